This is an optimization exercise on Yosys and OpenROAD, whose aim is small area, not a production implementation.
Where RTL was checked, it was by simulation tests only, not by an equivalence proof against the original.
Runs are listed by start time; runs that overlapped did not see each other's results, and the first one shown may already differ from the original design.
The series may have gaps, and a smaller design here may also do less where the tests do not look.
Function not checked in runs 1, 2, 4 and 12: the RTL went through the layout flow alone.

$ cat config.mk
export PLATFORM = sky130hd
export DESIGN_NAME = feed_forward_neural_network_top
export DESIGN_NICKNAME = feed_forward_neural_network_top
export VERILOG_FILES = /design/flow/design.v
export SDC_FILE = /design/flow/constraint.sdc
export NUM_CORES = 4
export LEC_CHECK = 0
export CAP_MARGIN = 20
export CORE_MARGIN = 2
export CORE_UTILIZATION = 40
export SLEW_MARGIN = 20
$ cat constraint.sdc
create_clock -name core_clock -period 20.0 [get_ports {clk}]
set_input_delay 4.0000 -clock core_clock [delete_from_list [all_inputs] [get_ports {clk}]]
set_output_delay 4.0000 -clock core_clock [all_outputs]
set_load 0.01 [all_outputs]
$ cat design.v
module feed_forward_neural_network_top #(parameter
    BITS_PER_WORD = 32,
    INPUT_VECTOR_COUNT = 1,
    INPUT_VECTOR_SIZE=2,
    INPUT_WORD_SIZE=1,
    HIDDEN_LAYER_SIZE = 2,
    OUTPUT_VECTOR_SIZE = 1,
    BIAS_SIZE = 1,
    CLOG2_MAX_WEIGHTS_N = 2,
    CLOG2_MAX_WEIGHTS_M = 2
) (
    input clk,
    input reset_n,
    input weights_en,
    input [0:0] weights_layer_address,
    input [CLOG2_MAX_WEIGHTS_N-1:0] weights_n_address,
    input [CLOG2_MAX_WEIGHTS_M-1:0] weights_m_address,
    input signed [BITS_PER_WORD-1:0] weights_data,
    input in_en,
    input[INPUT_VECTOR_SIZE-1:0] in_data,
    output reg out_en,
    output reg[(BITS_PER_WORD * OUTPUT_VECTOR_SIZE)-1:0] out_data
);
reg [BITS_PER_WORD-1:0] x [INPUT_VECTOR_COUNT-1:0][INPUT_VECTOR_SIZE / INPUT_WORD_SIZE+BIAS_SIZE-1:0];
reg signed [BITS_PER_WORD-1:0]  w1 [INPUT_VECTOR_SIZE / INPUT_WORD_SIZE + BIAS_SIZE-1:0][HIDDEN_LAYER_SIZE-1:0];
reg signed [BITS_PER_WORD-1:0] h1 [INPUT_VECTOR_COUNT-1:0][HIDDEN_LAYER_SIZE+BIAS_SIZE-1:0];
reg signed [BITS_PER_WORD-1:0] w2 [HIDDEN_LAYER_SIZE+BIAS_SIZE-1:0][OUTPUT_VECTOR_SIZE-1:0];
reg [(BITS_PER_WORD * OUTPUT_VECTOR_SIZE)-1:0] out_acc;
localparam MULTIPLY_RESULT_HI_BIT = BITS_PER_WORD + BITS_PER_WORD/2 - 1;
localparam MULTIPLY_RESULT_LOW_BIT = BITS_PER_WORD/2;
reg [(BITS_PER_WORD*2)-1:0] multiply_result;
function automatic [BITS_PER_WORD-1:0] relu ;
    input signed [BITS_PER_WORD-1:0] value;
    begin
        relu = (value[BITS_PER_WORD-1] == 1) ? 0 : value;
    end
endfunction
integer i, j, k;
always @( posedge clk) begin
    if (!reset_n) begin
        out_en <= 0;
        out_data <= 0;
    end else begin
        if (weights_en) begin
            if (weights_layer_address == 0) begin
                if (weights_n_address < INPUT_VECTOR_SIZE / INPUT_WORD_SIZE + BIAS_SIZE && weights_m_address < HIDDEN_LAYER_SIZE)
                    w1[weights_n_address][weights_m_address] <= weights_data;
            end else if (weights_layer_address == 1) begin
                if (weights_n_address < HIDDEN_LAYER_SIZE + BIAS_SIZE && weights_m_address < OUTPUT_VECTOR_SIZE)
                    w2[weights_n_address][weights_m_address] <= weights_data;
            end
        end
        if (in_en) begin    
            for(i = 0; i < INPUT_VECTOR_COUNT; i=i+1) begin
                x[i][0] = 1  << BITS_PER_WORD/2;
                for(j = 0; j < INPUT_VECTOR_SIZE / INPUT_WORD_SIZE; j=j+1) begin
                    x[i][j+1] = (in_data[INPUT_WORD_SIZE * j +: INPUT_WORD_SIZE]  << BITS_PER_WORD/2);
                end
            end
            for(i = 0; i < INPUT_VECTOR_COUNT; i=i+1) begin
                h1[i][0] = 1  << BITS_PER_WORD/2;;
                for(j = 0; j < HIDDEN_LAYER_SIZE; j=j+1) begin
                    h1[i][j+1] = 0;
                    for(k = 0; k < INPUT_VECTOR_SIZE / INPUT_WORD_SIZE + BIAS_SIZE; k=k+1) begin
                        multiply_result =  {{BITS_PER_WORD{x[i][k][BITS_PER_WORD-1]}}, x[i][k]} * {{BITS_PER_WORD{w1[k][j][BITS_PER_WORD-1]}}, w1[k][j]};
                        h1[i][j+1] = h1[i][j+1] + multiply_result[MULTIPLY_RESULT_HI_BIT:MULTIPLY_RESULT_LOW_BIT];
                    end
                     h1[i][j+1] = relu(h1[i][j+1]);
                end
            end
            for(i = 0; i < OUTPUT_VECTOR_SIZE; i=i+1) begin
                out_acc = 0;
                for(j = 0; j < HIDDEN_LAYER_SIZE + BIAS_SIZE; j=j+1) begin
                    for(k = 0; k < INPUT_VECTOR_COUNT; k=k+1) begin
                        multiply_result =  {{BITS_PER_WORD{h1[k][j][BITS_PER_WORD-1]}}, h1[k][j]} * {{BITS_PER_WORD{w2[j][i][BITS_PER_WORD-1]}}, w2[j][i]};
                        out_acc = out_acc + (multiply_result[MULTIPLY_RESULT_HI_BIT:MULTIPLY_RESULT_LOW_BIT] << (i * BITS_PER_WORD));
                    end
                end
            end
            out_en <= 1;
            out_data <= out_acc;
        end
    end
end
endmodule
$ cat run.sh
#!/bin/bash
# synth_recipe.tcl (not shown) runs the flow's synth.tcl, then flattens the netlist and writes it again
# the make line also repeats each setting of config.mk as NAME=value (left out here)
make -C /OpenROAD-flow-scripts/flow DESIGN_CONFIG=/design/flow/config.mk WORK_HOME=/design/flow/orfs CLKGATE_MAP_FILE= SYNTH_SCRIPT=/design/flow/synth_recipe.tcl finish
==> flow_summary_export.csv, run 1 <==
group,metric,value,unit
critical_path,cp.depth,56,
die,design.die.area,0.1852,mm²
die,die_w,430.3,µm
detailed_routing,firstDrtPassIters,6,
clock_tree,sinks_on_the_clock_net,321,
clock_tree,ctsHtreeMaxLevel,1,
finish,area_delta_synth_final,7.157,%
synthesis,synth-warning-count,3,
clock_tree,clock_insertion_delay_worst_skew,0.62,ns
finish,drive_gt1_share,4.455,%
timing,min_period_over_period,94.80,%
global_route,first_global_vias,56200,
timing,fin_crit,18.96,ns
critical_path,worstPathBufferInverterCount,9,
placed_design,port-buffer-count,75,
global_route,grt_pass1_wl,329700,µm
detailed_routing,wirelength,207700,µm
synthesis,synth.cell_area,0.07270,mm²
clock_tree,tritoncts,"built",
clock_tree,cts_made_buffers,30,
global_route,number_of_antenna_violations_at_the_first_check_in_global_routing,26,
critical_path,dominant_cell_type_by_count_on_the_critical_path,"sky130_fd_sc_hd__fa_1",
global_route,global_route.usage.total,23.06,%
clock_tree,cts.repair_timing.setup_buffer_count,0,
critical_path,cp.arrival,19.46,ns
detailed_routing,antenna_violating_nets_post_route,0,
timing,timing.final.ws_setup,1.040,ns
critical_path,critPathCaptureType,"flip-flop",
critical_path,worst-r2r-cell-count,59,
timing,grt_setup_unrepaired,"false",
placed_design,setup_slack_after_placement,0.5287,ns
critical_path,critical_path.max_fanout,58,
critical_path,critPathLaunchType,"input pin",
detailed_routing,drc_errors,0,
detailed_routing,detail_route.wl_per_cell,21.04,µm
flow_run,drv_cap,0,
critical_path,timing_worst_setup_path_type,"in2reg",
critical_path,critical_path_required,20.50,ns
timing,worst_pin_slew,1.143,ns
timing,final_number_of_setup_violating_endpoints,0,
synthesis,synth-seq-cells,321,
clock_tree,post_cts_resize_count,0,
min_path,hold_path.class,"reg2reg",
min_path,whs_path_depth,1,
timing,timing.slew.headroom,23.31,%
clock_tree,clk_root_buffer_cell,"sky130_fd_sc_hd__clkbuf_16",
finish,final.fill_count,17590,
timing,slew_violations,0,
timing,hold_viol_final,0,
timing,finalClockSkew,0.02451,ns
die,fp-row-count,156,
die,io_pins,76,
timing,fmax,52.74,MHz
critical_path,critical_path.max_stage_delay,0.56,ns
global_route,gr-total-overflow,0,
synthesis,async_reset_ff_share,0,%
die,chipHeight,430.3,µm
clock_tree,postCtsHoldBufs,0,
synthesis,synth_top_flop_cell,"sky130_fd_sc_hd__edfxtp_1",
finish,final_util,43.10,%
die,placeableCoreArea,0.1807,mm²
synthesis,avgSynthCellArea,9.612,µm²
global_route,largest_net_degree_at_the_start_of_global_routing,76,
critical_path,critical_path.slowest_cell,"sky130_fd_sc_hd__fa_1",
synthesis,postSynthCellCount,7563,
detailed_routing,dr.first_iter.drc_count,3868,
die,initial_standard_cell_utilization_of_the_core,40.22,%
placed_design,detailed_place_hpwl,167600,µm
run_status,run_status,"finished clean",
detailed_routing,drt-vias-per-instance,5.230,
clock_tree,cts.reportedPaths.clkPinSlew,0.07,ns
timing,setup-tns-final,0,ns
synthesis,yosysSeqAreaShare,12.81,%
synthesis,synth_edf_count,288,
detailed_routing,route.vias.total,51630,
finish,fin_nets,9637,
synthesis,ys_types,86,
placed_design,gp_congestion,0.8981,
clock_tree,max-clock-path-buffers,3,
critical_path,crit_path_max_delay_family,"adder cells",
==> worst paths after layout <==
path	endpoint	startpoint	slack, ns
setup / recovery	out_data[31]	in_data[1]	1.04
hold / removal	out_en	out_en	0.47
setup reg to reg	out_data[31]	w1[1][1]	4.39
hold reg to reg	out_en	out_en	0.47
==> placed cells by master, fill, tap and decap left out, drive strengths merged, types with 6 or more instances in the layout <==
cell,instances
o211ai,12
clkbuf,33
xor2,58
nand3,36
fa,1626
o21bai,16
and3,355
a31oi,14
nor2,136
inv,1767
a41oi,6
a211oi,14
o211a,7
nor2b,67
bufinv,6
a21oi,116
clkinv,10
nand2b,25
nand4,14
nand3b,8
and2,611
a211o,7
nand2,991
xnor2,123
edfxtp,288
mux2i,17
buf,206
clkdlybuf4s50,71
or3,9
xnor3,6
a21o,81
o21ai,69
o21a,21
and4,8
or2,9
dfxtp,33
a31o,6
nor3,47
ha,495
==> stage by stage <==
stage	cell area, µm²	std cells	hold WS, ns
3_5_place_dp	76680	9807	0.4575
3_3_place_gp	76650	9806	0.4625
5_1_grt	77900	9871	0.4914
4_1_cts	77790	9863	0.4743
2_1_floorplan	72700	7563	0.5095
6_report	77900	9872	0.4724
==> cell usage after synthesis (7+ instances only) <==
cell type / number / area (µm²)
sky130_fd_sc_hd__o21a_1: 21 / 157.7
sky130_fd_sc_hd__edfxtp_1: 288 / 8648
sky130_fd_sc_hd__clkbuf_1: 390 / 1464
sky130_fd_sc_hd__o211a_1: 7 / 70.07
sky130_fd_sc_hd__dfxtp_1: 33 / 660.6
sky130_fd_sc_hd__and3_1: 355 / 2221
sky130_fd_sc_hd__a211o_1: 7 / 61.31
sky130_fd_sc_hd__nand4_1: 14 / 87.58
sky130_fd_sc_hd__nand2b_1: 25 / 156.4
sky130_fd_sc_hd__nor2_1: 136 / 510.5
sky130_fd_sc_hd__nor2b_1: 67 / 419.2
sky130_fd_sc_hd__a21o_1: 81 / 608.1
sky130_fd_sc_hd__or3_1: 9 / 56.30
sky130_fd_sc_hd__fa_1: 1626 / 32550
sky130_fd_sc_hd__o21bai_1: 15 / 112.6
sky130_fd_sc_hd__nand3b_1: 8 / 60.06
sky130_fd_sc_hd__xor2_1: 58 / 508.0
sky130_fd_sc_hd__mux2i_1: 17 / 170.2
sky130_fd_sc_hd__a21oi_1: 114 / 570.6
sky130_fd_sc_hd__a211oi_1: 14 / 105.1
sky130_fd_sc_hd__or2_2: 8 / 50.05
sky130_fd_sc_hd__o211ai_1: 10 / 75.07
sky130_fd_sc_hd__nor3_1: 47 / 235.2
sky130_fd_sc_hd__and2_0: 8 / 50.05
sky130_fd_sc_hd__nand3_1: 35 / 175.2
sky130_fd_sc_hd__and2_1: 603 / 3772
sky130_fd_sc_hd__nand2_1: 991 / 3720
sky130_fd_sc_hd__o21ai_0: 65 / 325.3
sky130_fd_sc_hd__xnor2_1: 122 / 1069
sky130_fd_sc_hd__ha_1: 495 / 6193
sky130_fd_sc_hd__inv_1: 1762 / 6614
sky130_fd_sc_hd__a31oi_1: 14 / 87.58
==> flip-flops by register name, summed over array words and instances, names as in the netlist <==
signal,cells
w1,192
w2,96
out_data,32
out_en,1
==> routing by layer <==
metal / global-route usage [%] / vias up / part of all wire [%]
li1: - / 22370 / -
met1: 32.50 / 27170 / 43
met2: 37.78 / 1851 / 47
met3: 3.563 / 238 / 7.8
met4: 4.757 / 0 / 2.2
met5: 0 / - / 0
==> area by class of cell <==
cell class	count	area, µm²	area share (%)
Antenna cell	5	12.51	0.01606
Inverter	1764	6621	8.500
Clock buffer	33	772.0	0.9910
Sequential cell	321	9309	11.95
Timing Repair Buffer	277	2397	3.077
Multi-Input combinational cell	5079	55480	71.22
Tap cell	2370	2965	3.807
Clock inverter	23	340.3	0.4369
==> kinds of logic after synthesis <==
group / count (synthesis) / share of synthesized area [%]
buf+inv: 2163 / 11.18
compound gates: 427 / 3.993
simple gates: 2326 / 16.08
mux: 17 / 0.2341
flops: 321 / 12.81
fa+ha+maj: 2121 / 53.30
xor+xnor: 188 / 2.411
Power of run 1 is not shown: default switching activity piles up to over one toggle a cycle in this logic, so the estimate is an artifact.
--- run 2: outline of the changes from run 1 ---
design.v: 85 -> 4800 lines; modules unchanged: 0
  feed_forward_neural_network_top: edited, 85 -> 54 lines
  ffnn_mac: new, 4742 lines, shown in part
  ffnn_fa: new, 4 lines
==> module feed_forward_neural_network_top as of run 2 <==
module feed_forward_neural_network_top #(parameter
    BITS_PER_WORD = 32,
    INPUT_VECTOR_COUNT = 1,
    INPUT_VECTOR_SIZE=2,
    INPUT_WORD_SIZE=1,
    HIDDEN_LAYER_SIZE = 2,
    OUTPUT_VECTOR_SIZE = 1,
    BIAS_SIZE = 1,
    CLOG2_MAX_WEIGHTS_N = 2,
    CLOG2_MAX_WEIGHTS_M = 2
) (
    input clk,
    input reset_n,
    input weights_en,
    input [0:0] weights_layer_address,
    input [CLOG2_MAX_WEIGHTS_N-1:0] weights_n_address,
    input [CLOG2_MAX_WEIGHTS_M-1:0] weights_m_address,
    input signed [BITS_PER_WORD-1:0] weights_data,
    input in_en,
    input[INPUT_VECTOR_SIZE-1:0] in_data,
    output reg out_en,
    output reg[(BITS_PER_WORD * OUTPUT_VECTOR_SIZE)-1:0] out_data
);
reg [31:0] w1_00, w1_01, w1_10, w1_11, w1_20, w1_21;
reg [31:0] w2_0, w2_1, w2_2;
wire wr1 = reset_n & weights_en & ~weights_layer_address[0] & ~weights_m_address[1];
wire wr2 = reset_n & weights_en &  weights_layer_address[0] & (weights_m_address == 2'd0);
always @(posedge clk) begin
    if (wr1 && weights_n_address == 2'd0 && !weights_m_address[0]) w1_00 <= weights_data;
    if (wr1 && weights_n_address == 2'd0 &&  weights_m_address[0]) w1_01 <= weights_data;
    if (wr1 && weights_n_address == 2'd1 && !weights_m_address[0]) w1_10 <= weights_data;
    if (wr1 && weights_n_address == 2'd1 &&  weights_m_address[0]) w1_11 <= weights_data;
    if (wr1 && weights_n_address == 2'd2 && !weights_m_address[0]) w1_20 <= weights_data;
    if (wr1 && weights_n_address == 2'd2 &&  weights_m_address[0]) w1_21 <= weights_data;
    if (wr2 && weights_n_address == 2'd0) w2_0 <= weights_data;
    if (wr2 && weights_n_address == 2'd1) w2_1 <= weights_data;
    if (wr2 && weights_n_address == 2'd2) w2_2 <= weights_data;
end
wire [31:0] h0 = w1_00 + ({32{in_data[0]}} & w1_10) + ({32{in_data[1]}} & w1_20);
wire [31:0] h1 = w1_01 + ({32{in_data[0]}} & w1_11) + ({32{in_data[1]}} & w1_21);
wire [30:0] a0 = h0[30:0] & {31{~h0[31]}};
wire [30:0] a1 = h1[30:0] & {31{~h1[31]}};
wire [31:0] y;
ffnn_mac mac (.a0(a0), .a1(a1), .w21(w2_1), .w22(w2_2), .b(w2_0), .y(y));
always @(posedge clk) begin
    if (!reset_n) begin
        out_en <= 1'b0;
        out_data <= 32'd0;
    end else if (in_en) begin
        out_en <= 1'b1;
        out_data <= y;
    end
end
endmodule
==> module ffnn_mac as of run 2, first 132 of 4742 lines <==
module ffnn_mac (
    input  [30:0] a0,
    input  [30:0] a1,
    input  [31:0] w21,
    input  [31:0] w22,
    input  [31:0] b,
    output [31:0] y
);
wire p0one1;
wire p0two2;
wire p0pp3;
wire p0pp4;
wire p0pp5;
wire p0pp6;
wire p0pp7;
wire p0pp8;
wire p0pp9;
wire p0pp10;
wire p0pp11;
wire p0pp12;
wire p0pp13;
wire p0pp14;
wire p0pp15;
wire p0pp16;
wire p0pp17;
wire p0pp18;
wire p0pp19;
wire p0pp20;
wire p0pp21;
wire p0pp22;
wire p0pp23;
wire p0pp24;
wire p0pp25;
wire p0pp26;
wire p0pp27;
wire p0pp28;
wire p0pp29;
wire p0pp30;
wire p0pp31;
wire p0pp32;
wire p0pp33;
wire p0pp34;
wire p0sx35;
wire p0one36;
wire p0two37;
wire p0pp38;
wire p0pp39;
wire p0pp40;
wire p0pp41;
wire p0pp42;
wire p0pp43;
wire p0pp44;
wire p0pp45;
wire p0pp46;
wire p0pp47;
wire p0pp48;
wire p0pp49;
wire p0pp50;
wire p0pp51;
wire p0pp52;
wire p0pp53;
wire p0pp54;
wire p0pp55;
wire p0pp56;
wire p0pp57;
wire p0pp58;
wire p0pp59;
wire p0pp60;
wire p0pp61;
wire p0pp62;
wire p0pp63;
wire p0pp64;
wire p0pp65;
wire p0pp66;
wire p0pp67;
wire p0pp68;
wire p0pp69;
wire p0sx70;
wire p0one71;
wire p0two72;
wire p0pp73;
wire p0pp74;
wire p0pp75;
wire p0pp76;
wire p0pp77;
wire p0pp78;
wire p0pp79;
wire p0pp80;
wire p0pp81;
wire p0pp82;
wire p0pp83;
wire p0pp84;
wire p0pp85;
wire p0pp86;
wire p0pp87;
wire p0pp88;
wire p0pp89;
wire p0pp90;
wire p0pp91;
wire p0pp92;
wire p0pp93;
wire p0pp94;
wire p0pp95;
wire p0pp96;
wire p0pp97;
wire p0pp98;
wire p0pp99;
wire p0pp100;
wire p0pp101;
wire p0pp102;
wire p0pp103;
wire p0pp104;
wire p0sx105;
wire p0one106;
wire p0two107;
wire p0pp108;
wire p0pp109;
wire p0pp110;
wire p0pp111;
wire p0pp112;
wire p0pp113;
wire p0pp114;
wire p0pp115;
wire p0pp116;
wire p0pp117;
wire p0pp118;
wire p0pp119;
wire p0pp120;
wire p0pp121;
wire p0pp122;
wire p0pp123;
wire p0pp124;
==> module ffnn_fa as of run 2 <==
module ffnn_fa (input a, input b, input c, output s, output co);
assign s = a ^ b ^ c;
assign co = (a & b) | (a & c) | (b & c);
endmodule
--- a/config.mk
+++ b/config.mk
@@ -7,2 +7,3 @@
 export LEC_CHECK = 0
+export ABC_AREA = 1
 export CAP_MARGIN = 20
@@ -11 +12,2 @@
 export SLEW_MARGIN = 20
+export SYNTH_HIERARCHICAL = 1
==> run 2 against run 1 <==
Effect of this change:
- still clean
- final area is 26% lower
- clock skew is 0.0073 ns higher
- synthesized cell count is 25% lower
- flip-flop and latch count stayed put
- first-iteration DRC count is 44% higher
- maximum frequency is 21% higher
- register-to-register slack better by 3.4 ns
- via count is 15% lower
- critical path depth is 5 lower
- core utilization is 0.39 points lower
- critical path type unchanged
- largest cell class unchanged
==> flow_summary_export.csv, run 2 <==
group,metric,value,unit
synthesis,synth_edf_count,288,
synthesis,postSynthCellCount,5695,
clock_tree,clk_root_buffer_cell,"sky130_fd_sc_hd__clkbuf_16",
placed_design,detailed_place_hpwl,149600,µm
finish,layout_commonest_cell,"sky130_fd_sc_hd__fa_1",
finish,register_area,0.009309,mm²
synthesis,yosysSeqAreaShare,17.15,%
min_path,min_from,"out_en",
die,chipHeight,372.3,µm
detailed_routing,dr.first_iter.drc_count,5551,
synthesis,synth_area_leader_cell,"sky130_fd_sc_hd__fa_1",
finish,final.fill_count,13100,
critical_path,timing_worst_setup_path_type,"in2reg",
timing,timing.final.ws_setup,4.317,ns
detailed_routing,antenna_violating_nets_post_route,0,
timing,grt_setup_unrepaired,"false",
global_route,largest_net_degree_at_the_start_of_global_routing,65,
synthesis,synth-warning-count,7,
clock_tree,cts_made_buffers,38,
critical_path,reg2reg_setup_slack,7.81,ns
critical_path,critical_path.max_fanout,57,
critical_path,critPathCaptureType,"flip-flop",
synthesis,netlist_top_cells_count,"sky130_fd_sc_hd__fa_1 (959), sky130_fd_sc_hd__xor2_1 (907), sky130_fd_sc_hd__nand2_1 (878)",
global_route,number_of_antenna_violations_at_the_first_check_in_global_routing,9,
critical_path,cp.arrival,16.17,ns
min_path,whs_path_depth,1,
critical_path,reg2reg_from,"w2_2[1]",
finish,mostFrequentLayoutCells,"sky130_fd_sc_hd__fa_1 (959), sky130_fd_sc_hd__xor2_1 (907), sky130_fd_sc_hd__nand2_1 (877)",
critical_path,critical_path.reg2reg.endpoint,"out_data[31]",
detailed_routing,detail_route.wl_per_cell,28.62,µm
die,initial_standard_cell_utilization_of_the_core,40.16,%
critical_path,worstPathBufferInverterCount,9,
placed_design,gp_congestion,0.9847,
global_route,gr-total-overflow,0,
global_route,global_route.usage.total,30.26,%
placed_design,port-buffer-count,75,
synthesis,async_reset_ff_share,0,%
timing,final_number_of_setup_violating_endpoints,0,
clock_tree,tritoncts,"built",
finish,drive_gt1_share,7.344,%
timing,fmax,63.76,MHz
clock_tree,max-clock-path-buffers,3,
min_path,worstHoldEndpoint,"out_en",
clock_tree,clock_insertion_delay_worst_skew,0.60,ns
detailed_routing,drt-vias-per-instance,6.009,
die,fp-row-count,135,
critical_path,dominant_cell_type_by_count_on_the_critical_path,"sky130_fd_sc_hd__fa_1",
clock_tree,cts.reportedPaths.clkPinSlew,0.05,ns
critical_path,crit_path_max_delay_family,"adder cells",
critical_path,critical_path.max_stage_delay,0.62,ns
timing,finalClockSkew,0.03186,ns
synthesis,synth_top_cells_by_area,"sky130_fd_sc_hd__fa_1 (35%), sky130_fd_sc_hd__edfxtp_1 (16%), sky130_fd_sc_hd__xor2_1 (15%)",
die,die_w,372.3,µm
finish,area_delta_synth_final,6.343,%
synthesis,synth_top_flop_cell,"sky130_fd_sc_hd__edfxtp_1",
clock_tree,sinks_on_the_clock_net,321,
detailed_routing,firstDrtPassIters,6,
finish,multi_input_area,0.04083,mm²
timing,slew_violations,0,
critical_path,critical_path.slowest_cell,"sky130_fd_sc_hd__buf_4",
die,io_pins,76,
critical_path,critPathLaunchType,"input pin",
global_route,first_global_vias,45160,
critical_path,critical_path_required,20.49,ns
synthesis,avgSynthCellArea,9.528,µm²
global_route,grt_pass1_wl,306800,µm
die,placeableCoreArea,0.1351,mm²
clock_tree,post_cts_resize_count,0,
die,design.die.area,0.1386,mm²
timing,fin_crit,15.68,ns
clock_tree,cts.repair_timing.setup_buffer_count,0,
min_path,hold_path.class,"reg2reg",
synthesis,synth-seq-cells,321,
synthesis,ys_types,43,
timing,hold_viol_final,0,
run_status,run_status,"finished clean",
detailed_routing,wirelength,209700,µm
critical_path,worst-r2r-cell-count,30,
timing,timing.slew.headroom,21.09,%
timing,min_period_over_period,78.41,%
timing,worst_pin_slew,1.180,ns
flow_run,drv_cap,0,
timing,setup-tns-final,0,ns
finish,fin_nets,6596,
clock_tree,ctsHtreeMaxLevel,2,
detailed_routing,drc_errors,0,
detailed_routing,route.vias.total,44010,
clock_tree,postCtsHoldBufs,0,
synthesis,synth_top_cell_area_share,35.38,%
synthesis,synth.cell_area,0.05426,mm²
placed_design,setup_slack_after_placement,3.839,ns
synthesis,post-synth-top-count-cell,"sky130_fd_sc_hd__fa_1",
## run 2: cell count changes after synthesis, sizes merged, moves of 220 or more
cell	before	now
and2	611	10
and3	355	0
buf	9	300
clkbuf	390	170
fa	1626	959
ha	495	82
inv	1762	544
o22ai	2	860
xor2	58	907
## run 2: worst register-to-register path: cells and delay by family, from the launching register on
| kind | cells | cell delay [ns] |
|---|---|---|
| adders and majority gates | 22 | 9.68 |
| buffers and inverters | 3 | 1.10 |
| and+or+nand+nor | 4 | 0.31 |
| DFF | 1 | 0.32 |
| xor gates and xnor gates | 1 | 0.65 |
## run 2: through the flow
| step | hold slack (ns) | instance area (µm²) | utilization [%] | std cells |
|---|---|---|---|---|
| 6_report | 0.4559 | 57710 | 42.70 | 7325 |
| 5_1_grt | 0.4967 | 57700 | 42.70 | 7324 |
| 4_1_cts | 0.4662 | 57690 | 42.70 | 7323 |
| 3_5_place_dp | 0.4530 | 56420 | 41.75 | 7253 |
| 3_3_place_gp | 0.4406 | 56400 | 41.74 | 7252 |
| 2_1_floorplan | 0.4951 | 54290 | - | 5702 |
## run 2: how the worst max path moves through the flow
stage                           from           end  slack, ns  cells past startpoint
after floorplan           in_data[0]  out_data[28]       5.47                     52
after global placement    in_data[0]  out_data[28]       3.92                     51
after detailed placement  in_data[0]  out_data[28]       3.84                     51
after CTS                 in_data[0]  out_data[28]       4.43                     51
after global routing      in_data[0]  out_data[28]       3.63                     51
final                     in_data[0]  out_data[28]       4.32                     51
## run 2: area by class of cell
type | count | share of cell area, %
antenna | 2 | 0.008673
clock buffer | 42 | 1.691
clock inverter | 28 | 0.5225
inverter | 550 | 3.578
multi-input combinational | 4361 | 70.76
sequential | 321 | 16.13
tap | 1781 | 3.862
timing repair buffer | 240 | 3.452
## run 2: cell families after synthesis
family,Yosys count,synth area share (%)
other,1,0.006911
buffers and inverters,1020,7.869
XOR/XNOR,941,15.19
AND/OR/NAND/NOR,1355,10.21
adder cells (fa/ha/maj),1041,37.27
AO/OA/AOI/OAI,1016,12.30
flip-flops,321,17.15
## run 2: layer usage
| metal | global-route usage [%] | part of all wire (%) |
|---|---|---|
| met1 | 36.32 | 35 |
| met2 | 46.92 | 44 |
| met3 | 8.262 | 12 |
| met4 | 21.58 | 9.1 |
| met5 | 0 | 0.022 |
## run 2: per-module statistics from Yosys (local to each module, per instance)
module                           times used  flops+latches  cells inside  cell area, µm²
ffnn_mac                                  1              0          3011           19260
feed_forward_neural_network_top           1            321          1790           17110
ffnn_fa                                 894              0             1           20.02
Power of run 2 is left out for the same reason.
--- run 3: outline of the changes from run 2 ---
design.v: 4800 -> 5309 lines; modules unchanged: 1
  feed_forward_neural_network_top: edited, 54 -> 53 lines
  ffnn_hidden: new, 510 lines, not shown
  ffnn_mac: edited, 4742 -> 4742 lines, shown in part
==> module feed_forward_neural_network_top, changes in run 3 <==
@@ -38,8 +38,7 @@
 end
-wire [31:0] h0 = w1_00 + ({32{in_data[0]}} & w1_10) + ({32{in_data[1]}} & w1_20);
-wire [31:0] h1 = w1_01 + ({32{in_data[0]}} & w1_11) + ({32{in_data[1]}} & w1_21);
-wire [30:0] a0 = h0[30:0] & {31{~h0[31]}};
-wire [30:0] a1 = h1[30:0] & {31{~h1[31]}};
+wire [30:0] a0, a1;
+ffnn_hidden hid0 (.x(in_data), .w0(w1_00), .w1(w1_10), .w2(w1_20), .a(a0));
+ffnn_hidden hid1 (.x(in_data), .w0(w1_01), .w1(w1_11), .w2(w1_21), .a(a1));
 wire [31:0] y;
-ffnn_mac mac (.a0(a0), .a1(a1), .w21(w2_1), .w22(w2_2), .b(w2_0), .y(y));
+ffnn_mac mac (.a0(a0), .a1(a1), .w2_0(w2_0), .w2_1(w2_1), .w2_2(w2_2), .y(y));
 always @(posedge clk) begin
==> module ffnn_mac as of run 3, first 124 of 4742 lines <==
module ffnn_mac (
    input  [30:0] a0,
    input  [30:0] a1,
    input  [31:0] w2_0,
    input  [31:0] w2_1,
    input  [31:0] w2_2,
    output [31:0] y
);
wire p0one292;
wire p0two293;
wire p0pp294;
wire p0pp295;
wire p0pp296;
wire p0pp297;
wire p0pp298;
wire p0pp299;
wire p0pp300;
wire p0pp301;
wire p0pp302;
wire p0pp303;
wire p0pp304;
wire p0pp305;
wire p0pp306;
wire p0pp307;
wire p0pp308;
wire p0pp309;
wire p0pp310;
wire p0pp311;
wire p0pp312;
wire p0pp313;
wire p0pp314;
wire p0pp315;
wire p0pp316;
wire p0pp317;
wire p0pp318;
wire p0pp319;
wire p0pp320;
wire p0pp321;
wire p0pp322;
wire p0pp323;
wire p0pp324;
wire p0pp325;
wire p0sx326;
wire p0one327;
wire p0two328;
wire p0pp329;
wire p0pp330;
wire p0pp331;
wire p0pp332;
wire p0pp333;
wire p0pp334;
wire p0pp335;
wire p0pp336;
wire p0pp337;
wire p0pp338;
wire p0pp339;
wire p0pp340;
wire p0pp341;
wire p0pp342;
wire p0pp343;
wire p0pp344;
wire p0pp345;
wire p0pp346;
wire p0pp347;
wire p0pp348;
wire p0pp349;
wire p0pp350;
wire p0pp351;
wire p0pp352;
wire p0pp353;
wire p0pp354;
wire p0pp355;
wire p0pp356;
wire p0pp357;
wire p0pp358;
wire p0pp359;
wire p0pp360;
wire p0sx361;
wire p0one362;
wire p0two363;
wire p0pp364;
wire p0pp365;
wire p0pp366;
wire p0pp367;
wire p0pp368;
wire p0pp369;
wire p0pp370;
wire p0pp371;
wire p0pp372;
wire p0pp373;
wire p0pp374;
wire p0pp375;
wire p0pp376;
wire p0pp377;
wire p0pp378;
wire p0pp379;
wire p0pp380;
wire p0pp381;
wire p0pp382;
wire p0pp383;
wire p0pp384;
wire p0pp385;
wire p0pp386;
wire p0pp387;
wire p0pp388;
wire p0pp389;
wire p0pp390;
wire p0pp391;
wire p0pp392;
wire p0pp393;
wire p0pp394;
wire p0pp395;
wire p0sx396;
wire p0one397;
wire p0two398;
wire p0pp399;
wire p0pp400;
wire p0pp401;
wire p0pp402;
wire p0pp403;
wire p0pp404;
wire p0pp405;
wire p0pp406;
wire p0pp407;
==> run 3 against run 2 <==
Effect of this change:
- count of clock-buffer cells in the layout is 2 higher
- final cell count is 9.2% lower
- routed wire length is 6.3% lower
- core utilization is 0.12 points lower
- non-clock buffer count is 10 lower
- largest cell class unchanged
- final area is 2.7% lower
- first-iteration DRC count is 5.4% lower
- register-to-register slack worse by 2.2 ns
- worst setup slack worse by 2.2 ns
- worst hold slack worse by 0.0041 ns
- sequential share of layout area is 0.45 points higher
- critical endpoint unchanged
==> flow_summary_export.csv, run 3 <==
group,metric,value,unit
critical_path,timing_worst_setup_path_type,"in2reg",
finish,fin_area,0.05612,mm²
placed_design,gp_congestion,0.9837,
die,fp-row-count,133,
placed_design,postPlaceCellArea,0.05483,mm²
die,initial_standard_cell_utilization_of_the_core,40.43,%
timing,fmax,56.00,MHz
synthesis,ys_types,44,
global_route,global_route.usage.total,28.74,%
synthesis,synth_area_leader_cell,"sky130_fd_sc_hd__fa_1",
synthesis,post-synth-top-count-cell,"sky130_fd_sc_hd__fa_1",
timing,finalClockSkew,0.03474,ns
global_route,first_global_vias,42130,
finish,layout_commonest_cell,"sky130_fd_sc_hd__fa_1",
critical_path,reg2reg_from,"w1_20[1]",
timing,final_number_of_setup_violating_endpoints,0,
synthesis,async_reset_ff_share,0,%
flow_run,drv_cap,0,
detailed_routing,drt-vias-per-instance,6.063,
synthesis,postSynthCellCount,5123,
synthesis,yosysSeqAreaShare,17.47,%
timing,timing.slew.headroom,18.28,%
detailed_routing,route.vias.total,40330,
critical_path,critPathLaunchType,"input pin",
run_status,run_status,"finished clean",
detailed_routing,detail_route.wl_per_cell,29.55,µm
timing,min_period_over_period,89.28,%
clock_tree,clk_root_buffer_cell,"sky130_fd_sc_hd__clkbuf_16",
global_route,number_of_antenna_violations_at_the_first_check_in_global_routing,2,
placed_design,placed_instance_count,6581,
global_route,gr-total-overflow,0,
detailed_routing,wirelength,196500,µm
finish,finalNonFillerCells,6651,
clock_tree,clock_insertion_delay_worst_skew,0.61,ns
clock_tree,cts_made_buffers,37,
min_path,hold_path.class,"reg2reg",
timing,setup-tns-final,0,ns
placed_design,port-buffer-count,75,
placed_design,detailed_place_hpwl,139800,µm
synthesis,synth_top_flop_cell,"sky130_fd_sc_hd__edfxtp_1",
timing,grt_setup_unrepaired,"false",
detailed_routing,drc_errors,0,
clock_tree,postCtsHoldBufs,0,
detailed_routing,dr.first_iter.drc_count,5254,
finish,drive_gt1_share,7.455,%
clock_tree,post_cts_resize_count,0,
critical_path,crit_path_max_delay_family,"adder cells",
min_path,worstHoldEndpoint,"out_en",
critical_path,worst-r2r-cell-count,51,
timing,fin_crit,17.86,ns
critical_path,critical_path.max_fanout,32,
clock_tree,cts.reportedPaths.clkPinSlew,0.06,ns
critical_path,dominant_cell_type_by_count_on_the_critical_path,"sky130_fd_sc_hd__fa_1",
clock_tree,max-clock-path-buffers,3,
global_route,largest_net_degree_at_the_start_of_global_routing,52,
timing,slew_violations,0,
clock_tree,sinks_on_the_clock_net,321,
detailed_routing,firstDrtPassIters,8,
die,chipHeight,369.0,µm
synthesis,synth-seq-cells,321,
finish,area_delta_synth_final,5.320,%
critical_path,critical_path.reg2reg.endpoint,"out_data[28]",
critical_path,cp.arrival,18.36,ns
timing,hold_viol_final,0,
die,die_w,369.0,µm
synthesis,avgSynthCellArea,10.40,µm²
synthesis,synth_edf_count,288,
clock_tree,cts.repair_timing.setup_buffer_count,0,
critical_path,critPathCaptureType,"flip-flop",
die,placeableCoreArea,0.1318,mm²
timing,worst_pin_slew,1.218,ns
finish,fin_nets,5999,
detailed_routing,antenna_violating_nets_post_route,0,
critical_path,critical_path.max_stage_delay,0.66,ns
min_path,min_from,"out_en",
synthesis,netlist_top_cells_count,"sky130_fd_sc_hd__fa_1 (1,057), sky130_fd_sc_hd__xor2_1 (904), sky130_fd_sc_hd__o22ai_1 (794)",
critical_path,reg2reg_setup_slack,5.62,ns
global_route,grt_pass1_wl,289200,µm
critical_path,critical_path_required,20.51,ns
min_path,whs_path_depth,1,
finish,n_antenna_cell,0,
die,design.die.area,0.1362,mm²
die,io_pins,76,
clock_tree,tritoncts,"built",
clock_tree,ctsHtreeMaxLevel,2,
synthesis,synth_top_cells_by_area,"sky130_fd_sc_hd__fa_1 (40%), sky130_fd_sc_hd__edfxtp_1 (16%), sky130_fd_sc_hd__xor2_1 (15%)",
critical_path,critical_path.slowest_cell,"sky130_fd_sc_hd__fa_1",
synthesis,synth_top_cell_area_share,39.71,%
synthesis,synth.cell_area,0.05329,mm²
finish,mostFrequentLayoutCells,"sky130_fd_sc_hd__fa_1 (1,057), sky130_fd_sc_hd__xor2_1 (904), sky130_fd_sc_hd__o22ai_1 (794)",
critical_path,worstPathBufferInverterCount,7,
synthesis,synth-warning-count,7,
run 3: through the flow:
stage / setup slack, ns / hold WS, ns / util (%)
4_1_cts: 2.238 / 0.4593 / 42.51
3_5_place_dp: 1.596 / 0.4461 / 41.60
3_3_place_gp: 1.735 / 0.4428 / 41.60
6_report: 2.144 / 0.4518 / 42.58
2_1_floorplan: 3.069 / 0.4951 / -
5_1_grt: 1.425 / 0.4845 / 42.58
run 3: cell families after synthesis:
group | Yosys count | synth area share [%]
adder cells (fa/ha/maj) | 1087 | 40.41
AO/OA/AOI/OAI | 970 | 12.02
buffers and inverters | 938 | 7.962
XOR/XNOR | 910 | 14.96
AND/OR/NAND/NOR | 878 | 6.861
flip-flops | 321 | 17.47
multiplexers | 16 | 0.3005
other | 3 | 0.02113
run 3: layout make-up:
type / instances / area (µm²)
repair buffers: 230 / 1989
flip-flops and latches: 321 / 9309
multi-input cells: 3875 / 39920
well taps: 1755 / 2196
clock inverters: 22 / 241.5
inverters: 404 / 1516
fillers: 12560 / 75670
clock buffers: 44 / 952.2
run 3: how the worst max path moves through the flow:
| stage | startpoint | end | slack, ns | cells after the start |
|---|---|---|---|---|
| finish | in_data[1] | out_data[28] | 2.14 | 53 |
| global route | in_data[1] | out_data[28] | 1.43 | 53 |
| CTS | in_data[1] | out_data[28] | 2.24 | 53 |
| detailed placement | in_data[1] | out_data[28] | 1.60 | 53 |
| global placement | in_data[1] | out_data[28] | 1.74 | 52 |
| floorplan | in_data[0] | out_data[28] | 3.07 | 53 |
run 3: modules after synthesis, one instance, submodules excluded:
| module | area (µm²) | times used |
|---|---|---|
| ffnn_mac | 19260 | 1 |
| feed_forward_neural_network_top | 9889 | 1 |
| ffnn_hidden | 1501 | 2 |
| ffnn_fa | 20.02 | 1056 |
run 3: routing by layer:
| layer | vias up | part of all wire (%) | routed length (µm) | global-route usage [%] |
|---|---|---|---|---|
| li1 | 16310 | - | - | - |
| met1 | 20370 | 38 | 75160 | 37.66 |
| met2 | 2996 | 43 | 85170 | 43.43 |
| met3 | 646 | 14 | 27780 | 11.03 |
| met5 | - | 0.069 | 135 | 0.6410 |
| met4 | 4 | 4.2 | 8297 | 9.702 |
Power of run 3 is left out for the same reason.
## Run 4: large edit since run 3, in outline
design.v: 5309 -> 5277 lines; modules unchanged: 2
  ffnn_hidden: edited, 510 -> 478 lines
  ffnn_mac: edited, 4742 -> 4742 lines, shown in part
==> module ffnn_hidden, changes in run 4 <==
@@ -267,33 +267,2 @@
 wire mx260;
-wire a0_261;
-wire a0_262;
-wire a0_263;
-wire a0_264;
-wire a0_265;
-wire a0_266;
-wire a0_267;
-wire a0_268;
-wire a0_269;
-wire a0_270;
-wire a0_271;
-wire a0_272;
-wire a0_273;
-wire a0_274;
-wire a0_275;
-wire a0_276;
-wire a0_277;
-wire a0_278;
-wire a0_279;
-wire a0_280;
-wire a0_281;
-wire a0_282;
-wire a0_283;
-wire a0_284;
-wire a0_285;
-wire a0_286;
-wire a0_287;
-wire a0_288;
-wire a0_289;
-wire a0_290;
-wire a0_291;
 assign g1 = x[0] & w1[0];
@@ -477,34 +446,33 @@
 assign mx260 = mx225 ? s252 : s238;
-assign a0_261 = s65 & ~mx260;
-assign a0_262 = hs128 & ~mx260;
-assign a0_263 = s130 & ~mx260;
-assign a0_264 = s132 & ~mx260;
-assign a0_265 = s134 & ~mx260;
-assign a0_266 = s136 & ~mx260;
-assign a0_267 = s138 & ~mx260;
-assign a0_268 = s140 & ~mx260;
-assign a0_269 = s142 & ~mx260;
-assign a0_270 = mx176 & ~mx260;
-assign a0_271 = mx177 & ~mx260;
-assign a0_272 = mx178 & ~mx260;
-assign a0_273 = mx179 & ~mx260;
-assign a0_274 = mx180 & ~mx260;
-assign a0_275 = mx181 & ~mx260;
-assign a0_276 = mx182 & ~mx260;
-assign a0_277 = mx183 & ~mx260;
-assign a0_278 = mx217 & ~mx260;
-assign a0_279 = mx218 & ~mx260;
-assign a0_280 = mx219 & ~mx260;
-assign a0_281 = mx220 & ~mx260;
-assign a0_282 = mx221 & ~mx260;
-assign a0_283 = mx222 & ~mx260;
-assign a0_284 = mx223 & ~mx260;
-assign a0_285 = mx224 & ~mx260;
-assign a0_286 = mx254 & ~mx260;
-assign a0_287 = mx255 & ~mx260;
-assign a0_288 = mx256 & ~mx260;
-assign a0_289 = mx257 & ~mx260;
-assign a0_290 = mx258 & ~mx260;
-assign a0_291 = mx259 & ~mx260;
-assign a = {a0_291, a0_290, a0_289, a0_288, a0_287, a0_286, a0_285, a0_284, a0_283, a0_282, a0_281, a0_280, a0_279, a0_278, a0_277, a0_276, a0_275, a0_274, a0_273, a0_272, a0_271, a0_270, a0_269, a0_268, a0_267, a0_266, a0_265, a0_264, a0_263, a0_262, a0_261};
+assign a[0] = s65 & ~mx260;
+assign a[1] = hs128 & ~mx260;
+assign a[2] = s130 & ~mx260;
+assign a[3] = s132 & ~mx260;
+assign a[4] = s134 & ~mx260;
+assign a[5] = s136 & ~mx260;
+assign a[6] = s138 & ~mx260;
+assign a[7] = s140 & ~mx260;
+assign a[8] = s142 & ~mx260;
+assign a[9] = mx176 & ~mx260;
+assign a[10] = mx177 & ~mx260;
+assign a[11] = mx178 & ~mx260;
+assign a[12] = mx179 & ~mx260;
+assign a[13] = mx180 & ~mx260;
+assign a[14] = mx181 & ~mx260;
+assign a[15] = mx182 & ~mx260;
+assign a[16] = mx183 & ~mx260;
+assign a[17] = mx217 & ~mx260;
+assign a[18] = mx218 & ~mx260;
+assign a[19] = mx219 & ~mx260;
+assign a[20] = mx220 & ~mx260;
+assign a[21] = mx221 & ~mx260;
+assign a[22] = mx222 & ~mx260;
+assign a[23] = mx223 & ~mx260;
+assign a[24] = mx224 & ~mx260;
+assign a[25] = mx254 & ~mx260;
+assign a[26] = mx255 & ~mx260;
+assign a[27] = mx256 & ~mx260;
+assign a[28] = mx257 & ~mx260;
+assign a[29] = mx258 & ~mx260;
+assign a[30] = mx259 & ~mx260;
 endmodule
==> module ffnn_mac, changes in run 4, first 117 of 8033 lines <==
@@ -8,8 +8,39 @@
 );
-wire p0one292;
-wire p0two293;
+wire p0one261;
+wire p0two262;
+wire p0pp263;
+wire p0pp264;
+wire p0pp265;
+wire p0pp266;
+wire p0pp267;
+wire p0pp268;
+wire p0pp269;
+wire p0pp270;
+wire p0pp271;
+wire p0pp272;
+wire p0pp273;
+wire p0pp274;
+wire p0pp275;
+wire p0pp276;
+wire p0pp277;
+wire p0pp278;
+wire p0pp279;
+wire p0pp280;
+wire p0pp281;
+wire p0pp282;
+wire p0pp283;
+wire p0pp284;
+wire p0pp285;
+wire p0pp286;
+wire p0pp287;
+wire p0pp288;
+wire p0pp289;
+wire p0pp290;
+wire p0pp291;
+wire p0pp292;
+wire p0pp293;
 wire p0pp294;
-wire p0pp295;
-wire p0pp296;
-wire p0pp297;
+wire p0sx295;
+wire p0one296;
+wire p0two297;
 wire p0pp298;
@@ -42,9 +73,9 @@
 wire p0pp325;
-wire p0sx326;
-wire p0one327;
-wire p0two328;
+wire p0pp326;
+wire p0pp327;
+wire p0pp328;
 wire p0pp329;
-wire p0pp330;
-wire p0pp331;
-wire p0pp332;
+wire p0sx330;
+wire p0one331;
+wire p0two332;
 wire p0pp333;
@@ -77,9 +108,9 @@
 wire p0pp360;
-wire p0sx361;
-wire p0one362;
-wire p0two363;
+wire p0pp361;
+wire p0pp362;
+wire p0pp363;
 wire p0pp364;
-wire p0pp365;
-wire p0pp366;
-wire p0pp367;
+wire p0sx365;
+wire p0one366;
+wire p0two367;
 wire p0pp368;
@@ -112,9 +143,9 @@
 wire p0pp395;
-wire p0sx396;
-wire p0one397;
-wire p0two398;
+wire p0pp396;
+wire p0pp397;
+wire p0pp398;
 wire p0pp399;
-wire p0pp400;
-wire p0pp401;
-wire p0pp402;
+wire p0sx400;
+wire p0one401;
+wire p0two402;
 wire p0pp403;
@@ -147,9 +178,9 @@
 wire p0pp430;
-wire p0sx431;
-wire p0one432;
-wire p0two433;
+wire p0pp431;
+wire p0pp432;
+wire p0pp433;
 wire p0pp434;
-wire p0pp435;
-wire p0pp436;
-wire p0pp437;
+wire p0sx435;
+wire p0one436;
+wire p0two437;
 wire p0pp438;
@@ -182,9 +213,9 @@
 wire p0pp465;
-wire p0sx466;
-wire p0one467;
-wire p0two468;
+wire p0pp466;
+wire p0pp467;
+wire p0pp468;
removed: run.sh
==> flow/run.sh (new file) <==
#!/bin/bash
# The standard layout, except that ABC maps the combinational logic with an
# area-oriented script (flow/abc_area.script, selected by ABC_AREA=1) instead of
# ORFS's delay-driven one. Everything else is ORFS's own scripts, unchanged.
set -euo pipefail
work=$(pwd)
rm -rf "$work/scripts"
cp -r "$FLOW_HOME/scripts" "$work/scripts"
cp "$work/flow/abc_area.script" "$work/scripts/abc_area.script"
bash "$work/standard.sh" SCRIPTS_DIR="$work/scripts" finish > "$work/standard.log" 2>&1
==> flow/abc_area.script (new file) <==
&get -n
&st
&dch
&nf -R 1000
&put
==> standard.sh (new file) <==
#!/bin/bash
# synth_recipe.tcl (not shown) runs the flow's synth.tcl, then flattens the netlist and writes it again
# the make line also repeats each setting of config.mk as NAME=value (left out here)
make -C /OpenROAD-flow-scripts/flow DESIGN_CONFIG=/design/flow/config.mk WORK_HOME=/design/flow/orfs CLKGATE_MAP_FILE= SYNTH_SCRIPT=/design/flow/synth_recipe.tcl "${@:-finish}"
==> run 4 against run 3 <==
Effect of this change:
- global-route usage is 1.4 points higher
- via count shrank 7.6%
- core utilization rose by 2.9 points
- sequential share of layout area increased by 0.20 points
- die area is 7.5% lower
- critical path depth decreased by 1
- worst hold slack better by 0.00066 ns
- count of clock-buffer cells in the layout rose by 3
==> flow_summary_export.csv, run 4 <==
group,metric,value,unit
run_status,run_status,"finished clean",
critical_path,dominant_cell_type_by_count_on_the_critical_path,"sky130_fd_sc_hd__fa_1",
timing,timing.slew.headroom,13.09,%
die,die_w,354.8,µm
detailed_routing,firstDrtPassIters,8,
detailed_routing,dr.first_iter.drc_count,4878,
timing,slew_violations,0,
global_route,global_route.usage.total,30.18,%
global_route,gr-total-overflow,0,
detailed_routing,wirelength,188500,µm
timing,setup-tns-final,0,ns
critical_path,critical_path_required,20.54,ns
detailed_routing,antenna_violating_nets_post_route,0,
synthesis,synth-warning-count,7,
die,design.die.area,0.1259,mm²
timing,hold_viol_final,0,
critical_path,critical_path.max_stage_delay,0.57,ns
clock_tree,clk_root_buffer_cell,"sky130_fd_sc_hd__clkbuf_16",
timing,grt_setup_unrepaired,"false",
finish,layout_commonest_cell,"sky130_fd_sc_hd__fa_1",
placed_design,placed_instance_count,5800,
global_route,number_of_antenna_violations_at_the_first_check_in_global_routing,3,
placed_design,port-buffer-count,75,
critical_path,timing_worst_setup_path_type,"in2reg",
synthesis,ys_types,37,
timing,finalClockSkew,0.03173,ns
synthesis,synth_area_leader_cell,"sky130_fd_sc_hd__fa_1",
die,fp-row-count,128,
global_route,grt_most_used_layer,"met2",
critical_path,critPathCaptureType,"flip-flop",
die,chipHeight,354.8,µm
finish,mostFrequentLayoutCells,"sky130_fd_sc_hd__fa_1 (1,057), sky130_fd_sc_hd__xnor2_1 (929), sky130_fd_sc_hd__a22oi_1 (860)",
synthesis,synth.cell_area,0.04923,mm²
critical_path,critPathLaunchType,"input pin",
clock_tree,cts.reportedPaths.clkPinSlew,0.06,ns
synthesis,synth_top_flop_cell,"sky130_fd_sc_hd__edfxtp_1",
clock_tree,cts_made_buffers,41,
timing,fin_crit,19.19,ns
finish,finalNonFillerCells,5875,
finish,drive_gt1_share,8.943,%
synthesis,netlist_top_cells_count,"sky130_fd_sc_hd__fa_1 (1,057), sky130_fd_sc_hd__xnor2_1 (929), sky130_fd_sc_hd__a22oi_1 (860)",
critical_path,critical_path.max_fanout,31,
flow_run,drv_cap,0,
synthesis,avgSynthCellArea,12.67,µm²
finish,fin_nets,5349,
global_route,use_met3,9.928,%
timing,fmax,52.12,MHz
clock_tree,max-clock-path-buffers,3,
detailed_routing,drc_errors,0,
finish,final_util,45.49,%
placed_design,gp_congestion,0.9981,
synthesis,synth_top_cells_by_area,"sky130_fd_sc_hd__fa_1 (43%), sky130_fd_sc_hd__edfxtp_1 (18%), sky130_fd_sc_hd__xnor2_1 (17%)",
die,placeableCoreArea,0.1219,mm²
die,initial_standard_cell_utilization_of_the_core,40.39,%
placed_design,detailed_place_hpwl,134200,µm
detailed_routing,detail_route.wl_per_cell,32.09,µm
timing,worst_pin_slew,1.302,ns
synthesis,synth_top_cell_area_share,42.98,%
clock_tree,tritoncts,"built",
synthesis,synth-seq-cells,321,
synthesis,post-synth-top-count-cell,"sky130_fd_sc_hd__fa_1",
finish,area_delta_synth_final,12.63,%
global_route,grt_use_met1,38.41,%
clock_tree,postCtsHoldBufs,0,
timing,final_number_of_setup_violating_endpoints,0,
critical_path,cp.arrival,19.73,ns
die,io_pins,76,
global_route,first_global_vias,40190,
global_route,met2_usage,46.20,%
clock_tree,sinks_on_the_clock_net,321,
synthesis,synth_edf_count,288,
synthesis,yosysSeqAreaShare,18.91,%
min_path,hold_path.class,"reg2reg",
critical_path,critical_path.slowest_cell,"sky130_fd_sc_hd__fa_1",
finish,final.fill_count,11050,
global_route,largest_net_degree_at_the_start_of_global_routing,66,
detailed_routing,route.vias.total,37260,
synthesis,async_reset_ff_share,0,%
global_route,grt_pass1_wl,277800,µm
clock_tree,ctsHtreeMaxLevel,2,
timing,min_period_over_period,95.93,%
synthesis,postSynthCellCount,3884,
detailed_routing,drt-vias-per-instance,6.343,
clock_tree,clock_insertion_delay_worst_skew,0.62,ns
## run 4: cell count changes after synthesis, sizes merged, moves of 34 or more
cell / delta
a22oi: +860
and2: +120
buf: -368
clkbuf: -166
clkinv: +47
inv: -398
nand2: -406
nand3: -82
nor2: -147
nor2b: +34
o22ai: -860
xnor2: +923
xor2: -877
## run 4: critical path: cells and delay by family
| kind | cells | cell delay (ns) |
|---|---|---|
| compound gates | 7 | 1.52 |
| fa+ha+maj | 23 | 9.56 |
| xor+xnor | 2 | 0.39 |
| buf+inv | 7 | 1.29 |
| simple gates | 10 | 1.79 |
| mux | 3 | 1.09 |
## run 4: kinds of logic (layout without fill, tap and decap cells)
group                    Yosys count  in the layout  share of synthesized area, %
buffers and inverters             53            407                        0.4041
AND/OR/NAND/NOR                  407            407                         4.179
adder cells (fa/ha/maj)         1087           1087                         43.75
XOR/XNOR                         956            956                         17.01
other                              3             15                       0.02287
AO/OA/AOI/OAI                   1007           1007                         14.71
multiplexers                      50             50                         1.022
flip-flops                       321            321                         18.91
## run 4: final cells by class
type	instances	area [µm²]	share of cell area [%]
multi-input combinational	3521	40230	72.56
sequential	321	9309	16.79
timing repair buffer	281	2312	4.170
tap	1625	2033	3.667
clock buffer	47	1049	1.891
clock inverter	26	310.3	0.5597
inverter	53	198.9	0.3588
antenna	1	2.502	0.004513
## run 4: final timing paths
check	startpoint	to	slack, ns	cells past startpoint
setup / recovery	in_data[0]	out_data[31]	0.81	52
hold / removal	out_en	out_en	0.45	1
setup reg to reg	w1_10[9]	out_data[31]	4.15	50
hold reg to reg	out_en	out_en	0.45	1
## run 4: Yosys stat by module (local to each module, per instance)
| module | cells | flip-flops and latches |
|---|---|---|
| ffnn_hidden | 127 | 0 |
| feed_forward_neural_network_top | 432 | 321 |
| ffnn_fa | 1 | 0 |
| ffnn_mac | 2142 | 0 |
## run 4: metal layers
metal	vias to the layer above	part of all wire (%)
met1	19350	37
li1	14630	-
met2	2629	44
met4	6	6.1
met3	648	13
met5	-	0.024
## run 4: repair_timing
| action | 4_1_cts | 5_1_grt |
|---|---|---|
| hold endpoints to repair | 0 | 0 |
| gates resized for setup | 0 | 4 |
| buffers inserted | 0 | 0 |
| endpoints found under the setup margin | 0 | 1 |
## run 4: stage by stage
step / cell area (µm²) / setup WS [ns] / hold WS, ns
global route: 55440 / 0.02138 / 0.4979
finish: 55440 / 0.8146 / 0.4525
floorplan: 49340 / 0.03577 / 0.4951
CTS: 55390 / 0.7298 / 0.4587
global placement: 54030 / 0.2675 / 0.4377
detailed placement: 54030 / 0.1352 / 0.4450
Power of run 4 is left out for the same reason.
--- run 5: outline of the changes from run 4 ---
design.v: 5277 -> 5277 lines; modules unchanged: 1
  feed_forward_neural_network_top: edited, 53 -> 53 lines
  ffnn_hidden: edited, 478 -> 478 lines
  ffnn_mac: edited, 4742 -> 4742 lines, shown in part
==> module feed_forward_neural_network_top, changes in run 5 <==
@@ -38,7 +38,7 @@
 end
-wire [30:0] a0, a1;
-ffnn_hidden hid0 (.x(in_data), .w0(w1_00), .w1(w1_10), .w2(w1_20), .a(a0));
-ffnn_hidden hid1 (.x(in_data), .w0(w1_01), .w1(w1_11), .w2(w1_21), .a(a1));
+wire [30:0] an0, an1;
+ffnn_hidden hid0 (.x(in_data), .w0(w1_00), .w1(w1_10), .w2(w1_20), .an(an0));
+ffnn_hidden hid1 (.x(in_data), .w0(w1_01), .w1(w1_11), .w2(w1_21), .an(an1));
 wire [31:0] y;
-ffnn_mac mac (.a0(a0), .a1(a1), .w2_0(w2_0), .w2_1(w2_1), .w2_2(w2_2), .y(y));
+ffnn_mac mac (.an0(an0), .an1(an1), .w2_0(w2_0), .w2_1(w2_1), .w2_2(w2_2), .y(y));
 always @(posedge clk) begin
==> module ffnn_hidden, changes in run 5 <==
@@ -5,3 +5,3 @@
     input  [31:0] w2,
-    output [30:0] a
+    output [30:0] an
 );
@@ -446,33 +446,33 @@
 assign mx260 = mx225 ? s252 : s238;
-assign a[0] = s65 & ~mx260;
-assign a[1] = hs128 & ~mx260;
-assign a[2] = s130 & ~mx260;
-assign a[3] = s132 & ~mx260;
-assign a[4] = s134 & ~mx260;
-assign a[5] = s136 & ~mx260;
-assign a[6] = s138 & ~mx260;
-assign a[7] = s140 & ~mx260;
-assign a[8] = s142 & ~mx260;
-assign a[9] = mx176 & ~mx260;
-assign a[10] = mx177 & ~mx260;
-assign a[11] = mx178 & ~mx260;
-assign a[12] = mx179 & ~mx260;
-assign a[13] = mx180 & ~mx260;
-assign a[14] = mx181 & ~mx260;
-assign a[15] = mx182 & ~mx260;
-assign a[16] = mx183 & ~mx260;
-assign a[17] = mx217 & ~mx260;
-assign a[18] = mx218 & ~mx260;
-assign a[19] = mx219 & ~mx260;
-assign a[20] = mx220 & ~mx260;
-assign a[21] = mx221 & ~mx260;
-assign a[22] = mx222 & ~mx260;
-assign a[23] = mx223 & ~mx260;
-assign a[24] = mx224 & ~mx260;
-assign a[25] = mx254 & ~mx260;
-assign a[26] = mx255 & ~mx260;
-assign a[27] = mx256 & ~mx260;
-assign a[28] = mx257 & ~mx260;
-assign a[29] = mx258 & ~mx260;
-assign a[30] = mx259 & ~mx260;
+assign an[0] = ~(s65 & ~mx260);
+assign an[1] = ~(hs128 & ~mx260);
+assign an[2] = ~(s130 & ~mx260);
+assign an[3] = ~(s132 & ~mx260);
+assign an[4] = ~(s134 & ~mx260);
+assign an[5] = ~(s136 & ~mx260);
+assign an[6] = ~(s138 & ~mx260);
+assign an[7] = ~(s140 & ~mx260);
+assign an[8] = ~(s142 & ~mx260);
+assign an[9] = ~(mx176 & ~mx260);
+assign an[10] = ~(mx177 & ~mx260);
+assign an[11] = ~(mx178 & ~mx260);
+assign an[12] = ~(mx179 & ~mx260);
+assign an[13] = ~(mx180 & ~mx260);
+assign an[14] = ~(mx181 & ~mx260);
+assign an[15] = ~(mx182 & ~mx260);
+assign an[16] = ~(mx183 & ~mx260);
+assign an[17] = ~(mx217 & ~mx260);
+assign an[18] = ~(mx218 & ~mx260);
+assign an[19] = ~(mx219 & ~mx260);
+assign an[20] = ~(mx220 & ~mx260);
+assign an[21] = ~(mx221 & ~mx260);
+assign an[22] = ~(mx222 & ~mx260);
+assign an[23] = ~(mx223 & ~mx260);
+assign an[24] = ~(mx224 & ~mx260);
+assign an[25] = ~(mx254 & ~mx260);
+assign an[26] = ~(mx255 & ~mx260);
+assign an[27] = ~(mx256 & ~mx260);
+assign an[28] = ~(mx257 & ~mx260);
+assign an[29] = ~(mx258 & ~mx260);
+assign an[30] = ~(mx259 & ~mx260);
 endmodule
==> module ffnn_mac as of run 5, first 124 of 4742 lines <==
module ffnn_mac (
    input  [30:0] an0,
    input  [30:0] an1,
    input  [31:0] w2_0,
    input  [31:0] w2_1,
    input  [31:0] w2_2,
    output [31:0] y
);
wire p0one261;
wire p0two262;
wire p0pp263;
wire p0pp264;
wire p0pp265;
wire p0pp266;
wire p0pp267;
wire p0pp268;
wire p0pp269;
wire p0pp270;
wire p0pp271;
wire p0pp272;
wire p0pp273;
wire p0pp274;
wire p0pp275;
wire p0pp276;
wire p0pp277;
wire p0pp278;
wire p0pp279;
wire p0pp280;
wire p0pp281;
wire p0pp282;
wire p0pp283;
wire p0pp284;
wire p0pp285;
wire p0pp286;
wire p0pp287;
wire p0pp288;
wire p0pp289;
wire p0pp290;
wire p0pp291;
wire p0pp292;
wire p0pp293;
wire p0pp294;
wire p0sx295;
wire p0one296;
wire p0two297;
wire p0pp298;
wire p0pp299;
wire p0pp300;
wire p0pp301;
wire p0pp302;
wire p0pp303;
wire p0pp304;
wire p0pp305;
wire p0pp306;
wire p0pp307;
wire p0pp308;
wire p0pp309;
wire p0pp310;
wire p0pp311;
wire p0pp312;
wire p0pp313;
wire p0pp314;
wire p0pp315;
wire p0pp316;
wire p0pp317;
wire p0pp318;
wire p0pp319;
wire p0pp320;
wire p0pp321;
wire p0pp322;
wire p0pp323;
wire p0pp324;
wire p0pp325;
wire p0pp326;
wire p0pp327;
wire p0pp328;
wire p0pp329;
wire p0sx330;
wire p0one331;
wire p0two332;
wire p0pp333;
wire p0pp334;
wire p0pp335;
wire p0pp336;
wire p0pp337;
wire p0pp338;
wire p0pp339;
wire p0pp340;
wire p0pp341;
wire p0pp342;
wire p0pp343;
wire p0pp344;
wire p0pp345;
wire p0pp346;
wire p0pp347;
wire p0pp348;
wire p0pp349;
wire p0pp350;
wire p0pp351;
wire p0pp352;
wire p0pp353;
wire p0pp354;
wire p0pp355;
wire p0pp356;
wire p0pp357;
wire p0pp358;
wire p0pp359;
wire p0pp360;
wire p0pp361;
wire p0pp362;
wire p0pp363;
wire p0pp364;
wire p0sx365;
wire p0one366;
wire p0two367;
wire p0pp368;
wire p0pp369;
wire p0pp370;
wire p0pp371;
wire p0pp372;
wire p0pp373;
wire p0pp374;
wire p0pp375;
wire p0pp376;
==> run 5 against run 4 <==
Effect of this change:
- still clean on timing, DRC and antenna
- routed wire length grew 2.2%
- via count grew 2.8%
- die area shrank 1.8%
- worst setup slack gained 0.073 ns
- worst hold slack gained 0.018 ns
- highest routed layer unchanged
==> flow_summary_export.csv, run 5 <==
group,metric,value,unit
placed_design,gp_congestion,0.9998,
detailed_routing,route.vias.total,38300,
synthesis,netlist_top_cells_count,"sky130_fd_sc_hd__fa_1 (1,058), sky130_fd_sc_hd__o22ai_1 (860), sky130_fd_sc_hd__xnor2_1 (558)",
critical_path,dominant_cell_type_by_count_on_the_critical_path,"sky130_fd_sc_hd__fa_1",
clock_tree,sinks_on_the_clock_net,321,
critical_path,worst-r2r-cell-count,50,
clock_tree,cts.repair_timing.setup_buffer_count,0,
synthesis,ys_types,41,
die,fp-row-count,127,
finish,layout_commonest_cell,"sky130_fd_sc_hd__fa_1",
detailed_routing,dr.first_iter.drc_count,5132,
synthesis,synth-seq-cells,321,
synthesis,async_reset_ff_share,0,%
clock_tree,max-clock-path-buffers,3,
critical_path,critPathLaunchType,"input pin",
global_route,number_of_antenna_violations_at_the_first_check_in_global_routing,5,
finish,multi_input_area,0.03925,mm²
detailed_routing,antenna_violating_nets_post_route,0,
die,design.die.area,0.1237,mm²
synthesis,fraction_of_synthesized_area_in_multiplexers,1.149,%
critical_path,timing_worst_setup_path_type,"in2reg",
finish,drive_gt1_share,7.501,%
min_path,hold_path.class,"reg2reg",
placed_design,postPlaceCellArea,0.05292,mm²
global_route,largest_net_degree_at_the_start_of_global_routing,66,
run_status,run_status,"finished clean",
timing,finalClockSkew,0.05591,ns
synthesis,synth_edf_count,288,
timing,setup-tns-final,0,ns
synthesis,synth_area_leader_cell,"sky130_fd_sc_hd__fa_1",
synthesis,synth-warning-count,7,
die,initial_standard_cell_utilization_of_the_core,40.30,%
synthesis,synth.cell_area,0.04835,mm²
timing,grt_setup_unrepaired,"false",
critical_path,critical_path.max_stage_delay,0.50,ns
synthesis,synth_top_flop_cell,"sky130_fd_sc_hd__edfxtp_1",
clock_tree,cts.reportedPaths.clkPinSlew,0.05,ns
die,io_pins,76,
placed_design,port-buffer-count,75,
timing,final_number_of_setup_violating_endpoints,0,
finish,fin_area,0.05425,mm²
detailed_routing,detail_route.wl_per_cell,32.83,µm
critical_path,critical_path.slowest_cell,"sky130_fd_sc_hd__fa_1",
clock_tree,cts_made_buffers,40,
global_route,first_global_vias,40210,
clock_tree,clk_root_buffer_cell,"sky130_fd_sc_hd__clkbuf_16",
critical_path,cp.arrival,19.65,ns
global_route,gr-total-overflow,0,
detailed_routing,drt-vias-per-instance,6.528,
timing,slew_violations,0,
die,die_w,351.7,µm
critical_path,critical_path_required,20.54,ns
timing,fmax,52.32,MHz
critical_path,critical_path.max_fanout,28,
finish,area_delta_synth_final,12.20,%
finish,register_area,0.009309,mm²
clock_tree,ctsHtreeMaxLevel,2,
global_route,grt_pass1_wl,281300,µm
global_route,global_route.usage.total,31.53,%
min_path,whs_path_depth,1,
synthesis,yosysSeqAreaShare,19.25,%
synthesis,postSynthCellCount,3906,
finish,fin_nets,5353,
finish,final.fill_count,10970,
synthesis,synth_adder_area_share,44.58,%
synthesis,synth_compound_gate_area_share,12.81,%
die,chipHeight,351.7,µm
synthesis,post-synth-top-count-cell,"sky130_fd_sc_hd__fa_1",
timing,min_period_over_period,95.56,%
detailed_routing,drc_errors,0,
synthesis,synth_top_cells_by_area,"sky130_fd_sc_hd__fa_1 (44%), sky130_fd_sc_hd__edfxtp_1 (18%), sky130_fd_sc_hd__o22ai_1 (11%)",
detailed_routing,wirelength,192600,µm
critical_path,critPathCaptureType,"flip-flop",
clock_tree,tritoncts,"built",
synthesis,combinational_family_with_the_most_area_after_synthesis,"adder cells",
timing,timing.slew.headroom,23.73,%
placed_design,detailed_place_hpwl,129500,µm
detailed_routing,firstDrtPassIters,8,
finish,mostFrequentLayoutCells,"sky130_fd_sc_hd__fa_1 (1,058), sky130_fd_sc_hd__o22ai_1 (860), sky130_fd_sc_hd__xnor2_1 (531)",
synthesis,synth_xor_area_share,17.59,%
die,placeableCoreArea,0.1200,mm²
synthesis,synth_top_cell_area_share,43.81,%
timing,worst_pin_slew,1.138,ns
flow_run,drv_cap,0,
clock_tree,clock_insertion_delay_worst_skew,0.64,ns
synthesis,post_synth_and_or_nand_nor_area_fraction,4.169,%
timing,hold_viol_final,0,
synthesis,avgSynthCellArea,12.38,µm²
timing,fin_crit,19.11,ns
## run 5: through the flow
step | util (%) | hold WS [ns] | setup WS [ns] | std cells
2_1_floorplan | - | 0.4951 | 0.3134 | 3917
3_3_place_gp | 44.11 | 0.4349 | 0.2447 | 5792
3_5_place_dp | 44.11 | 0.4625 | 0.1717 | 5792
4_1_cts | 45.21 | 0.4754 | 0.8122 | 5865
5_1_grt | 45.21 | 0.4811 | 0.1070 | 5865
6_report | 45.22 | 0.4700 | 0.8875 | 5866
## run 5: final timing paths
kind / startpoint / to / slack [ns]
max: in_data[1] / out_data[30] / 0.89
min: out_en / out_en / 0.47
max reg2reg: w1_10[9] / out_data[30] / 4.24
min reg2reg: out_en / out_en / 0.47
## run 5: routing by layer
metal | wire length (µm) | vias to the layer above | track usage (%)
met5 | 49 | - | 0.2355
met1 | 71130 | 19690 | 40.50
met2 | 80200 | 3108 | 45.61
met4 | 11760 | 4 | 15.52
met3 | 29430 | 755 | 13.37
li1 | - | 14740 | -
## run 5: final cells by class
cell class                      instances  share of cell area [%]
Multi-Input combinational cell       3542                   72.35
Clock inverter                         28                  0.5466
Antenna cell                            1                0.004613
Clock buffer                           45                   1.880
Timing Repair Buffer                  263                   3.963
Sequential cell                       321                   17.16
Inverter                               54                  0.3737
Tap cell                             1612                   3.718
## run 5: worst max-delay path, delay by kind of cell
kind / cells / cell delay, ns
AND/OR/NAND/NOR: 9 / 1.82
buffers and inverters: 6 / 1.26
adder cells (fa/ha/maj): 24 / 9.79
XOR/XNOR: 2 / 0.27
AO/OA/AOI/OAI: 7 / 1.77
multiplexers: 3 / 0.72
## run 5: what timing repair did
action	CTS	global route
resized for setup	0	2
hold buffers	0	0
setup endpoints to repair	0	1
## run 5: per-module statistics from Yosys (local to each module, per instance)
module,times used,cells inside
feed_forward_neural_network_top,1,432
ffnn_hidden,2,127
ffnn_mac,1,2164
ffnn_fa,1056,1
## run 5: cell families (layout without fill, tap and decap cells)
| logic type | count (synthesis) | after routing |
|---|---|---|
| adders and majority gates | 1088 | 1088 |
| AOI/OAI and AO/OA | 1010 | 1010 |
| xor gates and xnor gates | 971 | 971 |
| and+or+nand+nor | 409 | 409 |
| DFF | 321 | 321 |
| buffers and inverters | 54 | 390 |
| muxes | 50 | 50 |
| other | 3 | 15 |
Power of run 5 is left out for the same reason.
==> inputs of run 6 (changes only) <==
--- a/config.mk
+++ b/config.mk
@@ -8,6 +8,7 @@
 export ABC_AREA = 1
-export CAP_MARGIN = 20
+export CAP_MARGIN = 5
 export CORE_MARGIN = 2
 export CORE_UTILIZATION = 40
-export SLEW_MARGIN = 20
+export CTS_BUF_LIST = sky130_fd_sc_hd__clkbuf_2 sky130_fd_sc_hd__clkbuf_4
+export SLEW_MARGIN = 5
 export SYNTH_HIERARCHICAL = 1
==> run 6 against run 5 <==
Effect of this change:
- clock skew grew 0.088 ns
- count of clock-buffer cells in the layout rose by 78
- first-iteration DRC count rose by 0.35%
- via count grew 0.89%
- non-clock buffer count did not move
- worst setup slack better by 0.27 ns
- highest routed layer unchanged
==> flow_summary_export.csv, run 6 <==
group,metric,value,unit
critical_path,timing_worst_setup_path_type,"in2reg",
detailed_routing,drt-vias-per-instance,6.497,
finish,fin_area,0.05407,mm²
clock_tree,cts.reportedPaths.clkPinSlew,0.06,ns
die,placeableCoreArea,0.1200,mm²
critical_path,critical_path_required,20.94,ns
run_status,run_status,"finished clean",
detailed_routing,route.vias.total,38640,
finish,finalNonFillerCells,5947,
min_path,hold_path.class,"reg2reg",
finish,mostFrequentLayoutCells,"sky130_fd_sc_hd__fa_1 (1,058), sky130_fd_sc_hd__o22ai_1 (860), sky130_fd_sc_hd__xnor2_1 (531)",
die,initial_standard_cell_utilization_of_the_core,40.30,%
finish,final.fill_count,11120,
placed_design,detailed_place_hpwl,129600,µm
finish,area_delta_synth_final,11.83,%
synthesis,post-synth-top-count-cell,"sky130_fd_sc_hd__fa_1",
timing,hold_viol_final,0,
global_route,number_of_antenna_violations_at_the_first_check_in_global_routing,8,
synthesis,synth-warning-count,7,
critical_path,critPathCaptureType,"flip-flop",
synthesis,synth-seq-cells,321,
synthesis,synth.cell_area,0.04835,mm²
global_route,gr-total-overflow,0,
synthesis,synth_area_leader_cell,"sky130_fd_sc_hd__fa_1",
detailed_routing,wirelength,192900,µm
die,chipHeight,351.7,µm
synthesis,synth_top_cells_by_area,"sky130_fd_sc_hd__fa_1 (44%), sky130_fd_sc_hd__edfxtp_1 (18%), sky130_fd_sc_hd__o22ai_1 (11%)",
detailed_routing,firstDrtPassIters,8,
synthesis,ys_types,41,
clock_tree,cts.repair_timing.setup_buffer_count,0,
detailed_routing,dr.first_iter.drc_count,5150,
synthesis,postSynthCellCount,3906,
timing,grt_setup_unrepaired,"false",
critical_path,dominant_cell_type_by_count_on_the_critical_path,"sky130_fd_sc_hd__fa_1",
placed_design,gp_congestion,0.9998,
die,design.die.area,0.1237,mm²
clock_tree,max-clock-path-buffers,3,
finish,drive_gt1_share,9.095,%
placed_design,postPlaceCellArea,0.05292,mm²
placed_design,placed_instance_count,5792,
clock_tree,tritoncts,"built",
critical_path,critPathLaunchType,"input pin",
global_route,grt_pass1_wl,282700,µm
timing,fin_crit,18.85,ns
timing,setup-tns-final,0,ns
detailed_routing,antenna_violating_nets_post_route,0,
die,fp-row-count,127,
clock_tree,clock_insertion_delay_worst_skew,1.06,ns
synthesis,avgSynthCellArea,12.38,µm²
die,die_w,351.7,µm
synthesis,netlist_top_cells_count,"sky130_fd_sc_hd__fa_1 (1,058), sky130_fd_sc_hd__o22ai_1 (860), sky130_fd_sc_hd__xnor2_1 (558)",
timing,final_number_of_setup_violating_endpoints,0,
clock_tree,cts_made_buffers,86,
synthesis,synth_top_flop_cell,"sky130_fd_sc_hd__edfxtp_1",
clock_tree,post_cts_resize_count,0,
synthesis,synth_top_cell_area_share,43.81,%
global_route,first_global_vias,40740,
clock_tree,postCtsHoldBufs,0,
die,io_pins,76,
flow_run,drv_cap,0,
synthesis,synth_edf_count,288,
timing,fmax,53.06,MHz
synthesis,yosysSeqAreaShare,19.25,%
critical_path,critical_path.max_stage_delay,0.50,ns
detailed_routing,detail_route.wl_per_cell,32.43,µm
clock_tree,sinks_on_the_clock_net,321,
timing,worst_pin_slew,1.162,ns
timing,slew_violations,0,
detailed_routing,drc_errors,0,
clock_tree,clk_root_buffer_cell,"sky130_fd_sc_hd__clkbuf_4",
timing,min_period_over_period,94.23,%
critical_path,critical_path.slowest_cell,"sky130_fd_sc_hd__fa_1",
finish,final_util,45.07,%
clock_tree,ctsHtreeMaxLevel,3,
finish,fin_nets,5399,
timing,finalClockSkew,0.1441,ns
timing,timing.slew.headroom,22.18,%
finish,layout_commonest_cell,"sky130_fd_sc_hd__fa_1",
critical_path,critical_path.max_fanout,28,
global_route,global_route.usage.total,31.71,%
critical_path,cp.arrival,19.79,ns
placed_design,port-buffer-count,75,
synthesis,async_reset_ff_share,0,%
global_route,largest_net_degree_at_the_start_of_global_routing,66,
==> run 6: cell counts after synthesis <==
No cell type changed its count.
==> run 6: worst paths after layout <==
path,from,end,slack (ns),cells after the start
max,in_data[1],out_data[30],1.15,51
min reg2reg,out_en,out_en,0.48,1
max reg2reg,w1_10[9],out_data[30],4.28,50
min,out_en,out_en,0.48,1
==> run 6: metrics by stage <==
| stage | hold slack (ns) | worst slack, ns |
|---|---|---|
| 2_1_floorplan | 0.4951 | 0.3134 |
| 3_3_place_gp | 0.4349 | 0.2447 |
| 3_5_place_dp | 0.4625 | 0.1938 |
| 4_1_cts | 0.4775 | 1.322 |
| 5_1_grt | 0.4835 | 0.5082 |
| 6_report | 0.4763 | 1.154 |
==> run 6: modules after synthesis (local to each module, per instance) <==
module	cells	area (µm²)	copies in the design
ffnn_hidden	127	860.8	2
ffnn_mac	2164	15630	1
ffnn_fa	1	20.02	1056
feed_forward_neural_network_top	432	9853	1
==> run 6: cells by family (layout without fill, tap and decap cells) <==
family / Yosys count / in the layout / synth area share [%]
flip-flops: 321 / 321 / 19.25
XOR/XNOR: 971 / 971 / 17.59
adder cells (fa/ha/maj): 1088 / 1088 / 44.58
AND/OR/NAND/NOR: 409 / 409 / 4.169
other: 3 / 17 / 0.02329
AO/OA/AOI/OAI: 1010 / 1010 / 12.81
buffers and inverters: 54 / 469 / 0.4192
multiplexers: 50 / 50 / 1.149
==> run 6: metal layers <==
| metal | up-vias | global-route usage [%] | share of wire (%) |
|---|---|---|---|
| li1 | 14900 | - | - |
| met1 | 19660 | 40.53 | 37 |
| met2 | 3241 | 45.83 | 42 |
| met3 | 834 | 13.31 | 15 |
| met4 | 4 | 16.46 | 6.3 |
| met5 | - | 0 | 0.018 |
==> run 6: final cells by class <==
cell class                      count  area, µm²  area share [%]
Antenna cell                        3      7.507         0.01388
Clock buffer                      123      923.4           1.708
Clock inverter                     29      217.7          0.4027
Inverter                           54      202.7          0.3749
Multi-Input combinational cell   3542      39250           72.59
Sequential cell                   321       9309           17.22
Tap cell                         1612       2017           3.730
Timing Repair Buffer              263       2142           3.962
==> run 6: worst max-delay path: cells and delay by family <==
kind | cells | cell delay (ns)
buffers and inverters | 5 | 1.06
multiplexers | 3 | 0.71
adder cells (fa/ha/maj) | 25 | 10.10
AND/OR/NAND/NOR | 9 | 1.83
AO/OA/AOI/OAI | 7 | 1.77
XOR/XNOR | 2 | 0.27
Power of run 6 is left out for the same reason.
==> inputs of run 7 (changes only) <==
--- a/config.mk
+++ b/config.mk
@@ -10,3 +10,3 @@
 export CORE_MARGIN = 2
-export CORE_UTILIZATION = 40
+export CORE_UTILIZATION = 65
 export CTS_BUF_LIST = sky130_fd_sc_hd__clkbuf_2 sky130_fd_sc_hd__clkbuf_4
==> run 7 against run 6 <==
Effect of this change:
- die area down 38%
- critical path type unchanged
- global-route usage up 19 points
- final area down 1.6%
- critical path depth down 1
- still clean on timing, DRC and antenna
- critical endpoint unchanged
==> flow_summary_export.csv, run 7 <==
group,metric,value,unit
run_status,run_status,"finished clean",
clock_tree,clock_insertion_delay_worst_skew,0.90,ns
timing,worst_pin_slew,1.338,ns
finish,area_delta_synth_final,10.08,%
synthesis,synth_adder_area_share,44.58,%
clock_tree,sinks_on_the_clock_net,321,
timing,final.hold.worst_slack,0.4604,ns
die,design.die.area,0.07658,mm²
synthesis,netlist_top_cells_count,"sky130_fd_sc_hd__fa_1 (1,058), sky130_fd_sc_hd__o22ai_1 (860), sky130_fd_sc_hd__xnor2_1 (558)",
timing,min_period_over_period,96.32,%
synthesis,combinational_family_with_the_most_area_after_synthesis,"adder cells",
die,fp-row-count,100,
timing,finalClockSkew,0.1034,ns
critical_path,critPathCaptureType,"flip-flop",
die,io_pins,76,
finish,final_util,71.85,%
timing,hold_viol_final,0,
synthesis,synth-warning-count,7,
synthesis,synth_top_cells_by_area,"sky130_fd_sc_hd__fa_1 (44%), sky130_fd_sc_hd__edfxtp_1 (18%), sky130_fd_sc_hd__o22ai_1 (11%)",
critical_path,cp.arrival,20.09,ns
synthesis,synth_top_flop_cell,"sky130_fd_sc_hd__edfxtp_1",
synthesis,post_synth_and_or_nand_nor_area_fraction,4.169,%
synthesis,synth_top_cell_area_share,43.81,%
critical_path,critical_path.max_fanout,35,
synthesis,synth_edf_count,288,
clock_tree,postCtsHoldBufs,0,
flow_run,drv_cap,0,
detailed_routing,drt-vias-per-instance,7.678,
critical_path,critical_path_required,20.83,ns
clock_tree,cts_made_buffers,84,
finish,mostFrequentLayoutCells,"sky130_fd_sc_hd__fa_1 (1,058), sky130_fd_sc_hd__o22ai_1 (860), sky130_fd_sc_hd__xnor2_1 (532)",
synthesis,avgSynthCellArea,12.38,µm²
critical_path,critPathLaunchType,"input pin",
synthesis,synth_area_leader_cell,"sky130_fd_sc_hd__fa_1",
placed_design,placed_instance_count,5143,
global_route,gr-total-overflow,0,
synthesis,ys_types,41,
synthesis,fraction_of_synthesized_area_in_multiplexers,1.149,%
global_route,number_of_antenna_violations_at_the_first_check_in_global_routing,9,
clock_tree,cts.repair_timing.setup_buffer_count,0,
synthesis,synth_compound_gate_area_share,12.81,%
finish,layout_commonest_cell,"sky130_fd_sc_hd__fa_1",
clock_tree,clk_root_buffer_cell,"sky130_fd_sc_hd__clkbuf_4",
critical_path,critical_path.max_stage_delay,0.50,ns
finish,drive_gt1_share,8.671,%
synthesis,synth.cell_area,0.04835,mm²
clock_tree,tritoncts,"built",
synthesis,yosysSeqAreaShare,19.25,%
min_path,hold_path.class,"reg2reg",
detailed_routing,firstDrtPassIters,15,
finish,final.fill_count,5227,
clock_tree,post_cts_resize_count,0,
global_route,global_route.usage.total,50.77,%
die,placeableCoreArea,0.07407,mm²
timing,timing.slew.headroom,10.39,%
critical_path,critical_path.slowest_cell,"sky130_fd_sc_hd__fa_1",
global_route,grt_pass1_wl,280500,µm
synthesis,post-synth-top-count-cell,"sky130_fd_sc_hd__fa_1",
die,chipHeight,276.7,µm
clock_tree,max-clock-path-buffers,3,
timing,grt_setup_unrepaired,"false",
placed_design,port-buffer-count,75,
die,die_w,276.7,µm
detailed_routing,route.vias.total,40700,
placed_design,detailed_place_hpwl,131700,µm
clock_tree,ctsHtreeMaxLevel,3,
synthesis,synth-seq-cells,321,
synthesis,postSynthCellCount,3906,
detailed_routing,wirelength,192300,µm
critical_path,dominant_cell_type_by_count_on_the_critical_path,"sky130_fd_sc_hd__fa_1",
placed_design,gp_congestion,1.060,
die,initial_standard_cell_utilization_of_the_core,65.27,%
detailed_routing,antenna_violating_nets_post_route,0,
timing,fmax,51.91,MHz
timing,fin_crit,19.26,ns
global_route,first_global_vias,43030,
synthesis,synth_xor_area_share,17.59,%
synthesis,async_reset_ff_share,0,%
finish,fin_nets,5391,
global_route,largest_net_degree_at_the_start_of_global_routing,66,
finish,finalNonFillerCells,5301,
detailed_routing,drc_errors,0,
detailed_routing,detail_route.wl_per_cell,36.28,µm
clock_tree,cts.reportedPaths.clkPinSlew,0.06,ns
detailed_routing,dr.first_iter.drc_count,6848,
critical_path,timing_worst_setup_path_type,"in2reg",
timing,final_number_of_setup_violating_endpoints,0,
timing,setup-tns-final,0,ns
timing,slew_violations,0,
==> run 7: area by class of cell <==
type | instances | area [µm²] | share of cell area [%]
timing repair buffer | 257 | 2102 | 3.950
antenna | 7 | 17.52 | 0.03291
inverter | 54 | 202.7 | 0.3809
clock buffer | 114 | 855.8 | 1.608
multi-input combinational | 3542 | 39230 | 73.70
sequential | 321 | 9309 | 17.49
clock inverter | 37 | 295.3 | 0.5548
tap | 969 | 1212 | 2.278
==> run 7: worst max-delay path: cells and delay by family <==
| kind | cells | cell delay (ns) |
|---|---|---|
| muxes | 3 | 0.92 |
| AOI/OAI and AO/OA | 7 | 1.76 |
| buffers and inverters | 5 | 1.29 |
| adders and majority gates | 24 | 9.87 |
| xor gates and xnor gates | 2 | 0.29 |
| and+or+nand+nor | 9 | 1.92 |
==> run 7: through the flow <==
stage | cell area [µm²] | setup WS (ns)
after floorplan | 48400 | 0.3134
after global placement | 52050 | 0.3424
after detailed placement | 52050 | -0.006041
after CTS | 53200 | 0.9722
after global routing | 53210 | 0.1569
final | 53220 | 0.7356
==> run 7: Yosys stat by module (local to each module, per instance) <==
module / cells inside / flip-flops and latches / copies in the design
feed_forward_neural_network_top: 432 / 321 / 1
ffnn_fa: 1 / 0 / 1056
ffnn_hidden: 127 / 0 / 2
ffnn_mac: 2164 / 0 / 1
==> run 7: final timing paths <==
kind / start / end / slack (ns) / cells after the start
setup reg to reg: w1_10[9] / out_data[30] / 4.11 / 49
setup / recovery: in_data[0] / out_data[30] / 0.74 / 50
hold reg to reg: out_en / out_en / 0.46 / 1
hold / removal: out_en / out_en / 0.46 / 1
==> run 7: cell families after synthesis <==
logic type / Yosys count
buffers and inverters: 54
xor gates and xnor gates: 971
other: 3
DFF: 321
adders and majority gates: 1088
AOI/OAI and AO/OA: 1010
muxes: 50
and+or+nand+nor: 409
==> run 7: metal layers <==
layer	share of wire (%)	track usage [%]	vias up
met4	9.1	31.70	10
met2	40	71.03	4355
met1	32	61.62	19930
met3	19	27.23	1523
met5	0.059	0.8130	-
li1	-	-	14890
Power of run 7 is left out for the same reason.
==> inputs of run 8 (changes only) <==
--- a/config.mk
+++ b/config.mk
@@ -10,4 +10,6 @@
 export CORE_MARGIN = 2
-export CORE_UTILIZATION = 65
-export CTS_BUF_LIST = sky130_fd_sc_hd__clkbuf_2 sky130_fd_sc_hd__clkbuf_4
+export CORE_UTILIZATION = 40
+export CTS_BUF_LIST = sky130_fd_sc_hd__clkbuf_4 sky130_fd_sc_hd__clkbuf_8
+export CTS_CLUSTER_DIAMETER = 80
+export CTS_CLUSTER_SIZE = 14
 export SLEW_MARGIN = 5
==> run 8 against run 7 <==
Effect of this change:
- highest routed layer unchanged
- final area increased by 0.57%
- worst setup slack better by 0.13 ns
- critical path type unchanged
- still clean on timing, DRC and antenna
- die area up 61%
==> flow_summary_export.csv, run 8 <==
group,metric,value,unit
critical_path,critical_path.max_stage_delay,0.50,ns
global_route,global_route.usage.total,31.46,%
detailed_routing,drc_errors,0,
clock_tree,cts_made_buffers,34,
global_route,first_global_vias,40230,
detailed_routing,detail_route.wl_per_cell,32.85,µm
clock_tree,clock_insertion_delay_worst_skew,0.70,ns
critical_path,critical_path.slowest_cell,"sky130_fd_sc_hd__fa_1",
global_route,gr-total-overflow,0,
synthesis,synth_top_cells_by_area,"sky130_fd_sc_hd__fa_1 (44%), sky130_fd_sc_hd__edfxtp_1 (18%), sky130_fd_sc_hd__o22ai_1 (11%)",
clock_tree,sinks_on_the_clock_net,321,
finish,area_delta_synth_final,10.71,%
synthesis,synth-seq-cells,321,
finish,register_area,0.009309,mm²
timing,timing.slew.headroom,19.40,%
synthesis,avgSynthCellArea,12.38,µm²
synthesis,synth_edf_count,288,
detailed_routing,wirelength,191900,µm
detailed_routing,met3_wirelength,28670,µm
synthesis,synth-warning-count,7,
critical_path,critPathCaptureType,"flip-flop",
synthesis,postSynthCellCount,3906,
placed_design,port-buffer-count,75,
die,initial_standard_cell_utilization_of_the_core,40.30,%
synthesis,netlist_top_cells_count,"sky130_fd_sc_hd__fa_1 (1,058), sky130_fd_sc_hd__o22ai_1 (860), sky130_fd_sc_hd__xnor2_1 (558)",
synthesis,synth_area_leader_cell,"sky130_fd_sc_hd__fa_1",
critical_path,crit_path_max_delay_family,"adder cells",
synthesis,synth_top_flop_cell,"sky130_fd_sc_hd__edfxtp_1",
global_route,largest_net_degree_at_the_start_of_global_routing,66,
synthesis,synth_top_cell_area_share,43.81,%
finish,drive_gt1_share,7.216,%
run_status,run_status,"finished clean",
synthesis,yosysSeqAreaShare,19.25,%
clock_tree,cts.reportedPaths.clkPinSlew,0.08,ns
die,die_w,351.7,µm
synthesis,async_reset_ff_share,0,%
detailed_routing,drt-vias-per-instance,6.551,
placed_design,detailed_place_hpwl,129600,µm
critical_path,critPathLaunchType,"input pin",
critical_path,worstPathBufferInverterCount,5,
detailed_routing,antenna_violating_nets_post_route,0,
finish,layout_commonest_cell,"sky130_fd_sc_hd__fa_1",
detailed_routing,dr.max_layer_used,"met5",
clock_tree,clk_root_buffer_cell,"sky130_fd_sc_hd__clkbuf_8",
clock_tree,tritoncts,"built",
timing,finalClockSkew,0.08036,ns
placed_design,gp_congestion,0.9998,
synthesis,ys_types,41,
synthesis,post-synth-top-count-cell,"sky130_fd_sc_hd__fa_1",
critical_path,critical_path_required,20.63,ns
detailed_routing,firstDrtPassIters,6,
detailed_routing,dr.first_iter.drc_count,5098,
detailed_routing,route.vias.total,38270,
die,design.die.area,0.1237,mm²
timing,slew_violations,0,
clock_tree,max-clock-path-buffers,3,
critical_path,critical_path.max_fanout,28,
synthesis,synth.cell_area,0.04835,mm²
timing,final_number_of_setup_violating_endpoints,0,
clock_tree,ctsHtreeMaxLevel,2,
clock_tree,post_cts_resize_count,0,
global_route,number_of_antenna_violations_at_the_first_check_in_global_routing,5,
timing,grt_setup_unrepaired,"false",
finish,fin_nets,5347,
timing,min_period_over_period,95.68,%
critical_path,cp.arrival,19.76,ns
timing,fin_crit,19.14,ns
timing,setup-tns-final,0,ns
clock_tree,postCtsHoldBufs,0,
finish,final.fill_count,11120,
finish,mostFrequentLayoutCells,"sky130_fd_sc_hd__fa_1 (1,058), sky130_fd_sc_hd__o22ai_1 (860), sky130_fd_sc_hd__xnor2_1 (531)",
detailed_routing,met2_wirelength,80300,µm
flow_run,drv_cap,0,
die,placeableCoreArea,0.1200,mm²
global_route,grt_pass1_wl,281200,µm
detailed_routing,met1Wirelength,71510,µm
min_path,hold_path.class,"reg2reg",
critical_path,timing_worst_setup_path_type,"in2reg",
timing,hold_viol_final,0,
die,chipHeight,351.7,µm
clock_tree,cts.repair_timing.setup_buffer_count,0,
critical_path,dominant_cell_type_by_count_on_the_critical_path,"sky130_fd_sc_hd__fa_1",
timing,fmax,52.26,MHz
die,io_pins,76,
finish,multi_input_area,0.03925,mm²
die,fp-row-count,127,
timing,worst_pin_slew,1.203,ns
[run 8: cell counts after synthesis]
Identical to the previous run, type by type.
[run 8: metrics by stage]
stage / setup WS [ns] / hold slack [ns] / util (%) / instances / cell area (µm²)
final: 0.8636 / 0.4725 / 44.61 / 5841 / 53530
after global routing: 0.1765 / 0.4879 / 44.61 / 5840 / 53520
after CTS: 0.9475 / 0.4816 / 44.61 / 5839 / 53520
after detailed placement: 0.1938 / 0.4625 / 44.11 / 5792 / 52920
after global placement: 0.2447 / 0.4349 / 44.11 / 5792 / 52920
after floorplan: 0.3134 / 0.4951 / - / 3917 / 48400
[run 8: routing by layer]
layer	track usage, %	vias up
met5	0	-
met4	15.03	2
met3	13.33	781
met2	45.71	3116
met1	40.43	19660
li1	-	14710
[run 8: layout make-up]
type	instances	share of cell area, %
clock inverter	13	0.2478
multi-input combinational	3542	73.33
clock buffer	34	0.8743
inverter	54	0.3787
antenna	2	0.009350
sequential	321	17.39
tap	1612	3.768
timing repair buffer	263	4.002
[run 8: worst paths after layout]
check / from / endpoint / slack, ns / depth (start not counted)
hold reg to reg: out_en / out_en / 0.47 / 1
setup / recovery: in_data[1] / out_data[30] / 0.86 / 51
setup reg to reg: w1_10[9] / out_data[30] / 4.31 / 50
hold / removal: out_en / out_en / 0.47 / 1
[run 8: Yosys stat by module (local to each module, per instance)]
module | cells inside | flip-flops and latches
ffnn_hidden | 127 | 0
ffnn_mac | 2164 | 0
ffnn_fa | 1 | 0
feed_forward_neural_network_top | 432 | 321
[run 8: kinds of logic after synthesis]
kind of cell             count (synthesis)  synth area share, %
adder cells (fa/ha/maj)               1088                44.58
AO/OA/AOI/OAI                         1010                12.81
XOR/XNOR                               971                17.59
AND/OR/NAND/NOR                        409                4.169
flip-flops                             321                19.25
buffers and inverters                   54               0.4192
multiplexers                            50                1.149
other                                    3              0.02329
[run 8: worst reg2reg max path, delay by kind of cell, from the launching register on]
kind / cells / cell delay, ns
adders and majority gates: 25 / 10.13
buffers and inverters: 4 / 0.62
AOI/OAI and AO/OA: 7 / 1.76
xor gates and xnor gates: 2 / 0.27
DFF: 1 / 0.37
and+or+nand+nor: 9 / 1.78
muxes: 3 / 0.72
Power of run 8 is left out for the same reason.
==> inputs of run 9 (changes only) <==
--- a/config.mk
+++ b/config.mk
@@ -11,5 +11,5 @@
 export CORE_UTILIZATION = 40
-export CTS_BUF_LIST = sky130_fd_sc_hd__clkbuf_4 sky130_fd_sc_hd__clkbuf_8
-export CTS_CLUSTER_DIAMETER = 80
-export CTS_CLUSTER_SIZE = 14
+export CTS_BUF_LIST = sky130_fd_sc_hd__clkbuf_8
+export CTS_CLUSTER_DIAMETER = 60
+export CTS_CLUSTER_SIZE = 18
 export SLEW_MARGIN = 5
==> run 9 against run 8 <==
Effect of this change:
- synthesized cell count unchanged
- maximum frequency hardly changed
- non-clock buffer count stayed put
- global-route usage increased by 0.081 points
- highest routed layer unchanged
- critical path depth stayed put
- first-iteration DRC count shrank 2.6%
- final cell count up 0.27%
- register-to-register slack worse by 0.05 ns
- final area is 0.36% higher
- clock skew is 0.0087 ns lower
==> flow_summary_export.csv, run 9 <==
group,metric,value,unit
critical_path,cp.arrival,19.78,ns
critical_path,critical_path.slowest_cell,"sky130_fd_sc_hd__fa_1",
synthesis,synth_edf_count,288,
synthesis,async_reset_ff_share,0,%
critical_path,critPathLaunchType,"input pin",
detailed_routing,drt-vias-per-instance,6.545,
global_route,gr-total-overflow,0,
critical_path,critPathLaunch,"in_data[1]",
detailed_routing,route.vias.total,38340,
finish,drive_gt1_share,7.471,%
synthesis,ys_types,41,
flow_run,drv_cap,0,
critical_path,worst-r2r-cell-count,50,
synthesis,postSynthCellCount,3906,
placed_design,port-buffer-count,75,
clock_tree,max-clock-path-buffers,3,
synthesis,synth_top_cell_area_share,43.81,%
critical_path,dominant_cell_type_by_count_on_the_critical_path,"sky130_fd_sc_hd__fa_1",
clock_tree,cts.reportedPaths.clkPinSlew,0.08,ns
placed_design,gp_congestion,0.9998,
synthesis,yosysSeqAreaShare,19.25,%
timing,finalClockSkew,0.07170,ns
finish,mostFrequentLayoutCells,"sky130_fd_sc_hd__fa_1 (1,058), sky130_fd_sc_hd__o22ai_1 (860), sky130_fd_sc_hd__xnor2_1 (531)",
timing,fmax,52.29,MHz
critical_path,timing_worst_setup_path_type,"in2reg",
finish,final.fill_count,11120,
finish,layout_commonest_cell,"sky130_fd_sc_hd__fa_1",
synthesis,avgSynthCellArea,12.38,µm²
global_route,number_of_antenna_violations_at_the_first_check_in_global_routing,6,
timing,fin_crit,19.12,ns
clock_tree,cts_made_buffers,36,
timing,min_period_over_period,95.61,%
die,placeableCoreArea,0.1200,mm²
critical_path,cp.depth,51,
critical_path,critical_path_required,20.66,ns
detailed_routing,detail_route.wl_per_cell,32.86,µm
synthesis,netlist_top_cells_count,"sky130_fd_sc_hd__fa_1 (1,058), sky130_fd_sc_hd__o22ai_1 (860), sky130_fd_sc_hd__xnor2_1 (558)",
min_path,hold_path.class,"reg2reg",
finish,area_delta_synth_final,11.10,%
timing,worst_pin_slew,1.178,ns
detailed_routing,drc_errors,0,
critical_path,critical_path.reg2reg.endpoint,"out_data[30]",
timing,timing.slew.headroom,21.10,%
clock_tree,sinks_on_the_clock_net,321,
synthesis,synth-warning-count,7,
timing,hold_viol_final,0,
global_route,first_global_vias,40190,
critical_path,reg2reg_from,"w1_10[9]",
global_route,largest_net_degree_at_the_start_of_global_routing,66,
clock_tree,post_cts_resize_count,0,
detailed_routing,dr.first_iter.drc_count,4966,
clock_tree,postCtsHoldBufs,0,
timing,setup-tns-final,0,ns
synthesis,synth_top_flop_cell,"sky130_fd_sc_hd__edfxtp_1",
detailed_routing,antenna_violating_nets_post_route,0,
placed_design,detailed_place_hpwl,129600,µm
critical_path,reg2reg_setup_slack,4.26,ns
die,chipHeight,351.7,µm
timing,final_number_of_setup_violating_endpoints,0,
die,initial_standard_cell_utilization_of_the_core,40.30,%
critical_path,critical_path.max_stage_delay,0.50,ns
clock_tree,clk_root_buffer_cell,"sky130_fd_sc_hd__clkbuf_8",
timing,slew_violations,0,
finish,register_area,0.009309,mm²
synthesis,synth_top_cells_by_area,"sky130_fd_sc_hd__fa_1 (44%), sky130_fd_sc_hd__edfxtp_1 (18%), sky130_fd_sc_hd__o22ai_1 (11%)",
synthesis,synth_area_leader_cell,"sky130_fd_sc_hd__fa_1",
critical_path,worstSetupEndpoint,"out_data[30]",
clock_tree,clock_insertion_delay_worst_skew,0.72,ns
critical_path,crit_path_max_delay_family,"adder cells",
clock_tree,tritoncts,"built",
critical_path,critical_path.max_fanout,28,
die,die_w,351.7,µm
clock_tree,ctsHtreeMaxLevel,2,
critical_path,worstPathBufferInverterCount,5,
global_route,grt_pass1_wl,282000,µm
synthesis,post-synth-top-count-cell,"sky130_fd_sc_hd__fa_1",
detailed_routing,wirelength,192400,µm
finish,fin_nets,5349,
finish,multi_input_area,0.03925,mm²
die,io_pins,76,
die,design.die.area,0.1237,mm²
global_route,global_route.usage.total,31.54,%
die,fp-row-count,127,
timing,grt_setup_unrepaired,"false",
run_status,run_status,"finished clean",
synthesis,synth.cell_area,0.04835,mm²
clock_tree,cts.repair_timing.setup_buffer_count,0,
critical_path,critPathCaptureType,"flip-flop",
synthesis,synth-seq-cells,321,
detailed_routing,firstDrtPassIters,8,
-- run 9: cell counts after synthesis --
No cell type changed its count.
-- run 9: modules after synthesis, one instance, submodules excluded --
module,flops+latches,copies in the design,area (µm²),cells
ffnn_fa,0,1056,20.02,1
ffnn_hidden,0,2,860.8,127
ffnn_mac,0,1,15630,2164
feed_forward_neural_network_top,321,1,9853,432
-- run 9: final cells by class --
type	instances	share of cell area [%]
sequential	321	17.33
clock inverter	27	0.5520
antenna	2	0.009317
timing repair buffer	263	3.988
inverter	54	0.3773
clock buffer	36	0.9224
tap	1612	3.755
multi-input combinational	3542	73.07
-- run 9: layer usage --
layer	global-route usage (%)	vias up	part of all wire [%]
li1	-	14720	-
met1	40.39	19630	37
met2	45.77	3198	42
met3	13.54	785	15
met4	15.26	4	6.1
met5	0	-	0.0088
-- run 9: cells by family after synthesis --
logic type	count (synthesis)	share of synthesized area [%]
compound gates	1010	12.81
xor+xnor	971	17.59
fa+ha+maj	1088	44.58
buf+inv	54	0.4192
flops	321	19.25
mux	50	1.149
other cells	3	0.02329
simple gates	409	4.169
-- run 9: worst min path at each step --
stage	from	endpoint	slack, ns	depth (start not counted)
CTS	out_en	out_en	0.48	1
finish	out_en	out_en	0.47	1
floorplan	out_en	out_en	0.50	1
global placement	out_en	out_en	0.43	1
detailed placement	out_en	out_en	0.46	1
global route	out_en	out_en	0.49	1
-- run 9: per-stage QoR --
step                      std cells  hold WS [ns]  area (µm²)  utilization, %  setup slack (ns)
after CTS                      5855        0.4826       53710           44.77            0.9821
after global placement         5792        0.4349       52920           44.11            0.2447
after floorplan                3917        0.4951       48400               -            0.3134
after global routing           5857        0.4891       53720           44.77            0.1925
after detailed placement       5792        0.4625       52920           44.11            0.1938
final                          5857        0.4742       53720           44.77            0.8776
Power of run 9 is left out for the same reason.
==> inputs of run 10 (changes only) <==
==> flow/run.sh (replaced) <==
#!/bin/bash
# The standard layout, except that ABC maps the combinational logic with an
# area-oriented script (flow/abc_area.script, selected by ABC_AREA=1) instead of
# ORFS's delay-driven one, and the port buffers are the smallest buffer cell.
# Everything else is ORFS's own scripts, unchanged.
set -euo pipefail
work=$(pwd)
rm -rf "$work/scripts"
cp -r "$FLOW_HOME/scripts" "$work/scripts"
cp "$work/flow/abc_area.script" "$work/scripts/abc_area.script"
bash "$work/standard.sh" SCRIPTS_DIR="$work/scripts" BUFFER_PORTS_ARGS="-buffer_cell sky130_fd_sc_hd__buf_1" finish > "$work/standard.log" 2>&1
--- a/config.mk
+++ b/config.mk
@@ -11,5 +11,5 @@
 export CORE_UTILIZATION = 40
-export CTS_BUF_LIST = sky130_fd_sc_hd__clkbuf_8
-export CTS_CLUSTER_DIAMETER = 60
-export CTS_CLUSTER_SIZE = 18
+export CTS_BUF_LIST = sky130_fd_sc_hd__clkbuf_4 sky130_fd_sc_hd__clkbuf_8
+export CTS_CLUSTER_DIAMETER = 80
+export CTS_CLUSTER_SIZE = 14
 export SLEW_MARGIN = 5
==> run 10 against run 9 <==
Effect of this change:
- final cell count shrank 0.15%
- clock skew is 0.012 ns higher
- flip-flop and latch count did not move
- worst hold slack lost 0.0052 ns
- global-route usage is 0.22 points higher
- register-to-register slack improved by 0.11 ns
- final area is 1.0% lower
- critical endpoint unchanged
- largest cell class unchanged
- highest routed layer unchanged
==> flow_summary_export.csv, run 10 <==
group,metric,value,unit
detailed_routing,firstDrtPassIters,9,
timing,timing.slew.headroom,14.71,%
critical_path,critical_path_required,20.61,ns
finish,fin_nets,5354,
placed_design,port-buffer-count,75,
critical_path,worst-r2r-cell-count,50,
clock_tree,clock_insertion_delay_worst_skew,0.73,ns
detailed_routing,wirelength,193700,µm
critical_path,reg2reg_from,"w1_11[9]",
synthesis,ys_types,41,
timing,finalClockSkew,0.08394,ns
finish,final.fill_count,11150,
detailed_routing,drt-vias-per-instance,6.527,
global_route,grt_pass1_wl,283500,µm
timing,fmax,52.68,MHz
clock_tree,clk_root_buffer_cell,"sky130_fd_sc_hd__clkbuf_8",
critical_path,cp.arrival,19.59,ns
synthesis,synth-warning-count,7,
detailed_routing,route.vias.total,38170,
critical_path,critical_path.max_stage_delay,0.49,ns
synthesis,synth-seq-cells,321,
global_route,number_of_antenna_violations_at_the_first_check_in_global_routing,5,
global_route,global_route.usage.total,31.75,%
critical_path,dominant_cell_type_by_count_on_the_critical_path,"sky130_fd_sc_hd__fa_1",
global_route,first_global_vias,40150,
timing,hold_viol_final,0,
timing,timing.final.ws_setup,1.018,ns
synthesis,postSynthCellCount,3906,
clock_tree,tritoncts,"built",
synthesis,post-synth-top-count-cell,"sky130_fd_sc_hd__fa_1",
critical_path,critPathCaptureType,"flip-flop",
detailed_routing,detail_route.wl_per_cell,33.12,µm
clock_tree,max-clock-path-buffers,3,
synthesis,netlist_top_cells_count,"sky130_fd_sc_hd__fa_1 (1,058), sky130_fd_sc_hd__o22ai_1 (860), sky130_fd_sc_hd__xnor2_1 (558)",
critical_path,worstPathBufferInverterCount,5,
timing,fin_crit,18.98,ns
timing,slew_violations,0,
die,initial_standard_cell_utilization_of_the_core,40.30,%
placed_design,setup_slack_after_placement,0.3359,ns
synthesis,synth_top_cell_area_share,43.81,%
min_path,whs_path_depth,1,
synthesis,synth.cell_area,0.04835,mm²
clock_tree,sinks_on_the_clock_net,321,
timing,setup-tns-final,0,ns
clock_tree,postCtsHoldBufs,0,
critical_path,cp.depth,51,
flow_run,drv_cap,0,
die,fp-row-count,127,
min_path,hold_path.class,"reg2reg",
critical_path,critPathLaunchType,"input pin",
die,io_pins,76,
die,die_w,351.7,µm
synthesis,yosysSeqAreaShare,19.25,%
finish,layout_commonest_cell,"sky130_fd_sc_hd__fa_1",
synthesis,synth_edf_count,288,
synthesis,synth_top_cells_by_area,"sky130_fd_sc_hd__fa_1 (44%), sky130_fd_sc_hd__edfxtp_1 (18%), sky130_fd_sc_hd__o22ai_1 (11%)",
run_status,run_status,"finished clean",
min_path,min_from,"out_en",
critical_path,critical_path.slowest_cell,"sky130_fd_sc_hd__fa_1",
clock_tree,post_cts_resize_count,0,
detailed_routing,antenna_violating_nets_post_route,0,
synthesis,async_reset_ff_share,0,%
placed_design,gp_congestion,1.015,
timing,grt_setup_unrepaired,"false",
timing,worst_pin_slew,1.273,ns
die,design.die.area,0.1237,mm²
global_route,largest_net_degree_at_the_start_of_global_routing,66,
die,placeableCoreArea,0.1200,mm²
synthesis,avgSynthCellArea,12.38,µm²
die,chipHeight,351.7,µm
critical_path,crit_path_max_delay_family,"adder cells",
clock_tree,cts_made_buffers,34,
finish,drive_gt1_share,7.322,%
finish,area_delta_synth_final,9.982,%
synthesis,synth_top_flop_cell,"sky130_fd_sc_hd__edfxtp_1",
timing,final_number_of_setup_violating_endpoints,0,
critical_path,critPathLaunch,"in_data[1]",
global_route,gr-total-overflow,0,
detailed_routing,dr.first_iter.drc_count,5121,
clock_tree,ctsHtreeMaxLevel,2,
critical_path,critical_path.max_fanout,23,
timing,min_period_over_period,94.91,%
placed_design,detailed_place_hpwl,132300,µm
clock_tree,cts.reportedPaths.clkPinSlew,0.09,ns
synthesis,synth_area_leader_cell,"sky130_fd_sc_hd__fa_1",
detailed_routing,drc_errors,0,
clock_tree,cts.repair_timing.setup_buffer_count,0,
finish,mostFrequentLayoutCells,"sky130_fd_sc_hd__fa_1 (1,058), sky130_fd_sc_hd__o22ai_1 (860), sky130_fd_sc_hd__xnor2_1 (531)",
critical_path,timing_worst_setup_path_type,"in2reg",
## run 10: area by class of cell
type	count	area [µm²]	share of cell area, %
repair buffers	270	1775	3.339
flip-flops and latches	321	9309	17.51
clock inverters	13	143.9	0.2706
inverters	54	202.7	0.3812
multi-input cells	3542	39250	73.82
well taps	1612	2017	3.793
diodes	2	5.005	0.009412
clock buffers	34	467.9	0.8800
## run 10: cell families after synthesis
kind of cell	synth area share [%]
compound gates	12.81
xor+xnor	17.59
fa+ha+maj	44.58
buf+inv	0.4192
flops	19.25
mux	1.149
other cells	0.02329
simple gates	4.169
## run 10: through the flow
stage / hold WS (ns) / cell area, µm² / util (%) / cells
2_1_floorplan: 0.4951 / 48400 / - / 3917
3_3_place_gp: 0.4351 / 52550 / 43.80 / 5799
3_5_place_dp: 0.4480 / 52550 / 43.80 / 5799
4_1_cts: 0.4704 / 53160 / 44.31 / 5846
5_1_grt: 0.4752 / 53170 / 44.32 / 5847
6_report: 0.4690 / 53170 / 44.32 / 5848
## run 10: worst reg2reg max path: cells and delay by family, from the launching register on
kind | cells | cell delay (ns)
AO/OA/AOI/OAI | 7 | 1.64
XOR/XNOR | 2 | 0.26
adder cells (fa/ha/maj) | 25 | 10.09
buffers and inverters | 4 | 0.62
flip-flops | 1 | 0.36
multiplexers | 3 | 0.83
AND/OR/NAND/NOR | 9 | 1.73
## run 10: routing by layer
metal / global-route usage, % / wire [µm] / vias up
met3: 13.24 / 29350 / 811
met5: 0 / 13 / -
met4: 15.96 / 12350 / 2
met2: 46.08 / 81250 / 3197
li1: - / - / 14730
met1: 40.71 / 70750 / 19430
## run 10: path summary, 6_finish.rpt
| kind | endpoint | slack (ns) |
|---|---|---|
| hold reg to reg | out_en | 0.47 |
| hold / removal | out_en | 0.47 |
| setup / recovery | out_data[30] | 1.02 |
| setup reg to reg | out_data[30] | 4.37 |
## run 10: modules after synthesis (local to each module, per instance)
module                           flops+latches  copies in the design  cell area (µm²)
feed_forward_neural_network_top            321                     1             9853
ffnn_hidden                                  0                     2            860.8
ffnn_fa                                      0                  1056            20.02
ffnn_mac                                     0                     1            15630
Power of run 10 is left out for the same reason.
==> inputs of run 11 (changes only) <==
==> flow/run.sh (replaced) <==
#!/bin/bash
# The standard layout, except that ABC maps the combinational logic with an
# area-oriented script (flow/abc_area.script, selected by ABC_AREA=1) instead of
# ORFS's delay-driven one, the port buffers are the smallest buffer cell, and the
# resizer repairs with the smaller buffers only (the platform's don't-use list plus
# buf_4 and up). Everything else is ORFS's own scripts, unchanged.
set -euo pipefail
work=$(pwd)
rm -rf "$work/scripts"
cp -r "$FLOW_HOME/scripts" "$work/scripts"
cp "$work/flow/abc_area.script" "$work/scripts/abc_area.script"
dont_use=" sky130_fd_sc_hd__probe_p_8 sky130_fd_sc_hd__probec_p_8 sky130_fd_sc_hd__lpflow_bleeder_1 sky130_fd_sc_hd__lpflow_clkbufkapwr_1 sky130_fd_sc_hd__lpflow_clkbufkapwr_16 sky130_fd_sc_hd__lpflow_clkbufkapwr_2 sky130_fd_sc_hd__lpflow_clkbufkapwr_4 sky130_fd_sc_hd__lpflow_clkbufkapwr_8 sky130_fd_sc_hd__lpflow_clkinvkapwr_1 sky130_fd_sc_hd__lpflow_clkinvkapwr_16 sky130_fd_sc_hd__lpflow_clkinvkapwr_2 sky130_fd_sc_hd__lpflow_clkinvkapwr_4 sky130_fd_sc_hd__lpflow_clkinvkapwr_8 sky130_fd_sc_hd__lpflow_decapkapwr_12 sky130_fd_sc_hd__lpflow_decapkapwr_3 sky130_fd_sc_hd__lpflow_decapkapwr_4 sky130_fd_sc_hd__lpflow_decapkapwr_6 sky130_fd_sc_hd__lpflow_decapkapwr_8 sky130_fd_sc_hd__lpflow_inputiso0n_1 sky130_fd_sc_hd__lpflow_inputiso0p_1 sky130_fd_sc_hd__lpflow_inputiso1n_1 sky130_fd_sc_hd__lpflow_inputiso1p_1 sky130_fd_sc_hd__lpflow_inputisolatch_1 sky130_fd_sc_hd__lpflow_isobufsrc_1 sky130_fd_sc_hd__lpflow_isobufsrc_16 sky130_fd_sc_hd__lpflow_isobufsrc_2 sky130_fd_sc_hd__lpflow_isobufsrc_4 sky130_fd_sc_hd__lpflow_isobufsrc_8 sky130_fd_sc_hd__lpflow_isobufsrckapwr_16 sky130_fd_sc_hd__lpflow_lsbuf_lh_hl_isowell_tap_1 sky130_fd_sc_hd__lpflow_lsbuf_lh_hl_isowell_tap_2 sky130_fd_sc_hd__lpflow_lsbuf_lh_hl_isowell_tap_4 sky130_fd_sc_hd__lpflow_lsbuf_lh_isowell_4 sky130_fd_sc_hd__lpflow_lsbuf_lh_isowell_tap_1 sky130_fd_sc_hd__lpflow_lsbuf_lh_isowell_tap_2 sky130_fd_sc_hd__lpflow_lsbuf_lh_isowell_tap_4 #  sky130_fd_sc_hd__buf_4 sky130_fd_sc_hd__buf_6 sky130_fd_sc_hd__buf_8 sky130_fd_sc_hd__buf_12 sky130_fd_sc_hd__buf_16"
bash "$work/standard.sh" SCRIPTS_DIR="$work/scripts" BUFFER_PORTS_ARGS="-buffer_cell sky130_fd_sc_hd__buf_1" DONT_USE_CELLS="$dont_use" finish > "$work/standard.log" 2>&1
==> run 11 against run 10 <==
Effect of this change:
- still clean on timing, DRC and antenna
- register-to-register slack got worse by 0.32 ns
- worst setup slack worse by 0.24 ns
- synthesized cell count did not move
- clock skew shrank 0.042 ns
- synthesized area did not move
- routed wire length decreased by 0.30%
- final area rose by 1.0%
==> flow_summary_export.csv, run 11 <==
group,metric,value,unit
critical_path,worst-r2r-cell-count,48,
detailed_routing,drt-vias-per-instance,6.511,
die,chipHeight,351.7,µm
global_route,gr-total-overflow,0,
timing,timing.slew.headroom,7.076,%
die,io_pins,76,
clock_tree,sinks_on_the_clock_net,321,
timing,fmax,52.02,MHz
timing,worst_pin_slew,1.394,ns
flow_run,drv_cap,0,
critical_path,dominant_cell_type_by_count_on_the_critical_path,"sky130_fd_sc_hd__fa_1",
clock_tree,ctsHtreeMaxLevel,1,
timing,setup-tns-final,0,ns
clock_tree,clock_insertion_delay_worst_skew,0.76,ns
global_route,largest_net_degree_at_the_start_of_global_routing,39,
critical_path,critical_path.slowest_cell,"sky130_fd_sc_hd__mux2i_2",
min_path,hold_path.class,"reg2reg",
critical_path,critical_path.max_fanout,22,
die,design.die.area,0.1237,mm²
timing,min_period_over_period,96.12,%
global_route,global_route.usage.total,31.44,%
synthesis,synth_edf_count,288,
global_route,grt_most_used_layer,"met2",
timing,finalClockSkew,0.04183,ns
global_route,first_global_vias,39740,
detailed_routing,firstDrtPassIters,9,
critical_path,critical_path_required,20.67,ns
timing,grt_setup_unrepaired,"false",
placed_design,port-buffer-count,75,
finish,fin_area,0.05373,mm²
synthesis,avgSynthCellArea,12.38,µm²
global_route,grt_pass1_wl,280900,µm
synthesis,synth_top_cell_area_share,43.81,%
synthesis,synth-warning-count,7,
run_status,run_status,"finished clean",
critical_path,cp.arrival,19.90,ns
global_route,grt_use_met1,40.80,%
critical_path,critPathCaptureType,"flip-flop",
detailed_routing,wirelength,193100,µm
clock_tree,cts_made_buffers,30,
placed_design,postPlaceCellArea,0.05311,mm²
clock_tree,max-clock-path-buffers,3,
min_path,min_from,"out_en",
detailed_routing,dr.first_iter.drc_count,5389,
timing,slew_violations,0,
finish,area_delta_synth_final,11.13,%
min_path,whs_path_depth,1,
finish,final.fill_count,11140,
global_route,number_of_antenna_violations_at_the_first_check_in_global_routing,7,
clock_tree,clk_root_buffer_cell,"sky130_fd_sc_hd__clkbuf_8",
finish,fin_nets,5356,
finish,drive_gt1_share,5.120,%
critical_path,reg2reg_setup_slack,4.05,ns
synthesis,postSynthCellCount,3906,
synthesis,synth_top_cells_by_area,"sky130_fd_sc_hd__fa_1 (44%), sky130_fd_sc_hd__edfxtp_1 (18%), sky130_fd_sc_hd__o22ai_1 (11%)",
global_route,met2_usage,46.19,%
timing,hold_viol_final,0,
critical_path,critical_path.reg2reg.endpoint,"out_data[30]",
detailed_routing,route.vias.total,38120,
clock_tree,cts.reportedPaths.clkPinSlew,0.10,ns
clock_tree,postCtsHoldBufs,0,
synthesis,yosysSeqAreaShare,19.25,%
global_route,use_met3,12.72,%
min_path,worstHoldEndpoint,"out_en",
timing,final_number_of_setup_violating_endpoints,0,
critical_path,critPathLaunchType,"input pin",
die,placeableCoreArea,0.1200,mm²
synthesis,post-synth-top-count-cell,"sky130_fd_sc_hd__fa_1",
clock_tree,tritoncts,"built",
clock_tree,cts.repair_timing.setup_buffer_count,0,
detailed_routing,detail_route.wl_per_cell,32.99,µm
synthesis,netlist_top_cells_count,"sky130_fd_sc_hd__fa_1 (1,058), sky130_fd_sc_hd__o22ai_1 (860), sky130_fd_sc_hd__xnor2_1 (558)",
critical_path,critical_path.max_stage_delay,0.58,ns
synthesis,synth.cell_area,0.04835,mm²
placed_design,gp_congestion,1.018,
timing,final.hold.worst_slack,0.4744,ns
die,initial_standard_cell_utilization_of_the_core,40.30,%
synthesis,synth_area_leader_cell,"sky130_fd_sc_hd__fa_1",
critical_path,timing_worst_setup_path_type,"in2reg",
timing,fin_crit,19.22,ns
finish,mostFrequentLayoutCells,"sky130_fd_sc_hd__fa_1 (1,058), sky130_fd_sc_hd__o22ai_1 (860), sky130_fd_sc_hd__xnor2_1 (531)",
synthesis,ys_types,41,
die,die_w,351.7,µm
placed_design,detailed_place_hpwl,141500,µm
die,fp-row-count,127,
synthesis,synth-seq-cells,321,
synthesis,async_reset_ff_share,0,%
detailed_routing,antenna_violating_nets_post_route,0,
detailed_routing,drc_errors,0,
critical_path,reg2reg_from,"w1_10[9]",
clock_tree,post_cts_resize_count,0,
finish,layout_commonest_cell,"sky130_fd_sc_hd__fa_1",
synthesis,synth_top_flop_cell,"sky130_fd_sc_hd__edfxtp_1",
## run 11: area by class of cell
| cell class | instances | area [µm²] | area share [%] |
|---|---|---|---|
| diodes | 4 | 10.01 | 0.01863 |
| clock buffers | 36 | 457.9 | 0.8523 |
| clock inverters | 9 | 115.1 | 0.2142 |
| inverters | 54 | 202.7 | 0.3772 |
| multi-input cells | 3542 | 39250 | 73.05 |
| flip-flops and latches | 321 | 9309 | 17.33 |
| well taps | 1612 | 2017 | 3.754 |
| repair buffers | 276 | 2366 | 4.404 |
## run 11: worst max path at each step
| stage | from | endpoint | slack, ns | depth (start not counted) |
|---|---|---|---|---|
| 6_report | in_data[1] | out_data[30] | 0.78 | 49 |
| 5_1_grt | in_data[1] | out_data[30] | 0.04 | 49 |
| 4_1_cts | in_data[1] | out_data[30] | 0.87 | 49 |
| 3_5_place_dp | in_data[1] | out_data[30] | 0.09 | 49 |
| 3_3_place_gp | in_data[1] | out_data[30] | 0.20 | 49 |
| 2_1_floorplan | in_data[0] | out_data[30] | 0.31 | 46 |
## run 11: per-module statistics from Yosys (local to each module, per instance)
module / copies in the design / cells inside / flip-flops and latches
feed_forward_neural_network_top: 1 / 432 / 321
ffnn_fa: 1056 / 1 / 0
ffnn_hidden: 2 / 127 / 0
ffnn_mac: 1 / 2164 / 0
## run 11: cell families after synthesis
family / Yosys count / share of synthesized area, %
adder cells (fa/ha/maj): 1088 / 44.58
AO/OA/AOI/OAI: 1010 / 12.81
XOR/XNOR: 971 / 17.59
AND/OR/NAND/NOR: 409 / 4.169
flip-flops: 321 / 19.25
buffers and inverters: 54 / 0.4192
multiplexers: 50 / 1.149
other: 3 / 0.02329
## run 11: worst max-delay path, delay by kind of cell
family          cells  cell delay [ns]
buf+inv             3             0.60
fa+ha+maj          25            10.12
compound gates      6             1.53
simple gates       10             2.13
xor+xnor            2             0.26
mux                 3             1.23
## run 11: routing by layer
layer / wire length, µm / up-vias
li1: - / 14730
met1: 71870 / 19560
met2: 82140 / 3155
met3: 28270 / 663
met4: 10550 / 6
met5: 291 / -
## run 11: through the flow
stage          util [%]  std cells  worst slack [ns]
3_5_place_dp      44.27       5803           0.09431
5_1_grt           44.78       5853           0.03980
3_3_place_gp      44.26       5803            0.1977
4_1_cts           44.74       5848            0.8748
6_report          44.79       5854            0.7767
2_1_floorplan         -       3917            0.3134
Power of run 11 is left out for the same reason.
## Run 12: large edit since run 11, in outline
design.v: 5277 -> 5315 lines; modules unchanged: 1
  feed_forward_neural_network_top: edited, 53 -> 53 lines
  ffnn_hidden: edited, 478 -> 511 lines
  ffnn_mac: edited, 4742 -> 4744 lines, shown in part
  ffnn_relu: new, 3 lines
==> module feed_forward_neural_network_top, changes in run 12 <==
@@ -38,7 +38,7 @@
 end
-wire [30:0] an0, an1;
-ffnn_hidden hid0 (.x(in_data), .w0(w1_00), .w1(w1_10), .w2(w1_20), .an(an0));
-ffnn_hidden hid1 (.x(in_data), .w0(w1_01), .w1(w1_11), .w2(w1_21), .an(an1));
+wire [30:0] an0, an1, an0b, an1b;
+ffnn_hidden hid0 (.x(in_data), .w0(w1_00), .w1(w1_10), .w2(w1_20), .an(an0), .anb(an0b));
+ffnn_hidden hid1 (.x(in_data), .w0(w1_01), .w1(w1_11), .w2(w1_21), .an(an1), .anb(an1b));
 wire [31:0] y;
-ffnn_mac mac (.an0(an0), .an1(an1), .w2_0(w2_0), .w2_1(w2_1), .w2_2(w2_2), .y(y));
+ffnn_mac mac (.an0(an0), .an1(an1), .an0b(an0b), .an1b(an1b), .w2_0(w2_0), .w2_1(w2_1), .w2_2(w2_2), .y(y));
 always @(posedge clk) begin
==> module ffnn_hidden, changes in run 12 <==
@@ -5,3 +5,4 @@
     input  [31:0] w2,
-    output [30:0] an
+    output [30:0] an,
+    output [30:0] anb
 );
@@ -446,33 +447,65 @@
 assign mx260 = mx225 ? s252 : s238;
-assign an[0] = ~(s65 & ~mx260);
-assign an[1] = ~(hs128 & ~mx260);
-assign an[2] = ~(s130 & ~mx260);
-assign an[3] = ~(s132 & ~mx260);
-assign an[4] = ~(s134 & ~mx260);
-assign an[5] = ~(s136 & ~mx260);
-assign an[6] = ~(s138 & ~mx260);
-assign an[7] = ~(s140 & ~mx260);
-assign an[8] = ~(s142 & ~mx260);
-assign an[9] = ~(mx176 & ~mx260);
-assign an[10] = ~(mx177 & ~mx260);
-assign an[11] = ~(mx178 & ~mx260);
-assign an[12] = ~(mx179 & ~mx260);
-assign an[13] = ~(mx180 & ~mx260);
-assign an[14] = ~(mx181 & ~mx260);
-assign an[15] = ~(mx182 & ~mx260);
-assign an[16] = ~(mx183 & ~mx260);
-assign an[17] = ~(mx217 & ~mx260);
-assign an[18] = ~(mx218 & ~mx260);
-assign an[19] = ~(mx219 & ~mx260);
-assign an[20] = ~(mx220 & ~mx260);
-assign an[21] = ~(mx221 & ~mx260);
-assign an[22] = ~(mx222 & ~mx260);
-assign an[23] = ~(mx223 & ~mx260);
-assign an[24] = ~(mx224 & ~mx260);
-assign an[25] = ~(mx254 & ~mx260);
-assign an[26] = ~(mx255 & ~mx260);
-assign an[27] = ~(mx256 & ~mx260);
-assign an[28] = ~(mx257 & ~mx260);
-assign an[29] = ~(mx258 & ~mx260);
-assign an[30] = ~(mx259 & ~mx260);
+wire sn = ~mx260;
+ffnn_relu ura0 (.h(s65), .sn(sn), .an(an[0]));
+ffnn_relu urb0 (.h(s65), .sn(sn), .an(anb[0]));
+ffnn_relu ura1 (.h(hs128), .sn(sn), .an(an[1]));
+ffnn_relu urb1 (.h(hs128), .sn(sn), .an(anb[1]));
+ffnn_relu ura2 (.h(s130), .sn(sn), .an(an[2]));
+ffnn_relu urb2 (.h(s130), .sn(sn), .an(anb[2]));
+ffnn_relu ura3 (.h(s132), .sn(sn), .an(an[3]));
+ffnn_relu urb3 (.h(s132), .sn(sn), .an(anb[3]));
+ffnn_relu ura4 (.h(s134), .sn(sn), .an(an[4]));
+ffnn_relu urb4 (.h(s134), .sn(sn), .an(anb[4]));
+ffnn_relu ura5 (.h(s136), .sn(sn), .an(an[5]));
+ffnn_relu urb5 (.h(s136), .sn(sn), .an(anb[5]));
+ffnn_relu ura6 (.h(s138), .sn(sn), .an(an[6]));
+ffnn_relu urb6 (.h(s138), .sn(sn), .an(anb[6]));
+ffnn_relu ura7 (.h(s140), .sn(sn), .an(an[7]));
+ffnn_relu urb7 (.h(s140), .sn(sn), .an(anb[7]));
+ffnn_relu ura8 (.h(s142), .sn(sn), .an(an[8]));
+ffnn_relu urb8 (.h(s142), .sn(sn), .an(anb[8]));
+ffnn_relu ura9 (.h(mx176), .sn(sn), .an(an[9]));
+ffnn_relu urb9 (.h(mx176), .sn(sn), .an(anb[9]));
+ffnn_relu ura10 (.h(mx177), .sn(sn), .an(an[10]));
+ffnn_relu urb10 (.h(mx177), .sn(sn), .an(anb[10]));
+ffnn_relu ura11 (.h(mx178), .sn(sn), .an(an[11]));
+ffnn_relu urb11 (.h(mx178), .sn(sn), .an(anb[11]));
+ffnn_relu ura12 (.h(mx179), .sn(sn), .an(an[12]));
+ffnn_relu urb12 (.h(mx179), .sn(sn), .an(anb[12]));
+ffnn_relu ura13 (.h(mx180), .sn(sn), .an(an[13]));
+ffnn_relu urb13 (.h(mx180), .sn(sn), .an(anb[13]));
+ffnn_relu ura14 (.h(mx181), .sn(sn), .an(an[14]));
+ffnn_relu urb14 (.h(mx181), .sn(sn), .an(anb[14]));
+ffnn_relu ura15 (.h(mx182), .sn(sn), .an(an[15]));
+ffnn_relu urb15 (.h(mx182), .sn(sn), .an(anb[15]));
+ffnn_relu ura16 (.h(mx183), .sn(sn), .an(an[16]));
+ffnn_relu urb16 (.h(mx183), .sn(sn), .an(anb[16]));
+ffnn_relu ura17 (.h(mx217), .sn(sn), .an(an[17]));
+ffnn_relu urb17 (.h(mx217), .sn(sn), .an(anb[17]));
+ffnn_relu ura18 (.h(mx218), .sn(sn), .an(an[18]));
+ffnn_relu urb18 (.h(mx218), .sn(sn), .an(anb[18]));
+ffnn_relu ura19 (.h(mx219), .sn(sn), .an(an[19]));
+ffnn_relu urb19 (.h(mx219), .sn(sn), .an(anb[19]));
+ffnn_relu ura20 (.h(mx220), .sn(sn), .an(an[20]));
+ffnn_relu urb20 (.h(mx220), .sn(sn), .an(anb[20]));
+ffnn_relu ura21 (.h(mx221), .sn(sn), .an(an[21]));
+ffnn_relu urb21 (.h(mx221), .sn(sn), .an(anb[21]));
+ffnn_relu ura22 (.h(mx222), .sn(sn), .an(an[22]));
+ffnn_relu urb22 (.h(mx222), .sn(sn), .an(anb[22]));
+ffnn_relu ura23 (.h(mx223), .sn(sn), .an(an[23]));
+ffnn_relu urb23 (.h(mx223), .sn(sn), .an(anb[23]));
+ffnn_relu ura24 (.h(mx224), .sn(sn), .an(an[24]));
+ffnn_relu urb24 (.h(mx224), .sn(sn), .an(anb[24]));
+ffnn_relu ura25 (.h(mx254), .sn(sn), .an(an[25]));
+ffnn_relu urb25 (.h(mx254), .sn(sn), .an(anb[25]));
+ffnn_relu ura26 (.h(mx255), .sn(sn), .an(an[26]));
+ffnn_relu urb26 (.h(mx255), .sn(sn), .an(anb[26]));
+ffnn_relu ura27 (.h(mx256), .sn(sn), .an(an[27]));
+ffnn_relu urb27 (.h(mx256), .sn(sn), .an(anb[27]));
+ffnn_relu ura28 (.h(mx257), .sn(sn), .an(an[28]));
+ffnn_relu urb28 (.h(mx257), .sn(sn), .an(anb[28]));
+ffnn_relu ura29 (.h(mx258), .sn(sn), .an(an[29]));
+ffnn_relu urb29 (.h(mx258), .sn(sn), .an(anb[29]));
+ffnn_relu ura30 (.h(mx259), .sn(sn), .an(an[30]));
+ffnn_relu urb30 (.h(mx259), .sn(sn), .an(anb[30]));
 endmodule
==> module ffnn_mac, changes in run 12, first 27 of 839 lines <==
@@ -3,2 +3,4 @@
     input  [30:0] an1,
+    input  [30:0] an0b,
+    input  [30:0] an1b,
     input  [31:0] w2_0,
@@ -3102,216 +3104,216 @@
 assign p0two542 = (w2_1[17] & ~w2_1[16] & ~w2_1[15]) | (~w2_1[17] & w2_1[16] & w2_1[15]);
-assign p0pp543 = ((p0one541 & ~an0[0])) ^ w2_1[17];
-assign p0pp544 = ((p0one541 & ~an0[1]) | (p0two542 & ~an0[0])) ^ w2_1[17];
-assign p0pp545 = ((p0one541 & ~an0[2]) | (p0two542 & ~an0[1])) ^ w2_1[17];
-assign p0pp546 = ((p0one541 & ~an0[3]) | (p0two542 & ~an0[2])) ^ w2_1[17];
-assign p0pp547 = ((p0one541 & ~an0[4]) | (p0two542 & ~an0[3])) ^ w2_1[17];
-assign p0pp548 = ((p0one541 & ~an0[5]) | (p0two542 & ~an0[4])) ^ w2_1[17];
-assign p0pp549 = ((p0one541 & ~an0[6]) | (p0two542 & ~an0[5])) ^ w2_1[17];
-assign p0pp550 = ((p0one541 & ~an0[7]) | (p0two542 & ~an0[6])) ^ w2_1[17];
-assign p0pp551 = ((p0one541 & ~an0[8]) | (p0two542 & ~an0[7])) ^ w2_1[17];
-assign p0pp552 = ((p0one541 & ~an0[9]) | (p0two542 & ~an0[8])) ^ w2_1[17];
-assign p0pp553 = ((p0one541 & ~an0[10]) | (p0two542 & ~an0[9])) ^ w2_1[17];
-assign p0pp554 = ((p0one541 & ~an0[11]) | (p0two542 & ~an0[10])) ^ w2_1[17];
-assign p0pp555 = ((p0one541 & ~an0[12]) | (p0two542 & ~an0[11])) ^ w2_1[17];
-assign p0pp556 = ((p0one541 & ~an0[13]) | (p0two542 & ~an0[12])) ^ w2_1[17];
-assign p0pp557 = ((p0one541 & ~an0[14]) | (p0two542 & ~an0[13])) ^ w2_1[17];
-assign p0pp558 = ((p0one541 & ~an0[15]) | (p0two542 & ~an0[14])) ^ w2_1[17];
-assign p0pp559 = ((p0one541 & ~an0[16]) | (p0two542 & ~an0[15])) ^ w2_1[17];
-assign p0pp560 = ((p0one541 & ~an0[17]) | (p0two542 & ~an0[16])) ^ w2_1[17];
-assign p0pp561 = ((p0one541 & ~an0[18]) | (p0two542 & ~an0[17])) ^ w2_1[17];
-assign p0pp562 = ((p0one541 & ~an0[19]) | (p0two542 & ~an0[18])) ^ w2_1[17];
==> module ffnn_relu as of run 12 <==
module ffnn_relu (input h, input sn, output an);
assign an = ~(h & sn);
endmodule
==> flow/run.sh (replaced) <==
#!/bin/bash
# The standard layout, except that ABC maps the combinational logic with an
# area-oriented script (flow/abc_area.script, selected by ABC_AREA=1) instead of
# ORFS's delay-driven one, and the port buffers are the smallest buffer cell.
# Everything else is ORFS's own scripts, unchanged.
set -euo pipefail
work=$(pwd)
rm -rf "$work/scripts"
cp -r "$FLOW_HOME/scripts" "$work/scripts"
cp "$work/flow/abc_area.script" "$work/scripts/abc_area.script"
bash "$work/standard.sh" SCRIPTS_DIR="$work/scripts" BUFFER_PORTS_ARGS="-buffer_cell sky130_fd_sc_hd__buf_1" finish > "$work/standard.log" 2>&1
==> run 12 against run 11 <==
Effect of this change:
- still clean
- sequential share of layout area rose by 0.18 points
- core utilization fell by 0.51 points
- final cell count rose by 0.65%
- final area fell by 1.0%
- synthesized area rose by 0.47%
- global-route usage fell by 1.9 points
- worst hold slack got worse by 0.017 ns
- worst setup slack improved by 0.11 ns
- critical path type unchanged
==> flow_summary_export.csv, run 12 <==
group,metric,value,unit
run_status,run_status,"finished clean",
placed_design,gp_congestion,0.9918,
clock_tree,post_cts_resize_count,0,
synthesis,synth-seq-cells,321,
flow_run,drv_cap,0,
clock_tree,cts_made_buffers,31,
clock_tree,postCtsHoldBufs,0,
critical_path,critical_path.max_fanout,27,
detailed_routing,wirelength,185900,µm
die,chipHeight,352.5,µm
timing,final_number_of_setup_violating_endpoints,0,
die,placeableCoreArea,0.1201,mm²
critical_path,critical_path.reg2reg.endpoint,"out_data[30]",
timing,setup-tns-final,0,ns
synthesis,synth_top_cells_by_area,"sky130_fd_sc_hd__fa_1 (44%), sky130_fd_sc_hd__edfxtp_1 (18%), sky130_fd_sc_hd__o22ai_1 (11%)",
synthesis,postSynthCellCount,3969,
critical_path,critical_path.slowest_cell,"sky130_fd_sc_hd__mux2i_4",
synthesis,post-synth-top-count-cell,"sky130_fd_sc_hd__fa_1",
timing,worst_pin_slew,1.242,ns
die,fp-row-count,127,
timing,min_period_over_period,95.56,%
synthesis,synth_adder_area_share,44.38,%
critical_path,dominant_cell_type_by_count_on_the_critical_path,"sky130_fd_sc_hd__fa_1",
critical_path,reg2reg_setup_slack,4.31,ns
timing,grt_setup_unrepaired,"false",
critical_path,timing_worst_setup_path_type,"in2reg",
global_route,global_route.usage.total,29.50,%
min_path,hold_path.class,"reg2reg",
finish,drive_gt1_share,6.851,%
die,io_pins,76,
finish,layout_commonest_cell,"sky130_fd_sc_hd__fa_1",
synthesis,avgSynthCellArea,12.24,µm²
critical_path,worst-r2r-cell-count,48,
synthesis,synth_top_flop_cell,"sky130_fd_sc_hd__edfxtp_1",
critical_path,cp.arrival,19.79,ns
critical_path,critical_path_required,20.67,ns
critical_path,reg2reg_from,"w1_10[9]",
timing,hold_viol_final,0,
clock_tree,cts.repair_timing.setup_buffer_count,0,
timing,slew_violations,0,
synthesis,async_reset_ff_share,0,%
synthesis,ys_types,40,
synthesis,netlist_top_cells_count,"sky130_fd_sc_hd__fa_1 (1,058), sky130_fd_sc_hd__o22ai_1 (860), sky130_fd_sc_hd__xnor2_1 (558)",
clock_tree,tritoncts,"built",
synthesis,synth-warning-count,7,
critical_path,critPathCaptureType,"flip-flop",
synthesis,synth_top_cell_area_share,43.61,%
die,die_w,352.5,µm
global_route,gr-total-overflow,0,
global_route,largest_net_degree_at_the_start_of_global_routing,66,
detailed_routing,route.vias.total,37820,
synthesis,combinational_family_with_the_most_area_after_synthesis,"adder cells",
placed_design,detailed_place_hpwl,135600,µm
detailed_routing,firstDrtPassIters,7,
global_route,number_of_antenna_violations_at_the_first_check_in_global_routing,5,
finish,fin_nets,5389,
detailed_routing,antenna_violating_nets_post_route,0,
timing,finalClockSkew,0.04042,ns
finish,mostFrequentLayoutCells,"sky130_fd_sc_hd__fa_1 (1,058), sky130_fd_sc_hd__o22ai_1 (860), sky130_fd_sc_hd__xnor2_1 (532)",
clock_tree,sinks_on_the_clock_net,321,
timing,timing.slew.headroom,16.99,%
clock_tree,ctsHtreeMaxLevel,1,
die,initial_standard_cell_utilization_of_the_core,40.43,%
synthesis,synth.cell_area,0.04857,mm²
synthesis,post_synth_and_or_nand_nor_area_fraction,4.650,%
placed_design,port-buffer-count,75,
detailed_routing,dr.first_iter.drc_count,5449,
clock_tree,clock_insertion_delay_worst_skew,0.74,ns
timing,fmax,52.32,MHz
synthesis,fraction_of_synthesized_area_in_multiplexers,1.144,%
finish,final.fill_count,11280,
detailed_routing,detail_route.wl_per_cell,31.55,µm
synthesis,synth_area_leader_cell,"sky130_fd_sc_hd__fa_1",
finish,area_delta_synth_final,9.505,%
synthesis,synth_xor_area_share,17.51,%
detailed_routing,drt-vias-per-instance,6.419,
critical_path,critPathLaunchType,"input pin",
critical_path,critPathLaunch,"in_data[0]",
clock_tree,clk_root_buffer_cell,"sky130_fd_sc_hd__clkbuf_8",
critical_path,critical_path.max_stage_delay,0.53,ns
critical_path,worstSetupEndpoint,"out_data[30]",
detailed_routing,drc_errors,0,
global_route,first_global_vias,38850,
synthesis,yosysSeqAreaShare,19.16,%
synthesis,synth_compound_gate_area_share,12.71,%
synthesis,synth_edf_count,288,
global_route,grt_pass1_wl,271300,µm
timing,fin_crit,19.11,ns
clock_tree,cts.reportedPaths.clkPinSlew,0.09,ns
die,design.die.area,0.1242,mm²
clock_tree,max-clock-path-buffers,3,
## run 12: changes by cell type in the layout (fill, tap and decap cells not counted), moves of 6 or more
cell	delta
sky130_fd_sc_hd__nand2_1	+63
sky130_fd_sc_hd__clkdlybuf4s18_2	-76
sky130_fd_sc_hd__dlygate4sd1_1	-102
sky130_fd_sc_hd__bufbuf_8	-20
sky130_fd_sc_hd__buf_4	+169
sky130_fd_sc_hd__clkbuf_4	+6
## run 12: worst max-delay path: cells and delay by family
| family | cells | cell delay (ns) |
|---|---|---|
| compound gates | 7 | 1.72 |
| xor+xnor | 2 | 0.26 |
| fa+ha+maj | 25 | 10.12 |
| buf+inv | 3 | 0.65 |
| mux | 3 | 1.23 |
| simple gates | 9 | 1.75 |
## run 12: modules after synthesis, one instance, submodules excluded
module	flops+latches	times used
feed_forward_neural_network_top	321	1
ffnn_mac	0	1
ffnn_fa	0	1056
ffnn_relu	0	124
ffnn_hidden	0	2
## run 12: worst min path at each step
| stage | depth (start not counted) | end | startpoint | slack [ns] |
|---|---|---|---|---|
| final | 1 | out_en | out_en | 0.46 |
| after global routing | 1 | out_en | out_en | 0.48 |
| after CTS | 1 | out_en | out_en | 0.47 |
| after detailed placement | 1 | out_en | out_en | 0.44 |
| after global placement | 1 | out_en | out_en | 0.44 |
| after floorplan | 1 | out_en | out_en | 0.50 |
## run 12: through the flow
stage,setup slack [ns],cell area [µm²],hold WS [ns],cells,utilization [%]
after detailed placement,0.1050,52570,0.4446,5837,43.76
after floorplan,0.3770,48640,0.4951,3980,-
final,0.8879,53190,0.4574,5892,44.28
after global routing,0.1443,53180,0.4785,5890,44.27
after CTS,0.8929,53180,0.4678,5889,44.27
after global placement,0.3352,52570,0.4362,5837,43.76
## run 12: cell type report
type	instances	area (µm²)	share of cell area (%)
clock buffer	43	516.7	0.9715
sequential	321	9309	17.50
tap	1612	2017	3.792
antenna	3	7.507	0.01411
inverter	54	202.7	0.3811
clock inverter	9	96.34	0.1811
timing repair buffer	245	1575	2.962
multi-input combinational	3605	39470	74.20
## run 12: kinds of logic after synthesis
logic type	after synthesis
adder cells (fa/ha/maj)	1088
AO/OA/AOI/OAI	1008
XOR/XNOR	971
AND/OR/NAND/NOR	474
flip-flops	321
buffers and inverters	54
multiplexers	50
other	3
## run 12: routing by layer
metal	global-route usage, %	vias to the layer above	part of all wire, %
met5	0.8077	-	0.10
met4	11.03	10	5.1
met3	13.92	715	15
met2	42.50	2906	41
met1	38.43	19340	38
li1	-	14850	-
Power of run 12 is left out for the same reason.
==> inputs of run 13 (changes only) <==
==> design.v: back to that of run 5 <==
--- a/config.mk
+++ b/config.mk
@@ -14,2 +14,3 @@
 export CTS_CLUSTER_SIZE = 14
+export GPL_TIMING_DRIVEN = 0
 export SLEW_MARGIN = 5
==> run 13 against run 12 <==
Effect of this change:
- critical path depth up 5
- final area up 4.6%
- flip-flop and latch count unchanged
- via count up 0.33%
- die area down 0.46%
- clock skew up 0.0062 ns
- non-clock buffer count up 19
- maximum frequency down 1.1%
- routed wire length up 0.86%
- critical path type unchanged
- critical endpoint unchanged
==> flow_summary_export.csv, run 13 <==
group,metric,value,unit
run_status,run_status,"finished clean",
timing,slew_violations,0,
critical_path,timing_worst_setup_path_type,"in2reg",
detailed_routing,firstDrtPassIters,8,
finish,mostFrequentLayoutCells,"sky130_fd_sc_hd__fa_1 (1,057), sky130_fd_sc_hd__o22ai_1 (860), sky130_fd_sc_hd__xnor2_1 (528)",
global_route,gr-total-overflow,0,
synthesis,avgSynthCellArea,12.38,µm²
synthesis,netlist_top_cells_count,"sky130_fd_sc_hd__fa_1 (1,058), sky130_fd_sc_hd__o22ai_1 (860), sky130_fd_sc_hd__xnor2_1 (558)",
finish,layout_commonest_cell,"sky130_fd_sc_hd__fa_1",
critical_path,critPathCaptureType,"flip-flop",
timing,fmax,51.73,MHz
critical_path,worstPathBufferInverterCount,8,
clock_tree,cts.reportedPaths.clkPinSlew,0.09,ns
timing,min_period_over_period,96.65,%
die,placeableCoreArea,0.1200,mm²
die,fp-row-count,127,
die,initial_standard_cell_utilization_of_the_core,40.30,%
synthesis,ys_types,41,
synthesis,yosysSeqAreaShare,19.25,%
die,io_pins,76,
detailed_routing,drt-vias-per-instance,6.500,
detailed_routing,wirelength,187500,µm
critical_path,cp.arrival,20.02,ns
clock_tree,max-clock-path-buffers,3,
die,chipHeight,351.7,µm
detailed_routing,dr.first_iter.drc_count,5030,
synthesis,synth_top_flop_cell,"sky130_fd_sc_hd__edfxtp_1",
synthesis,synth_area_leader_cell,"sky130_fd_sc_hd__fa_1",
critical_path,critical_path.max_stage_delay,0.61,ns
clock_tree,clk_root_buffer_cell,"sky130_fd_sc_hd__clkbuf_8",
placed_design,port-buffer-count,75,
critical_path,crit_path_max_delay_family,"adder cells",
synthesis,post-synth-top-count-cell,"sky130_fd_sc_hd__fa_1",
clock_tree,clock_insertion_delay_worst_skew,0.76,ns
synthesis,async_reset_ff_share,0,%
timing,timing.slew.headroom,8.559,%
detailed_routing,route.vias.total,37940,
detailed_routing,detail_route.wl_per_cell,32.12,µm
synthesis,synth_top_cell_area_share,43.81,%
global_route,number_of_antenna_violations_at_the_first_check_in_global_routing,4,
flow_run,drv_cap,0,
timing,final_number_of_setup_violating_endpoints,0,
global_route,global_route.usage.total,30.71,%
finish,fin_nets,5345,
clock_tree,ctsHtreeMaxLevel,1,
critical_path,dominant_cell_type_by_count_on_the_critical_path,"sky130_fd_sc_hd__fa_1",
die,design.die.area,0.1237,mm²
timing,finalClockSkew,0.04661,ns
critical_path,critPathLaunchType,"input pin",
synthesis,synth.cell_area,0.04835,mm²
finish,final.fill_count,10770,
synthesis,synth-warning-count,7,
timing,worst_pin_slew,1.368,ns
timing,fin_crit,19.33,ns
die,die_w,351.7,µm
global_route,largest_net_degree_at_the_start_of_global_routing,37,
global_route,first_global_vias,39910,
critical_path,critical_path.slowest_cell,"sky130_fd_sc_hd__fa_1",
synthesis,synth_edf_count,288,
finish,drive_gt1_share,8.998,%
synthesis,postSynthCellCount,3906,
min_path,hold_path.class,"reg2reg",
global_route,grt_pass1_wl,276400,µm
placed_design,gp_congestion,0.9697,
detailed_routing,antenna_violating_nets_post_route,0,
critical_path,critical_path.max_fanout,34,
synthesis,synth-seq-cells,321,
timing,setup-tns-final,0,ns
timing,hold_viol_final,0,
finish,area_delta_synth_final,15.12,%
clock_tree,sinks_on_the_clock_net,321,
placed_design,detailed_place_hpwl,143200,µm
clock_tree,tritoncts,"built",
critical_path,critical_path_required,20.68,ns
clock_tree,cts_made_buffers,31,
synthesis,synth_top_cells_by_area,"sky130_fd_sc_hd__fa_1 (44%), sky130_fd_sc_hd__edfxtp_1 (18%), sky130_fd_sc_hd__o22ai_1 (11%)",
detailed_routing,drc_errors,0,
-- run 13: layout make-up --
cell class	count	area (µm²)	area share (%)
inverters	54	222.7	0.4002
well taps	1612	2017	3.624
repair buffers	264	3821	6.866
multi-input cells	3542	39710	71.34
flip-flops and latches	321	9309	16.73
clock buffers	31	426.7	0.7666
diodes	2	5.005	0.008992
clock inverters	11	148.9	0.2675
-- run 13: metrics by stage --
step           std cells  util [%]  worst slack [ns]  hold slack, ns  instance area, µm²
2_1_floorplan       3917         -            0.3134          0.4951               48400
3_3_place_gp        5604     42.26            -6.044          0.4328               50690
3_5_place_dp        5781     45.69            -2.659          0.4744               54810
4_1_cts             5827     46.26          0.004546          0.4970               55500
5_1_grt             5836     46.39         -0.001602          0.5129               55650
6_report            5837     46.39            0.6697          0.4803               55660
-- run 13: layer usage --
| metal | wire length (µm) | global-route usage, % |
|---|---|---|
| met2 | 81880 | 46.75 |
| met1 | 68860 | 39.35 |
| met4 | 12730 | 16.34 |
| met3 | 23990 | 9.409 |
| met5 | 13 | 0 |
-- run 13: path summary, 6_finish.rpt --
check,slack [ns],to,cells past startpoint,startpoint
max,0.67,out_data[30],54,in_data[0]
min,0.48,out_en,1,out_en
max reg2reg,3.92,out_data[30],50,w1_10[9]
min reg2reg,0.48,out_en,1,out_en
-- run 13: cell families (layout without fill, tap and decap cells) --
kind of cell / count (synthesis) / count (layout) / share of synthesized area, %
other cells: 3 / 16 / 0.02329
simple gates: 409 / 409 / 4.169
mux: 50 / 50 / 1.149
fa+ha+maj: 1088 / 1088 / 44.58
flops: 321 / 321 / 19.25
xor+xnor: 971 / 971 / 17.59
buf+inv: 54 / 360 / 0.4192
compound gates: 1010 / 1010 / 12.81
-- run 13: Yosys stat by module (local to each module, per instance) --
module,flip-flops and latches,times used,area (µm²)
ffnn_mac,0,1,15630
feed_forward_neural_network_top,321,1,9853
ffnn_hidden,0,2,860.8
ffnn_fa,0,1056,20.02
-- run 13: worst reg2reg max path, delay by kind of cell (launching register included) --
family / cells / cell delay [ns]
simple gates: 9 / 1.98
mux: 3 / 0.99
compound gates: 7 / 1.72
flops: 1 / 0.36
xor+xnor: 2 / 0.29
fa+ha+maj: 25 / 10.16
buf+inv: 4 / 0.55
-- run 13: timing repair --
item	4_1_cts	5_1_grt
gates resized for setup	15	11
hold buffers	0	0
cloned	0	0
buffers inserted	4	7
setup endpoints to repair	21	10
Power of run 13 is left out for the same reason.
==> inputs of run 14 (changes only) <==
--- a/config.mk
+++ b/config.mk
@@ -10,3 +10,3 @@
 export CORE_MARGIN = 2
-export CORE_UTILIZATION = 40
+export CORE_UTILIZATION = 52
 export CTS_BUF_LIST = sky130_fd_sc_hd__clkbuf_4 sky130_fd_sc_hd__clkbuf_8
@@ -14,3 +14,2 @@
 export CTS_CLUSTER_SIZE = 14
-export GPL_TIMING_DRIVEN = 0
 export SLEW_MARGIN = 5
==> run 14 against run 13 <==
Effect of this change:
- still clean
- synthesized area unchanged
- critical path depth down 5
- flip-flop and latch count unchanged
- sequential share of layout area up 0.97 points
- global-route usage up 9.7 points
- first-iteration DRC count up 6.0%
- worst hold slack worse by 0.024 ns
- synthesized cell count unchanged
- via count down 0.33%
- die area down 23%
- count of clock-buffer cells in the layout up 1
- final area down 5.5%
- critical endpoint unchanged
- highest routed layer unchanged
==> flow_summary_export.csv, run 14 <==
group,metric,value,unit
synthesis,synth_top_flop_cell,"sky130_fd_sc_hd__edfxtp_1",
timing,timing.slew.headroom,14.34,%
global_route,global_route.usage.total,40.40,%
synthesis,synth-warning-count,7,
critical_path,critical_path.max_fanout,16,
finish,finalNonFillerCells,5475,
global_route,gr-total-overflow,0,
detailed_routing,wirelength,188000,µm
timing,hold_viol_final,0,
finish,area_delta_synth_final,8.789,%
clock_tree,tritoncts,"built",
critical_path,timing_worst_setup_path_type,"in2reg",
timing,finalClockSkew,0.09426,ns
critical_path,crit_path_max_delay_family,"adder cells",
placed_design,detailed_place_hpwl,129600,µm
die,io_pins,76,
die,design.die.area,0.09543,mm²
critical_path,critPathLaunchType,"input pin",
finish,drive_gt1_share,7.192,%
synthesis,postSynthCellCount,3906,
detailed_routing,detail_route.wl_per_cell,34.33,µm
clock_tree,sinks_on_the_clock_net,321,
die,fp-row-count,111,
clock_tree,clk_root_buffer_cell,"sky130_fd_sc_hd__clkbuf_8",
finish,fin_nets,5348,
clock_tree,max-clock-path-buffers,3,
synthesis,synth_top_cells_by_area,"sky130_fd_sc_hd__fa_1 (44%), sky130_fd_sc_hd__edfxtp_1 (18%), sky130_fd_sc_hd__o22ai_1 (11%)",
clock_tree,postCtsHoldBufs,0,
synthesis,avgSynthCellArea,12.38,µm²
placed_design,port-buffer-count,75,
timing,fmax,52.61,MHz
detailed_routing,antenna_violating_nets_post_route,0,
timing,grt_setup_unrepaired,"false",
timing,setup-tns-final,0,ns
critical_path,critical_path.slowest_cell,"sky130_fd_sc_hd__mux2i_2",
synthesis,ys_types,41,
clock_tree,cts.repair_timing.setup_buffer_count,0,
critical_path,cp.arrival,19.71,ns
timing,slew_violations,0,
placed_design,setup_slack_after_placement,0.2675,ns
die,die_w,308.9,µm
clock_tree,cts_made_buffers,31,
clock_tree,cts.reportedPaths.clkPinSlew,0.09,ns
critical_path,worstPathBufferInverterCount,3,
global_route,number_of_antenna_violations_at_the_first_check_in_global_routing,9,
timing,worst_pin_slew,1.279,ns
detailed_routing,route.vias.total,37820,
placed_design,gp_congestion,1.041,
synthesis,async_reset_ff_share,0,%
global_route,grt_pass1_wl,276200,µm
critical_path,critical_path_required,20.70,ns
critical_path,critical_path.max_stage_delay,0.54,ns
global_route,largest_net_degree_at_the_start_of_global_routing,66,
die,chipHeight,308.9,µm
critical_path,dominant_cell_type_by_count_on_the_critical_path,"sky130_fd_sc_hd__fa_1",
placed_design,placed_instance_count,5427,
timing,timing.final.ws_setup,0.9922,ns
detailed_routing,drt-vias-per-instance,6.907,
run_status,run_status,"finished clean",
detailed_routing,drc_errors,0,
detailed_routing,dr.first_iter.drc_count,5332,
timing,fin_crit,19.01,ns
critical_path,critPathCaptureType,"flip-flop",
clock_tree,clock_insertion_delay_worst_skew,0.78,ns
synthesis,netlist_top_cells_count,"sky130_fd_sc_hd__fa_1 (1,058), sky130_fd_sc_hd__o22ai_1 (860), sky130_fd_sc_hd__xnor2_1 (558)",
synthesis,yosysSeqAreaShare,19.25,%
die,placeableCoreArea,0.09194,mm²
finish,layout_commonest_cell,"sky130_fd_sc_hd__fa_1",
timing,min_period_over_period,95.04,%
clock_tree,ctsHtreeMaxLevel,1,
finish,mostFrequentLayoutCells,"sky130_fd_sc_hd__fa_1 (1,058), sky130_fd_sc_hd__o22ai_1 (860), sky130_fd_sc_hd__xnor2_1 (531)",
synthesis,synth_top_cell_area_share,43.81,%
global_route,first_global_vias,39910,
timing,final.hold.worst_slack,0.4561,ns
synthesis,synth-seq-cells,321,
die,initial_standard_cell_utilization_of_the_core,52.59,%
flow_run,drv_cap,0,
synthesis,synth.cell_area,0.04835,mm²
synthesis,synth_edf_count,288,
synthesis,synth_area_leader_cell,"sky130_fd_sc_hd__fa_1",
timing,final_number_of_setup_violating_endpoints,0,
detailed_routing,firstDrtPassIters,6,
min_path,hold_path.class,"reg2reg",
synthesis,post-synth-top-count-cell,"sky130_fd_sc_hd__fa_1",
clock_tree,post_cts_resize_count,0,
==> run 14: metal layers <==
metal | vias up | part of all wire [%] | global-route usage, %
li1 | 14690 | - | -
met1 | 19350 | 37 | 52.59
met2 | 3042 | 42 | 59.00
met3 | 717 | 15 | 16.47
met4 | 12 | 5.8 | 18.88
met5 | - | 0.12 | 1.163
==> run 14: worst reg2reg max path, delay by kind of cell (launching register included) <==
family / cells / cell delay [ns]
buffers and inverters: 2 / 0.21
AOI/OAI and AO/OA: 7 / 1.70
DFF: 1 / 0.39
xor gates and xnor gates: 2 / 0.26
muxes: 3 / 1.32
adders and majority gates: 25 / 10.13
and+or+nand+nor: 9 / 1.74
==> run 14: cell families (layout without fill, tap and decap cells) <==
| family | after synthesis | in the layout | synth area share, % |
|---|---|---|---|
| flops | 321 | 321 | 19.25 |
| compound gates | 1010 | 1010 | 12.81 |
| buf+inv | 54 | 364 | 0.4192 |
| fa+ha+maj | 1088 | 1088 | 44.58 |
| simple gates | 409 | 409 | 4.169 |
| xor+xnor | 971 | 971 | 17.59 |
| other cells | 3 | 19 | 0.02329 |
| mux | 50 | 50 | 1.149 |
==> run 14: modules after synthesis (local to each module, per instance) <==
module | times used | flip-flops and latches | area (µm²)
ffnn_hidden | 2 | 0 | 860.8
ffnn_mac | 1 | 0 | 15630
ffnn_fa | 1056 | 0 | 20.02
feed_forward_neural_network_top | 1 | 321 | 9853
==> run 14: cell type report <==
cell class	count	area, µm²
inverter	54	202.7
timing repair buffer	267	1728
clock inverter	11	113.9
multi-input combinational	3542	39240
clock buffer	32	434.2
fill	7855	39340
antenna	5	12.51
tap	1243	1555
sequential	321	9309
==> run 14: path summary, 6_finish.rpt <==
path | slack [ns] | from | endpoint | cells after the start
hold / removal | 0.46 | out_en | out_en | 1
setup / recovery | 0.99 | in_data[0] | out_data[30] | 49
hold reg to reg | 0.46 | out_en | out_en | 1
setup reg to reg | 4.24 | w1_10[9] | out_data[30] | 48
==> run 14: through the flow <==
stage | utilization [%] | cell area (µm²)
2_1_floorplan | - | 48400
3_3_place_gp | 56.59 | 52030
3_5_place_dp | 56.59 | 52030
4_1_cts | 57.19 | 52580
5_1_grt | 57.20 | 52590
6_report | 57.21 | 52600
Power of run 14 is left out for the same reason.
## Run 15: large edit since run 14, in outline
design.v: 5277 -> 5248 lines; modules unchanged: 2
  ffnn_hidden: edited, 478 -> 449 lines, not shown
  ffnn_mac: edited, 4742 -> 4742 lines, shown in part
==> module ffnn_mac, changes in run 15, first 116 of 4563 lines <==
@@ -8,4 +8,30 @@
 );
-wire p0one261;
-wire p0two262;
+wire p0one235;
+wire p0two236;
+wire p0pp237;
+wire p0pp238;
+wire p0pp239;
+wire p0pp240;
+wire p0pp241;
+wire p0pp242;
+wire p0pp243;
+wire p0pp244;
+wire p0pp245;
+wire p0pp246;
+wire p0pp247;
+wire p0pp248;
+wire p0pp249;
+wire p0pp250;
+wire p0pp251;
+wire p0pp252;
+wire p0pp253;
+wire p0pp254;
+wire p0pp255;
+wire p0pp256;
+wire p0pp257;
+wire p0pp258;
+wire p0pp259;
+wire p0pp260;
+wire p0pp261;
+wire p0pp262;
 wire p0pp263;
@@ -16,5 +42,5 @@
 wire p0pp268;
-wire p0pp269;
-wire p0pp270;
-wire p0pp271;
+wire p0sx269;
+wire p0one270;
+wire p0two271;
 wire p0pp272;
@@ -42,5 +68,5 @@
 wire p0pp294;
-wire p0sx295;
-wire p0one296;
-wire p0two297;
+wire p0pp295;
+wire p0pp296;
+wire p0pp297;
 wire p0pp298;
@@ -51,5 +77,5 @@
 wire p0pp303;
-wire p0pp304;
-wire p0pp305;
-wire p0pp306;
+wire p0sx304;
+wire p0one305;
+wire p0two306;
 wire p0pp307;
@@ -77,5 +103,5 @@
 wire p0pp329;
-wire p0sx330;
-wire p0one331;
-wire p0two332;
+wire p0pp330;
+wire p0pp331;
+wire p0pp332;
 wire p0pp333;
@@ -86,5 +112,5 @@
 wire p0pp338;
-wire p0pp339;
-wire p0pp340;
-wire p0pp341;
+wire p0sx339;
+wire p0one340;
+wire p0two341;
 wire p0pp342;
@@ -112,5 +138,5 @@
 wire p0pp364;
-wire p0sx365;
-wire p0one366;
-wire p0two367;
+wire p0pp365;
+wire p0pp366;
+wire p0pp367;
 wire p0pp368;
@@ -121,5 +147,5 @@
 wire p0pp373;
-wire p0pp374;
-wire p0pp375;
-wire p0pp376;
+wire p0sx374;
+wire p0one375;
+wire p0two376;
 wire p0pp377;
@@ -147,5 +173,5 @@
 wire p0pp399;
-wire p0sx400;
-wire p0one401;
-wire p0two402;
+wire p0pp400;
+wire p0pp401;
+wire p0pp402;
 wire p0pp403;
@@ -156,5 +182,5 @@
 wire p0pp408;
-wire p0pp409;
-wire p0pp410;
-wire p0pp411;
+wire p0sx409;
+wire p0one410;
+wire p0two411;
 wire p0pp412;
@@ -182,5 +208,5 @@
 wire p0pp434;
==> run 15 against run 14 <==
Effect of this change:
- sequential share of layout area rose by 0.30 points
- non-clock buffer count fell by 1
- core utilization rose by 0.075 points
- first-iteration DRC count rose by 6.1%
- worst hold slack improved by 0.0043 ns
- global-route usage fell by 0.12 points
- final area fell by 1.7%
- register-to-register slack got worse by 0.32 ns
- clock skew fell by 0.046 ns
- die area fell by 1.7%
- via count rose by 0.29%
- synthesized cell count fell by 0.20%
- highest routed layer unchanged
==> flow_summary_export.csv, run 15 <==
group,metric,value,unit
die,initial_standard_cell_utilization_of_the_core,52.61,%
finish,area_delta_synth_final,8.877,%
die,die_w,306.2,µm
detailed_routing,route.vias.total,37930,
timing,timing.slew.headroom,11.97,%
critical_path,critPathLaunch,"in_data[1]",
die,placeableCoreArea,0.09029,mm²
critical_path,critical_path.slowest_cell,"sky130_fd_sc_hd__fa_1",
global_route,global_route.usage.total,40.27,%
synthesis,post-synth-top-count-cell,"sky130_fd_sc_hd__fa_1",
global_route,first_global_vias,39060,
clock_tree,cts.reportedPaths.clkPinSlew,0.09,ns
finish,layout_commonest_cell,"sky130_fd_sc_hd__fa_1",
die,io_pins,76,
synthesis,synth_top_cells_by_area,"sky130_fd_sc_hd__fa_1 (43%), sky130_fd_sc_hd__edfxtp_1 (18%), sky130_fd_sc_hd__o22ai_1 (11%)",
synthesis,netlist_top_cells_count,"sky130_fd_sc_hd__fa_1 (1,012), sky130_fd_sc_hd__o22ai_1 (860), sky130_fd_sc_hd__xnor2_1 (564)",
global_route,largest_net_degree_at_the_start_of_global_routing,66,
synthesis,synth_edf_count,288,
detailed_routing,drc_errors,0,
critical_path,dominant_cell_type_by_count_on_the_critical_path,"sky130_fd_sc_hd__fa_1",
synthesis,async_reset_ff_share,0,%
critical_path,worstSetupEndpoint,"out_data[30]",
timing,final_number_of_setup_violating_endpoints,0,
synthesis,synth-warning-count,7,
clock_tree,clock_insertion_delay_worst_skew,0.75,ns
critical_path,critPathLaunchType,"input pin",
finish,mostFrequentLayoutCells,"sky130_fd_sc_hd__fa_1 (1,012), sky130_fd_sc_hd__o22ai_1 (860), sky130_fd_sc_hd__xnor2_1 (537)",
timing,min_period_over_period,96.32,%
timing,final.hold.worst_slack,0.4604,ns
timing,worst_pin_slew,1.317,ns
synthesis,synth_area_leader_cell,"sky130_fd_sc_hd__fa_1",
finish,final_util,57.28,%
critical_path,cp.arrival,19.94,ns
min_path,hold_path.class,"reg2reg",
clock_tree,max-clock-path-buffers,3,
detailed_routing,dr.first_iter.drc_count,5655,
die,design.die.area,0.09378,mm²
clock_tree,tritoncts,"built",
timing,slew_violations,0,
timing,fin_crit,19.26,ns
critical_path,reg2reg_from,"w1_10[1]",
detailed_routing,firstDrtPassIters,7,
clock_tree,cts.repair_timing.setup_buffer_count,0,
global_route,gr-total-overflow,0,
detailed_routing,detail_route.wl_per_cell,34.58,µm
timing,finalClockSkew,0.04839,ns
synthesis,avgSynthCellArea,12.19,µm²
detailed_routing,wirelength,186500,µm
critical_path,critical_path_required,20.68,ns
synthesis,yosysSeqAreaShare,19.60,%
finish,final.fill_count,7686,
finish,drive_gt1_share,7.550,%
critical_path,reg2reg_setup_slack,3.92,ns
synthesis,synth_top_flop_cell,"sky130_fd_sc_hd__edfxtp_1",
clock_tree,clk_root_buffer_cell,"sky130_fd_sc_hd__clkbuf_8",
finish,fin_nets,5294,
finish,finalNonFillerCells,5392,
flow_run,drv_cap,0,
synthesis,ys_types,41,
placed_design,gp_congestion,1.046,
die,chipHeight,306.2,µm
detailed_routing,drt-vias-per-instance,7.034,
run_status,run_status,"finished clean",
die,fp-row-count,110,
timing,grt_setup_unrepaired,"false",
synthesis,postSynthCellCount,3898,
timing,hold_viol_final,0,
synthesis,synth.cell_area,0.04750,mm²
global_route,grt_pass1_wl,272600,µm
synthesis,synth-seq-cells,321,
critical_path,critPathCaptureType,"flip-flop",
clock_tree,cts_made_buffers,30,
placed_design,detailed_place_hpwl,129700,µm
critical_path,critical_path.max_fanout,8,
critical_path,timing_worst_setup_path_type,"in2reg",
synthesis,synth_top_cell_area_share,42.65,%
critical_path,critical_path.reg2reg.endpoint,"out_data[30]",
placed_design,port-buffer-count,75,
critical_path,critical_path.max_stage_delay,0.49,ns
detailed_routing,antenna_violating_nets_post_route,0,
placed_design,placed_instance_count,5347,
clock_tree,ctsHtreeMaxLevel,1,
global_route,number_of_antenna_violations_at_the_first_check_in_global_routing,6,
timing,fmax,51.91,MHz
critical_path,worst-r2r-cell-count,53,
clock_tree,sinks_on_the_clock_net,321,
-- run 15: modules after synthesis (local to each module, per instance) --
module                           flip-flops and latches  copies in the design
ffnn_mac                                              0                     1
feed_forward_neural_network_top                     321                     1
ffnn_hidden                                           0                     2
ffnn_fa                                               0                  1010
-- run 15: kinds of logic after synthesis --
| kind of cell | share of synthesized area (%) |
|---|---|
| flip-flops | 19.60 |
| XOR/XNOR | 18.27 |
| adder cells (fa/ha/maj) | 43.60 |
| AO/OA/AOI/OAI | 13.27 |
| AND/OR/NAND/NOR | 4.812 |
| buffers and inverters | 0.4425 |
| other | 0.007894 |
-- run 15: layer usage --
layer,vias to the layer above,share of wire (%),global-route usage (%)
li1,14700,-,-
met2,3341,42,58.41
met3,738,16,15.46
met5,-,0.018,0
met1,19150,37,53.75
met4,4,6.1,18.10
-- run 15: final cells by class --
class | count | area [µm²] | area share, %
multi-input cells | 3528 | 38440 | 74.33
flip-flops and latches | 321 | 9309 | 18.00
repair buffers | 266 | 1739 | 3.363
well taps | 1176 | 1471 | 2.845
clock buffers | 34 | 442.9 | 0.8564
inverters | 56 | 210.2 | 0.4064
clock inverters | 7 | 93.84 | 0.1814
diodes | 4 | 10.01 | 0.01935
-- run 15: timing repair --
| item | CTS | global route |
|---|---|---|
| endpoints found under the hold margin | 0 | 0 |
| gates resized for setup | 0 | 5 |
| hold buffers | 0 | 0 |
| setup endpoints to repair | 0 | 2 |
-- run 15: how the worst min path moves through the flow --
| stage | startpoint | to | slack (ns) | cells after the start |
|---|---|---|---|---|
| 2_1_floorplan | out_en | out_en | 0.50 | 1 |
| 3_3_place_gp | out_en | out_en | 0.44 | 1 |
| 3_5_place_dp | out_en | out_en | 0.44 | 1 |
| 4_1_cts | out_en | out_en | 0.47 | 1 |
| 5_1_grt | out_en | out_en | 0.49 | 1 |
| 6_report | out_en | out_en | 0.46 | 1 |
-- run 15: critical path: cells and delay by family --
family | cells | cell delay (ns)
xor gates and xnor gates | 3 | 0.59
AOI/OAI and AO/OA | 8 | 1.87
and+or+nand+nor | 15 | 2.99
buffers and inverters | 4 | 0.66
adders and majority gates | 24 | 9.82
-- run 15: metrics by stage --
stage	setup WS (ns)	cell area [µm²]	setup TNS, ns
2_1_floorplan	0.1257	47530	0
3_3_place_gp	0.05341	51150	0
3_5_place_dp	-0.1189	51150	-0.1538
4_1_cts	0.6107	51680	0
5_1_grt	0.06684	51710	0
6_report	0.7369	51720	0
Power of run 15 is left out for the same reason.
--- run 16: outline of the changes from run 15 ---
design.v: 5248 -> 5256 lines; modules unchanged: 2
  ffnn_hidden: edited, 449 -> 457 lines, not shown
  ffnn_mac: edited, 4742 -> 4742 lines, shown in part
==> module ffnn_mac, changes in run 16, first 116 of 4357 lines <==
@@ -8,8 +8,4 @@
 );
-wire p0one235;
-wire p0two236;
-wire p0pp237;
-wire p0pp238;
-wire p0pp239;
-wire p0pp240;
+wire p0one239;
+wire p0two240;
 wire p0pp241;
@@ -42,9 +38,9 @@
 wire p0pp268;
-wire p0sx269;
-wire p0one270;
-wire p0two271;
+wire p0pp269;
+wire p0pp270;
+wire p0pp271;
 wire p0pp272;
-wire p0pp273;
-wire p0pp274;
-wire p0pp275;
+wire p0sx273;
+wire p0one274;
+wire p0two275;
 wire p0pp276;
@@ -77,9 +73,9 @@
 wire p0pp303;
-wire p0sx304;
-wire p0one305;
-wire p0two306;
+wire p0pp304;
+wire p0pp305;
+wire p0pp306;
 wire p0pp307;
-wire p0pp308;
-wire p0pp309;
-wire p0pp310;
+wire p0sx308;
+wire p0one309;
+wire p0two310;
 wire p0pp311;
@@ -112,9 +108,9 @@
 wire p0pp338;
-wire p0sx339;
-wire p0one340;
-wire p0two341;
+wire p0pp339;
+wire p0pp340;
+wire p0pp341;
 wire p0pp342;
-wire p0pp343;
-wire p0pp344;
-wire p0pp345;
+wire p0sx343;
+wire p0one344;
+wire p0two345;
 wire p0pp346;
@@ -147,9 +143,9 @@
 wire p0pp373;
-wire p0sx374;
-wire p0one375;
-wire p0two376;
+wire p0pp374;
+wire p0pp375;
+wire p0pp376;
 wire p0pp377;
-wire p0pp378;
-wire p0pp379;
-wire p0pp380;
+wire p0sx378;
+wire p0one379;
+wire p0two380;
 wire p0pp381;
@@ -182,9 +178,9 @@
 wire p0pp408;
-wire p0sx409;
-wire p0one410;
-wire p0two411;
+wire p0pp409;
+wire p0pp410;
+wire p0pp411;
 wire p0pp412;
-wire p0pp413;
-wire p0pp414;
-wire p0pp415;
+wire p0sx413;
+wire p0one414;
+wire p0two415;
 wire p0pp416;
@@ -217,9 +213,9 @@
 wire p0pp443;
-wire p0sx444;
-wire p0one445;
-wire p0two446;
+wire p0pp444;
+wire p0pp445;
+wire p0pp446;
 wire p0pp447;
-wire p0pp448;
-wire p0pp449;
-wire p0pp450;
+wire p0sx448;
+wire p0one449;
+wire p0two450;
 wire p0pp451;
@@ -252,9 +248,9 @@
 wire p0pp478;
-wire p0sx479;
-wire p0one480;
-wire p0two481;
+wire p0pp479;
+wire p0pp480;
+wire p0pp481;
 wire p0pp482;
==> run 16 against run 15 <==
Effect of this change:
- still clean
- clock skew is 0.039 ns higher
- sequential share of layout area about the same
- die area about the same
==> flow_summary_export.csv, run 16 <==
group,metric,value,unit
finish,layout_commonest_cell,"sky130_fd_sc_hd__fa_1",
global_route,number_of_antenna_violations_at_the_first_check_in_global_routing,4,
die,initial_standard_cell_utilization_of_the_core,52.63,%
critical_path,critical_path.max_stage_delay,0.53,ns
synthesis,netlist_top_cells_count,"sky130_fd_sc_hd__fa_1 (1,012), sky130_fd_sc_hd__o22ai_1 (860), sky130_fd_sc_hd__xnor2_1 (562)",
die,design.die.area,0.09381,mm²
critical_path,critPathLaunchType,"input pin",
detailed_routing,wirelength,185000,µm
synthesis,avgSynthCellArea,12.17,µm²
global_route,first_global_vias,39320,
finish,final_util,57.26,%
synthesis,synth-seq-cells,321,
synthesis,async_reset_ff_share,0,%
detailed_routing,firstDrtPassIters,8,
finish,drive_gt1_share,7.341,%
clock_tree,clock_insertion_delay_worst_skew,0.76,ns
critical_path,cp.arrival,19.82,ns
finish,area_delta_synth_final,8.811,%
timing,min_period_over_period,95.67,%
global_route,global_route.usage.total,40.09,%
detailed_routing,route.vias.total,37820,
clock_tree,cts.reportedPaths.clkPinSlew,0.10,ns
synthesis,synth_top_cell_area_share,42.64,%
timing,grt_setup_unrepaired,"false",
timing,fmax,52.26,MHz
critical_path,critical_path_required,20.68,ns
finish,fin_nets,5305,
timing,worst_pin_slew,1.309,ns
min_path,whs_path_depth,1,
critical_path,reg2reg_from,"w1_11[14]",
finish,mostFrequentLayoutCells,"sky130_fd_sc_hd__fa_1 (1,012), sky130_fd_sc_hd__o22ai_1 (860), sky130_fd_sc_hd__xnor2_1 (535)",
synthesis,synth.cell_area,0.04751,mm²
flow_run,drv_cap,0,
clock_tree,postCtsHoldBufs,0,
detailed_routing,dr.first_iter.drc_count,5406,
critical_path,dominant_cell_type_by_count_on_the_critical_path,"sky130_fd_sc_hd__fa_1",
synthesis,synth_edf_count,288,
critical_path,timing_worst_setup_path_type,"in2reg",
min_path,hold_path.class,"reg2reg",
synthesis,post-synth-top-count-cell,"sky130_fd_sc_hd__fa_1",
critical_path,critical_path.reg2reg.endpoint,"out_data[30]",
synthesis,yosysSeqAreaShare,19.59,%
timing,finalClockSkew,0.08697,ns
critical_path,worst-r2r-cell-count,54,
die,chipHeight,306.3,µm
critical_path,reg2reg_setup_slack,4.07,ns
clock_tree,max-clock-path-buffers,3,
detailed_routing,antenna_violating_nets_post_route,0,
clock_tree,cts_made_buffers,29,
die,placeableCoreArea,0.09029,mm²
timing,timing.slew.headroom,12.71,%
die,fp-row-count,110,
synthesis,postSynthCellCount,3904,
critical_path,critical_path.slowest_cell,"sky130_fd_sc_hd__fa_1",
placed_design,gp_congestion,1.014,
global_route,grt_pass1_wl,272200,µm
critical_path,critical_path.max_fanout,9,
timing,slew_violations,0,
min_path,min_from,"out_en",
clock_tree,ctsHtreeMaxLevel,1,
die,io_pins,76,
detailed_routing,drt-vias-per-instance,7.001,
global_route,gr-total-overflow,0,
detailed_routing,detail_route.wl_per_cell,34.25,µm
detailed_routing,drc_errors,0,
timing,final_number_of_setup_violating_endpoints,0,
global_route,largest_net_degree_at_the_start_of_global_routing,66,
placed_design,detailed_place_hpwl,129200,µm
min_path,worstHoldEndpoint,"out_en",
synthesis,synth_area_leader_cell,"sky130_fd_sc_hd__fa_1",
synthesis,synth-warning-count,7,
timing,fin_crit,19.13,ns
placed_design,port-buffer-count,75,
run_status,run_status,"finished clean",
synthesis,synth_top_cells_by_area,"sky130_fd_sc_hd__fa_1 (43%), sky130_fd_sc_hd__edfxtp_1 (18%), sky130_fd_sc_hd__o22ai_1 (11%)",
timing,hold_viol_final,0,
finish,final.fill_count,7644,
die,die_w,306.3,µm
synthesis,synth_top_flop_cell,"sky130_fd_sc_hd__edfxtp_1",
clock_tree,sinks_on_the_clock_net,321,
clock_tree,clk_root_buffer_cell,"sky130_fd_sc_hd__clkbuf_8",
synthesis,ys_types,40,
clock_tree,tritoncts,"built",
critical_path,critPathCaptureType,"flip-flop",
-- run 16: cell type report --
class | count | area [µm²] | area share, %
multi-input combinational | 3532 | 38380 | 74.24
sequential | 321 | 9309 | 18.01
timing repair buffer | 272 | 1817 | 3.514
tap | 1176 | 1471 | 2.846
clock buffer | 33 | 429.2 | 0.8301
inverter | 58 | 217.7 | 0.4211
clock inverter | 7 | 66.31 | 0.1283
antenna | 3 | 7.507 | 0.01452
-- run 16: routing by layer --
layer | global-route usage (%) | share of wire (%)
met1 | 53.19 | 37
met2 | 58.86 | 42
met3 | 14.69 | 15
met4 | 18.47 | 6.1
met5 | 0 | 0.0076
-- run 16: critical path, delay by kind of cell --
| kind | cells | cell delay, ns |
|---|---|---|
| buffers and inverters | 4 | 0.63 |
| AND/OR/NAND/NOR | 15 | 2.94 |
| adder cells (fa/ha/maj) | 26 | 10.35 |
| XOR/XNOR | 2 | 0.31 |
| AO/OA/AOI/OAI | 8 | 1.53 |
-- run 16: what timing repair did --
item,4_1_cts,5_1_grt
endpoints found under the setup margin,0,5
buffers inserted,0,0
gates resized for setup,0,9
-- run 16: cells by family after synthesis --
logic type,after synthesis,synth area share [%]
adder cells (fa/ha/maj),1048,43.59
AO/OA/AOI/OAI,1038,13.38
AND/OR/NAND/NOR,445,4.674
other,1,0.007892
buffers and inverters,58,0.4582
flip-flops,321,19.59
XOR/XNOR,993,18.30
-- run 16: per-module statistics from Yosys, one instance, submodules excluded --
module,cells inside,flip-flops and latches,copies in the design,cell area (µm²)
ffnn_mac,2164,0,1,15630
ffnn_fa,1,0,1010,20.02
feed_forward_neural_network_top,432,321,1,9853
ffnn_hidden,149,0,2,904.6
-- run 16: per-stage QoR --
stage / worst slack [ns] / cells / hold WS [ns] / instance area [µm²] / TNS [ns]
finish: 0.8658 / 5402 / 0.4709 / 51700 / 0
global route: 0.008637 / 5400 / 0.4854 / 51700 / 0
CTS: 0.6961 / 5398 / 0.4759 / 51640 / 0
detailed placement: -0.1083 / 5358 / 0.4520 / 51150 / -0.2122
global placement: 0.08202 / 5358 / 0.4370 / 51150 / 0
floorplan: 0.8852 / 3911 / 0.4951 / 47540 / 0
-- run 16: worst max-delay path by stage --
stage	from	endpoint	slack, ns
floorplan	in_data[0]	out_data[30]	0.89
global placement	in_data[0]	out_data[24]	0.08
detailed placement	in_data[0]	out_data[24]	-0.11
CTS	in_data[0]	out_data[24]	0.70
global route	in_data[0]	out_data[30]	0.009
finish	in_data[1]	out_data[30]	0.87
Power of run 16 is left out for the same reason.
==> inputs of run 17 (changes only) <==
--- a/config.mk
+++ b/config.mk
@@ -10,3 +10,3 @@
 export CORE_MARGIN = 2
-export CORE_UTILIZATION = 52
+export CORE_UTILIZATION = 58
 export CTS_BUF_LIST = sky130_fd_sc_hd__clkbuf_4 sky130_fd_sc_hd__clkbuf_8
==> run 17 against run 16 <==
Effect of this change:
- still clean on timing, DRC and antenna
- first-iteration DRC count rose by 8.7%
- die area fell by 10%
- flip-flop and latch count did not move
- sequential share of layout area barely moved
==> flow_summary_export.csv, run 17 <==
group,metric,value,unit
run_status,run_status,"finished clean",
synthesis,synth_xor_area_share,18.30,%
clock_tree,max-clock-path-buffers,3,
detailed_routing,drc_errors,0,
clock_tree,clk_root_buffer_cell,"sky130_fd_sc_hd__clkbuf_8",
critical_path,critical_path.max_fanout,10,
finish,mostFrequentLayoutCells,"sky130_fd_sc_hd__fa_1 (1,012), sky130_fd_sc_hd__o22ai_1 (860), sky130_fd_sc_hd__xnor2_1 (535)",
finish,area_delta_synth_final,8.880,%
synthesis,avgSynthCellArea,12.17,µm²
critical_path,timing_worst_setup_path_type,"in2reg",
die,die_w,290.2,µm
timing,slew_violations,0,
critical_path,dominant_cell_type_by_count_on_the_critical_path,"sky130_fd_sc_hd__fa_1",
synthesis,synth_area_leader_cell,"sky130_fd_sc_hd__fa_1",
synthesis,synth_top_flop_cell,"sky130_fd_sc_hd__edfxtp_1",
timing,setup-tns-final,0,ns
timing,finalClockSkew,0.05607,ns
clock_tree,cts.repair_timing.setup_buffer_count,0,
global_route,largest_net_degree_at_the_start_of_global_routing,66,
min_path,whs_path_depth,1,
clock_tree,cts_made_buffers,35,
die,design.die.area,0.08423,mm²
clock_tree,cts.reportedPaths.clkPinSlew,0.08,ns
finish,layout_commonest_cell,"sky130_fd_sc_hd__fa_1",
finish,drive_gt1_share,7.790,%
critical_path,cp.arrival,19.87,ns
timing,final_number_of_setup_violating_endpoints,0,
clock_tree,tritoncts,"built",
placed_design,detailed_place_hpwl,134400,µm
global_route,grt_pass1_wl,284900,µm
detailed_routing,drt-vias-per-instance,7.384,
global_route,gr-total-overflow,0,
synthesis,async_reset_ff_share,0,%
synthesis,synth_adder_area_share,43.59,%
synthesis,post-synth-top-count-cell,"sky130_fd_sc_hd__fa_1",
clock_tree,ctsHtreeMaxLevel,2,
finish,fin_nets,5314,
clock_tree,clock_insertion_delay_worst_skew,0.68,ns
synthesis,postSynthCellCount,3904,
global_route,first_global_vias,41770,
synthesis,synth_edf_count,288,
timing,hold_viol_final,0,
synthesis,synth.cell_area,0.04751,mm²
timing,min_period_over_period,96.31,%
min_path,hold_path.class,"reg2reg",
synthesis,fraction_of_synthesized_area_in_multiplexers,0,%
die,fp-row-count,104,
synthesis,netlist_top_cells_count,"sky130_fd_sc_hd__fa_1 (1,012), sky130_fd_sc_hd__o22ai_1 (860), sky130_fd_sc_hd__xnor2_1 (562)",
placed_design,gp_congestion,1.027,
global_route,global_route.usage.total,46.77,%
timing,fin_crit,19.26,ns
critical_path,critPathLaunchType,"input pin",
detailed_routing,firstDrtPassIters,8,
critical_path,critPathCaptureType,"flip-flop",
synthesis,ys_types,40,
synthesis,yosysSeqAreaShare,19.59,%
global_route,number_of_antenna_violations_at_the_first_check_in_global_routing,6,
detailed_routing,detail_route.wl_per_cell,36.79,µm
synthesis,synth_compound_gate_area_share,13.38,%
die,io_pins,76,
detailed_routing,antenna_violating_nets_post_route,0,
placed_design,port-buffer-count,75,
synthesis,synth-warning-count,7,
timing,grt_setup_unrepaired,"false",
die,placeableCoreArea,0.08081,mm²
synthesis,combinational_family_with_the_most_area_after_synthesis,"adder cells",
detailed_routing,dr.first_iter.drc_count,5874,
die,chipHeight,290.2,µm
timing,final.hold.worst_slack,0.4547,ns
placed_design,setup_slack_after_placement,-0.1401,ns
timing,timing.final.ws_setup,0.7380,ns
synthesis,post_synth_and_or_nand_nor_area_fraction,4.674,%
synthesis,synth_top_cells_by_area,"sky130_fd_sc_hd__fa_1 (43%), sky130_fd_sc_hd__edfxtp_1 (18%), sky130_fd_sc_hd__o22ai_1 (11%)",
critical_path,critical_path.max_stage_delay,0.54,ns
detailed_routing,route.vias.total,39110,
synthesis,synth-seq-cells,321,
timing,fmax,51.92,MHz
timing,worst_pin_slew,1.349,ns
detailed_routing,wirelength,194900,µm
flow_run,drv_cap,0,
synthesis,synth_top_cell_area_share,42.64,%
critical_path,critical_path_required,20.61,ns
critical_path,critical_path.slowest_cell,"sky130_fd_sc_hd__fa_1",
timing,timing.slew.headroom,10.08,%
clock_tree,sinks_on_the_clock_net,321,
die,initial_standard_cell_utilization_of_the_core,58.80,%
critical_path,worst-r2r-cell-count,55,
==> run 17: changes by cell type in the layout (fill, tap and decap cells not counted), sizes merged <==
cell,delta
clkinv,+5
buf,+4
inv,+1
bufinv,+1
diode,-2
clkinvlp,+1
clkbuf,+1
==> run 17: kinds of logic (layout without fill, tap and decap cells) <==
family | count (synthesis) | after routing
xor gates and xnor gates | 993 | 993
adders and majority gates | 1048 | 1048
AOI/OAI and AO/OA | 1038 | 1038
DFF | 321 | 321
buffers and inverters | 58 | 383
and+or+nand+nor | 445 | 445
other | 1 | 9
==> run 17: layer usage <==
metal / up-vias / GRT usage, % / wire [µm] / share of wire (%)
li1: 14740 / - / - / -
met1: 19590 / 59.68 / 67090 / 34
met2: 3782 / 67.64 / 81880 / 42
met3: 996 / 20.10 / 32100 / 16
met4: 6 / 24.99 / 13690 / 7.0
met5: - / 1.191 / 97 / 0.050
==> run 17: layout make-up <==
cell class                 instances  area, µm²
clock buffer                      35      481.7
antenna                            1      2.502
timing repair buffer             275       1787
fill                            6394      29070
clock inverter                    15      188.9
multi-input combinational       3532      38420
inverter                          58      217.7
tap                             1060       1326
sequential                       321       9309
==> run 17: worst paths after layout <==
| kind | startpoint | slack (ns) | end |
|---|---|---|---|
| max reg2reg | w1_11[14] | 4.00 | out_data[24] |
| max | in_data[1] | 0.74 | out_data[24] |
| min reg2reg | out_en | 0.45 | out_en |
| min | out_en | 0.45 | out_en |
==> run 17: modules after synthesis (local to each module, per instance) <==
module                           area, µm²  flip-flops and latches  cells
feed_forward_neural_network_top       9853                     321    432
ffnn_mac                             15630                       0   2164
ffnn_fa                              20.02                       0      1
ffnn_hidden                          904.6                       0    149
==> run 17: what timing repair did <==
action                                  4_1_cts  5_1_grt
resized for setup                             0        7
endpoints found under the setup margin        0        5
hold buffers                                  0        0
==> run 17: through the flow <==
stage          cells  area (µm²)  util [%]
6_report        5297       51730     64.02
5_1_grt         5297       51730     64.02
4_1_cts         5296       51720     64.00
3_5_place_dp    5246       51050     63.17
3_3_place_gp    5246       51050     63.17
2_1_floorplan   3911       47540         -
==> run 17: worst max-delay path: cells and delay by family <==
family | cells | cell delay (ns)
compound gates | 8 | 1.47
xor+xnor | 2 | 0.33
buf+inv | 5 | 0.85
fa+ha+maj | 26 | 10.48
simple gates | 15 | 2.71
Power of run 17 is left out for the same reason.
==> inputs of run 18 (changes only) <==
--- a/config.mk
+++ b/config.mk
@@ -10,6 +10,6 @@
 export CORE_MARGIN = 2
-export CORE_UTILIZATION = 58
+export CORE_UTILIZATION = 52
 export CTS_BUF_LIST = sky130_fd_sc_hd__clkbuf_4 sky130_fd_sc_hd__clkbuf_8
-export CTS_CLUSTER_DIAMETER = 80
-export CTS_CLUSTER_SIZE = 14
+export CTS_CLUSTER_DIAMETER = 90
+export CTS_CLUSTER_SIZE = 17
 export SLEW_MARGIN = 5
==> run 18 against run 17 <==
Effect of this change:
- the layout now fails its checks (capacitance limit, slew limit)
- global-route usage decreased by 6.7 points
- core utilization decreased by 6.7 points
- maximum frequency increased by 0.49%
- register-to-register slack improved by 0.08 ns
- die area increased by 11%
- worst setup slack improved by 0.095 ns
- clock skew increased by 0.0097 ns
- flip-flop and latch count unchanged
- non-clock buffer count decreased by 4
- synthesized area unchanged
- largest cell class unchanged
==> flow_summary_export.csv, run 18 <==
group,metric,value,unit
run_status,run_status,"complete, but fails checks",
run_status,blocking_checks,"capacitance limit, slew limit",
synthesis,synth_edf_count,288,
detailed_routing,drc_errors,0,
detailed_routing,route.vias.total,37770,
finish,fin_nets,5302,
finish,layout_commonest_cell,"sky130_fd_sc_hd__fa_1",
clock_tree,cts.reportedPaths.clkPinSlew,0.11,ns
finish,final.fill_count,7647,
synthesis,ys_types,40,
synthesis,post-synth-top-count-cell,"sky130_fd_sc_hd__fa_1",
die,placeableCoreArea,0.09029,mm²
synthesis,netlist_top_cells_count,"sky130_fd_sc_hd__fa_1 (1,012), sky130_fd_sc_hd__o22ai_1 (860), sky130_fd_sc_hd__xnor2_1 (562)",
finish,final_util,57.31,%
detailed_routing,dr.first_iter.drc_count,5366,
die,io_pins,76,
die,chipHeight,306.3,µm
critical_path,critical_path_required,20.66,ns
synthesis,post_synth_and_or_nand_nor_area_fraction,4.674,%
clock_tree,clock_insertion_delay_worst_skew,0.73,ns
global_route,gr-total-overflow,0,
critical_path,dominant_cell_type_by_count_on_the_critical_path,"sky130_fd_sc_hd__fa_1",
detailed_routing,detail_route.wl_per_cell,34.30,µm
die,initial_standard_cell_utilization_of_the_core,52.63,%
detailed_routing,dr.max_layer_used,"met5",
detailed_routing,met3_wirelength,27400,µm
synthesis,fraction_of_synthesized_area_in_multiplexers,0,%
clock_tree,max-clock-path-buffers,3,
global_route,first_global_vias,39310,
detailed_routing,drt-vias-per-instance,6.995,
die,design.die.area,0.09381,mm²
placed_design,port-buffer-count,75,
die,die_w,306.3,µm
clock_tree,cts.repair_timing.setup_buffer_count,0,
synthesis,synth-warning-count,7,
placed_design,detailed_place_hpwl,129200,µm
synthesis,postSynthCellCount,3904,
clock_tree,clk_root_buffer_cell,"sky130_fd_sc_hd__clkbuf_8",
detailed_routing,firstDrtPassIters,6,
synthesis,synth_adder_area_share,43.59,%
clock_tree,ctsHtreeMaxLevel,1,
global_route,number_of_antenna_violations_at_the_first_check_in_global_routing,6,
detailed_routing,antenna_violating_nets_post_route,0,
global_route,global_route.usage.total,40.09,%
global_route,grt_pass1_wl,272200,µm
timing,final_number_of_setup_violating_endpoints,0,
finish,register_area,0.009309,mm²
timing,min_period_over_period,95.84,%
synthesis,synth-seq-cells,321,
clock_tree,sinks_on_the_clock_net,321,
clock_tree,tritoncts,"built",
critical_path,critical_path.slowest_cell,"sky130_fd_sc_hd__fa_1",
placed_design,gp_congestion,1.014,
global_route,largest_net_degree_at_the_start_of_global_routing,66,
detailed_routing,wirelength,185200,µm
detailed_routing,met2_wirelength,78300,µm
detailed_routing,met1Wirelength,68130,µm
critical_path,critical_path.max_stage_delay,0.53,ns
synthesis,synth_compound_gate_area_share,13.38,%
critical_path,critical_path.max_fanout,31,
synthesis,yosysSeqAreaShare,19.59,%
finish,mostFrequentLayoutCells,"sky130_fd_sc_hd__fa_1 (1,012), sky130_fd_sc_hd__o22ai_1 (860), sky130_fd_sc_hd__xnor2_1 (535)",
finish,area_delta_synth_final,8.906,%
synthesis,synth_top_cell_area_share,42.64,%
finish,multi_input_area,0.03838,mm²
synthesis,synth_top_flop_cell,"sky130_fd_sc_hd__edfxtp_1",
finish,drive_gt1_share,7.342,%
timing,finalClockSkew,0.06574,ns
die,fp-row-count,110,
critical_path,timing_worst_setup_path_type,"in2reg",
synthesis,synth_area_leader_cell,"sky130_fd_sc_hd__fa_1",
synthesis,synth.cell_area,0.04751,mm²
clock_tree,cts_made_buffers,27,
synthesis,synth_top_cells_by_area,"sky130_fd_sc_hd__fa_1 (43%), sky130_fd_sc_hd__edfxtp_1 (18%), sky130_fd_sc_hd__o22ai_1 (11%)",
flow_run,drv_cap,1,
timing,fin_crit,19.17,ns
min_path,hold_path.class,"reg2reg",
timing,slew_violations,15,
timing,hold_viol_final,0,
synthesis,async_reset_ff_share,0,%
synthesis,combinational_family_with_the_most_area_after_synthesis,"adder cells",
timing,worst_pin_slew,1.558,ns
critical_path,critPathCaptureType,"flip-flop",
timing,timing.slew.headroom,-4.106,%
synthesis,synth_xor_area_share,18.30,%
critical_path,critPathLaunchType,"input pin",
critical_path,cp.arrival,19.83,ns
synthesis,avgSynthCellArea,12.17,µm²
timing,fmax,52.17,MHz
run 18: what timing repair did:
item                       in CTS  in global routing
hold buffers                    0                  0
gates resized for setup         0                  9
setup endpoints to repair       0                  5
run 18: cell families after synthesis:
logic type | Yosys count
AOI/OAI and AO/OA | 1038
other | 1
and+or+nand+nor | 445
buffers and inverters | 58
adders and majority gates | 1048
DFF | 321
xor gates and xnor gates | 993
run 18: per-layer routing:
layer / track usage, % / vias up
li1: - / 14720
met1: 53.39 / 19160
met2: 58.98 / 3170
met3: 14.26 / 710
met4: 18.46 / 6
met5: 0 / -
run 18: worst max-delay path, delay by kind of cell:
kind / cells / cell delay [ns]
compound gates: 9 / 1.70
xor+xnor: 2 / 0.37
fa+ha+maj: 24 / 9.93
buf+inv: 5 / 0.99
simple gates: 14 / 2.81
run 18: layout make-up:
cell class / instances / share of cell area (%)
diodes: 1 / 0.004836
clock buffers: 30 / 0.7617
clock inverters: 10 / 0.3458
inverters: 58 / 0.4207
multi-input cells: 3532 / 74.18
flip-flops and latches: 321 / 17.99
well taps: 1176 / 2.844
repair buffers: 271 / 3.458
run 18: final timing paths:
path,slack [ns],startpoint,cells after the start,end
setup / recovery,0.83,in_data[1],54,out_data[30]
hold / removal,0.47,out_en,1,out_en
setup reg to reg,4.08,w1_10[14],53,out_data[30]
hold reg to reg,0.47,out_en,1,out_en
run 18: modules after synthesis, one instance, submodules excluded:
module / copies in the design / cells / area, µm²
feed_forward_neural_network_top: 1 / 432 / 9853
ffnn_hidden: 2 / 149 / 904.6
ffnn_mac: 1 / 2164 / 15630
ffnn_fa: 1010 / 1 / 20.02
run 18: through the flow:
step	setup slack (ns)	cells	TNS [ns]	hold slack [ns]	cell area, µm²
3_5_place_dp	-0.1083	5358	-0.2122	0.4520	51150
4_1_cts	0.6688	5398	0	0.4791	51720
6_report	0.8329	5399	0	0.4744	51750
3_3_place_gp	0.08202	5358	0	0.4370	51150
5_1_grt	-0.003308	5399	-0.003308	0.4889	51750
2_1_floorplan	0.8852	3911	0	0.4951	47540
Power of run 18 is left out for the same reason.
==> inputs of run 19 (changes only) <==
--- a/config.mk
+++ b/config.mk
@@ -12,4 +12,5 @@
 export CTS_BUF_LIST = sky130_fd_sc_hd__clkbuf_4 sky130_fd_sc_hd__clkbuf_8
-export CTS_CLUSTER_DIAMETER = 90
-export CTS_CLUSTER_SIZE = 17
+export CTS_CLUSTER_DIAMETER = 80
+export CTS_CLUSTER_SIZE = 14
+export PLACE_DENSITY = 0.75
 export SLEW_MARGIN = 5
==> run 19 against run 18 <==
Effect of this change:
- now clean on timing, DRC and antenna
- worst hold slack got worse by 0.015 ns
- core utilization about the same
- flip-flop and latch count unchanged
- first-iteration DRC count increased by 18%
- sequential share of layout area about the same
- final area about the same
- via count increased by 3.2%
- die area unchanged
- synthesized cell count unchanged
- largest cell class unchanged
==> flow_summary_export.csv, run 19 <==
group,metric,value,unit
run_status,run_status,"finished clean",
critical_path,worst-r2r-cell-count,53,
detailed_routing,drc_errors,0,
finish,fin_area,0.05177,mm²
timing,finalClockSkew,0.07627,ns
min_path,hold_path.class,"reg2reg",
die,io_pins,76,
timing,grt_setup_unrepaired,"false",
detailed_routing,firstDrtPassIters,13,
timing,worst_pin_slew,1.276,ns
clock_tree,postCtsHoldBufs,0,
timing,slew_violations,0,
finish,mostFrequentLayoutCells,"sky130_fd_sc_hd__fa_1 (1,012), sky130_fd_sc_hd__o22ai_1 (860), sky130_fd_sc_hd__xnor2_1 (537)",
synthesis,synth-seq-cells,321,
critical_path,critical_path_required,20.68,ns
critical_path,critPathCaptureType,"flip-flop",
finish,final.fill_count,7445,
global_route,grt_pass1_wl,272500,µm
finish,layout_commonest_cell,"sky130_fd_sc_hd__fa_1",
finish,multi_input_area,0.03839,mm²
detailed_routing,drt-vias-per-instance,7.206,
critical_path,critPathLaunch,"in_data[0]",
die,placeableCoreArea,0.09029,mm²
clock_tree,sinks_on_the_clock_net,321,
detailed_routing,detail_route.wl_per_cell,34.12,µm
timing,fin_crit,19.15,ns
critical_path,dominant_cell_type_by_count_on_the_critical_path,"sky130_fd_sc_hd__fa_1",
synthesis,ys_types,40,
critical_path,critical_path.reg2reg.endpoint,"out_data[30]",
detailed_routing,antenna_violating_nets_post_route,0,
synthesis,synth_area_leader_cell,"sky130_fd_sc_hd__fa_1",
placed_design,port-buffer-count,75,
synthesis,async_reset_ff_share,0,%
synthesis,synth.cell_area,0.04751,mm²
finish,area_delta_synth_final,8.956,%
global_route,first_global_vias,41180,
placed_design,placed_instance_count,5363,
clock_tree,max-clock-path-buffers,3,
clock_tree,ctsHtreeMaxLevel,1,
timing,timing.slew.headroom,14.92,%
min_path,min_from,"out_en",
clock_tree,tritoncts,"built",
detailed_routing,wirelength,184600,µm
critical_path,critical_path.slowest_cell,"sky130_fd_sc_hd__fa_1",
finish,fin_nets,5311,
die,design.die.area,0.09381,mm²
synthesis,synth_edf_count,288,
detailed_routing,dr.first_iter.drc_count,6329,
critical_path,critPathLaunchType,"input pin",
synthesis,synth_top_flop_cell,"sky130_fd_sc_hd__edfxtp_1",
clock_tree,clock_insertion_delay_worst_skew,0.76,ns
critical_path,worstSetupEndpoint,"out_data[30]",
critical_path,reg2reg_setup_slack,4.06,ns
synthesis,postSynthCellCount,3904,
synthesis,post-synth-top-count-cell,"sky130_fd_sc_hd__fa_1",
finish,drive_gt1_share,7.520,%
placed_design,detailed_place_hpwl,125800,µm
die,chipHeight,306.3,µm
critical_path,critical_path.max_stage_delay,0.49,ns
synthesis,netlist_top_cells_count,"sky130_fd_sc_hd__fa_1 (1,012), sky130_fd_sc_hd__o22ai_1 (860), sky130_fd_sc_hd__xnor2_1 (562)",
global_route,largest_net_degree_at_the_start_of_global_routing,66,
timing,final.hold.worst_slack,0.4589,ns
critical_path,reg2reg_from,"w1_11[14]",
synthesis,synth_top_cell_area_share,42.64,%
critical_path,timing_worst_setup_path_type,"in2reg",
clock_tree,cts_made_buffers,31,
die,initial_standard_cell_utilization_of_the_core,52.63,%
global_route,gr-total-overflow,0,
global_route,number_of_antenna_violations_at_the_first_check_in_global_routing,7,
finish,register_area,0.009309,mm²
clock_tree,clk_root_buffer_cell,"sky130_fd_sc_hd__clkbuf_8",
global_route,global_route.usage.total,39.88,%
synthesis,yosysSeqAreaShare,19.59,%
timing,final_number_of_setup_violating_endpoints,0,
critical_path,critical_path.max_fanout,32,
timing,min_period_over_period,95.73,%
clock_tree,cts.reportedPaths.clkPinSlew,0.09,ns
timing,fmax,52.23,MHz
placed_design,postPlaceCellArea,0.05118,mm²
flow_run,drv_cap,0,
timing,hold_viol_final,0,
synthesis,synth-warning-count,7,
detailed_routing,route.vias.total,38980,
die,die_w,306.3,µm
synthesis,avgSynthCellArea,12.17,µm²
finish,finalNonFillerCells,5409,
finish,final_util,57.34,%
placed_design,gp_congestion,1.043,
die,fp-row-count,110,
critical_path,cp.arrival,19.83,ns
min_path,whs_path_depth,1,
synthesis,synth_top_cells_by_area,"sky130_fd_sc_hd__fa_1 (43%), sky130_fd_sc_hd__edfxtp_1 (18%), sky130_fd_sc_hd__o22ai_1 (11%)",
-- run 19: area by class of cell --
class                   count  area share, %
clock inverters            10         0.2489
clock buffers              32         0.8386
flip-flops and latches    321          17.98
repair buffers            276          3.502
inverters                  58         0.4205
multi-input cells        3532          74.15
well taps                1176          2.842
diodes                      4        0.01933
-- run 19: worst min-delay path by stage --
stage	end	slack [ns]
after floorplan	out_en	0.50
after global placement	out_en	0.44
after detailed placement	out_en	0.44
after CTS	out_en	0.47
after global routing	out_en	0.49
final	out_en	0.46
-- run 19: stage by stage --
step,setup slack [ns],TNS (ns)
after detailed placement,-0.08719,-0.1267
after floorplan,0.8852,0
after global routing,0.005137,0
after global placement,0.1922,0
final,0.8542,0
after CTS,0.6822,0
-- run 19: layer usage --
metal	up-vias	global-route usage (%)	share of wire, %
met3	1173	21.37	18
met5	-	1.189	0.12
met1	19190	48.84	34
met4	12	21.56	7.7
met2	3872	56.40	40
li1	14730	-	-
-- run 19: what timing repair did --
item / in CTS / in global routing
hold endpoints to repair: 0 / 0
gates resized for setup: 0 / 7
buffers inserted: 0 / 0
setup endpoints to repair: 0 / 5
-- run 19: critical path: cells and delay by family --
kind / cells / cell delay [ns]
compound gates: 10 / 2.25
xor+xnor: 2 / 0.29
fa+ha+maj: 23 / 9.12
simple gates: 17 / 3.39
buf+inv: 5 / 0.74
-- run 19: cell families (layout without fill, tap and decap cells) --
logic type / Yosys count / after routing / share of synthesized area, %
simple gates: 445 / 445 / 4.674
xor+xnor: 993 / 993 / 18.30
fa+ha+maj: 1048 / 1048 / 43.59
other cells: 1 / 12 / 0.007892
flops: 321 / 321 / 19.59
buf+inv: 58 / 376 / 0.4582
compound gates: 1038 / 1038 / 13.38
-- run 19: modules after synthesis, one instance, submodules excluded --
module	cells	flops+latches	copies in the design	area [µm²]
feed_forward_neural_network_top	432	321	1	9853
ffnn_fa	1	0	1010	20.02
ffnn_hidden	149	0	2	904.6
ffnn_mac	2164	0	1	15630
Power of run 19 is left out for the same reason.
==> inputs of run 20 (changes only) <==
--- a/config.mk
+++ b/config.mk
@@ -14,3 +14,3 @@
 export CTS_CLUSTER_SIZE = 14
-export PLACE_DENSITY = 0.75
+export PLACE_DENSITY_LB_ADDON = 0.05
 export SLEW_MARGIN = 5
==> run 20 against run 19 <==
Effect of this change:
- still clean on timing, DRC and antenna
- clock skew fell by 0.034 ns
- core utilization barely moved
- via count fell by 3.2%
- synthesized cell count did not move
- maximum frequency fell by 0.55%
- global-route usage rose by 1.2 points
- critical path type unchanged
- critical endpoint unchanged
==> flow_summary_export.csv, run 20 <==
group,metric,value,unit
synthesis,synth_compound_gate_area_share,13.38,%
clock_tree,clock_insertion_delay_worst_skew,0.76,ns
synthesis,synth_top_cell_area_share,42.64,%
detailed_routing,detail_route.wl_per_cell,35.21,µm
synthesis,post_synth_and_or_nand_nor_area_fraction,4.674,%
synthesis,synth_xor_area_share,18.30,%
detailed_routing,antenna_violating_nets_post_route,0,
timing,grt_setup_unrepaired,"false",
clock_tree,tritoncts,"built",
clock_tree,sinks_on_the_clock_net,321,
min_path,hold_path.class,"reg2reg",
synthesis,yosysSeqAreaShare,19.59,%
die,fp-row-count,110,
global_route,gr-total-overflow,0,
critical_path,dominant_cell_type_by_count_on_the_critical_path,"sky130_fd_sc_hd__fa_1",
timing,hold_viol_final,0,
finish,mostFrequentLayoutCells,"sky130_fd_sc_hd__fa_1 (1,012), sky130_fd_sc_hd__o22ai_1 (860), sky130_fd_sc_hd__xnor2_1 (535)",
synthesis,synth_top_flop_cell,"sky130_fd_sc_hd__edfxtp_1",
die,placeableCoreArea,0.09029,mm²
timing,min_period_over_period,96.26,%
global_route,largest_net_degree_at_the_start_of_global_routing,66,
timing,final_number_of_setup_violating_endpoints,0,
synthesis,synth-warning-count,7,
finish,area_delta_synth_final,8.890,%
synthesis,combinational_family_with_the_most_area_after_synthesis,"adder cells",
synthesis,async_reset_ff_share,0,%
detailed_routing,dr.first_iter.drc_count,5284,
synthesis,netlist_top_cells_count,"sky130_fd_sc_hd__fa_1 (1,012), sky130_fd_sc_hd__o22ai_1 (860), sky130_fd_sc_hd__xnor2_1 (562)",
die,chipHeight,306.3,µm
global_route,global_route.usage.total,41.12,%
critical_path,critical_path.slowest_cell,"sky130_fd_sc_hd__fa_1",
synthesis,synth-seq-cells,321,
critical_path,critPathLaunch,"in_data[1]",
critical_path,reg2reg_from,"w1_10[14]",
synthesis,postSynthCellCount,3904,
timing,fin_crit,19.25,ns
detailed_routing,drc_errors,0,
synthesis,ys_types,40,
detailed_routing,wirelength,190600,µm
finish,fin_nets,5312,
synthesis,post-synth-top-count-cell,"sky130_fd_sc_hd__fa_1",
flow_run,drv_cap,0,
die,initial_standard_cell_utilization_of_the_core,52.63,%
min_path,min_from,"out_en",
detailed_routing,firstDrtPassIters,7,
die,design.die.area,0.09381,mm²
die,die_w,306.3,µm
run_status,run_status,"finished clean",
critical_path,critical_path.max_stage_delay,0.53,ns
critical_path,cp.arrival,19.94,ns
finish,drive_gt1_share,7.469,%
critical_path,timing_worst_setup_path_type,"in2reg",
critical_path,critPathCaptureType,"flip-flop",
clock_tree,ctsHtreeMaxLevel,1,
die,io_pins,76,
clock_tree,cts.reportedPaths.clkPinSlew,0.09,ns
global_route,number_of_antenna_violations_at_the_first_check_in_global_routing,2,
critical_path,critical_path_required,20.69,ns
critical_path,critical_path.max_fanout,12,
clock_tree,cts.repair_timing.setup_buffer_count,0,
synthesis,fraction_of_synthesized_area_in_multiplexers,0,%
placed_design,detailed_place_hpwl,134200,µm
synthesis,synth_adder_area_share,43.59,%
timing,timing.slew.headroom,15.43,%
clock_tree,clk_root_buffer_cell,"sky130_fd_sc_hd__clkbuf_8",
clock_tree,max-clock-path-buffers,3,
detailed_routing,drt-vias-per-instance,6.970,
placed_design,gp_congestion,1.060,
synthesis,synth_edf_count,288,
global_route,grt_pass1_wl,276300,µm
timing,fmax,51.94,MHz
finish,layout_commonest_cell,"sky130_fd_sc_hd__fa_1",
synthesis,synth_area_leader_cell,"sky130_fd_sc_hd__fa_1",
timing,slew_violations,0,
placed_design,port-buffer-count,75,
timing,finalClockSkew,0.04211,ns
global_route,first_global_vias,39120,
detailed_routing,route.vias.total,37740,
timing,setup-tns-final,0,ns
clock_tree,cts_made_buffers,30,
synthesis,avgSynthCellArea,12.17,µm²
critical_path,critPathLaunchType,"input pin",
synthesis,synth.cell_area,0.04751,mm²
synthesis,synth_top_cells_by_area,"sky130_fd_sc_hd__fa_1 (43%), sky130_fd_sc_hd__edfxtp_1 (18%), sky130_fd_sc_hd__o22ai_1 (11%)",
timing,worst_pin_slew,1.266,ns
## run 20: cell counts after synthesis
Identical to the previous run, type by type.
## run 20: per-module statistics from Yosys, one instance, submodules excluded
module	cells inside	area [µm²]	copies in the design
ffnn_fa	1	20.02	1010
ffnn_hidden	149	904.6	2
ffnn_mac	2164	15630	1
feed_forward_neural_network_top	432	9853	1
## run 20: final timing paths
| kind | to | slack [ns] | cells after the start |
|---|---|---|---|
| max | out_data[30] | 0.75 | 54 |
| min | out_en | 0.46 | 1 |
| max reg2reg | out_data[30] | 3.89 | 53 |
| min reg2reg | out_en | 0.46 | 1 |
## run 20: worst max-delay path, delay by kind of cell
| kind | cells | cell delay (ns) |
|---|---|---|
| XOR/XNOR | 2 | 0.32 |
| buffers and inverters | 3 | 0.47 |
| AO/OA/AOI/OAI | 9 | 1.80 |
| adder cells (fa/ha/maj) | 26 | 10.40 |
| AND/OR/NAND/NOR | 14 | 2.91 |
## run 20: area by class of cell
| cell class | instances | area, µm² |
|---|---|---|
| fill | 7728 | 38550 |
| multi-input combinational | 3532 | 38370 |
| sequential | 321 | 9309 |
| timing repair buffer | 278 | 1817 |
| tap | 1176 | 1471 |
| clock buffer | 33 | 435.4 |
| inverter | 58 | 217.7 |
| clock inverter | 9 | 96.34 |
| antenna | 7 | 17.52 |
## run 20: kinds of logic after synthesis
group | after synthesis
other | 1
and+or+nand+nor | 445
DFF | 321
adders and majority gates | 1048
xor gates and xnor gates | 993
buffers and inverters | 58
AOI/OAI and AO/OA | 1038
## run 20: per-layer routing
metal  vias to the layer above  GRT usage [%]  routed length [µm]
met5                         -              0                  11
met4                         2          17.88               10130
met3                       666          16.34               28890
met2                      3130          59.44               80060
met1                     19190          54.95               71550
li1                      14750              -                   -
## run 20: per-stage QoR
stage	std cells	setup WS [ns]	util [%]	cell area [µm²]	hold WS [ns]
after floorplan	3911	0.8852	-	47540	0.4951
after global placement	5365	0.1891	56.69	51180	0.4333
after detailed placement	5365	0.03368	56.69	51180	0.4389
after CTS	5407	0.8395	57.28	51710	0.4620
after global routing	5410	0.01321	57.29	51730	0.4777
final	5414	0.7475	57.30	51740	0.4573
## run 20: repair_timing
item | CTS | global route
hold buffers | 0 | 0
gates resized for setup | 0 | 2
setup endpoints to repair | 0 | 2
Power of run 20 is left out for the same reason.

-- separate check: timing with driven ports --
No port has a modelled driver above. Below, the same layouts with a new extraction and two added sets of constraints.
Step 1 (the two cells are an assumption about what drives the block):
set clk [get_ports {clk}]
set_driving_cell -lib_cell sky130_fd_sc_hd__clkbuf_16 $clk
set_driving_cell -lib_cell sky130_fd_sc_hd__buf_2 [delete_from_list [all_inputs] $clk]
Step 2, shift: input delay + t, output delay - t, t = (earliest + latest rising clock arrival at the registers) / 2. This alone moves slack from input paths to output paths.
Slacks: no drivers / after step 1 / after step 2; pairs: no drivers / after step 1.
run	t (ns)	slack for setup (ns)	hold WS [ns]	worst setup path at the end	slew at the worst register clock pin (ns)
run 1	0.677	1.040 / 1.025 / 0.347	0.472 / 0.472 / 0.472	input to register	0.08 / 0.08
run 2	0.665	4.317 / 4.365 / 3.699	0.456 / 0.456 / 0.456	input to register	0.07 / 0.07
run 3	0.675	2.144 / 2.200 / 1.525	0.452 / 0.452 / 0.452	input to register	0.07 / 0.07
run 4	0.687	0.815 / 0.862 / 0.175	0.452 / 0.452 / 0.452	input to register	0.06 / 0.06
run 5	0.684	0.887 / 0.931 / 0.247	0.470 / 0.470 / 0.470	input to register	0.06 / 0.06
run 6	1.053	1.154 / 1.193 / 0.139	0.476 / 0.476 / 0.476	input to register	0.08 / 0.08
run 7	0.919	0.736 / 0.776 / -0.144	0.460 / 0.460 / 0.460	input to register	0.08 / 0.08
run 8	0.733	0.864 / 0.904 / 0.171	0.472 / 0.472 / 0.472	input to register	0.11 / 0.11
run 9	0.753	0.878 / 0.918 / 0.165	0.474 / 0.474 / 0.474	input to register	0.11 / 0.11
run 10	0.757	1.018 / 1.062 / 0.305	0.469 / 0.469 / 0.469	input to register	0.10 / 0.10
run 11	0.803	0.777 / 0.823 / 0.020	0.474 / 0.474 / 0.474	input to register	0.11 / 0.11
run 12	0.793	0.888 / 0.895 / 0.101	0.457 / 0.457 / 0.457	input to register	0.10 / 0.10
run 13	0.802	0.670 / 0.684 / -0.118	0.480 / 0.480 / 0.480	input to register	0.11 / 0.11
run 14	0.797	0.992 / 1.038 / 0.241	0.456 / 0.456 / 0.456	input to register	0.10 / 0.10
run 15	0.792	0.737 / 0.775 / -0.017	0.460 / 0.460 / 0.460	input to register	0.10 / 0.10
run 16	0.793	0.866 / 0.917 / 0.124	0.471 / 0.471 / 0.471	input to register	0.11 / 0.11
run 17	0.728	0.738 / 0.774 / 0.046	0.455 / 0.455 / 0.455	input to register	0.10 / 0.10
run 18	0.781	0.833 / 0.886 / 0.105	0.474 / 0.474 / 0.474	input to register	0.12 / 0.12
run 19	0.784	0.854 / 0.895 / 0.111	0.459 / 0.459 / 0.459	input to register	0.11 / 0.11
run 20	0.807	0.747 / 0.790 / -0.017	0.457 / 0.457 / 0.457	input to register	0.11 / 0.11
Met with ideal ports but missed after step 2: setup timing in run 7, run 13, run 15 and run 20. The setup slack of run 6, which loses most, moves by +0.039 ns with the drivers and by -1.015 ns with both steps.
